This design comes from an exercise in tuning for small area on the open sky130 flow, not from production work.
At most, simulation tests tie the RTL to the original design; equivalence was not proved.
The runs stand in the order in which they began. Some may have run side by side, so a run need not build on the results above it, and the first need not be the original design.
Not every run is shown, and edits may drop behaviour that the tests do not exercise.
For runs 5 to 10 and 13 to 16, only the layout was checked, not whether the RTL still works.
Power and IR drop assume default switching activity.

$ cat flow/design.v
module ram16x8 (data_out, clk, w_mem, address, data_in);
input[3:0] address;
input[7:0] data_in;
input w_mem, clk;
output[7:0] data_out;
reg[7:0] ram_data[15:0]; 
reg[7:0] data_out;
always@(posedge clk)begin
	if (w_mem == 1'b0)
		data_out <= ram_data[address];
	else
		ram_data[address] <= data_in;
end
endmodule
module cpu(out, in, clk, reset);
parameter DATA_IN=0, REG_C_O=1, ALU_OUT=2, MEM_OUT=3;
input[7:0] in;
input clk, reset;
output[7:0] out;
reg[7:0] reg_a, reg_b, reg_c, instr, write_data, out;
wire[7:0] in, mem_out, alu_out;
wire clk, reset;
wire [3:0] addr;
wire [1:0] sel;
wire ready, w_out, w_reg_a, w_reg_b, w_reg_c, w_mem;
always@(alu_out or in or mem_out or reg_c or sel)begin
	if (sel == DATA_IN) 
		write_data = in;
	else if (sel == REG_C_O) 
		write_data = reg_c;
	else if (sel == ALU_OUT) 
		write_data = alu_out;
	else
		write_data = mem_out;
end
always@(posedge clk)begin
	if(reset)begin
		instr <= 0;
		reg_a <= 0;
		reg_b <= 0;
		reg_c <= 0;
		out <= 0;
	end
	else begin
	    instr <= in;
		if(ready)begin
			if (w_reg_c)
				reg_c <= write_data;
			else if (w_reg_a)
				reg_a <= write_data;
			else if (w_reg_b)
				reg_b <= write_data;
			else if (w_out)
				out <= write_data;
			else
				out <= 0;
		end
	end
end
ram16x8 r1(
	.data_out	(mem_out[7:0]),
	.address	(addr[3:0]),
	.data_in	(write_data[7:0]),
	.w_mem		(w_mem & ~reset),
	.clk		(clk));
ALU a1(
	.alu_out	(alu_out[7:0]),
	.reg_a		(reg_a[7:0]),
	.reg_b		(reg_b[7:0]),
	.sel_fun	(instr[6:4]));
Control c1(
	.addr		(addr[3:0]),
	.sel		(sel[1:0]),
	.ready		(ready),
	.w_out		(w_out),
	.w_reg_a	(w_reg_a),
	.w_reg_b	(w_reg_b),
	.w_reg_c	(w_reg_c),
	.w_mem		(w_mem),
	.opcode		(instr[7:0]),
	.clk		(clk),
	.reset		(reset));
endmodule
module Control(opcode, clk, reset, addr, sel, ready,
		w_out, w_reg_a, w_reg_b, w_reg_c, w_mem) ;
parameter DATA_IN=0, REG_C_O=1, ALU_OUT=2, MEM_OUT=3;
parameter ST_0=0, ST_1=1, ST_2=2, ST_3=3;
input[7:0] opcode;
input clk, reset;
output[3:0] addr;
output[1:0] sel;
output ready, w_out, w_reg_a, w_reg_b, w_reg_c, w_mem;
reg[3:0] addr;
reg[1:0] sel;
reg ready, w_mem, w_out, w_reg_a, w_reg_b, w_reg_c;
reg[1:0] current_state, next_state;
always@(posedge clk)begin
	if (!reset)
		current_state <= next_state;
	else
		current_state <= ST_0;
	end
always@(current_state or opcode)begin
	ready = 0; addr = 0;
	w_out=0; w_reg_a=0; w_reg_b=0; w_reg_c=0; w_mem=0;
	sel=DATA_IN; next_state=ST_0;
	case(current_state)
	ST_0:begin
		ready = 1;
		addr = opcode[3:0];
		case (opcode[7:4])
		4'b0000:begin  
				w_out=0; w_reg_a=0; w_reg_b=0; w_reg_c=1; w_mem=0;
				sel=ALU_OUT; next_state=ST_0;  
				end
		4'b0001:begin  
				w_out=0; w_reg_a=0; w_reg_b=0; w_reg_c=1; w_mem=0;
				sel=ALU_OUT; next_state=ST_0;
				end
		4'b0010:begin  
				w_out=0; w_reg_a=0; w_reg_b=0; w_reg_c=1; w_mem=0;
				sel=ALU_OUT; next_state=ST_0;
				end
		4'b0011:begin  
				w_out=0; w_reg_a=0; w_reg_b=0; w_reg_c=1; w_mem=0;
				sel=ALU_OUT; next_state=ST_0;
				end
		4'b0100:begin  
				w_out=0; w_reg_a=0; w_reg_b=0; w_reg_c=1; w_mem=0;
				sel=ALU_OUT; next_state=ST_0;
				end
		4'b0101:begin  
				w_out=0; w_reg_a=0; w_reg_b=0; w_reg_c=1; w_mem=0;
				sel=ALU_OUT; next_state=ST_0;
				end
		4'b0110:begin  
				w_out=1; w_reg_a=1; w_reg_b=0; w_reg_c=0; w_mem=0;
				sel=DATA_IN;
				next_state=ST_1;
				end
		4'b0111:begin  
				w_out=0; w_reg_a=0; w_reg_b=1; w_reg_c=0; w_mem=0;
				sel=DATA_IN;
				next_state=ST_1;
				end
		4'b1000:begin  
				w_out=0; w_reg_a=0; w_reg_b=0; w_reg_c=0; w_mem=1;
				sel=DATA_IN; next_state=ST_1;
				end
		4'b1001:begin  
				w_out=0; w_reg_a=0; w_reg_b=0; w_reg_c=0; w_mem=1;
				sel=REG_C_O; next_state=ST_0;
				end
		4'b1010:begin  
				w_out=0; w_reg_a=0; w_reg_b=0; w_reg_c=0; w_mem=0;
				sel=MEM_OUT; next_state=ST_2;
				ready = 0;
				end
		4'b1011:begin  
				w_out=1; w_reg_a=0; w_reg_b=0; w_reg_c=0; w_mem=0;
				sel=REG_C_O; next_state=ST_0;
				end
		4'b1100:begin  
				w_out=0; w_reg_a=0; w_reg_b=0; w_reg_c=0; w_mem=0;
				sel=MEM_OUT; next_state=ST_3;
				ready = 0;
				end
		4'b1101:begin  
				w_out=0; w_reg_a=1; w_reg_b=0; w_reg_c=0; w_mem=0;
				sel=REG_C_O; next_state=ST_0;
				end
		4'b1110:begin  
				w_out=0; w_reg_a=0; w_reg_b=1; w_reg_c=0; w_mem=0;
				sel=REG_C_O; next_state=ST_0;
				end
		default:begin
				w_out=0; w_reg_a=0; w_reg_b=0; w_reg_c=0; w_mem=0;
				sel=ALU_OUT; next_state=ST_0;
				ready = 0;
				end
		endcase
	end
	ST_1 : begin  
			ready = 0; addr = 0;
			next_state = ST_0;
			end
	ST_2 : begin  
			ready = 1; w_reg_c = 1;
			sel = MEM_OUT;
			next_state = ST_0;
			end
	ST_3 : begin  
			ready = 1; w_out = 1;
			sel = MEM_OUT;
			next_state = ST_0;
			end
	endcase
end
endmodule
module ALU(alu_out, reg_a, reg_b, sel_fun) ;
input[7:0]  reg_a, reg_b;
input[2:0] 	sel_fun;
output[7:0] alu_out;
reg[7:0] 	alu_out;
always@(reg_a or reg_b or sel_fun)begin
	case (sel_fun)
	3'b000 : alu_out = reg_a + reg_b;
	3'b001 : alu_out = reg_a - reg_b;
	3'b010 : alu_out = reg_a + 1;
	3'b011 : alu_out = reg_a - 1;
	3'b100 : alu_out = reg_a + reg_b + 1;
	3'b101 : alu_out = (-reg_a);
	default: alu_out = 8'b0;
	endcase
end
endmodule
$ cat flow/run.sh
#!/bin/bash
# synth_recipe.tcl (not shown) runs the flow's synth.tcl, then flattens the netlist and writes it again
# the make line also repeats each setting of config.mk as NAME=value (left out here)
make -C /OpenROAD-flow-scripts/flow DESIGN_CONFIG=/design/flow/config.mk WORK_HOME=/design/flow/orfs CLKGATE_MAP_FILE= SYNTH_SCRIPT=/design/flow/synth_recipe.tcl finish
$ cat flow/config.mk
export PLATFORM = sky130hd
export DESIGN_NAME = cpu
export DESIGN_NICKNAME = cpu
export VERILOG_FILES = /design/flow/design.v
export SDC_FILE = /design/flow/constraint.sdc
export NUM_CORES = 4
export LEC_CHECK = 0
export CAP_MARGIN = 20
export CORE_MARGIN = 2
export CORE_UTILIZATION = 40
export SLEW_MARGIN = 20
$ cat flow/constraint.sdc
create_clock -name core_clock -period 5.0 [get_ports {clk}]
set_input_delay 1.0000 -clock core_clock [delete_from_list [all_inputs] [get_ports {clk}]]
set_output_delay 1.0000 -clock core_clock [all_outputs]
set_load 0.01 [all_outputs]
==> run_results.csv, run 1 <==
group,metric,value,unit
synth,netlist_top_cells_area,"edfxtp_1 (46%), dfxtp_1 (12%), nor2_1 (4.2%)",
setup_path,critPathBufInv,0,
timing,drv_slew,0,
placement,io_buffers,17,
timing,hold_ws,0.454,ns
synth,ys.flop_type,"edfxtp_1",
floorplan,dieHeight,152,um
power_and_ir_drop,ir_drop,0.000260,V
cts,ctsHtreeMaxLevel,4,
global_route,grt_antenna_before_repair,0,
layout,area_growth,11.1,%
global_route,grt_overflow,0,
synth,ys_seq_area_share,57.9,%
cts,clock_latency,0.44,ns
power_and_ir_drop,power_switching_share,27.2,%
cts,cts_tree,"built",
routing,ant_nets,0,
setup_path,crit_chain,"nor2b_1, nor3_1, a311oi_1, ha_1, and2_1, a221oi_1, nand4_1, nand3_1, mux2i_1, nor3_4, nor2_1",
layout,drive_gt1_share,10.6,%
synth,ys_async_sr_fraction,0,%
power_and_ir_drop,powerDensity,359,nW/um^2
timing,finalHoldViolations,0,
routing,wl_per_cell,20.4,um
routing,vias,6045,
setup_path,cp_data_arrival_time,4.25,ns
timing,worst_clock_skew,0.0107,ns
setup_path,criticalPathCategory,"flip-flop to flip-flop",
power_and_ir_drop,p_leak,0.00342,uW
run_status,status,"no timing/DRC/antenna violations",
synth,yosys_warnings,4,
setup_path,cp_max_fo,16,
timing,final.setup.tns,0,ns
setup_path,cp-startpoint,"instr[4]$_SDFF_PP0_",
synth,synth_area_per_cell,11.6,um^2
cts,cts_resized,0,
synth,synth.most_common_cell,"edfxtp_1",
floorplan,pin_count,18,
global_route,grt_pass1_wl,34100,um
power_and_ir_drop,p_seq_share,50.7,%
global_route,grt_max_degree,50,
cts,path_clk_slew,0.07,ns
timing,fin_crit,4.15,ns
cts,cts_setup_buffers,0,
routing,routed_via_density,5.70,
setup_path,crit_path_start_kind,"flip-flop",
synth,synth_area_leader_cell,"edfxtp_1",
power_and_ir_drop,comb_power_share,12.3,%
synth,netlist_area,8810,um^2
synth,synth_edf_count,136,
worst_hold_path,worstHoldStart,"out[4]$_SDFFE_PP0P_",
setup_path,crit_family,"simple AND/OR/NAND/NOR gates",
placement,dp_hpwl,14900,um
routing,drt_iter0_markers,525,
synth,synth_cells,759,
layout,nNetsFinal,803,
floorplan,start_util,40.5,%
setup_path,critPathRequiredTime,5.10,ns
timing,setup_violations,0,
timing,fmax,241,MHz
synth,ys_types,75,
synth,synth-seq-cells,187,
cts,numClockSinks,187,
routing,drtPass1Iterations,5,
timing,rsz0062_at_grt,"false",
power_and_ir_drop,p_switching,958,uW
floorplan,fp.dieArea,23200,um^2
placement,gp_congestion,0.870,
setup_path,cpPeakStageDelay,0.75,ns
setup_path,cpMaxStageDelayCell,"nor2_1",
timing,slew_headroom,32.1,%
floorplan,coreArea,21800,um^2
cts,cts_buffers,17,
timing,fin_crit_sh,83.0,%
setup_path,worst_setup_path_end_kind,"flip-flop",
synth,netlist.area_leader.share,46.3,%
synth,netlist_top_cells_count,"edfxtp_1 (136), nor2_1 (98), dfxtp_1 (51)",
setup_path,worstReg2RegStart,"instr[4]$_SDFF_PP0_",
cts,cts_root_buffer,"clkbuf_16",
global_route,gr-usage-all-layers,18.9,%
routing,drc_errors,0,
routing,drt_wl_total,21700,um
worst_hold_path,worst_hold_path_type,"flip-flop to flip-flop",
synth,syn_nets,794,
cts,cts_buffer_depth,2,
power_and_ir_drop,pwr-share-clk,37.0,%
floorplan,fp-row-count,54,
power_and_ir_drop,p_int,2560,uW
layout,antennaDiodeCount,0,
job,cap_viol_max_count,0,
timing,tightest_slew,1.01,ns
cts,cts_hold_buf,0,
global_route,grt_pass1_vias,6037,
floorplan,die_w,152,um
sequential cells by signal, indices dropped and copies added (netlist names), named ones only:
| name | flops |
|---|---|
| c1.current_state | 2 |
| instr | 7 |
| out | 8 |
| r1.data_out | 8 |
| r1.ram_data | 128 |
| reg_a | 8 |
| reg_b | 8 |
| reg_c | 8 |
worst reg2reg max path: stages (launching register included):
cell	delay [ns]
dfxtp_1	0.58
nor2b_1	0.42
nor3_1	0.08
a311oi_1	0.28
ha_1	0.32
and2_1	0.21
a221oi_1	0.45
nand4_1	0.16
nand3_1	0.12
mux2i_1	0.34
nor3_4	0.12
nor2_1	0.75
path summary, 6_finish.rpt:
check | cells past startpoint | slack, ns | endpoint
max | 11 | 0.85 | r1.ram_data[6][7]$_DFFE_PP_
min | 2 | 0.45 | out[4]$_SDFFE_PP0P_
max reg2reg | 11 | 0.85 | r1.ram_data[6][7]$_DFFE_PP_
min reg2reg | 2 | 0.45 | out[4]$_SDFFE_PP0P_
layout make-up:
| cell class | count | area (um^2) |
|---|---|---|
| clock buffers | 17 | 425 |
| clock inverters | 15 | 154 |
| fillers | 2036 | 12000 |
| inverters | 22 | 82.6 |
| multi-input cells | 512 | 3430 |
| flip-flops and latches | 187 | 5110 |
| well taps | 280 | 350 |
| repair buffers | 28 | 248 |
per-layer routing:
metal  vias to the layer above  part of all wire (%)  global-route usage (%)
met2                       176                    49                    31.1
met3                        45                   4.7                    3.30
li1                       2858                     -                       -
met4                         0                   3.3                    8.16
met1                      2966                    43                    24.7
met5                         -                     0                       0
cell families after synthesis:
family / after synthesis / share of synthesized area (%)
flip-flops: 187 / 57.9
multiplexers: 51 / 6.73
AND/OR/NAND/NOR: 237 / 13.3
AO/OA/AOI/OAI: 191 / 14.2
adder cells (fa/ha/maj): 25 / 3.72
buffers and inverters: 60 / 3.29
XOR/XNOR: 8 / 0.795
cell usage in the layout (no fill, tap or decap), types with 16 or more instances in the layout:
cell / count
dfxtp_1: 50
clkdlybuf4s50_1: 16
ha_1: 23
a21oi_1: 49
a211oi_1: 20
clkbuf_16: 17
edfxtp_1: 136
inv_1: 22
nor2b_1: 17
o21ai_0: 43
nand2_1: 45
nor2_1: 98
mux2i_1: 33
metrics by stage:
stage	worst slack, ns	power, uW	instance area (um^2)	utilization (%)	instances
finish	0.851	3520	9790	45.0	1061
global route	0.623	3640	9790	45.0	1061
CTS	0.929	3540	9790	45.0	1061
detailed placement	0.949	2250	9210	42.3	1029
global placement	1.09	2240	9210	42.3	1029
floorplan	1.47	2080	8810	-	759
power by group through the flow:
| stage | logic, uW | registers, uW | clock network (uW) |
|---|---|---|---|
| after global routing | 473 | 1790 | 1380 |
| final | 432 | 1780 | 1300 |
| after floorplan | 278 | 1810 | 0 |
| after CTS | 430 | 1780 | 1320 |
| after global placement | 418 | 1820 | 0 |
| after detailed placement | 428 | 1820 | 0 |
==> inputs of run 2 (changes only) <==
==> flow/design.v (replaced) <==
module cpu(out, in, clk, reset);
input  [7:0] in;
input        clk, reset;
output [7:0] out;
reg [7:0] out;
reg [7:0] reg_a, reg_b, reg_c;
reg [7:0] mem [0:15];
reg [3:0] op;       
reg [3:0] n;        
reg       skip;     
reg       ldc;      
reg       outm;     
wire exec = ~skip & ~ldc & ~outm;
wire op_in  = exec & ((op == 4'h6) | (op == 4'h7) | (op == 4'h8));
wire op_a   = exec & ((op == 4'h6) | (op == 4'hd));
wire op_b   = exec & ((op == 4'h7) | (op == 4'he));
wire op_w   = exec & ((op == 4'h8) | (op == 4'h9));
wire op_alu = exec & ~op[3] & ~(op[2] & op[1]);
wire op_ld  = exec & (op == 4'ha);
wire op_om  = exec & (op == 4'hc);
wire op_oc  = exec & (op == 4'hb);
wire [7:0] bus = (op[3] & (op[0] | op[1])) ? reg_c : in;
reg  [7:0] x, y;
reg        cin;
always @* begin
	x = reg_a; y = reg_b; cin = 1'b0;
	case (op[2:0])
	3'b000: begin y = reg_b;  cin = 1'b0; end
	3'b001: begin y = ~reg_b; cin = 1'b1; end
	3'b010: begin y = 8'h00;  cin = 1'b1; end
	3'b011: begin y = 8'hff;  cin = 1'b0; end
	3'b100: begin y = reg_b;  cin = 1'b1; end
	default: begin x = ~reg_a; y = 8'h00; cin = 1'b1; end
	endcase
end
wire [7:0] alu = x + y + {7'b0, cin};
wire [7:0] rd = mem[n];
always @(posedge clk) begin
	if (op_w & ~reset)
		mem[n] <= bus;
end
always @(posedge clk) begin
	if (reset) begin
		reg_a <= 8'h00;
		reg_b <= 8'h00;
		reg_c <= 8'h00;
		out   <= 8'h00;
		skip  <= 1'b1;
		ldc   <= 1'b0;
		outm  <= 1'b0;
	end else begin
		if (op_a) reg_a <= bus;
		if (op_b) reg_b <= bus;
		if (op_alu) reg_c <= alu;
		else if (ldc) reg_c <= rd;
		if (op_w) out <= 8'h00;
		else if (op_oc) out <= reg_c;
		else if (outm) out <= rd;
		skip <= op_in;
		ldc  <= op_ld;
		outm <= op_om;
	end
end
always @(posedge clk) begin
	op <= in[7:4];
	if (~(op_ld | op_om))
		n <= in[3:0];
end
endmodule
==> run 2 against run 1 <==
Utilization up 0.89 points. Clock power down 4%. Total power down 11%. Count of clock-buffer cells in the layout up 2. First-iteration DRC count down 24%. Sequential cell count down 12. Fmax up 25%. Routed wire length down 23%. Non-clock buffer count down 6. Combinational power down about 40%. Hold slack better by 0.046 ns. Largest power group unchanged.
==> run_results.csv, run 2 <==
group,metric,value,unit
routing,drc_errors,0,
worst_hold_path,worst_hold_path_type,"flip-flop to flip-flop",
job,cap_viol_max_count,0,
placement,dp_hpwl,11200,um
global_route,grt_max_degree,33,
floorplan,pin_count,18,
power_and_ir_drop,ir_drop,0.000260,V
layout,largest_reg_flops,128,
cts,cts_root_buffer,"clkbuf_16",
layout,final_common_cell,"edfxtp_1",
synth,ys_async_sr_fraction,0,%
routing,ant_nets,0,
run_status,status,"no timing/DRC/antenna violations",
timing,finalHoldViolations,0,
routing,wl_per_cell,22.9,um
setup_path,critPathRequiredTime,5.36,ns
setup_path,cp_data_arrival_time,3.67,ns
timing,final.setup.tns,0,ns
routing,drt_iter0_markers,399,
layout,final_cell_mix,"edfxtp_1 (132), nor2_1 (49), dfxtp_1 (42), mux4_2 (39), a21oi_1 (21)",
setup_path,worst_setup_path_end_kind,"flip-flop",
synth,ys_types,50,
timing,setup_violations,0,
global_route,grt_pass1_wl,25900,um
synth,ys.flop_type,"edfxtp_1",
timing,fmax,302,MHz
synth,synth-seq-cells,175,
power_and_ir_drop,p_leak,0.00273,uW
floorplan,coreArea,18000,um^2
synth,netlist_top_cells_area,"edfxtp_1 (54%), mux4_2 (12%), dfxtp_1 (12%)",
layout,area_growth,12.6,%
floorplan,fp.dieArea,19400,um^2
synth,synth_edf_count,132,
timing,drv_slew,0,
layout,drive_gt1_share,17.6,%
cts,cts_buffer_depth,2,
floorplan,start_util,40.8,%
cts,ctsHtreeMaxLevel,4,
layout,regMostFlops,"mem",
setup_path,cp_max_fo,21,
routing,drt_wl_total,16700,um
layout,fill_cells,1555,
synth,synth_cells,471,
cts,clock_latency,0.43,ns
global_route,grt_pass1_vias,4185,
floorplan,dieHeight,139,um
synth,synth_area_leader_cell,"edfxtp_1",
cts,cts_resized,0,
layout,antennaDiodeCount,0,
cts,cts_buffers,17,
power_and_ir_drop,power_switching_share,24.9,%
timing,fin_crit,3.31,ns
power_and_ir_drop,pwr-share-clk,40.0,%
routing,routed_via_density,5.68,
routing,drtPass1Iterations,6,
cts,cts_tree,"built",
synth,synth_area_per_cell,15.5,um^2
global_route,grt_overflow,0,
synth,synth.most_common_cell,"edfxtp_1",
setup_path,crit_path_start_kind,"flip-flop",
timing,slew_headroom,29.2,%
placement,io_buffers,17,
synth,yosys_warnings,1,
timing,rsz0062_at_grt,"false",
timing,hold_ws,0.500,ns
timing,worst_clock_skew,0.0127,ns
synth,syn_nets,489,
setup_path,worst-r2r-setup-slack,1.69,ns
power_and_ir_drop,powerDensity,380,nW/um^2
cts,cts_hold_buf,0,
synth,netlist.area_leader.share,54.1,%
power_and_ir_drop,p_seq_share,51.7,%
placement,gp_congestion,0.828,
timing,tightest_slew,1.05,ns
synth,netlist_top_cells_count,"edfxtp_1 (132), nor2_1 (50), dfxtp_1 (43)",
layout,nNetsFinal,506,
power_and_ir_drop,p_switching,779,uW
routing,vias,4150,
global_route,gr-usage-all-layers,17.9,%
cts,numClockSinks,175,
synth,netlist_area,7320,um^2
cts,cts_setup_buffers,0,
timing,fin_crit_sh,66.2,%
floorplan,fp-row-count,49,
synth,ys_seq_area_share,65.9,%
floorplan,die_w,139,um
global_route,grt_antenna_before_repair,0,
power_and_ir_drop,p_int,2350,uW
setup_path,criticalPathCategory,"flip-flop to flip-flop",
cts,path_clk_slew,0.07,ns
power_and_ir_drop,comb_power_share,8.3,%
-- run 2: cell families after synthesis --
logic type / synth area share, %
adder cells (fa/ha/maj): 1.57
AO/OA/AOI/OAI: 5.81
flip-flops: 65.9
AND/OR/NAND/NOR: 7.55
buffers and inverters: 2.51
multiplexers: 15.2
XOR/XNOR: 1.44
-- run 2: layout make-up --
cell class | count | area, um^2 | area share (%)
inverters | 14 | 52.6 | 0.637
well taps | 229 | 287 | 3.47
clock inverters | 13 | 116 | 1.41
clock buffers | 19 | 433 | 5.25
flip-flops and latches | 175 | 4830 | 58.5
multi-input cells | 258 | 2320 | 28.2
repair buffers | 22 | 208 | 2.52
-- run 2: metrics by stage --
step	total power [uW]	cell area (um^2)	setup WS [ns]	util, %	std cells
floorplan	1820	7320	2.09	-	471
global placement	1910	7690	1.69	42.8	698
detailed placement	1910	7690	1.55	42.8	698
CTS	3150	8240	1.73	45.9	730
global route	3240	8250	1.49	45.9	730
finish	3130	8250	1.69	45.9	730
-- run 2: layer usage --
metal	global-route usage [%]	wire length [um]	vias to the layer above
li1	-	-	1860
met1	25.2	7510	2156
met2	28.4	8260	119
met3	3.89	715	15
met4	5.00	221	0
met5	0	0	-
-- run 2: power groups by stage --
stage / logic [uW] / clock network [uW] / registers, uW
3_5_place_dp: 261 / 0 / 1650
3_3_place_gp: 255 / 0 / 1650
4_1_cts: 261 / 1270 / 1620
6_report: 261 / 1250 / 1620
5_1_grt: 283 / 1330 / 1620
2_1_floorplan: 190 / 0 / 1630
-- run 2: worst max-delay path, stage by stage (launching register included) --
cell and delay, ns:
dfxtp_1 0.82, o21ai_1 0.47, xor2_1 0.27, fa_1 0.47, fa_1 0.39, nor2b_1 0.20
o31a_1 0.20, o211ai_1 0.10, a31o_2 0.21, a21oi_1 0.11
-- run 2: final timing paths --
check / cells after the start / endpoint / start
max: 9 / reg_c[6]$_SDFFE_PP0P_ / op[1]$_DFF_P_
min: 2 / reg_b[4]$_SDFFE_PP0P_ / reg_b[4]$_SDFFE_PP0P_
max reg2reg: 9 / reg_c[6]$_SDFFE_PP0P_ / op[1]$_DFF_P_
min reg2reg: 2 / reg_b[4]$_SDFFE_PP0P_ / reg_b[4]$_SDFFE_PP0P_
==> inputs of run 3 (changes only) <==
--- a/flow/config.mk
+++ b/flow/config.mk
@@ -9,3 +9,6 @@
 export CORE_MARGIN = 2
 export CORE_UTILIZATION = 40
+export CTS_BUF_LIST = sky130_fd_sc_hd__clkbuf_8
+export CTS_CLUSTER_DIAMETER = 100
+export CTS_CLUSTER_SIZE = 50
 export SLEW_MARGIN = 20
==> run 3 against run 2 <==
Critical path depth is the same. Clock skew grew 0.0014 ns. Area after synthesis is the same. Largest power group unchanged. Non-clock buffer count is the same. Global-route usage shrank 0.058 points.
==> run_results.csv, run 3 <==
group,metric,value,unit
setup_path,cp_data_arrival_time,3.71,ns
layout,final_common_cell,"edfxtp_1",
placement,gp_congestion,0.828,
cts,path_clk_slew,0.10,ns
layout,area_growth,10.0,%
power_and_ir_drop,powerDensity,347,nW/um^2
synth,synth-seq-cells,175,
cts,numClockSinks,175,
synth,synth.most_common_cell,"edfxtp_1",
setup_path,crit_family,"compound AO/OA/AOI/OAI gates",
routing,drc_errors,0,
global_route,grt_pass1_vias,4204,
placement,io_buffers,17,
global_route,gr-usage-all-layers,17.9,%
synth,ys_types,50,
synth,synth_compound_area_share,5.81,%
timing,rsz0062_at_grt,"false",
worst_hold_path,hold_depth,2,
setup_path,cpPeakStageDelay,0.84,ns
setup_path,path_depth,9,
routing,wl_per_cell,22.7,um
cts,cts_hold_buf,0,
timing,setup_violations,0,
routing,drtPass1Iterations,6,
setup_path,reg2regPathDepth,9,
layout,drive_gt1_share,17.6,%
layout,multi_input_area,2320,um^2
synth,yosys-mux-area-fraction,15.2,%
setup_path,worst_setup_path_end_kind,"flip-flop",
timing,finalHoldViolations,0,
routing,drt_iter0_markers,458,
floorplan,coreArea,18000,um^2
routing,vias,4159,
floorplan,pin_count,18,
synth,yosys.area_share.simple,7.55,%
synth,netlist.area_leader.share,54.1,%
synth,ys_async_sr_fraction,0,%
synth,ys_seq_area_share,65.9,%
global_route,grt_overflow,0,
global_route,grt_antenna_before_repair,0,
setup_path,critPathRequiredTime,5.39,ns
setup_path,criticalPathCategory,"flip-flop to flip-flop",
synth,synth_adder_area_share,1.57,%
setup_path,critPathBufInv,0,
synth,netlist_area,7320,um^2
setup_path,cp_max_fo,21,
synth,syn_nets,489,
layout,final_cell_mix,"edfxtp_1 (132), nor2_1 (49), dfxtp_1 (42), mux4_2 (39), a21oi_1 (21)",
routing,routed_via_density,5.70,
routing,drt_wl_total,16600,um
floorplan,start_util,40.8,%
synth,ys.flop_type,"edfxtp_1",
floorplan,dieHeight,139,um
cts,ctsHtreeMaxLevel,4,
global_route,grt_max_degree,33,
synth,synth_edf_count,132,
global_route,grt_pass1_wl,25800,um
cts,cts_buffers,17,
setup_path,crit_chain,"o21ai_1, xor2_1, fa_1, fa_1, nor2b_1, o31a_1, o211ai_1, a31o_2, a21oi_1",
power_and_ir_drop,ir_drop,0.000220,V
cts,cts_setup_buffers,0,
setup_path,cpMostUsedCell,"fa_1",
floorplan,fp-row-count,49,
synth,synth_cells,471,
cts,cts_root_buffer,"clkbuf_8",
synth,netlist_top_cells_count,"edfxtp_1 (132), nor2_1 (50), dfxtp_1 (43)",
floorplan,fp.dieArea,19400,um^2
layout,regMostFlops,"mem",
synth,synth_area_per_cell,15.5,um^2
setup_path,crit_path_start_kind,"flip-flop",
timing,fmax,301,MHz
worst_hold_path,worst_hold_path_type,"flip-flop to flip-flop",
layout,antennaDiodeCount,0,
timing,fin_crit,3.32,ns
floorplan,die_w,139,um
timing,slew_headroom,29.8,%
run_status,status,"no timing/DRC/antenna violations",
layout,largest_reg_flops,128,
setup_path,cpMaxStageDelayCell,"dfxtp_1",
synth,synth_top_family_by_area,"multiplexers",
cts,cts_buffer_depth,2,
placement,dp_hpwl,11200,um
placement,placedCellCount,698,
synth,netlist_top_cells_area,"edfxtp_1 (54%), mux4_2 (12%), dfxtp_1 (12%)",
synth,synth_area_leader_cell,"edfxtp_1",
cts,cts_resized,0,
layout,fin_cells,730,
cts,cts_tree,"built",
synth,synthXorXnorAreaFrac,1.44,%
layout,nNetsFinal,506,
timing,worst_clock_skew,0.0141,ns
timing,drv_slew,0,
timing,tightest_slew,1.04,ns
cts,clock_latency,0.45,ns
job,cap_viol_max_count,0,
layout,final-seq-area,4830,um^2
layout,fill_cells,1576,
synth,yosys_warnings,1,
timing,fin_crit_sh,66.4,%
power_and_ir_drop,p_leak,0.00265,uW
timing,final.setup.tns,0,ns
routing,ant_nets,0,
run 3: cell counts after synthesis:
Identical to the previous run, type by type.
run 3: layout make-up:
cell class / instances / share of cell area (%)
Multi-Input combinational cell: 258 / 28.9
Clock inverter: 15 / 1.54
Timing Repair Buffer: 22 / 2.58
Inverter: 14 / 0.652
Tap cell: 229 / 3.56
Sequential cell: 175 / 59.9
Clock buffer: 17 / 2.90
run 3: worst min-delay path, stage by stage (launching register included):
cell,delay [ns]
dfxtp_1,0.34
a21oi_1,0.06
nor2_1,0.07
run 3: path summary, 6_finish.rpt:
| kind | start | endpoint | slack [ns] |
|---|---|---|---|
| min | reg_b[1]$_SDFFE_PP0P_ | reg_b[1]$_SDFFE_PP0P_ | 0.50 |
| max reg2reg | op[1]$_DFF_P_ | reg_c[6]$_SDFFE_PP0P_ | 1.68 |
| max | op[1]$_DFF_P_ | reg_c[6]$_SDFFE_PP0P_ | 1.68 |
| min reg2reg | reg_b[1]$_SDFFE_PP0P_ | reg_b[1]$_SDFFE_PP0P_ | 0.50 |
run 3: report_power, final:
part / internal [uW] / switching, uW
Sequential: 1590 / 26.6
Clock: 361 / 552
Combinational: 104 / 155
Total: 2060 / 734
run 3: stage by stage:
stage / hold WS (ns) / instance area (um^2) / power (uW) / setup slack (ns) / utilization, %
finish: 0.499 / 8060 / 2790 / 1.68 / 44.8
global route: 0.535 / 8060 / 2900 / 1.47 / 44.8
CTS: 0.500 / 8050 / 2820 / 1.72 / 44.8
detailed placement: 0.478 / 7690 / 1910 / 1.55 / 42.8
global placement: 0.468 / 7690 / 1910 / 1.69 / 42.8
floorplan: 0.456 / 7320 / 1820 / 2.09 / -
run 3: logic make-up after synthesis:
kind of cell    after synthesis
buf+inv                      38
simple gates                115
compound gates               61
xor+xnor                     12
flops                       175
fa+ha+maj                     8
mux                          62
run 3: per-layer routing:
layer / track usage [%] / share of wire [%]
met1: 25.0 / 45
met2: 28.2 / 49
met3: 4.03 / 4.3
met4: 5.16 / 1.8
met5: 0 / 0
==> inputs of run 4 (changes only) <==
==> flow/flow/run.sh (new file) <==
#!/bin/bash
# Layout: the standard flow, with a smaller clock tree (no dummy loads, small buffers).
set -euo pipefail
CTS="-sink_clustering_enable -repair_clock_nets -dont_use_dummy_load -buf_list sky130_fd_sc_hd__clkbuf_8 -sink_clustering_size 40 -sink_clustering_max_diameter 100"
bash standard.sh "CTS_ARGS=$CTS" finish > standard.log 2>&1
==> flow/standard.sh (new file) <==
#!/bin/bash
# synth_recipe.tcl (not shown) runs the flow's synth.tcl, then flattens the netlist and writes it again
# the make line also repeats each setting of config.mk as NAME=value (left out here)
make -C /OpenROAD-flow-scripts/flow DESIGN_CONFIG=/design/flow/config.mk WORK_HOME=/design/flow/orfs CLKGATE_MAP_FILE= SYNTH_SCRIPT=/design/flow/synth_recipe.tcl "${@:-finish}"
--- a/flow/config.mk
+++ b/flow/config.mk
@@ -9,6 +9,3 @@
 export CORE_MARGIN = 2
 export CORE_UTILIZATION = 40
-export CTS_BUF_LIST = sky130_fd_sc_hd__clkbuf_8
-export CTS_CLUSTER_DIAMETER = 100
-export CTS_CLUSTER_SIZE = 50
 export SLEW_MARGIN = 20
removed: flow/run.sh
==> run 4 against run 3 <==
Synthesized cell count unchanged. Clock skew grew 0.023 ns. Utilization fell by 0.69 points. Global-route usage fell by 0.12 points. Die area unchanged. Sequential share of layout area up 0.94 points. Critical path type unchanged. Routed wire length decreased by 0.34%.
==> run_results.csv, run 4 <==
group,metric,value,unit
floorplan,fp.dieArea,19400,um^2
synth,yosys.area_share.simple,7.55,%
worst_hold_path,worst_hold_path_type,"flip-flop to flip-flop",
setup_path,r2r-end,"reg_c[6]$_SDFFE_PP0P_",
power_and_ir_drop,power_switching_share,23.4,%
synth,synth-seq-cells,175,
cts,ctsHtreeMaxLevel,4,
synth,ys_async_sr_fraction,0,%
global_route,grt_max_degree,33,
global_route,grt_pass1_vias,4174,
timing,setup_ws,1.68,ns
synth,netlist.area_leader.share,54.1,%
cts,cts_buffers,17,
floorplan,die_w,139,um
worst_hold_path,hold_path_end,"reg_b[0]$_SDFFE_PP0P_",
synth,netlist_top_cells_area,"edfxtp_1 (54%), mux4_2 (12%), dfxtp_1 (12%)",
synth,yosys-mux-area-fraction,15.2,%
synth,synth_cells,471,
synth,ys_types,50,
cts,numClockSinks,175,
synth,synth_adder_area_share,1.57,%
setup_path,criticalPathCategory,"flip-flop to flip-flop",
timing,final.setup.tns,0,ns
power_and_ir_drop,power,2610,uW
routing,drt_wl_total,16500,um
timing,drv_slew,0,
routing,vias,4098,
run_status,status,"no timing/DRC/antenna violations",
synth,netlist_area,7320,um^2
synth,synth_edf_count,132,
cts,cts_buffer_depth,2,
timing,setup_violations,0,
timing,fin_crit_sh,66.3,%
synth,yosys_warnings,1,
setup_path,cp_max_fo,21,
power_and_ir_drop,ir_drop,0.000208,V
power_and_ir_drop,comb_power_share,10.0,%
setup_path,worst_setup_path_end_kind,"flip-flop",
setup_path,critPathRequiredTime,5.36,ns
setup_path,worst-r2r-setup-slack,1.68,ns
synth,synth.most_common_cell,"edfxtp_1",
cts,cts_root_buffer,"clkbuf_8",
routing,drtPass1Iterations,5,
synth,synth_area_leader_cell,"edfxtp_1",
floorplan,start_util,40.8,%
floorplan,dieHeight,139,um
placement,gp_congestion,0.828,
cts,cts_resized,0,
timing,worst_clock_skew,0.0368,ns
global_route,grt_pass1_wl,25600,um
power_and_ir_drop,p_switching,610,uW
floorplan,fp-row-count,49,
routing,ant_nets,0,
power_and_ir_drop,powerDensity,329,nW/um^2
power_and_ir_drop,pwr-share-clk,28.0,%
cts,cts_hold_buf,0,
synth,ys_seq_area_share,65.9,%
setup_path,worstReg2RegStart,"op[1]$_DFF_P_",
synth,syn_nets,489,
layout,antennaDiodeCount,0,
synth,synth_area_per_cell,15.5,um^2
placement,io_buffers,17,
routing,wl_per_cell,23.1,um
cts,clock_latency,0.45,ns
floorplan,pin_count,18,
setup_path,crit_path_start_kind,"flip-flop",
layout,final_util,44.2,%
power_and_ir_drop,p_seq_share,62.1,%
cts,cts_setup_buffers,0,
layout,nNetsFinal,506,
placement,place_area,7690,um^2
power_and_ir_drop,p_leak,0.00258,uW
layout,regMostFlops,"mem",
timing,rsz0062_at_grt,"false",
timing,slew_headroom,26.9,%
worst_hold_path,worstHoldStart,"reg_b[0]$_SDFFE_PP0P_",
synth,ys.flop_type,"edfxtp_1",
global_route,grt_antenna_before_repair,0,
job,cap_viol_max_count,0,
layout,final_cell_mix,"edfxtp_1 (132), nor2_1 (49), dfxtp_1 (42), mux4_2 (39), a21oi_1 (21)",
synth,netlist_top_cells_count,"edfxtp_1 (132), nor2_1 (50), dfxtp_1 (43)",
timing,fmax,302,MHz
layout,area_growth,8.32,%
power_and_ir_drop,p_int,2000,uW
cts,path_clk_slew,0.07,ns
timing,finalHoldViolations,0,
floorplan,coreArea,18000,um^2
timing,fin_crit,3.32,ns
cts,cts_tree,"built",
synth,synthXorXnorAreaFrac,1.44,%
synth,synth_top_family_by_area,"multiplexers",
layout,final_area,7930,um^2
timing,tightest_slew,1.09,ns
setup_path,reg2regPathDepth,9,
setup_path,cp_data_arrival_time,3.68,ns
routing,drc_errors,0,
layout,largest_reg_flops,128,
routing,drt_iter0_markers,388,
global_route,gr-usage-all-layers,17.7,%
placement,dpl_worst_slack,1.55,ns
worst_hold_path,hold_depth,2,
routing,routed_via_density,5.73,
layout,final_common_cell,"edfxtp_1",
placement,dp_hpwl,11200,um
global_route,grt_overflow,0,
synth,synth_compound_area_share,5.81,%
layout,drive_gt1_share,15.6,%
==> run 4: power groups by stage <==
stage	clock network, uW	registers (uW)	logic [uW]
floorplan	0	1630	190
global placement	0	1650	255
detailed placement	0	1650	261
CTS	752	1620	261
global route	805	1620	283
finish	729	1620	260
==> run 4: cell type report <==
class,instances,area [um^2]
fillers,1588,10000
multi-input cells,258,2320
well taps,229,287
flip-flops and latches,175,4830
repair buffers,22,208
clock buffers,17,234
inverters,14,52.6
==> run 4: cells by family (layout without fill, tap and decap cells) <==
kind of cell | Yosys count | in the layout
flops | 175 | 175
xor+xnor | 12 | 12
buf+inv | 38 | 53
mux | 62 | 62
compound gates | 61 | 61
fa+ha+maj | 8 | 8
simple gates | 115 | 115
==> run 4: worst max-delay path by stage <==
stage / start / slack [ns] / endpoint
after floorplan: op[0]$_DFF_P_ / 2.09 / reg_c[6]$_SDFFE_PP0P_
after global placement: reset / 1.69 / mem[12][2]$_DFFE_PP_
after detailed placement: reset / 1.55 / mem[0][1]$_DFFE_PP_
after CTS: op[1]$_DFF_P_ / 1.73 / reg_c[6]$_SDFFE_PP0P_
after global routing: op[1]$_DFF_P_ / 1.49 / reg_c[6]$_SDFFE_PP0P_
final: op[1]$_DFF_P_ / 1.68 / reg_c[6]$_SDFFE_PP0P_
==> run 4: metrics by stage <==
| step | hold WS (ns) | std cells |
|---|---|---|
| final | 0.498 | 715 |
| after global routing | 0.526 | 715 |
| after CTS | 0.495 | 715 |
| after global placement | 0.468 | 698 |
| after floorplan | 0.456 | 471 |
| after detailed placement | 0.478 | 698 |
==> run 4: critical path, cell delays in order, from the launching register on <==
cell and delay, ns:
dfxtp_1 0.83, o21ai_1 0.48, xor2_1 0.27, fa_1 0.47
fa_1 0.39, nor2b_1 0.19, o31a_1 0.20, o211ai_1 0.10
a31o_2 0.21, a21oi_1 0.11
==> run 4: per-layer routing <==
metal | part of all wire [%] | up-vias | track usage [%] | routed length (um)
met5 | 0 | - | 0 | 0
met4 | 1.5 | 0 | 5.05 | 252
met3 | 5.0 | 13 | 4.03 | 827
met2 | 49 | 132 | 28.4 | 8090
met1 | 45 | 2118 | 24.6 | 7370
li1 | - | 1835 | - | -
==> inputs of run 5 (changes only) <==
--- a/flow/design.v
+++ b/flow/design.v
@@ -5,5 +5,6 @@
 reg [7:0] out;
 reg [7:0] reg_a, reg_b, reg_c;
-reg [7:0] mem [0:15];
+reg [7:0] m0, m1, m2, m3, m4, m5, m6, m7;
+reg [7:0] m8, m9, m10, m11, m12, m13, m14, m15;
 reg [3:0] op;       
 reg [3:0] n;        
@@ -35,8 +36,27 @@
 end
 wire [7:0] alu = x + y + {7'b0, cin};
-wire [7:0] rd = mem[n];
+wire [15:0] dec = 16'h0001 << n;
+wire [7:0] rd = ({8{dec[0]}}  & m0)  | ({8{dec[1]}}  & m1)  | ({8{dec[2]}}  & m2)  | ({8{dec[3]}}  & m3)
+              | ({8{dec[4]}}  & m4)  | ({8{dec[5]}}  & m5)  | ({8{dec[6]}}  & m6)  | ({8{dec[7]}}  & m7)
+              | ({8{dec[8]}}  & m8)  | ({8{dec[9]}}  & m9)  | ({8{dec[10]}} & m10) | ({8{dec[11]}} & m11)
+              | ({8{dec[12]}} & m12) | ({8{dec[13]}} & m13) | ({8{dec[14]}} & m14) | ({8{dec[15]}} & m15);
+wire wr = op_w & ~reset;
 always @(posedge clk) begin
-	if (op_w & ~reset)
-		mem[n] <= bus;
+	if (wr & dec[0]) m0  <= bus;
+	if (wr & dec[1]) m1  <= bus;
+	if (wr & dec[2]) m2  <= bus;
+	if (wr & dec[3]) m3  <= bus;
+	if (wr & dec[4]) m4  <= bus;
+	if (wr & dec[5]) m5  <= bus;
+	if (wr & dec[6]) m6  <= bus;
+	if (wr & dec[7]) m7  <= bus;
+	if (wr & dec[8]) m8  <= bus;
+	if (wr & dec[9]) m9  <= bus;
+	if (wr & dec[10]) m10 <= bus;
+	if (wr & dec[11]) m11 <= bus;
+	if (wr & dec[12]) m12 <= bus;
+	if (wr & dec[13]) m13 <= bus;
+	if (wr & dec[14]) m14 <= bus;
+	if (wr & dec[15]) m15 <= bus;
 end
 always @(posedge clk) begin
==> flow/flow/run.sh (replaced) <==
#!/bin/bash
# Own layout flow: the standard flow (standard.sh) with
#  - the standard synthesis script, except that ABC maps the logic with an
#    area-oriented script (flow/area.abc); registers are untouched by ABC,
#  - single-size buffers on the ports,
#  - a smaller clock tree.
set -euo pipefail
here=$(pwd)
{
  echo 'proc abc {args} {'
  echo '  set i [lsearch -exact $args -script]'
  echo "  if { \$i >= 0 } { lset args [expr {\$i + 1}] $here/flow/area.abc }"
  echo '  yosys abc {*}$args'
  echo '}'
  cat synth_recipe.tcl
} > own_synth.tcl
CTS="-sink_clustering_enable -repair_clock_nets -dont_use_dummy_load -buf_list sky130_fd_sc_hd__clkbuf_8 -sink_clustering_size 50 -sink_clustering_max_diameter 100"
bash standard.sh "SYNTH_SCRIPT=$here/own_synth.tcl" \
  "BUFFER_PORTS_ARGS=-buffer_cell sky130_fd_sc_hd__buf_1" \
  "CTS_ARGS=$CTS" finish > standard.log 2>&1
==> flow/flow/area.abc (new file) <==
strash
ifraig
scorr
dc2
strash
dch -f
amap
topo
==> run 5 against run 4 <==
Global-route usage rose by 2.1 points. Clock power decreased by 2.7%. Cell count up 7.0%. Critical path type unchanged. Critical endpoint unchanged. Largest power group unchanged. Highest routed layer unchanged.
==> run_results.csv, run 5 <==
group,metric,value,unit
synth,synth_area_per_cell,13.6,um^2
routing,drc_errors,0,
cts,cts_root_buffer,"clkbuf_8",
cts,ctsHtreeMaxLevel,4,
timing,slew_headroom,24.9,%
synth,synth_top_family_by_area,"compound AO/OA/AOI/OAI gates",
synth,ys.flop_type,"edfxtp_1",
synth,synth_cells,492,
setup_path,crit_path_start_kind,"flip-flop",
global_route,grt_antenna_before_repair,0,
setup_path,critPathRequiredTime,5.29,ns
synth,ys_seq_area_share,70.7,%
synth,yosys.area_share.simple,9.28,%
setup_path,cp_max_fo,16,
synth,netlist_top_cells_count,"edfxtp_1 (132), nor2_1 (53), clkinv_1 (39), dfxtp_1 (39), a22oi_1 (31)",
global_route,gr-usage-all-layers,19.9,%
setup_path,cp-startpoint,"op[2]$_DFF_P_",
floorplan,fp.dieArea,17800,um^2
job,cap_viol_max_count,0,
cts,cts_hold_buf,0,
timing,drv_slew,0,
floorplan,die_w,134,um
synth,synth_compound_area_share,16.1,%
routing,routed_via_density,6.07,
placement,place_area,7200,um^2
worst_hold_path,hold_depth,2,
setup_path,worst_setup_path_end_kind,"flip-flop",
global_route,grt_pass1_vias,4226,
floorplan,pin_count,18,
worst_hold_path,worst_hold_path_type,"flip-flop to flip-flop",
worst_hold_path,worstHoldStart,"reg_b[3]$_SDFFE_PP0P_",
setup_path,reg2regPathDepth,16,
floorplan,fp-row-count,47,
synth,netlist_top_cells_area,"edfxtp_1 (59%), dfxtp_1 (12%), a22oi_1 (3.5%)",
cts,cts_resized,0,
power_and_ir_drop,p_leak,0.00243,uW
cts,cts_tree,"built",
power_and_ir_drop,comb_power_share,9.1,%
power_and_ir_drop,p_switching,588,uW
cts,clock_latency,0.44,ns
power_and_ir_drop,ir_drop,0.000137,V
setup_path,criticalPathCategory,"flip-flop to flip-flop",
cts,numClockSinks,171,
routing,wl_per_cell,22.7,um
layout,nNetsFinal,565,
routing,drt_wl_total,17400,um
synth,synth-seq-cells,171,
timing,finalHoldViolations,0,
cts,path_clk_slew,0.06,ns
global_route,grt_pass1_wl,26000,um
synth,ys_types,38,
placement,placedCellCount,748,
layout,final_cell_mix,"edfxtp_1 (132), nor2_1 (53), clkinv_1 (39), dfxtp_1 (39), a22oi_1 (31)",
global_route,grt_max_degree,25,
routing,met1_length,7720,um
synth,synth_area_leader_cell,"edfxtp_1",
timing,worst_clock_skew,0.0213,ns
layout,final_common_cell,"edfxtp_1",
power_and_ir_drop,p_seq_share,62.6,%
layout,antennaDiodeCount,0,
timing,fin_crit,3.67,ns
global_route,grt_overflow,0,
synth,syn_nets,510,
routing,drtPass1Iterations,5,
layout,area_growth,10.7,%
power_and_ir_drop,powerDensity,338,nW/um^2
cts,cts_buffers,17,
layout,drive_gt1_share,6.79,%
layout,fin_cells,765,
placement,io_buffers,17,
synth,yosys-mux-area-fraction,0,%
floorplan,start_util,40.8,%
routing,drt_iter0_markers,661,
power_and_ir_drop,p_int,1920,uW
synth,synth_adder_area_share,1.71,%
placement,gp_congestion,0.906,
timing,fin_crit_sh,73.4,%
routing,vias,4642,
timing,final.setup.tns,0,ns
timing,setup_violations,0,
power_and_ir_drop,pwr-share-clk,28.3,%
synth,yosys_warnings,1,
setup_path,cp_data_arrival_time,3.95,ns
layout,fill_cells,1487,
synth,synth.most_common_cell,"edfxtp_1",
setup_path,worstReg2RegStart,"op[2]$_DFF_P_",
routing,ant_nets,0,
timing,rsz0062_at_grt,"false",
floorplan,dieHeight,134,um
placement,dp_hpwl,11800,um
synth,synthXorXnorAreaFrac,0,%
cts,cts_setup_buffers,0,
timing,fmax,273,MHz
routing,met3_length,1460,um
layout,final_area,7430,um^2
power_and_ir_drop,power_switching_share,23.4,%
worst_hold_path,hold_path_end,"reg_b[3]$_SDFFE_PP0P_",
cts,cts_buffer_depth,2,
run_status,status,"no timing/DRC/antenna violations",
synth,netlist.area_leader.share,59.0,%
timing,tightest_slew,1.10,ns
synth,ys_async_sr_fraction,0,%
routing,wl_met2,7810,um
synth,synth_edf_count,132,
setup_path,r2r-end,"reg_c[6]$_SDFFE_PP0P_",
synth,netlist_area,6710,um^2
setup_path,worst-r2r-setup-slack,1.33,ns
floorplan,coreArea,16500,um^2
routing,maxUsedRoutingLayer,"met4",
## run 5: cell count changes after synthesis, sizes merged, moves of 12 or more
cell	before	now
nor4	2	16
nor3	16	4
nand2b	13	1
mux2i	18	0
and3	0	12
nand2	15	27
clkinv	0	39
o221ai	0	12
inv	14	0
a22o	0	13
buf	13	0
a222oi	0	20
a22oi	9	31
mux4	39	0
## run 5: kinds of logic after synthesis
| kind of cell | count (synthesis) |
|---|---|
| compound gates | 141 |
| simple gates | 133 |
| buf+inv | 39 |
| fa+ha+maj | 8 |
| flops | 171 |
## run 5: cell type report
cell class	instances	area, um^2	area share (%)
sequential	171	4740	63.8
clock buffer	17	234	3.15
timing repair buffer	36	206	2.78
multi-input combinational	282	1830	24.6
inverter	39	146	1.97
tap	220	275	3.70
## run 5: worst max path at each step
stage	to	slack (ns)	cells after the start
finish	reg_c[6]$_SDFFE_PP0P_	1.33	16
global route	reg_c[6]$_SDFFE_PP0P_	1.02	16
CTS	reg_c[6]$_SDFFE_PP0P_	1.35	16
detailed placement	reg_c[6]$_SDFFE_PP0P_	1.37	16
global placement	reg_c[6]$_SDFFE_PP0P_	1.51	16
floorplan	reg_c[6]$_SDFFE_PP0P_	1.75	16
## run 5: stage by stage
stage	util (%)	hold WS, ns	worst slack (ns)	power (uW)
after detailed placement	43.7	0.450	1.37	1830
after CTS	45.1	0.460	1.35	2520
final	45.1	0.465	1.33	2510
after floorplan	-	0.434	1.75	1730
after global placement	43.7	0.450	1.51	1820
after global routing	45.1	0.469	1.02	2590
## run 5: power groups by stage
stage | clock network [uW] | registers, uW | logic, uW
finish | 709 | 1570 | 229
global route | 772 | 1570 | 248
CTS | 720 | 1570 | 225
detailed placement | 0 | 1600 | 225
global placement | 0 | 1600 | 222
floorplan | 0 | 1600 | 131
## run 5: layer usage
layer | up-vias | track usage [%]
met1 | 2294 | 28.9
met3 | 30 | 3.88
met5 | - | 0
met4 | 0 | 7.62
met2 | 230 | 29.6
li1 | 2088 | -
## run 5: worst max-delay path, stage by stage, from the launching register on
cell and delay [ns]:
dfxtp_1 0.47, clkinv_1 0.13, nor2_1 0.67, o21ai_0 0.25, fa_1 0.50, fa_1 0.47
clkinv_1 0.08, a21oi_1 0.06, o21ai_0 0.20, nand2_1 0.11, clkinv_1 0.05, o21a_1 0.10
nor2_1 0.04, nand2_1 0.06, o211ai_1 0.09, a32oi_1 0.21, nor2_1 0.05
==> inputs of run 6 (changes only) <==
--- a/flow/config.mk
+++ b/flow/config.mk
@@ -6,6 +6,7 @@
 export NUM_CORES = 4
 export LEC_CHECK = 0
-export CAP_MARGIN = 20
+export CAP_MARGIN = 0
 export CORE_MARGIN = 2
 export CORE_UTILIZATION = 40
-export SLEW_MARGIN = 20
+export GPL_TIMING_DRIVEN = 0
+export SLEW_MARGIN = 0
==> run 6 against run 5 <==
Non-clock buffer count fell by 5. Total power rose by 0.66%. Sequential power about the same. Count of clock-buffer cells in the layout did not move. Routed wire length fell by 0.62%. Register-to-register slack lost 0.20 ns. Setup slack got worse by 0.20 ns. Via count is 0.97% lower. Fmax fell by 5.2%. Final area is 0.91% higher. Critical endpoint unchanged. Largest power group unchanged.
==> run_results.csv, run 6 <==
group,metric,value,unit
timing,hold_ws,0.460,ns
timing,drv_slew,0,
synth,synthXorXnorAreaFrac,0,%
cts,cts_buffer_depth,2,
cts,cts_resized,0,
setup_path,cp_data_arrival_time,4.17,ns
synth,syn_nets,510,
setup_path,cp_max_fo,16,
synth,netlist.area_leader.share,59.0,%
synth,netlist_top_cells_area,"edfxtp_1 (59%), dfxtp_1 (12%), a22oi_1 (3.5%)",
layout,final_util,45.5,%
cts,cts_tree,"built",
synth,yosys.area_share.simple,9.28,%
power_and_ir_drop,p_leak,0.00241,uW
routing,drt_iter0_markers,590,
placement,io_buffers,17,
synth,netlist_area,6710,um^2
synth,ys.flop_type,"edfxtp_1",
timing,final.setup.tns,0,ns
routing,wl_per_cell,22.7,um
timing,fin_crit,3.87,ns
layout,nNetsFinal,560,
layout,final_common_cell,"edfxtp_1",
synth,ys_async_sr_fraction,0,%
synth,ys_seq_area_share,70.7,%
synth,synth-seq-cells,171,
global_route,grt_antenna_before_repair,0,
placement,dp_hpwl,11700,um
layout,final_cell_mix,"edfxtp_1 (132), nor2_1 (53), clkinv_1 (39), dfxtp_1 (39), a22oi_1 (31)",
timing,setup_ws,1.13,ns
synth,netlist_top_cells_count,"edfxtp_1 (132), nor2_1 (53), clkinv_1 (39), dfxtp_1 (39), a22oi_1 (31)",
floorplan,coreArea,16500,um^2
synth,ys_types,38,
global_route,grt_overflow,0,
power_and_ir_drop,powerDensity,337,nW/um^2
layout,antennaDiodeCount,0,
routing,drt_wl_total,17300,um
timing,tightest_slew,0.958,ns
cts,cts_root_buffer,"clkbuf_8",
cts,cts_hold_buf,0,
floorplan,start_util,40.8,%
timing,fin_crit_sh,77.4,%
job,cap_viol_max_count,0,
global_route,gr-usage-all-layers,20.0,%
floorplan,fp-row-count,47,
cts,ctsHtreeMaxLevel,4,
cts,clock_latency,0.45,ns
cts,numClockSinks,171,
setup_path,crit_path_start_kind,"flip-flop",
routing,drc_errors,0,
timing,rsz0062_at_grt,"false",
synth,synth_area_per_cell,13.6,um^2
synth,synth_adder_area_share,1.71,%
timing,worst_clock_skew,0.0152,ns
timing,finalHoldViolations,0,
synth,synth_edf_count,132,
synth,synth_top_family_by_area,"compound AO/OA/AOI/OAI gates",
placement,gp_congestion,0.899,
timing,slew_headroom,35.9,%
layout,fill_cells,1464,
floorplan,pin_count,18,
cts,cts_setup_buffers,0,
synth,synth_area_leader_cell,"edfxtp_1",
synth,yosys-mux-area-fraction,0,%
floorplan,dieHeight,134,um
setup_path,criticalPathCategory,"flip-flop to flip-flop",
synth,synth.most_common_cell,"edfxtp_1",
global_route,grt_pass1_vias,4318,
worst_hold_path,worst_hold_path_type,"flip-flop to flip-flop",
global_route,grt_pass1_wl,26100,um
synth,synth_compound_area_share,16.1,%
setup_path,critPathRequiredTime,5.30,ns
synth,yosys_warnings,1,
placement,place_area,7260,um^2
run_status,status,"no timing/DRC/antenna violations",
cts,cts_buffers,17,
global_route,grt_max_degree,25,
routing,vias,4597,
cts,path_clk_slew,0.07,ns
setup_path,worst_setup_path_end_kind,"flip-flop",
placement,dpl_worst_slack,1.17,ns
layout,final_area,7500,um^2
routing,routed_via_density,6.05,
power_and_ir_drop,ir_drop,0.000148,V
floorplan,fp.dieArea,17800,um^2
layout,drive_gt1_share,9.07,%
timing,setup_violations,0,
routing,drtPass1Iterations,8,
floorplan,die_w,134,um
timing,fmax,258,MHz
routing,ant_nets,0,
layout,area_growth,11.7,%
synth,synth_cells,492,
run 6: cell counts after synthesis:
Identical to the previous run, type by type.
run 6: area by class of cell:
class | count | area [um^2] | area share (%)
Tap cell | 220 | 275 | 3.67
Timing Repair Buffer | 31 | 169 | 2.25
Multi-Input combinational cell | 282 | 1930 | 25.7
Sequential cell | 171 | 4740 | 63.3
Clock buffer | 17 | 234 | 3.12
Inverter | 39 | 146 | 1.95
run 6: cells by family (layout without fill, tap and decap cells):
logic type / count (synthesis) / in the layout
flops: 171 / 171
simple gates: 133 / 133
compound gates: 141 / 141
fa+ha+maj: 8 / 8
buf+inv: 39 / 87
run 6: final timing paths:
check	start	to	slack (ns)	cells past startpoint
setup / recovery	op[2]$_DFF_P_	reg_c[6]$_SDFFE_PP0P_	1.13	16
hold reg to reg	reg_b[6]$_SDFFE_PP0P_	reg_b[6]$_SDFFE_PP0P_	0.46	2
setup reg to reg	op[2]$_DFF_P_	reg_c[6]$_SDFFE_PP0P_	1.13	16
hold / removal	reg_b[6]$_SDFFE_PP0P_	reg_b[6]$_SDFFE_PP0P_	0.46	2
run 6: routing by layer:
metal / up-vias / global-route usage [%] / wire length [um]
met5: - / 0 / 0
li1: 2085 / - / -
met3: 36 / 6.51 / 1540
met2: 214 / 29.6 / 7890
met1: 2262 / 27.5 / 7380
met4: 0 / 8.10 / 480
run 6: worst max-delay path, stage by stage, from the launching register on:
cell,delay (ns)
dfxtp_1,0.50
clkinv_1,0.14
nor2_1,0.72
o21ai_0,0.24
fa_1,0.49
fa_1,0.46
clkinv_1,0.07
a21oi_1,0.06
o21ai_0,0.22
nand2_1,0.11
clkinv_1,0.05
o21a_1,0.10
nor2_1,0.05
nand2_1,0.07
o211ai_1,0.14
a32oi_1,0.27
nor2_1,0.05
run 6: where the power goes:
part           internal [uW]  total, uW  leakage, uW  switching (uW)
Sequential              1550       1570      0.00152            20.2
Clock                    300        721     0.000122             421
Combinational           68.3        231     0.000769             163
Total                   1920       2530      0.00241             604
run 6: per-stage QoR:
| step | cells | power (uW) |
|---|---|---|
| floorplan | 492 | 1730 |
| global placement | 729 | 1810 |
| detailed placement | 743 | 1830 |
| CTS | 760 | 2530 |
| global route | 760 | 2610 |
| finish | 760 | 2530 |
==> inputs of run 7 (changes only) <==
--- a/flow/design.v
+++ b/flow/design.v
@@ -35,5 +35,11 @@
 	endcase
 end
-wire [7:0] alu = x + y + {7'b0, cin};
+wire [8:0] cy;
+assign cy[0] = cin;
+genvar i;
+generate for (i = 0; i < 8; i = i + 1) begin : add
+	assign cy[i+1] = (x[i] & y[i]) | (x[i] & cy[i]) | (y[i] & cy[i]);
+end endgenerate
+wire [7:0] alu = x ^ y ^ cy[7:0];
 wire [15:0] dec = 16'h0001 << n;
 wire [7:0] rd = ({8{dec[0]}}  & m0)  | ({8{dec[1]}}  & m1)  | ({8{dec[2]}}  & m2)  | ({8{dec[3]}}  & m3)
==> flow/flow/run.sh (replaced) <==
#!/bin/bash
# Own layout flow: the standard flow (standard.sh) with
#  - the standard synthesis script, except that ABC maps the logic with an
#    area-oriented script (flow/area.abc); ABC does not touch the registers,
#  - single-size buffers on the ports,
#  - a clock tree of mid-size buffers without dummy loads.
# All tool output goes to standard.log here and ORFS's logs under orfs/logs.
set -euo pipefail
here=$(pwd)
{
  echo 'proc abc {args} {'
  echo '  set i [lsearch -exact $args -script]'
  echo "  if { \$i >= 0 } { lset args [expr {\$i + 1}] $here/flow/area.abc }"
  echo '  yosys abc {*}$args'
  echo '}'
  cat synth_recipe.tcl
} > own_synth.tcl
CTS="-sink_clustering_enable -repair_clock_nets -dont_use_dummy_load -buf_list sky130_fd_sc_hd__clkbuf_8"
bash standard.sh "SYNTH_SCRIPT=$here/own_synth.tcl" \
  "BUFFER_PORTS_ARGS=-buffer_cell sky130_fd_sc_hd__buf_1" \
  "CTS_ARGS=$CTS" finish > standard.log 2>&1
--- a/flow/config.mk
+++ b/flow/config.mk
@@ -6,7 +6,7 @@
 export NUM_CORES = 4
 export LEC_CHECK = 0
-export CAP_MARGIN = 0
+export CAP_MARGIN = 20
 export CORE_MARGIN = 2
-export CORE_UTILIZATION = 40
+export CORE_UTILIZATION = 60
 export GPL_TIMING_DRIVEN = 0
-export SLEW_MARGIN = 0
+export SLEW_MARGIN = 20
==> run 7 against run 6 <==
Area after synthesis is 1.3% lower. Sequential cell count stayed put. Utilization is 23 points higher. Sequential share of layout area is 0.95 points higher. Setup slack worse by 0.92 ns. Non-clock buffer count is 6 higher. Sequential power hardly changed. Via count is 1.9% lower. Hold slack better by 0.022 ns. Critical path depth stayed put. Fmax is 19% lower. Critical path type unchanged. Critical endpoint is now reg_c[7]$_SDFFE_PP0P_. Largest cell class unchanged. Highest routed layer unchanged.
==> run_results.csv, run 7 <==
group,metric,value,unit
setup_path,worst_setup_path_end_kind,"flip-flop",
global_route,grt_antenna_before_repair,0,
layout,fill_cells,753,
timing,drv_slew,0,
setup_path,cp-startpoint,"op[2]$_DFF_P_",
floorplan,coreArea,10800,um^2
synth,synth_edf_count,132,
cts,ctsHtreeMaxLevel,4,
power_and_ir_drop,ir_drop,0.000208,V
setup_path,worstReg2RegStart,"op[2]$_DFF_P_",
layout,final_common_cell,"edfxtp_1",
global_route,gr-usage-all-layers,30.5,%
setup_path,reg2regPathDepth,16,
cts,path_clk_slew,0.07,ns
layout,fin_cells,655,
run_status,status,"no timing/DRC/antenna violations",
layout,final_cell_mix,"edfxtp_1 (132), nor2_1 (60), dfxtp_1 (36), clkinv_1 (24), a222oi_1 (24)",
layout,area_growth,11.7,%
synth,netlist_top_cells_count,"edfxtp_1 (132), nor2_1 (63), dfxtp_1 (39)",
cts,cts_root_buffer,"clkbuf_8",
global_route,grt_pass1_wl,25200,um
timing,slew_headroom,34.2,%
synth,synth_area_leader_cell,"edfxtp_1",
worst_hold_path,worst_hold_path_type,"flip-flop to flip-flop",
layout,drive_gt1_share,13.6,%
cts,cts_buffer_depth,2,
worst_hold_path,hold_depth,2,
placement,io_buffers,17,
worst_hold_path,worstHoldStart,"reg_b[7]$_SDFFE_PP0P_",
timing,rsz0062_at_grt,"false",
placement,place_area,7080,um^2
setup_path,critPathRequiredTime,5.31,ns
timing,setup_violations,0,
floorplan,fp.dieArea,11900,um^2
synth,ys_types,32,
setup_path,cp_max_fo,10,
synth,netlist_area,6620,um^2
job,cap_viol_max_count,0,
layout,nNetsFinal,534,
floorplan,fp-row-count,38,
cts,numClockSinks,171,
timing,hold_ws,0.482,ns
routing,vias,4510,
placement,dp_hpwl,11300,um
worst_hold_path,hold_path_end,"reg_b[7]$_SDFFE_PP0P_",
synth,netlist_top_cells_area,"edfxtp_1 (60%), dfxtp_1 (12%), a222oi_1 (3.6%)",
routing,drt_iter0_markers,697,
floorplan,dieHeight,109,um
cts,cts_hold_buf,0,
floorplan,die_w,109,um
setup_path,worst-r2r-setup-slack,0.21,ns
placement,gp_congestion,0.898,
synth,syn_nets,478,
synth,yosys_warnings,1,
layout,final_area,7400,um^2
floorplan,start_util,61.4,%
power_and_ir_drop,p_leak,0.00242,uW
placement,placedCellCount,634,
setup_path,crit_path_start_kind,"flip-flop",
timing,setup_ws,0.214,ns
synth,ys_async_sr_fraction,0,%
routing,ant_nets,0,
cts,cts_buffers,17,
timing,fmax,209,MHz
setup_path,r2r-end,"reg_c[7]$_SDFFE_PP0P_",
synth,netlist.area_leader.share,59.9,%
routing,drtPass1Iterations,6,
global_route,grt_overflow,0,
timing,finalHoldViolations,0,
placement,dpl_worst_slack,-0.546,ns
floorplan,pin_count,18,
routing,routed_via_density,6.89,
routing,drt_wl_total,16800,um
timing,tightest_slew,0.983,ns
setup_path,criticalPathCategory,"flip-flop to flip-flop",
global_route,grt_pass1_vias,4204,
timing,fin_crit,4.79,ns
synth,synth.most_common_cell,"edfxtp_1",
timing,worst_clock_skew,0.0249,ns
timing,fin_crit_sh,95.7,%
cts,cts_tree,"built",
synth,ys_seq_area_share,71.6,%
routing,drc_errors,0,
power_and_ir_drop,powerDensity,340,nW/um^2
setup_path,cp_data_arrival_time,5.09,ns
synth,synth_area_per_cell,14.4,um^2
global_route,grt_max_degree,23,
routing,wl_per_cell,25.7,um
synth,ys.flop_type,"edfxtp_1",
layout,antennaDiodeCount,0,
synth,synth-seq-cells,171,
synth,synth_cells,461,
cts,clock_latency,0.47,ns
==> run 7: cell count changes after synthesis, sizes merged, moves of 6 or more <==
| cell | previous run | this run |
|---|---|---|
| clkinv | 39 | 25 |
| o21ai | 16 | 5 |
| a22oi | 31 | 21 |
| nor2 | 53 | 63 |
| a21oi | 21 | 12 |
| ha | 6 | 0 |
==> run 7: cell families (layout without fill, tap and decap cells) <==
family	after synthesis	in the layout	synth area share (%)
compound gates	118	118	14.8
fa+ha+maj	7	7	2.12
buf+inv	25	79	1.42
flops	171	171	71.6
simple gates	140	140	10.0
==> run 7: timing repair <==
action	CTS	global route
setup buffers	3	1
endpoints found under the hold margin	0	0
setup endpoints to repair	1	1
pin swaps	2	2
cloned	0	0
gates resized for setup	11	6
==> run 7: routing by layer <==
layer | wire length [um] | part of all wire [%] | track usage [%]
met3 | 1810 | 11 | 9.92
met4 | 474 | 2.8 | 12.1
met2 | 7610 | 45 | 44.0
met5 | 0 | 0 | 0
met1 | 6930 | 41 | 43.2
==> run 7: stage by stage <==
| stage | total power, uW | util, % | setup TNS (ns) |
|---|---|---|---|
| 2_1_floorplan | 1720 | - | 0 |
| 3_3_place_gp | 1800 | 63.7 | -0.476 |
| 3_5_place_dp | 1820 | 65.6 | -0.546 |
| 4_1_cts | 2520 | 68.3 | 0 |
| 5_1_grt | 2590 | 68.5 | 0 |
| 6_report | 2520 | 68.5 | 0 |
==> run 7: report_power, final <==
part	internal [uW]	switching, uW
sequential	1560	20.8
combinational	71.4	153
clock	300	418
==> run 7: worst max path at each step <==
stage / end / slack (ns) / cells after the start
6_report: reg_c[7]$_SDFFE_PP0P_ / 0.21 / 16
5_1_grt: reg_c[7]$_SDFFE_PP0P_ / 0.05 / 16
4_1_cts: reg_c[7]$_SDFFE_PP0P_ / 0.003 / 17
3_5_place_dp: reg_c[7]$_SDFFE_PP0P_ / -0.55 / 16
3_3_place_gp: reg_c[7]$_SDFFE_PP0P_ / -0.48 / 16
2_1_floorplan: reg_c[7]$_SDFFE_PP0P_ / 0.02 / 17
==> run 7: area by class of cell <==
type / count / area (um^2) / area share [%]
Sequential cell: 171 / 4750 / 64.2
Multi-Input combinational cell: 265 / 1950 / 26.3
Clock buffer: 17 / 234 / 3.16
Timing Repair Buffer: 37 / 196 / 2.66
Tap cell: 140 / 175 / 2.37
Inverter: 25 / 95.1 / 1.29
==> run 7: worst max-delay path, stage by stage (launching register included) <==
cell and delay (ns):
dfxtp_4 0.40, nand3b_1 0.22, nor2_1 0.12, a211oi_1 0.07
fa_2 0.38, fa_2 0.40, fa_1 0.45, fa_1 0.48
fa_2 0.41, fa_1 0.46, fa_2 0.42, a21oi_2 0.18
nor2_1 0.07, a21oi_2 0.18, a211oi_1 0.11, a311oi_1 0.22
nor2_1 0.06
==> inputs of run 8 (changes only) <==
==> flow/flow/area.abc (replaced) <==
strash
ifraig
scorr
dc2
strash
dch -f
amap
topo
stime -c
buffer -c
upsize -c
dnsize -c
==> run 8 against run 7 <==
Largest cell class unchanged. Non-clock buffer count is 5 lower. Utilization shrank 1.9 points. Via count decreased by 2.4%. Clock skew increased by 0.011 ns. Sequential cell count unchanged. Register-to-register slack is essentially flat. Critical path type unchanged. Count of clock-buffer cells in the layout unchanged. Fmax is 0.15% higher. Setup slack improved by 0.0070 ns. Critical endpoint unchanged. Global-route usage decreased by 2.5 points.
==> run_results.csv, run 8 <==
group,metric,value,unit
power_and_ir_drop,p_seq_share,61.7,%
synth,yosys_warnings,1,
setup_path,cpMostUsedCell,"fa_2",
setup_path,crit_path_start_kind,"flip-flop",
job,cap_viol_max_count,0,
synth,netlist_top_cells_count,"edfxtp_1 (132), nor2_1 (57), dfxtp_1 (39)",
floorplan,fp.dieArea,12700,um^2
setup_path,cpPeakStageDelay,0.41,ns
routing,wl_per_cell,26.0,um
setup_path,r2r-end,"reg_c[7]$_SDFFE_PP0P_",
power_and_ir_drop,ir_drop,0.000258,V
cts,cts_tree,"built",
layout,final_cell_mix,"edfxtp_1 (132), nor2_1 (56), dfxtp_1 (36), a222oi_1 (24), a22oi_1 (21)",
routing,drt_iter0_markers,638,
routing,drtPass1Iterations,7,
synth,synth.most_common_cell,"edfxtp_1",
power_and_ir_drop,p_int,1940,uW
timing,slew_headroom,32.2,%
setup_path,cpMaxStageDelayCell,"fa_2",
synth,synth_area_per_cell,14.9,um^2
worst_hold_path,hold_depth,1,
global_route,grt_pass1_vias,4273,
setup_path,cp_data_arrival_time,5.08,ns
placement,place_area,7340,um^2
power_and_ir_drop,power_switching_share,23.7,%
global_route,grt_max_degree,19,
placement,io_buffers,17,
placement,gp_congestion,0.894,
cts,clock_latency,0.46,ns
setup_path,criticalPathCategory,"flip-flop to flip-flop",
synth,ys.flop_type,"edfxtp_1",
global_route,grt_overflow,0,
cts,numClockSinks,171,
layout,antennaDiodeCount,0,
layout,final_common_cell,"edfxtp_1",
timing,setup_violations,0,
routing,routed_via_density,6.74,
synth,ys_async_sr_fraction,0,%
setup_path,worstReg2RegStart,"op[1]$_DFF_P_",
layout,area_growth,7.99,%
setup_path,cp_max_fo,10,
routing,vias,4403,
floorplan,fp-row-count,39,
synth,syn_nets,491,
setup_path,worst-r2r-setup-slack,0.22,ns
synth,synth_area_leader_cell,"edfxtp_1",
synth,ys_seq_area_share,67.0,%
timing,drv_slew,0,
timing,tightest_slew,1.01,ns
cts,path_clk_slew,0.07,ns
global_route,grt_pass1_wl,25500,um
timing,setup_ws,0.221,ns
power_and_ir_drop,p_switching,603,uW
timing,rsz0062_at_grt,"false",
floorplan,dieHeight,113,um
global_route,grt_antenna_before_repair,0,
setup_path,endpoint,"reg_c[7]$_SDFFE_PP0P_",
floorplan,start_util,61.8,%
timing,worst_clock_skew,0.0357,ns
setup_path,worst_setup_path_end_kind,"flip-flop",
timing,fin_crit_sh,95.6,%
cts,cts_buffer_depth,2,
placement,dp_hpwl,11200,um
timing,fin_crit,4.78,ns
power_and_ir_drop,p_leak,0.00248,uW
cts,cts_buffers,17,
power_and_ir_drop,pwr-share-clk,27.9,%
routing,ant_nets,0,
setup_path,cp-startpoint,"op[1]$_DFF_P_",
layout,nNetsFinal,529,
floorplan,die_w,113,um
synth,synth-seq-cells,171,
power_and_ir_drop,powerDensity,332,nW/um^2
layout,final_area,7650,um^2
routing,drc_errors,0,
synth,ys_types,50,
run_status,status,"no timing/DRC/antenna violations",
floorplan,pin_count,18,
synth,netlist.area_leader.share,56.0,%
cts,cts_root_buffer,"clkbuf_8",
routing,drt_wl_total,17000,um
synth,synth_cells,474,
synth,synth_edf_count,132,
layout,drive_gt1_share,16.1,%
timing,fmax,209,MHz
worst_hold_path,worst_hold_path_type,"flip-flop to flip-flop",
setup_path,crit_chain,"nor2_4, inv_2, nand2_4, clkbuf_8, a21oi_1, fa_2, fa_2, fa_2, fa_2, fa_2, fa_2, fa_2, nor2_1, a21oi_2, nor2_1, a21oi_2, nor2_1, a211oi_2, a311oi_1, nor2_1",
setup_path,critPathRequiredTime,5.30,ns
floorplan,coreArea,11500,um^2
placement,dpl_worst_slack,-0.502,ns
global_route,gr-usage-all-layers,28.0,%
setup_path,reg2regPathDepth,20,
synth,netlist_area,7080,um^2
cts,cts_hold_buf,0,
cts,ctsHtreeMaxLevel,4,
synth,netlist_top_cells_area,"edfxtp_1 (56%), dfxtp_1 (11%), nor4_4 (4.5%)",
power_and_ir_drop,comb_power_share,10.4,%
timing,finalHoldViolations,0,
-- run 8: worst min-delay path by stage --
stage | to | start | slack (ns)
global route | out[7]$_SDFFE_PP0P_ | outm$_SDFF_PP0_ | 0.50
floorplan | out[7]$_SDFFE_PP0P_ | outm$_SDFF_PP0_ | 0.43
global placement | reg_b[7]$_SDFFE_PP0P_ | reg_b[7]$_SDFFE_PP0P_ | 0.45
finish | out[7]$_SDFFE_PP0P_ | outm$_SDFF_PP0_ | 0.47
detailed placement | out[7]$_SDFFE_PP0P_ | outm$_SDFF_PP0_ | 0.46
CTS | out[7]$_SDFFE_PP0P_ | outm$_SDFF_PP0_ | 0.47
-- run 8: cells by family after synthesis --
family          Yosys count  share of synthesized area (%)
buf+inv                  38                           3.43
compound gates          118                           14.4
simple gates            140                           13.2
fa+ha+maj                 7                           1.98
flops                   171                           67.0
-- run 8: worst max-delay path: cells and delay by family, from the launching register on --
kind,cells,cell delay (ns)
flops,1,0.38
compound gates,5,0.56
simple gates,6,0.66
buf+inv,2,0.25
fa+ha+maj,7,2.78
-- run 8: repair_timing --
item,CTS,global route
gates cloned,0,0
gates resized for setup,8,9
setup endpoints to repair,1,1
setup buffers,3,0
pin swaps,3,2
-- run 8: layout make-up --
type	count	area, um^2
flip-flops and latches	171	4750
fillers	846	3820
multi-input cells	265	2150
clock buffers	17	234
well taps	143	179
inverters	25	144
plain buffers	12	105
repair buffers	20	86.3
-- run 8: per-stage QoR --
step / cells / TNS, ns / hold slack, ns / util [%] / power (uW)
floorplan: 474 / 0 / 0.435 / - / 1760
global placement: 634 / -0.410 / 0.453 / 64.0 / 1850
detailed placement: 634 / -0.502 / 0.458 / 64.0 / 1850
CTS: 653 / 0 / 0.469 / 66.5 / 2540
global route: 653 / 0 / 0.497 / 66.7 / 2610
finish: 653 / 0 / 0.475 / 66.7 / 2540
-- run 8: power by group through the flow --
stage	clock [uW]	combinational [uW]	sequential, uW
2_1_floorplan	0	168	1600
3_3_place_gp	0	251	1600
3_5_place_dp	0	255	1600
4_1_cts	710	260	1570
5_1_grt	754	283	1570
6_report	708	265	1570
-- run 8: layer usage --
metal | global-route usage, % | routed length [um] | vias up | part of all wire [%]
li1 | - | - | 1972 | -
met1 | 40.7 | 7210 | 2183 | 43
met2 | 41.9 | 7840 | 217 | 46
met3 | 6.48 | 1510 | 31 | 8.9
met4 | 10.4 | 410 | 0 | 2.4
met5 | 0 | 0 | - | 0
==> inputs of run 9 (changes only) <==
==> flow/flow/area.abc (replaced) <==
strash
ifraig
scorr
dc2
strash
dch -f
amap
topo
--- a/flow/config.mk
+++ b/flow/config.mk
@@ -6,7 +6,7 @@
 export NUM_CORES = 4
 export LEC_CHECK = 0
-export CAP_MARGIN = 20
+export CAP_MARGIN = 0
 export CORE_MARGIN = 2
 export CORE_UTILIZATION = 60
 export GPL_TIMING_DRIVEN = 0
-export SLEW_MARGIN = 20
+export SLEW_MARGIN = 0
==> run 9 against run 8 <==
Clock skew fell by 0.016 ns. Fmax is 0.46% lower. Synthesized cell count shrank 2.7%. Hold slack improved by 0.0092 ns. First-iteration DRC count is 0.16% lower. Critical path depth down 3. Non-clock buffer count unchanged. Routed wire length is 2.7% lower. Area after synthesis fell by 6.5%. Final area is 3.5% lower. Critical path type unchanged. Critical endpoint unchanged. Largest cell class unchanged.
==> run_results.csv, run 9 <==
group,metric,value,unit
synth,ys.flop_type,"edfxtp_1",
layout,drive_gt1_share,12.4,%
timing,setup_violations,0,
global_route,grt_pass1_wl,24600,um
cts,path_clk_slew,0.07,ns
cts,ctsHtreeMaxLevel,4,
power_and_ir_drop,p_leak,0.00240,uW
power_and_ir_drop,powerDensity,342,nW/um^2
synth,yosys.area_share.simple,10.0,%
layout,antennaDiodeCount,0,
placement,gp_congestion,0.898,
cts,numClockSinks,171,
timing,fmax,208,MHz
cts,clock_latency,0.46,ns
setup_path,endpoint,"reg_c[7]$_SDFFE_PP0P_",
routing,drc_errors,0,
placement,dp_hpwl,11000,um
setup_path,crit_chain,"nor2_4, clkinv_4, nand2_8, a21oi_1, fa_1, fa_2, fa_1, fa_2, fa_1, fa_2, fa_2, a21oi_2, nor2_1, a21oi_2, a211oi_1, a311oi_1, nor2_1",
synth,syn_nets,478,
layout,final_common_cell,"edfxtp_1",
timing,slew_headroom,27.3,%
routing,drtPass1Iterations,5,
setup_path,criticalPathCategory,"flip-flop to flip-flop",
floorplan,coreArea,10800,um^2
setup_path,reg2regPathDepth,17,
synth,yosys_warnings,1,
run_status,status,"no timing/DRC/antenna violations",
timing,setup_ws,0.199,ns
setup_path,worstReg2RegStart,"op[0]$_DFF_P_",
synth,netlist_top_cells_count,"edfxtp_1 (132), nor2_1 (63), dfxtp_1 (39)",
timing,drv_slew,0,
synth,ys_seq_area_share,71.6,%
cts,cts_root_buffer,"clkbuf_8",
setup_path,worst-r2r-setup-slack,0.20,ns
synth,synth_top_family_by_area,"compound AO/OA/AOI/OAI gates",
placement,dpl_worst_slack,-0.534,ns
synth,ys_async_sr_fraction,0,%
power_and_ir_drop,ir_drop,0.000194,V
worst_hold_path,worst_hold_path_type,"flip-flop to flip-flop",
setup_path,cpMostUsedCell,"fa_2",
synth,synthXorXnorAreaFrac,0,%
global_route,gr-usage-all-layers,29.8,%
synth,synth.most_common_cell,"edfxtp_1",
cts,cts_buffer_depth,2,
routing,drt_iter0_markers,637,
synth,synth-seq-cells,171,
global_route,grt_max_degree,23,
routing,maxUsedRoutingLayer,"met4",
synth,synth_cells,461,
layout,final_util,68.4,%
setup_path,cpPeakStageDelay,0.46,ns
setup_path,critPathRequiredTime,5.30,ns
timing,worst_clock_skew,0.0198,ns
routing,ant_nets,0,
timing,fin_crit_sh,96.0,%
routing,met1_length,7100,um
floorplan,fp.dieArea,11900,um^2
synth,synth_area_per_cell,14.4,um^2
routing,wl_per_cell,25.4,um
routing,drt_wl_total,16500,um
job,cap_viol_max_count,0,
synth,synth_area_leader_cell,"edfxtp_1",
routing,wl_met2,7390,um
routing,vias,4494,
floorplan,fp-row-count,38,
timing,hold_ws,0.484,ns
timing,finalHoldViolations,0,
floorplan,pin_count,18,
synth,yosys-mux-area-fraction,0,%
global_route,grt_pass1_vias,4119,
synth,netlist_top_cells_area,"edfxtp_1 (60%), dfxtp_1 (12%), a222oi_1 (3.6%)",
synth,synth_edf_count,132,
synth,netlist.area_leader.share,59.9,%
floorplan,die_w,109,um
floorplan,start_util,61.4,%
global_route,grt_overflow,0,
setup_path,cpMaxStageDelayCell,"fa_1",
synth,ys_types,32,
layout,area_growth,11.4,%
floorplan,dieHeight,109,um
synth,synth_adder_area_share,2.12,%
setup_path,cp_data_arrival_time,5.10,ns
setup_path,cp-startpoint,"op[0]$_DFF_P_",
timing,rsz0062_at_grt,"false",
synth,netlist_area,6620,um^2
layout,nNetsFinal,529,
routing,routed_via_density,6.91,
setup_path,worst_setup_path_end_kind,"flip-flop",
timing,fin_crit,4.80,ns
timing,tightest_slew,1.08,ns
placement,io_buffers,17,
setup_path,crit_path_start_kind,"flip-flop",
cts,cts_hold_buf,0,
cts,cts_tree,"built",
cts,cts_buffers,17,
synth,synth_compound_area_share,14.8,%
routing,met3_length,1560,um
global_route,grt_antenna_before_repair,0,
setup_path,cp_max_fo,16,
setup_path,r2r-end,"reg_c[7]$_SDFFE_PP0P_",
layout,final_cell_mix,"edfxtp_1 (132), nor2_1 (60), dfxtp_1 (36), clkinv_1 (24), a222oi_1 (24)",
[run 9: cell types whose count changed after synthesis, sizes merged]
cell	change
inv	-22
buf	-6
clkbuf	-7
clkinv	+22
[run 9: worst min-delay path by stage]
stage | from | depth (start not counted) | slack, ns | end
finish | reg_b[7]$_SDFFE_PP0P_ | 2 | 0.48 | reg_b[7]$_SDFFE_PP0P_
global route | outm$_SDFF_PP0_ | 1 | 0.49 | out[7]$_SDFFE_PP0P_
CTS | outm$_SDFF_PP0_ | 1 | 0.48 | out[7]$_SDFFE_PP0P_
detailed placement | outm$_SDFF_PP0_ | 1 | 0.47 | out[7]$_SDFFE_PP0P_
global placement | reg_b[7]$_SDFFE_PP0P_ | 2 | 0.44 | reg_b[7]$_SDFFE_PP0P_
floorplan | reg_b[7]$_SDFFE_PP0P_ | 2 | 0.43 | reg_b[7]$_SDFFE_PP0P_
[run 9: final cells by class]
| type | count | area, um^2 |
|---|---|---|
| inverters | 25 | 98.8 |
| well taps | 140 | 175 |
| repair buffers | 32 | 180 |
| flip-flops and latches | 171 | 4750 |
| clock buffers | 17 | 234 |
| multi-input cells | 265 | 1940 |
| fillers | 755 | 3420 |
[run 9: what timing repair did]
| item | 4_1_cts | 5_1_grt |
|---|---|---|
| buffers inserted | 3 | 0 |
| resized for setup | 13 | 5 |
| pin swaps | 2 | 2 |
| endpoints found under the setup margin | 1 | 1 |
[run 9: power by group]
part	internal [uW]	leakage, uW	switching [uW]
clock network	300	0.000122	418
logic	71.8	0.000756	154
registers	1560	0.00152	20.8
[run 9: routing by layer]
layer  vias up  track usage, %
met2       246            41.5
met3        34            7.77
met5         -               0
met1      2236            44.6
li1       1978               -
met4         0            12.5
[run 9: stage by stage]
| step | instances | cell area, um^2 | power (uW) | setup TNS [ns] |
|---|---|---|---|---|
| final | 650 | 7380 | 2520 | 0 |
| after global placement | 618 | 6870 | 1800 | -0.476 |
| after detailed placement | 630 | 7070 | 1820 | -0.534 |
| after floorplan | 461 | 6630 | 1720 | 0 |
| after global routing | 650 | 7380 | 2590 | 0 |
| after CTS | 650 | 7360 | 2510 | 0 |
[run 9: logic make-up after synthesis]
| group | Yosys count |
|---|---|
| fa+ha+maj | 7 |
| flops | 171 |
| simple gates | 140 |
| compound gates | 118 |
| buf+inv | 25 |
[run 9: worst max-delay path, delay by kind of cell (launching register included)]
| kind | cells | cell delay (ns) |
|---|---|---|
| fa+ha+maj | 7 | 2.98 |
| compound gates | 5 | 0.77 |
| simple gates | 4 | 0.42 |
| flops | 1 | 0.37 |
| buf+inv | 1 | 0.10 |
==> inputs of run 10 (changes only) <==
--- a/flow/config.mk
+++ b/flow/config.mk
@@ -8,5 +8,5 @@
 export CAP_MARGIN = 0
 export CORE_MARGIN = 2
-export CORE_UTILIZATION = 60
+export CORE_UTILIZATION = 40
 export GPL_TIMING_DRIVEN = 0
 export SLEW_MARGIN = 0
==> run 10 against run 9 <==
Combinational power down 3%. Sequential cell count unchanged. Global-route usage down 9.4 points. Largest power group unchanged. Clock power down 0.6%. Synthesized cell count unchanged. Still clean. Sequential share of layout area down 1.1 points. Clock skew up 0.0044 ns.
==> run_results.csv, run 10 <==
group,metric,value,unit
layout,fill_cells,1451,
setup_path,crit_chain,"nor2_4, clkinv_4, nand2_8, a21oi_1, fa_1, fa_2, fa_2, fa_1, fa_1, fa_1, fa_2, nor2_2, a21oi_2, nor2_1, a21oi_2, nor2_1, a211oi_1, a311oi_1, nor2_1",
synth,synth_area_per_cell,14.4,um^2
setup_path,cpMaxStageDelayCell,"fa_1",
floorplan,fp-row-count,47,
routing,wl_per_cell,23.6,um
floorplan,start_util,40.4,%
synth,synth_area_leader_cell,"edfxtp_1",
timing,slew_headroom,30.0,%
placement,io_buffers,17,
routing,drtPass1Iterations,5,
floorplan,coreArea,16400,um^2
synth,ys_types,32,
power_and_ir_drop,ir_drop,0.000251,V
power_and_ir_drop,powerDensity,334,nW/um^2
timing,worst_clock_skew,0.0242,ns
cts,cts_root_buffer,"clkbuf_8",
cts,cts_buffers,17,
synth,netlist.area_leader.share,59.9,%
placement,gp_congestion,0.856,
layout,nNetsFinal,532,
setup_path,worst_setup_path_end_kind,"flip-flop",
timing,tightest_slew,1.05,ns
floorplan,pin_count,18,
synth,netlist_area,6620,um^2
routing,drt_iter0_markers,607,
setup_path,crit_path_start_kind,"flip-flop",
job,cap_viol_max_count,0,
setup_path,cpPeakStageDelay,0.46,ns
timing,drv_slew,0,
placement,dpl_worst_slack,-0.417,ns
placement,dp_hpwl,11600,um
floorplan,dieHeight,133,um
cts,path_clk_slew,0.07,ns
layout,antennaDiodeCount,0,
worst_hold_path,worst_hold_path_type,"flip-flop to flip-flop",
setup_path,cp_data_arrival_time,5.09,ns
floorplan,die_w,133,um
layout,area_growth,13.3,%
setup_path,crit_family,"adder cells",
cts,clock_latency,0.45,ns
cts,ctsHtreeMaxLevel,4,
layout,drive_gt1_share,12.9,%
setup_path,criticalPathCategory,"flip-flop to flip-flop",
global_route,grt_pass1_wl,26000,um
synth,synth.most_common_cell,"edfxtp_1",
synth,yosys_warnings,1,
power_and_ir_drop,power,2510,uW
routing,vias,4463,
setup_path,critPathRequiredTime,5.30,ns
run_status,status,"no timing/DRC/antenna violations",
placement,place_area,7190,um^2
timing,fmax,209,MHz
power_and_ir_drop,p_leak,0.00242,uW
routing,routed_via_density,6.09,
synth,ys_seq_area_share,71.6,%
synth,ys.flop_type,"edfxtp_1",
global_route,grt_antenna_before_repair,0,
cts,cts_tree,"built",
synth,synth-seq-cells,171,
synth,synth_cells,461,
layout,final_area,7500,um^2
synth,syn_nets,478,
timing,fin_crit,4.80,ns
setup_path,cpMostUsedCell,"fa_1",
setup_path,critPathBufInv,1,
routing,drc_errors,0,
synth,ys_async_sr_fraction,0,%
global_route,grt_overflow,0,
layout,fin_cells,733,
routing,ant_nets,0,
setup_path,cp_max_fo,16,
timing,setup_ws,0.204,ns
placement,placedCellCount,713,
floorplan,fp.dieArea,17600,um^2
layout,final_cell_mix,"edfxtp_1 (132), nor2_1 (60), dfxtp_1 (36), clkinv_1 (24), a222oi_1 (24)",
global_route,grt_max_degree,23,
synth,netlist_top_cells_count,"edfxtp_1 (132), nor2_1 (63), dfxtp_1 (39)",
synth,synth_edf_count,132,
cts,cts_buffer_depth,2,
timing,setup_violations,0,
cts,numClockSinks,171,
timing,finalHoldViolations,0,
layout,final_common_cell,"edfxtp_1",
timing,fin_crit_sh,95.9,%
global_route,gr-usage-all-layers,20.3,%
routing,drt_wl_total,17300,um
synth,netlist_top_cells_area,"edfxtp_1 (60%), dfxtp_1 (12%), a222oi_1 (3.6%)",
global_route,grt_pass1_vias,4179,
==> run 10: timing repair <==
action | 4_1_cts | 5_1_grt
endpoints found under the setup margin | 1 | 1
endpoints found under the hold margin | 0 | 0
pin swaps | 2 | 1
hold buffers | 0 | 0
resized for setup | 10 | 7
buffers inserted | 3 | 0
==> run 10: tightest hold or removal path: cells and delay by family, from the launching register on <==
kind | cells | cell delay (ns)
AO/OA/AOI/OAI | 1 | 0.05
buffers and inverters | 1 | 0.06
flip-flops | 1 | 0.31
==> run 10: final timing paths <==
path                                       startpoint                     to  slack, ns  cells past startpoint
worst max-delay path                    op[1]$_DFF_P_  reg_c[7]$_SDFFE_PP0P_       0.20                     19
worst min-delay path            reg_b[7]$_SDFFE_PP0P_  reg_b[7]$_SDFFE_PP0P_       0.46                      2
worst max register to register          op[1]$_DFF_P_  reg_c[7]$_SDFFE_PP0P_       0.20                     19
worst min register to register  reg_b[7]$_SDFFE_PP0P_  reg_b[7]$_SDFFE_PP0P_       0.46                      2
==> run 10: layout make-up <==
class / instances / area (um^2) / share of cell area, %
clock buffers: 17 / 234 / 3.12
inverters: 25 / 98.8 / 1.32
multi-input cells: 265 / 1940 / 25.9
flip-flops and latches: 171 / 4750 / 63.3
well taps: 220 / 275 / 3.67
repair buffers: 35 / 203 / 2.70
==> run 10: cell families (layout without fill, tap and decap cells) <==
family | count (synthesis) | after routing | share of synthesized area [%]
DFF | 171 | 171 | 71.6
and+or+nand+nor | 140 | 140 | 10.0
AOI/OAI and AO/OA | 118 | 118 | 14.8
buffers and inverters | 25 | 77 | 1.42
adders and majority gates | 7 | 7 | 2.12
==> run 10: power by group <==
part | internal, uW | switching, uW | total [uW] | leakage, uW
Combinational | 69.7 | 150 | 220 | 0.000774
Sequential | 1560 | 21.1 | 1580 | 0.00152
Clock | 300 | 413 | 713 | 0.000122
==> run 10: routing by layer <==
| metal | track usage (%) | share of wire (%) | up-vias |
|---|---|---|---|
| met5 | 0 | 0 | - |
| met3 | 4.44 | 7.7 | 28 |
| li1 | - | - | 1988 |
| met4 | 6.69 | 2.1 | 0 |
| met2 | 30.6 | 47 | 201 |
| met1 | 29.4 | 43 | 2246 |
==> run 10: metrics by stage <==
stage	utilization [%]	TNS (ns)	hold slack, ns
2_1_floorplan	-	0	0.434
3_3_place_gp	42.5	-0.388	0.441
3_5_place_dp	43.8	-0.417	0.460
4_1_cts	45.6	0	0.468
5_1_grt	45.7	-0.00294	0.502
6_report	45.7	0	0.465
==> inputs of run 11 (changes only) <==
--- a/flow/design.v
+++ b/flow/design.v
@@ -43,26 +43,37 @@
 wire [7:0] alu = x ^ y ^ cy[7:0];
 wire [15:0] dec = 16'h0001 << n;
-wire [7:0] rd = ({8{dec[0]}}  & m0)  | ({8{dec[1]}}  & m1)  | ({8{dec[2]}}  & m2)  | ({8{dec[3]}}  & m3)
+wire [7:0] rdq = ({8{dec[0]}}  & m0)  | ({8{dec[1]}}  & m1)  | ({8{dec[2]}}  & m2)  | ({8{dec[3]}}  & m3)
               | ({8{dec[4]}}  & m4)  | ({8{dec[5]}}  & m5)  | ({8{dec[6]}}  & m6)  | ({8{dec[7]}}  & m7)
               | ({8{dec[8]}}  & m8)  | ({8{dec[9]}}  & m9)  | ({8{dec[10]}} & m10) | ({8{dec[11]}} & m11)
               | ({8{dec[12]}} & m12) | ({8{dec[13]}} & m13) | ({8{dec[14]}} & m14) | ({8{dec[15]}} & m15);
-wire wr = op_w & ~reset;
+wire [7:0] rd = rdq ^ {8{ph}};
+reg ph;
+reg wr_q, wrn_q;    
+wire [15:0] we  = {16{wr_q & ~reset}} & dec;
+wire [15:0] wen = {16{wrn_q | reset}} | ~dec;
+wire [7:0]  wd  = bus ^ {8{ph}};
 always @(posedge clk) begin
-	if (wr & dec[0]) m0  <= bus;
-	if (wr & dec[1]) m1  <= bus;
-	if (wr & dec[2]) m2  <= bus;
-	if (wr & dec[3]) m3  <= bus;
-	if (wr & dec[4]) m4  <= bus;
-	if (wr & dec[5]) m5  <= bus;
-	if (wr & dec[6]) m6  <= bus;
-	if (wr & dec[7]) m7  <= bus;
-	if (wr & dec[8]) m8  <= bus;
-	if (wr & dec[9]) m9  <= bus;
-	if (wr & dec[10]) m10 <= bus;
-	if (wr & dec[11]) m11 <= bus;
-	if (wr & dec[12]) m12 <= bus;
-	if (wr & dec[13]) m13 <= bus;
-	if (wr & dec[14]) m14 <= bus;
-	if (wr & dec[15]) m15 <= bus;
+	ph <= ~ph;
+	m0  <= ~(({8{we[0]}}  | m0)  & ({8{wen[0]}}  | wd));
+	m1  <= ~(({8{we[1]}}  | m1)  & ({8{wen[1]}}  | wd));
+	m2  <= ~(({8{we[2]}}  | m2)  & ({8{wen[2]}}  | wd));
+	m3  <= ~(({8{we[3]}}  | m3)  & ({8{wen[3]}}  | wd));
+	m4  <= ~(({8{we[4]}}  | m4)  & ({8{wen[4]}}  | wd));
+	m5  <= ~(({8{we[5]}}  | m5)  & ({8{wen[5]}}  | wd));
+	m6  <= ~(({8{we[6]}}  | m6)  & ({8{wen[6]}}  | wd));
+	m7  <= ~(({8{we[7]}}  | m7)  & ({8{wen[7]}}  | wd));
+	m8  <= ~(({8{we[8]}}  | m8)  & ({8{wen[8]}}  | wd));
+	m9  <= ~(({8{we[9]}}  | m9)  & ({8{wen[9]}}  | wd));
+	m10 <= ~(({8{we[10]}} | m10) & ({8{wen[10]}} | wd));
+	m11 <= ~(({8{we[11]}} | m11) & ({8{wen[11]}} | wd));
+	m12 <= ~(({8{we[12]}} | m12) & ({8{wen[12]}} | wd));
+	m13 <= ~(({8{we[13]}} | m13) & ({8{wen[13]}} | wd));
+	m14 <= ~(({8{we[14]}} | m14) & ({8{wen[14]}} | wd));
+	m15 <= ~(({8{we[15]}} | m15) & ({8{wen[15]}} | wd));
+end
+wire wr_next = ~(reset | op_in | op_ld | op_om) & in[7] & ~in[6] & ~in[5];
+always @(posedge clk) begin
+	wr_q  <= wr_next;
+	wrn_q <= ~wr_next;
 end
 always @(posedge clk) begin
--- a/flow/config.mk
+++ b/flow/config.mk
@@ -6,7 +6,7 @@
 export NUM_CORES = 4
 export LEC_CHECK = 0
-export CAP_MARGIN = 0
+export CAP_MARGIN = 20
 export CORE_MARGIN = 2
-export CORE_UTILIZATION = 40
+export CORE_UTILIZATION = 50
 export GPL_TIMING_DRIVEN = 0
-export SLEW_MARGIN = 0
+export SLEW_MARGIN = 20
==> run 11 against run 10 <==
Critical path depth is 1 higher. Highest routed layer unchanged. Non-clock buffer count is 5 lower. Synthesized cell count increased by 44%. Final area is 3.8% lower. Sequential cell count up 3. Clock power rose by 3.2%. Largest power group unchanged. Setup slack improved by 0.065 ns. Cell count rose by 21%. Register-to-register slack improved by 0.06 ns. Via count up 31%. Still clean on timing, DRC and antenna. Die area shrank 22%.
==> run_results.csv, run 11 <==
group,metric,value,unit
global_route,grt_overflow,0,
cts,cts_buffer_depth,2,
synth,synth_edf_count,4,
job,cap_viol_max_count,0,
routing,vias,5857,
timing,fmax,211,MHz
cts,clock_latency,0.46,ns
setup_path,crit_path_start_kind,"flip-flop",
timing,drv_slew,0,
timing,worst_clock_skew,0.0190,ns
timing,finalHoldViolations,0,
layout,drive_gt1_share,8.01,%
timing,rsz0062_at_grt,"false",
floorplan,die_w,117,um
floorplan,pin_count,18,
layout,final-seq-area,3530,um^2
layout,final_area,7220,um^2
layout,fin_cells,884,
cts,cts_buffers,17,
layout,final_cell_mix,"dfxtp_1 (167), o22ai_1 (136), nor2_1 (80), clkinv_1 (46), nand2_1 (33)",
cts,numClockSinks,174,
worst_hold_path,worst_hold_path_type,"flip-flop to flip-flop",
synth,ys_types,25,
cts,cts_root_buffer,"clkbuf_8",
floorplan,coreArea,12600,um^2
setup_path,cp_data_arrival_time,5.04,ns
cts,ctsHtreeMaxLevel,4,
power_and_ir_drop,powerDensity,352,nW/um^2
synth,netlist_top_cells_area,"dfxtp_1 (53%), o22ai_1 (14%), nor2_1 (4.8%)",
synth,synth_area_leader_cell,"dfxtp_1",
layout,area_growth,12.2,%
layout,final_common_cell,"dfxtp_1",
global_route,grt_antenna_before_repair,0,
cts,cts_tree,"built",
synth,ys_seq_area_share,54.8,%
floorplan,dieHeight,117,um
setup_path,cp_max_fo,6,
routing,wl_per_cell,22.4,um
timing,tightest_slew,1.01,ns
power_and_ir_drop,ir_drop,0.000205,V
synth,ys.flop_type,"dfxtp_1",
synth,netlist_top_cells_count,"dfxtp_1 (170), o22ai_1 (143), nor2_1 (83)",
setup_path,critPathRequiredTime,5.31,ns
routing,ant_nets,0,
synth,syn_nets,682,
layout,antennaDiodeCount,0,
layout,fill_cells,1185,
synth,netlist.area_leader.share,52.9,%
floorplan,fp-row-count,41,
synth,yosys_warnings,1,
routing,drtPass1Iterations,6,
floorplan,fp.dieArea,13800,um^2
synth,synth-seq-cells,174,
run_status,status,"no timing/DRC/antenna violations",
setup_path,criticalPathCategory,"flip-flop to flip-flop",
global_route,gr-usage-all-layers,29.2,%
setup_path,worst_setup_path_end_kind,"flip-flop",
global_route,grt_pass1_wl,31300,um
synth,synth_cells,665,
layout,nNetsFinal,731,
global_route,grt_max_degree,28,
routing,drt_iter0_markers,724,
synth,synth_area_per_cell,9.67,um^2
placement,dp_hpwl,13800,um
timing,slew_headroom,30.7,%
placement,place_area,6890,um^2
synth,netlist_area,6430,um^2
placement,gp_congestion,0.960,
synth,ys_async_sr_fraction,0,%
global_route,grt_pass1_vias,5586,
timing,final.setup.tns,0,ns
floorplan,start_util,51.2,%
placement,placedCellCount,863,
placement,io_buffers,17,
timing,hold_ws,0.448,ns
routing,routed_via_density,6.63,
layout,multi_input_area,2850,um^2
routing,drc_errors,0,
timing,fin_crit_sh,94.6,%
synth,synth.most_common_cell,"dfxtp_1",
timing,fin_crit,4.73,ns
timing,setup_violations,0,
routing,drt_wl_total,19800,um
power_and_ir_drop,p_leak,0.00248,uW
cts,path_clk_slew,0.08,ns
==> run 11: kinds of logic (layout without fill, tap and decap cells) <==
family          count (synthesis)  count (layout)  share of synthesized area (%)
fa+ha+maj                       7               7                           2.18
flops                         174             174                           54.8
simple gates                  167             167                           11.5
buf+inv                        47              94                           2.74
compound gates                270             270                           28.8
==> run 11: final timing paths <==
| path | from | endpoint | slack, ns | cells past startpoint |
|---|---|---|---|---|
| worst max-delay path | op[0]$_DFF_P_ | reg_c[7]$_SDFFE_PP0P_ | 0.27 | 20 |
| worst min-delay path | m8[4]$_DFF_P_ | m8[4]$_DFF_P_ | 0.45 | 1 |
| worst max register to register | op[0]$_DFF_P_ | reg_c[7]$_SDFFE_PP0P_ | 0.27 | 20 |
| worst min register to register | m8[4]$_DFF_P_ | m8[4]$_DFF_P_ | 0.45 | 1 |
==> run 11: cell type report <==
type | instances | area share [%]
clock buffers | 17 | 3.24
inverters | 47 | 2.46
multi-input cells | 444 | 39.4
flip-flops and latches | 174 | 48.8
well taps | 172 | 2.98
repair buffers | 30 | 3.05
==> run 11: report_power, final <==
group          internal [uW]  switching, uW
clock network            300            436
registers               1470           54.5
logic                    101            183
total                   1870            673
==> run 11: per-stage QoR <==
stage          power [uW]  setup WS [ns]  utilization (%)
6_report             2540          0.269             57.5
2_1_floorplan        1680         0.0412                -
4_1_cts              2530        0.00366             57.3
3_3_place_gp         1780         -0.495             53.4
3_5_place_dp         1810         -0.547             54.8
5_1_grt              2630        0.00625             57.5
==> run 11: critical path: stages (launching register included) <==
cell and delay, ns:
dfxtp_2 0.37, nor2_4 0.21, nor2_4 0.07, nand2_1 0.06, o21ai_0 0.12, fa_2 0.37
fa_2 0.40, fa_1 0.46, fa_2 0.41, fa_2 0.41, fa_2 0.41, fa_2 0.41
nor2_1 0.13, a21oi_2 0.06, nand2_1 0.08, o21ai_2 0.06, nor2_1 0.12, a21oi_2 0.06
o22a_1 0.16, o21ai_0 0.14, a21oi_1 0.06
==> run 11: metal layers <==
layer | vias to the layer above | global-route usage (%) | wire, um
met5 | - | 0 | 0
met4 | 0 | 8.51 | 455
met3 | 42 | 9.82 | 1890
met2 | 269 | 43.2 | 8690
met1 | 2827 | 40.8 | 8740
li1 | 2719 | - | -
==> run 11: repair_timing <==
item                                    4_1_cts  5_1_grt
hold buffers                                  0        0
endpoints found under the setup margin        2        1
pin swaps                                     3        0
resized for setup                            16        5
buffers inserted                              4        0
hold endpoints to repair                      0        0
==> inputs of run 12 (changes only) <==
--- a/flow/config.mk
+++ b/flow/config.mk
@@ -8,5 +8,4 @@
 export CAP_MARGIN = 20
 export CORE_MARGIN = 2
-export CORE_UTILIZATION = 50
-export GPL_TIMING_DRIVEN = 0
+export CORE_UTILIZATION = 40
 export SLEW_MARGIN = 20
==> run 12 against run 11 <==
Still clean on timing, DRC and antenna. Sequential cell count did not move. Area after synthesis unchanged. Sequential share of layout area up 0.41 points. Global-route usage fell by 5.1 points. Die area grew 24%. Count of clock-buffer cells in the layout did not move. Critical endpoint unchanged. Largest cell class unchanged. Highest routed layer unchanged.
==> run_results.csv, run 12 <==
group,metric,value,unit
run_status,status,"no timing/DRC/antenna violations",
timing,setup_violations,0,
layout,area_growth,11.4,%
setup_path,cpMaxStageDelayCell,"fa_1",
synth,synth_edf_count,4,
job,cap_viol_max_count,0,
timing,worst_clock_skew,0.0275,ns
synth,yosys.area_share.simple,11.5,%
routing,ant_nets,0,
setup_path,crit_family,"adder cells",
setup_path,cpPeakStageDelay,0.47,ns
timing,slew_headroom,37.0,%
cts,cts_buffers,17,
global_route,grt_pass1_wl,31200,um
routing,vias,5889,
synth,ys_types,25,
layout,final_common_cell,"dfxtp_1",
power_and_ir_drop,p_switching,661,uW
layout,fill_cells,1506,
synth,synth.most_common_cell,"dfxtp_1",
floorplan,start_util,40.6,%
synth,netlist_top_cells_count,"dfxtp_1 (170), o22ai_1 (143), nor2_1 (83)",
synth,synth_top_family_by_area,"compound AO/OA/AOI/OAI gates",
global_route,grt_pass1_vias,5462,
synth,syn_nets,682,
placement,io_buffers,17,
setup_path,cp_max_fo,5,
placement,placedCellCount,913,
routing,drt_iter0_markers,714,
cts,cts_setup_buffers,0,
synth,netlist.area_leader.share,52.9,%
power_and_ir_drop,p_seq_share,60.4,%
timing,tightest_slew,0.935,ns
setup_path,cpMostUsedCell,"fa_2",
cts,clock_latency,0.48,ns
setup_path,critPathRequiredTime,5.32,ns
cts,numClockSinks,174,
routing,drtPass1Iterations,5,
floorplan,coreArea,15800,um^2
synth,synth_adder_area_share,2.18,%
global_route,grt_antenna_before_repair,0,
global_route,gr-usage-all-layers,24.2,%
setup_path,crit_chain,"clkinv_2, nand3_1, nor2_1, a211oi_1, fa_1, fa_2, fa_2, fa_2, fa_2, fa_2, fa_1, a21oi_2, nand2_1, o21ai_1, a21oi_1, o22a_1, o21ai_0, a21oi_1",
routing,drt_wl_total,20300,um
synth,synth_cells,665,
synth,synth_area_leader_cell,"dfxtp_1",
cts,ctsHtreeMaxLevel,4,
synth,ys_async_sr_fraction,0,%
setup_path,cp_data_arrival_time,4.97,ns
power_and_ir_drop,powerDensity,351,nW/um^2
power_and_ir_drop,p_int,1850,uW
timing,finalHoldViolations,0,
power_and_ir_drop,ir_drop,0.000193,V
cts,cts_hold_buf,0,
synth,netlist_top_cells_area,"dfxtp_1 (53%), o22ai_1 (14%), nor2_1 (4.8%)",
timing,fmax,215,MHz
timing,fin_crit,4.65,ns
timing,rsz0062_at_grt,"false",
global_route,grt_overflow,0,
layout,drive_gt1_share,6.58,%
synth,netlist_area,6430,um^2
layout,antennaDiodeCount,0,
placement,dp_hpwl,14200,um
power_and_ir_drop,pwr-share-clk,29.2,%
synth,yosys_warnings,1,
placement,gp_congestion,0.888,
floorplan,fp-row-count,46,
floorplan,pin_count,18,
setup_path,critPathBufInv,1,
layout,final_cell_mix,"dfxtp_1 (167), o22ai_1 (143), nor2_1 (79), clkinv_1 (46), nand2_1 (33)",
floorplan,fp.dieArea,17100,um^2
synth,ys.flop_type,"dfxtp_1",
layout,nNetsFinal,733,
power_and_ir_drop,p_leak,0.00242,uW
cts,cts_buffer_depth,2,
layout,fin_cells,930,
cts,cts_root_buffer,"clkbuf_8",
cts,path_clk_slew,0.08,ns
cts,cts_tree,"built",
synth,synth_area_per_cell,9.67,um^2
power_and_ir_drop,power_switching_share,26.3,%
global_route,grt_max_degree,43,
setup_path,worst_setup_path_end_kind,"flip-flop",
worst_hold_path,worst_hold_path_type,"flip-flop to flip-flop",
floorplan,dieHeight,131,um
setup_path,criticalPathCategory,"flip-flop to flip-flop",
routing,routed_via_density,6.33,
synth,synth-seq-cells,174,
routing,drc_errors,0,
synth,synthXorXnorAreaFrac,0,%
routing,wl_per_cell,21.8,um
setup_path,crit_path_start_kind,"flip-flop",
synth,yosys-mux-area-fraction,0,%
floorplan,die_w,131,um
timing,drv_slew,0,
timing,fin_crit_sh,92.9,%
synth,synth_compound_area_share,28.8,%
synth,ys_seq_area_share,54.8,%
power_and_ir_drop,comb_power_share,10.4,%
timing,final.setup.tns,0,ns
==> run 12: worst paths after layout <==
path	from	depth (start not counted)	to	slack, ns
hold / removal	m15[3]$_DFF_P_	1	m15[3]$_DFF_P_	0.45
setup / recovery	op[2]$_DFF_P_	18	reg_c[7]$_SDFFE_PP0P_	0.35
hold reg to reg	m15[3]$_DFF_P_	1	m15[3]$_DFF_P_	0.45
setup reg to reg	op[2]$_DFF_P_	18	reg_c[7]$_SDFFE_PP0P_	0.35
==> run 12: area by class of cell <==
| cell class | count | area [um^2] | area share [%] |
|---|---|---|---|
| Sequential cell | 174 | 3530 | 49.3 |
| Clock buffer | 17 | 234 | 3.27 |
| Timing Repair Buffer | 32 | 176 | 2.46 |
| Tap cell | 216 | 270 | 3.77 |
| Multi-Input combinational cell | 444 | 2780 | 38.8 |
| Inverter | 47 | 178 | 2.48 |
==> run 12: worst register-to-register path, stage by stage, from the launching register on <==
cell	delay, ns
dfxtp_4	0.37
clkinv_2	0.09
nand3_1	0.10
nor2_1	0.12
a211oi_1	0.08
fa_1	0.44
fa_2	0.43
fa_2	0.41
fa_2	0.42
fa_2	0.41
fa_2	0.40
fa_1	0.47
a21oi_2	0.17
nand2_1	0.06
o21ai_1	0.10
a21oi_1	0.09
o22a_1	0.16
o21ai_0	0.14
a21oi_1	0.05
==> run 12: logic make-up (layout without fill, tap and decap cells) <==
logic type	count (synthesis)	after routing
compound gates	270	270
fa+ha+maj	7	7
buf+inv	47	96
flops	174	174
simple gates	167	167
==> run 12: through the flow <==
stage / util, % / cell area (um^2) / hold slack (ns) / power [uW] / worst slack, ns
after global routing: 45.3 / 7170 / 0.466 / 2610 / 0.0789
after detailed placement: 43.5 / 6890 / 0.437 / 1800 / -0.0926
after global placement: 43.5 / 6890 / 0.433 / 1790 / 0.0633
after CTS: 45.0 / 7130 / 0.451 / 2510 / 0.00932
final: 45.3 / 7170 / 0.451 / 2520 / 0.354
after floorplan: - / 6440 / 0.418 / 1680 / 0.0412
==> run 12: repair_timing <==
action | 4_1_cts | 5_1_grt
resized for setup | 6 | 12
hold endpoints to repair | 0 | 0
setup endpoints to repair | 1 | 1
pin swaps | 0 | 0
==> run 12: layer usage <==
| metal | part of all wire, % | global-route usage (%) | up-vias |
|---|---|---|---|
| met5 | 0 | 0 | - |
| met2 | 44 | 34.3 | 285 |
| met3 | 8.2 | 6.19 | 44 |
| met1 | 45 | 35.3 | 2835 |
| met4 | 2.7 | 9.01 | 0 |
| li1 | - | - | 2725 |
==> run 12: power groups by stage <==
stage,clock network (uW),logic [uW],registers [uW]
after floorplan,0,153,1530
after global placement,0,246,1550
after detailed placement,0,251,1550
after CTS,739,252,1520
after global routing,797,283,1530
final,733,262,1520
==> inputs of run 13 (changes only) <==
--- a/flow/design.v
+++ b/flow/design.v
@@ -12,9 +12,11 @@
 reg       ldc;      
 reg       outm;     
+reg       wr_q;     
+reg       wrn_q;    
+reg       ph;       
 wire exec = ~skip & ~ldc & ~outm;
 wire op_in  = exec & ((op == 4'h6) | (op == 4'h7) | (op == 4'h8));
 wire op_a   = exec & ((op == 4'h6) | (op == 4'hd));
 wire op_b   = exec & ((op == 4'h7) | (op == 4'he));
-wire op_w   = exec & ((op == 4'h8) | (op == 4'h9));
 wire op_alu = exec & ~op[3] & ~(op[2] & op[1]);
 wire op_ld  = exec & (op == 4'ha);
@@ -48,6 +50,4 @@
               | ({8{dec[12]}} & m12) | ({8{dec[13]}} & m13) | ({8{dec[14]}} & m14) | ({8{dec[15]}} & m15);
 wire [7:0] rd = rdq ^ {8{ph}};
-reg ph;
-reg wr_q, wrn_q;    
 wire [15:0] we  = {16{wr_q & ~reset}} & dec;
 wire [15:0] wen = {16{wrn_q | reset}} | ~dec;
@@ -91,5 +91,5 @@
 		if (op_alu) reg_c <= alu;
 		else if (ldc) reg_c <= rd;
-		if (op_w) out <= 8'h00;
+		if (wr_q) out <= 8'h00;
 		else if (op_oc) out <= reg_c;
 		else if (outm) out <= rd;
==> run 13 against run 12 <==
Largest power group unchanged. Count of clock-buffer cells in the layout is the same. Hold slack worse by 0.0028 ns. Via count shrank 0.29%. Non-clock buffer count unchanged. Utilization about the same. Still clean on timing, DRC and antenna. Sequential cell count stayed put.
==> run_results.csv, run 13 <==
group,metric,value,unit
global_route,grt_overflow,0,
run_status,status,"no timing/DRC/antenna violations",
power_and_ir_drop,ir_drop,0.000157,V
setup_path,crit_family,"adder cells",
routing,wl_per_cell,21.1,um
timing,rsz0062_at_grt,"false",
setup_path,r2r-end,"reg_c[7]$_SDFFE_PP0P_",
cts,ctsHtreeMaxLevel,4,
setup_path,endpoint,"reg_c[7]$_SDFFE_PP0P_",
synth,netlist.area_leader.share,52.8,%
setup_path,crit_chain,"clkinv_1, nor2_4, o21ai_0, fa_1, fa_2, fa_2, fa_1, fa_1, fa_2, fa_2, a21oi_2, nand2_1, o21ai_1, nor2_1, a21oi_1, o22a_1, o21ai_1, a21oi_1",
floorplan,coreArea,15800,um^2
synth,ys_types,27,
job,cap_viol_max_count,0,
setup_path,crit_path_start_kind,"flip-flop",
placement,io_buffers,17,
setup_path,worst-r2r-setup-slack,0.30,ns
cts,cts_tree,"built",
global_route,grt_antenna_before_repair,0,
routing,ant_nets,0,
setup_path,worstReg2RegStart,"op[2]$_DFF_P_",
synth,synth_cells,669,
timing,fin_crit_sh,94.0,%
setup_path,worst_setup_path_end_kind,"flip-flop",
cts,cts_root_buffer,"clkbuf_8",
layout,drive_gt1_share,6.13,%
synth,synth_compound_area_share,28.5,%
floorplan,dieHeight,131,um
timing,slew_headroom,33.9,%
setup_path,cpMaxStageDelayCell,"fa_1",
routing,drt_wl_total,19700,um
cts,path_clk_slew,0.08,ns
placement,gp_congestion,0.923,
setup_path,reg2regPathDepth,18,
synth,yosys.area_share.simple,12.3,%
timing,setup_violations,0,
synth,yosys_warnings,1,
synth,synth_area_per_cell,9.64,um^2
floorplan,die_w,131,um
timing,tightest_slew,0.984,ns
setup_path,criticalPathCategory,"flip-flop to flip-flop",
synth,synth_edf_count,4,
synth,synth-seq-cells,174,
setup_path,critPathBufInv,1,
cts,cts_buffers,17,
synth,synth.most_common_cell,"dfxtp_1",
synth,ys_async_sr_fraction,0,%
synth,ys_seq_area_share,54.6,%
synth,synth_adder_area_share,2.17,%
setup_path,cp_data_arrival_time,5.08,ns
layout,final_common_cell,"dfxtp_1",
cts,clock_latency,0.46,ns
setup_path,cp-startpoint,"op[2]$_DFF_P_",
routing,routed_via_density,6.29,
setup_path,cp_max_fo,5,
synth,yosys-mux-area-fraction,0,%
routing,drtPass1Iterations,5,
setup_path,path_depth,18,
setup_path,cpPeakStageDelay,0.48,ns
synth,synthXorXnorAreaFrac,0,%
timing,fin_crit,4.70,ns
global_route,grt_max_degree,42,
synth,synth_top_family_by_area,"compound AO/OA/AOI/OAI gates",
floorplan,fp.dieArea,17200,um^2
global_route,grt_pass1_wl,31000,um
floorplan,start_util,40.7,%
power_and_ir_drop,p_leak,0.00243,uW
synth,netlist_area,6450,um^2
synth,netlist_top_cells_area,"dfxtp_1 (53%), o22ai_1 (14%), nor2_1 (4.7%)",
setup_path,critPathRequiredTime,5.38,ns
layout,final_cell_mix,"dfxtp_1 (168), o22ai_1 (143), nor2_1 (76), clkinv_1 (42), nand2_1 (41)",
layout,area_growth,11.1,%
synth,syn_nets,686,
setup_path,cpMostUsedCell,"fa_2",
cts,numClockSinks,174,
routing,drt_iter0_markers,682,
routing,vias,5872,
layout,nNetsFinal,737,
timing,drv_slew,0,
global_route,gr-usage-all-layers,23.8,%
placement,dp_hpwl,13800,um
timing,fmax,213,MHz
power_and_ir_drop,power,2510,uW
power_and_ir_drop,powerDensity,350,nW/um^2
worst_hold_path,worst_hold_path_type,"flip-flop to flip-flop",
layout,antennaDiodeCount,0,
synth,ys.flop_type,"dfxtp_1",
routing,drc_errors,0,
timing,finalHoldViolations,0,
timing,final.setup.tns,0,ns
timing,worst_clock_skew,0.0255,ns
floorplan,pin_count,18,
cts,cts_buffer_depth,2,
synth,synth_area_leader_cell,"dfxtp_1",
floorplan,fp-row-count,46,
synth,netlist_top_cells_count,"dfxtp_1 (170), o22ai_1 (143), nor2_1 (80)",
cts,cts_hold_buf,0,
global_route,grt_pass1_vias,5590,
==> run 13: report_power, final <==
part           switching [uW]  leakage [uW]  internal, uW  total, uW
Clock                     432      0.000122           301        732
Combinational             170      0.000766          86.0        256
Sequential               52.0       0.00155          1470       1520
==> run 13: cells by family (layout without fill, tap and decap cells) <==
family | Yosys count | in the layout
adders and majority gates | 7 | 7
buffers and inverters | 42 | 91
AOI/OAI and AO/OA | 269 | 269
DFF | 174 | 174
and+or+nand+nor | 177 | 177
==> run 13: worst min path at each step <==
stage | start | to | slack, ns | cells after the start
after detailed placement | m9[2]$_DFF_P_ | m9[2]$_DFF_P_ | 0.44 | 1
final | m1[1]$_DFF_P_ | m1[1]$_DFF_P_ | 0.45 | 1
after global placement | m10[2]$_DFF_P_ | m10[2]$_DFF_P_ | 0.43 | 1
after CTS | m10[2]$_DFF_P_ | m10[2]$_DFF_P_ | 0.45 | 1
after global routing | m14[5]$_DFF_P_ | m14[5]$_DFF_P_ | 0.47 | 1
after floorplan | m10[1]$_DFF_P_ | m10[1]$_DFF_P_ | 0.42 | 1
==> run 13: repair_timing <==
item | 4_1_cts | 5_1_grt
endpoints found under the setup margin | 1 | 1
setup buffers | 0 | 0
gates resized for setup | 1 | 12
==> run 13: cell type report <==
class                           count  area, um^2
Inverter                           42         158
Tap cell                          216         270
Fill cell                        1527        8660
Sequential cell                   174        3530
Clock buffer                       17         234
Multi-Input combinational cell    453        2800
Timing Repair Buffer               32         178
==> run 13: layer usage <==
layer	global-route usage [%]	wire length, um	up-vias
li1	-	-	2736
met1	33.9	9140	2859
met2	35.4	8740	244
met3	5.17	1380	33
met4	8.64	470	0
met5	0	0	-
==> run 13: metrics by stage <==
step | cells | util, % | worst slack, ns | hold slack (ns) | cell area (um^2)
after floorplan | 669 | - | 0.0334 | 0.418 | 6450
after global placement | 917 | 43.6 | 0.0609 | 0.431 | 6900
after detailed placement | 917 | 43.6 | 0.0156 | 0.437 | 6900
after CTS | 934 | 45.1 | 0.0187 | 0.447 | 7140
after global routing | 934 | 45.3 | 0.0437 | 0.467 | 7170
final | 934 | 45.3 | 0.301 | 0.449 | 7170
==> run 13: worst register-to-register path, delay by kind of cell, from the launching register on <==
kind | cells | cell delay, ns
buffers and inverters | 1 | 0.16
DFF | 1 | 0.38
and+or+nand+nor | 3 | 0.27
AOI/OAI and AO/OA | 7 | 0.82
adders and majority gates | 7 | 3.01
==> inputs of run 14 (changes only) <==
==> flow/flow/area.abc (replaced) <==
strash
&get -n
&st
&dch
&nf -R 1000
&put
topo
==> run 14 against run 13 <==
Global-route usage decreased by 2.3 points. Sequential share of layout area decreased by 0.39 points. Sequential cell count unchanged. Total power rose by 1.5%. Critical path depth is 1 higher. Via count fell by 7.8%.
==> run_results.csv, run 14 <==
group,metric,value,unit
layout,drive_gt1_share,8.61,%
layout,final_area,7220,um^2
synth,synth.most_common_cell,"dfxtp_1",
power_and_ir_drop,p_leak,0.00247,uW
synth,yosys_warnings,1,
global_route,grt_antenna_before_repair,0,
setup_path,endpoint,"reg_c[7]$_SDFFE_PP0P_",
floorplan,die_w,131,um
synth,synth_area_per_cell,10.4,um^2
cts,path_clk_slew,0.07,ns
power_and_ir_drop,powerDensity,352,nW/um^2
synth,netlist.area_leader.share,53.1,%
layout,final_util,45.8,%
placement,io_buffers,17,
timing,tightest_slew,1.07,ns
cts,cts_buffer_depth,2,
setup_path,cpMaxStageDelayCell,"fa_1",
layout,nNetsFinal,693,
synth,ys_types,28,
timing,final.setup.tns,0,ns
setup_path,cp-startpoint,"op[1]$_DFF_P_",
synth,synth_edf_count,4,
floorplan,fp.dieArea,17000,um^2
timing,drv_slew,0,
floorplan,coreArea,15800,um^2
synth,ys_seq_area_share,55.0,%
routing,drc_errors,0,
synth,synth_cells,617,
floorplan,fp-row-count,46,
power_and_ir_drop,p_switching,647,uW
setup_path,cpPeakStageDelay,0.44,ns
routing,ant_nets,0,
routing,drt_iter0_markers,555,
setup_path,r2r-end,"reg_c[7]$_SDFFE_PP0P_",
timing,slew_headroom,28.0,%
setup_path,cp_max_fo,5,
cts,cts_root_buffer,"clkbuf_8",
cts,cts_buffers,17,
power_and_ir_drop,comb_power_share,10.9,%
synth,syn_nets,634,
timing,fin_crit_sh,93.2,%
timing,fmax,215,MHz
setup_path,crit_chain,"nor2_4, clkinv_2, nand2_4, xor2_1, fa_2, fa_2, fa_2, fa_2, fa_2, fa_2, fa_1, xor2_1, xnor2_1, xnor2_1, nor2_1, a21oi_1, nor2_1, a21oi_1, nor2_1",
power_and_ir_drop,pwr-share-clk,28.1,%
global_route,grt_max_degree,31,
routing,routed_via_density,6.08,
worst_hold_path,worst_hold_path_type,"flip-flop to flip-flop",
placement,gp_congestion,0.833,
global_route,grt_pass1_wl,27800,um
setup_path,critPathRequiredTime,5.32,ns
timing,rsz0062_at_grt,"false",
floorplan,dieHeight,131,um
cts,cts_tree,"built",
setup_path,worstReg2RegStart,"op[1]$_DFF_P_",
floorplan,start_util,40.6,%
setup_path,worst-r2r-setup-slack,0.34,ns
setup_path,cp_data_arrival_time,4.98,ns
placement,placedCellCount,872,
global_route,gr-usage-all-layers,21.5,%
layout,area_growth,12.8,%
cts,ctsHtreeMaxLevel,4,
run_status,status,"no timing/DRC/antenna violations",
global_route,grt_pass1_vias,4950,
synth,ys.flop_type,"dfxtp_1",
routing,wl_per_cell,19.9,um
layout,fin_cells,890,
cts,numClockSinks,174,
layout,multi_input_area,2940,um^2
layout,final-seq-area,3520,um^2
setup_path,reg2regPathDepth,19,
global_route,grt_overflow,0,
timing,fin_crit,4.66,ns
routing,drt_wl_total,17700,um
layout,antennaDiodeCount,0,
placement,dp_hpwl,12400,um
power_and_ir_drop,p_int,1900,uW
layout,final_common_cell,"dfxtp_1",
routing,drtPass1Iterations,6,
setup_path,criticalPathCategory,"flip-flop to flip-flop",
timing,setup_violations,0,
timing,worst_clock_skew,0.0260,ns
power_and_ir_drop,power_switching_share,25.4,%
cts,clock_latency,0.46,ns
synth,synth_area_leader_cell,"dfxtp_1",
setup_path,crit_path_start_kind,"flip-flop",
timing,finalHoldViolations,0,
setup_path,worst_setup_path_end_kind,"flip-flop",
routing,vias,5415,
synth,netlist_top_cells_area,"dfxtp_1 (53%), o22ai_1 (13%), a221o_1 (5.0%)",
layout,fill_cells,1525,
synth,netlist_area,6400,um^2
placement,place_area,6940,um^2
setup_path,cpMostUsedCell,"fa_2",
job,cap_viol_max_count,0,
power_and_ir_drop,power,2540,uW
synth,ys_async_sr_fraction,0,%
synth,synth-seq-cells,174,
layout,final_cell_mix,"dfxtp_1 (169), o22ai_1 (128), nand2_1 (55), nor2_1 (48), a221o_1 (32)",
power_and_ir_drop,p_seq_share,61.0,%
synth,netlist_top_cells_count,"dfxtp_1 (170), o22ai_1 (128), nand2_1 (56)",
floorplan,pin_count,18,
power_and_ir_drop,ir_drop,0.000166,V
==> run 14: worst min path at each step <==
stage / from / endpoint / slack, ns / cells after the start
final: m12[3]$_DFF_P_ / m12[3]$_DFF_P_ / 0.43 / 1
after global routing: m7[4]$_DFF_P_ / m7[4]$_DFF_P_ / 0.45 / 1
after CTS: m12[3]$_DFF_P_ / m12[3]$_DFF_P_ / 0.44 / 1
after detailed placement: m4[4]$_DFF_P_ / m4[4]$_DFF_P_ / 0.43 / 1
after global placement: m7[0]$_DFF_P_ / m7[0]$_DFF_P_ / 0.42 / 1
after floorplan: m2[0]$_DFF_P_ / m2[0]$_DFF_P_ / 0.41 / 1
==> run 14: power groups by stage <==
| stage | logic, uW | clock network, uW | registers [uW] |
|---|---|---|---|
| 3_5_place_dp | 271 | 0 | 1580 |
| 4_1_cts | 272 | 736 | 1550 |
| 2_1_floorplan | 176 | 0 | 1560 |
| 3_3_place_gp | 263 | 0 | 1570 |
| 5_1_grt | 305 | 786 | 1560 |
| 6_report | 279 | 714 | 1550 |
==> run 14: cell families after synthesis <==
family | synth area share, %
AO/OA/AOI/OAI | 26.0
flip-flops | 55.0
AND/OR/NAND/NOR | 11.8
XOR/XNOR | 3.56
multiplexers | 1.25
adder cells (fa/ha/maj) | 2.19
buffers and inverters | 0.234
==> run 14: routing by layer <==
metal / part of all wire (%) / up-vias / track usage, % / routed length, um
li1: - / 2574 / - / -
met1: 47 / 2623 / 30.7 / 8290
met2: 45 / 197 / 31.8 / 7960
met3: 6.7 / 21 / 4.85 / 1190
met4: 1.6 / 0 / 7.82 / 286
met5: 0 / - / 0 / 0
==> run 14: timing repair <==
item | CTS | global route
endpoints found under the setup margin | 1 | 1
resized for setup | 1 | 6
hold buffers | 0 | 0
buffers inserted | 0 | 1
pin swaps | 0 | 2
==> run 14: critical path, delay by kind of cell, from the launching register on <==
kind | cells | cell delay [ns]
XOR/XNOR | 4 | 0.57
buffers and inverters | 1 | 0.11
adder cells (fa/ha/maj) | 7 | 2.84
AND/OR/NAND/NOR | 5 | 0.40
flip-flops | 1 | 0.36
AO/OA/AOI/OAI | 2 | 0.26
==> run 14: final cells by class <==
cell class	count	area share [%]
Clock buffer	17	3.24
Inverter	4	0.225
Multi-Input combinational cell	439	40.7
Sequential cell	174	48.8
Tap cell	216	3.74
Timing Repair Buffer	40	3.27
==> run 14: metrics by stage <==
stage	hold slack (ns)	setup WS (ns)
floorplan	0.411	0.0205
detailed placement	0.428	-0.000104
global route	0.448	0.0480
global placement	0.420	0.109
CTS	0.438	0.00245
finish	0.434	0.340
==> inputs of run 15 (changes only) <==
--- a/flow/design.v
+++ b/flow/design.v
@@ -13,5 +13,5 @@
 reg       outm;     
 reg       wr_q;     
-reg       wrn_q;    
+reg       actn_q;   
 reg       ph;       
 wire exec = ~skip & ~ldc & ~outm;
@@ -45,12 +45,12 @@
 wire [7:0] alu = x ^ y ^ cy[7:0];
 wire [15:0] dec = 16'h0001 << n;
-wire [7:0] rdq = ({8{dec[0]}}  & m0)  | ({8{dec[1]}}  & m1)  | ({8{dec[2]}}  & m2)  | ({8{dec[3]}}  & m3)
-              | ({8{dec[4]}}  & m4)  | ({8{dec[5]}}  & m5)  | ({8{dec[6]}}  & m6)  | ({8{dec[7]}}  & m7)
-              | ({8{dec[8]}}  & m8)  | ({8{dec[9]}}  & m9)  | ({8{dec[10]}} & m10) | ({8{dec[11]}} & m11)
-              | ({8{dec[12]}} & m12) | ({8{dec[13]}} & m13) | ({8{dec[14]}} & m14) | ({8{dec[15]}} & m15);
+wire [15:0] we  = {16{wr_q & ~reset}} & dec;
+wire [15:0] wen = {16{actn_q | reset}} | ~dec;
+wire [7:0] rdq = ({8{wen[0]}}  | m0)  & ({8{wen[1]}}  | m1)  & ({8{wen[2]}}  | m2)  & ({8{wen[3]}}  | m3)
+               & ({8{wen[4]}}  | m4)  & ({8{wen[5]}}  | m5)  & ({8{wen[6]}}  | m6)  & ({8{wen[7]}}  | m7)
+               & ({8{wen[8]}}  | m8)  & ({8{wen[9]}}  | m9)  & ({8{wen[10]}} | m10) & ({8{wen[11]}} | m11)
+               & ({8{wen[12]}} | m12) & ({8{wen[13]}} | m13) & ({8{wen[14]}} | m14) & ({8{wen[15]}} | m15);
 wire [7:0] rd = rdq ^ {8{ph}};
-wire [15:0] we  = {16{wr_q & ~reset}} & dec;
-wire [15:0] wen = {16{wrn_q | reset}} | ~dec;
-wire [7:0]  wd  = bus ^ {8{ph}};
+wire [7:0]  wd  = (bus ^ {8{ph}}) | {8{ldc | outm}};
 always @(posedge clk) begin
 	ph <= ~ph;
@@ -73,7 +73,8 @@
 end
 wire wr_next = ~(reset | op_in | op_ld | op_om) & in[7] & ~in[6] & ~in[5];
+wire act_next = wr_next | (~reset & (op_ld | op_om));
 always @(posedge clk) begin
-	wr_q  <= wr_next;
-	wrn_q <= ~wr_next;
+	wr_q   <= wr_next;
+	actn_q <= ~act_next;
 end
 always @(posedge clk) begin
==> run 15 against run 14 <==
Still clean. Global-route usage is 0.083 points lower. Routed wire length is 0.36% lower. Utilization is 0.24 points lower. First-iteration DRC count is 9.2% lower. Via count is 1.7% higher. Count of clock-buffer cells in the layout stayed put. Largest cell class unchanged. Largest power group unchanged.
==> run_results.csv, run 15 <==
group,metric,value,unit
cts,cts_setup_buffers,0,
routing,routed_via_density,6.00,
setup_path,criticalPathCategory,"flip-flop to flip-flop",
setup_path,cpMaxStageDelayCell,"fa_1",
cts,cts_buffer_depth,2,
layout,antennaDiodeCount,0,
timing,fmax,214,MHz
floorplan,coreArea,15800,um^2
timing,drv_slew,0,
cts,path_clk_slew,0.08,ns
placement,io_buffers,17,
layout,final_area,7180,um^2
layout,final_cell_mix,"dfxtp_1 (169), o22ai_1 (157), nor2_1 (86), nand2_1 (28), nor4_1 (22)",
routing,drt_iter0_markers,504,
floorplan,die_w,131,um
setup_path,cp_max_fo,5,
cts,cts_root_buffer,"clkbuf_8",
worst_hold_path,worst_hold_path_type,"flip-flop to flip-flop",
placement,gp_congestion,0.870,
power_and_ir_drop,p_seq_share,61.7,%
cts,ctsHtreeMaxLevel,4,
global_route,grt_max_degree,31,
job,cap_viol_max_count,0,
routing,drc_errors,0,
placement,place_area,6920,um^2
layout,drive_gt1_share,7.26,%
power_and_ir_drop,powerDensity,347,nW/um^2
power_and_ir_drop,ir_drop,0.000178,V
global_route,grt_antenna_before_repair,0,
global_route,grt_pass1_vias,5247,
synth,synth_cells,647,
floorplan,dieHeight,131,um
power_and_ir_drop,p_switching,624,uW
routing,vias,5507,
setup_path,cp_data_arrival_time,4.99,ns
power_and_ir_drop,p_leak,0.00262,uW
power_and_ir_drop,power_switching_share,25.0,%
floorplan,fp-row-count,46,
synth,synth_edf_count,4,
setup_path,cpPeakStageDelay,0.44,ns
timing,rsz0062_at_grt,"false",
timing,slew_headroom,30.7,%
placement,dp_hpwl,12200,um
cts,clock_latency,0.45,ns
global_route,grt_pass1_wl,28000,um
synth,synth_area_leader_cell,"dfxtp_1",
floorplan,start_util,40.7,%
synth,ys.flop_type,"dfxtp_1",
cts,cts_hold_buf,0,
timing,fin_crit_sh,93.2,%
global_route,gr-usage-all-layers,21.4,%
routing,ant_nets,0,
synth,syn_nets,664,
cts,numClockSinks,174,
power_and_ir_drop,comb_power_share,9.5,%
synth,synth.most_common_cell,"dfxtp_1",
synth,netlist_area,6420,um^2
setup_path,crit_chain,"buf_4, nor2b_1, nor3_1, fa_2, fa_2, fa_2, fa_2, fa_2, fa_2, fa_1, xor2_1, xnor2_1, xnor2_1, nor2_1, a21oi_1, nor2_1, a21oi_1, nor2_1",
setup_path,crit_path_start_kind,"flip-flop",
global_route,grt_overflow,0,
synth,synth_area_per_cell,9.92,um^2
floorplan,pin_count,18,
worst_hold_path,worstHoldStart,"m3[5]$_DFF_P_",
layout,fin_cells,918,
setup_path,cpMostUsedCell,"fa_2",
synth,netlist.area_leader.share,53.0,%
layout,final_common_cell,"dfxtp_1",
layout,nNetsFinal,721,
timing,tightest_slew,1.03,ns
synth,synth-seq-cells,174,
cts,cts_tree,"built",
setup_path,worst_setup_path_end_kind,"flip-flop",
timing,finalHoldViolations,0,
timing,fin_crit,4.66,ns
setup_path,critPathRequiredTime,5.33,ns
routing,drtPass1Iterations,5,
power_and_ir_drop,pwr-share-clk,28.8,%
placement,placedCellCount,901,
synth,netlist_top_cells_area,"dfxtp_1 (53%), o22ai_1 (15%), nor2_1 (5.1%)",
layout,area_growth,11.9,%
floorplan,fp.dieArea,17100,um^2
cts,cts_buffers,17,
run_status,status,"no timing/DRC/antenna violations",
synth,netlist_top_cells_count,"dfxtp_1 (170), o22ai_1 (157), nor2_1 (87)",
synth,ys_seq_area_share,54.9,%
timing,setup_violations,0,
setup_path,cp-startpoint,"op[1]$_DFF_P_",
synth,ys_async_sr_fraction,0,%
routing,wl_per_cell,19.2,um
timing,worst_clock_skew,0.0265,ns
setup_path,worstReg2RegStart,"op[1]$_DFF_P_",
synth,yosys_warnings,1,
synth,ys_types,28,
power_and_ir_drop,p_int,1870,uW
routing,drt_wl_total,17700,um
-- run 15: cell types whose count changed in the layout (fill, tap and decap cells not counted), sizes merged, moves of 12 or more --
| cell | previous run | this run |
|---|---|---|
| o221ai | 0 | 15 |
| nand3 | 5 | 17 |
| nor2 | 49 | 87 |
| o22ai | 128 | 157 |
| a221o | 32 | 0 |
| nand2 | 56 | 28 |
| nor4 | 8 | 22 |
-- run 15: layout make-up --
class,instances,area [um^2]
clock buffer,17,234
fill,1501,8590
inverter,2,7.51
multi-input combinational,471,2930
sequential,174,3520
tap,216,270
timing repair buffer,38,221
-- run 15: worst max-delay path, delay by kind of cell, from the launching register on --
family	cells	cell delay (ns)
buf+inv	1	0.16
xor+xnor	3	0.46
compound gates	2	0.26
fa+ha+maj	7	2.91
simple gates	5	0.41
flops	1	0.34
-- run 15: stage by stage --
| stage | total power, uW | utilization, % | TNS, ns | worst slack, ns | hold WS [ns] |
|---|---|---|---|---|---|
| 6_report | 2500 | 45.6 | 0 | 0.338 | 0.436 |
| 5_1_grt | 2610 | 45.6 | 0 | 0.0620 | 0.450 |
| 4_1_cts | 2510 | 45.4 | 0 | 0.0172 | 0.437 |
| 3_5_place_dp | 1800 | 43.9 | -0.0761 | -0.0761 | 0.427 |
| 3_3_place_gp | 1790 | 43.9 | 0 | 0.0228 | 0.419 |
| 2_1_floorplan | 1710 | - | 0 | 0.00932 | 0.412 |
-- run 15: routing by layer --
layer	part of all wire, %	global-route usage (%)	wire, um
met2	46	32.9	8090
met4	2.0	6.57	354
met3	5.0	5.05	886
met5	0	0	0
met1	47	29.9	8320
-- run 15: power groups by stage --
stage          registers [uW]  clock network, uW  logic [uW]
2_1_floorplan            1560                  0         153
3_3_place_gp             1570                  0         223
3_5_place_dp             1570                  0         231
4_1_cts                  1540                740         232
5_1_grt                  1550                795         263
6_report                 1540                718         237
-- run 15: logic make-up after synthesis --
kind of cell               Yosys count  synth area share, %
AOI/OAI and AO/OA                  229                 23.5
xor gates and xnor gates            26                 3.55
adders and majority gates            7                 2.18
buffers and inverters                2                0.117
DFF                                174                 54.9
muxes                                8                 1.25
and+or+nand+nor                    201                 14.5
-- run 15: worst paths after layout --
| path | to | slack [ns] | cells past startpoint |
|---|---|---|---|
| min | m3[5]$_DFF_P_ | 0.44 | 1 |
| min reg2reg | m3[5]$_DFF_P_ | 0.44 | 1 |
| max | reg_c[7]$_SDFFE_PP0P_ | 0.34 | 18 |
| max reg2reg | reg_c[7]$_SDFFE_PP0P_ | 0.34 | 18 |
-- run 15: repair_timing --
item	in CTS	in global routing
hold endpoints to repair	0	0
endpoints found under the setup margin	1	1
resized for setup	2	5
==> inputs of run 16 (changes only) <==
==> flow/flow/area.abc (replaced) <==
strash
ifraig
scorr
dc2
strash
dch -f
amap
topo
==> run 16 against run 15 <==
Fmax down 2.1%. Setup slack worse by 0.10 ns. Routed wire length is 15% higher. Sequential share of layout area shrank 0.31 points. Count of clock-buffer cells in the layout did not move. Clock power grew 3.6%. Via count increased by 8.3%. Utilization rose by 0.16 points. Sequential power hardly changed. Synthesized cell count rose by 6.0%. First-iteration DRC count rose by 17%. Non-clock buffer count did not move. Largest power group unchanged. Highest routed layer unchanged.
==> run_results.csv, run 16 <==
group,metric,value,unit
job,cap_viol_max_count,0,
synth,syn_nets,703,
synth,ys.flop_type,"dfxtp_1",
routing,ant_nets,0,
layout,multi_input_area,2890,um^2
synth,synthXorXnorAreaFrac,0,%
cts,clock_latency,0.49,ns
floorplan,pin_count,18,
power_and_ir_drop,p_seq_share,61.0,%
synth,synth_edf_count,4,
placement,gp_congestion,0.916,
global_route,grt_pass1_vias,5350,
setup_path,crit_family,"adder cells",
floorplan,coreArea,15800,um^2
synth,netlist.area_leader.share,52.8,%
synth,netlist_top_cells_area,"dfxtp_1 (53%), o22ai_1 (18%), nor2_1 (7.8%)",
synth,synth_cells,686,
floorplan,die_w,131,um
setup_path,worst_setup_path_end_kind,"flip-flop",
floorplan,fp.dieArea,17200,um^2
cts,cts_buffer_depth,2,
timing,fin_crit_sh,95.3,%
routing,drt_wl_total,20400,um
layout,drive_gt1_share,7.69,%
synth,ys_types,31,
layout,final_common_cell,"o22ai_1",
setup_path,cp_max_fo,8,
cts,ctsHtreeMaxLevel,4,
timing,hold_ws,0.451,ns
synth,yosys-mux-area-fraction,0,%
routing,wl_per_cell,21.3,um
synth,synth.most_common_cell,"o22ai_1",
routing,drt_iter0_markers,588,
synth,synth_top_family_by_area,"compound AO/OA/AOI/OAI gates",
timing,worst_clock_skew,0.0290,ns
cts,path_clk_slew,0.08,ns
timing,fmax,210,MHz
cts,cts_tree,"built",
cts,cts_buffers,17,
placement,io_buffers,17,
setup_path,critPathBufInv,1,
power_and_ir_drop,p_int,1890,uW
timing,finalHoldViolations,0,
floorplan,start_util,40.7,%
layout,area_growth,12.2,%
timing,slew_headroom,32.4,%
layout,final-seq-area,3530,um^2
worst_hold_path,worst_hold_path_type,"flip-flop to flip-flop",
cts,cts_setup_buffers,0,
cts,cts_root_buffer,"clkbuf_8",
global_route,grt_overflow,0,
timing,fin_crit,4.76,ns
run_status,status,"no timing/DRC/antenna violations",
power_and_ir_drop,power_switching_share,26.2,%
layout,nNetsFinal,760,
synth,ys_seq_area_share,54.6,%
synth,yosys_warnings,1,
global_route,grt_antenna_before_repair,0,
routing,routed_via_density,6.23,
placement,dp_hpwl,13900,um
routing,drc_errors,0,
timing,rsz0062_at_grt,"false",
power_and_ir_drop,p_leak,0.00262,uW
layout,final_area,7240,um^2
layout,antennaDiodeCount,0,
synth,synth_area_leader_cell,"dfxtp_1",
global_route,grt_pass1_wl,30800,um
synth,synth-seq-cells,174,
power_and_ir_drop,pwr-share-clk,29.1,%
synth,netlist_area,6450,um^2
power_and_ir_drop,p_switching,671,uW
synth,synth_adder_area_share,2.17,%
layout,final_cell_mix,"o22ai_1 (183), dfxtp_1 (167), nor2_1 (132), a21oi_1 (24), clkinv_1 (24)",
setup_path,cpMostUsedCell,"fa_2",
synth,ys_async_sr_fraction,0,%
layout,fill_cells,1515,
timing,drv_slew,0,
setup_path,criticalPathCategory,"flip-flop to flip-flop",
power_and_ir_drop,comb_power_share,9.9,%
timing,setup_violations,0,
synth,synth_compound_area_share,26.5,%
timing,tightest_slew,1.01,ns
global_route,gr-usage-all-layers,24.2,%
floorplan,fp-row-count,46,
routing,drtPass1Iterations,6,
cts,numClockSinks,174,
setup_path,crit_chain,"nor2_4, buf_4, a211oi_1, fa_2, fa_2, fa_2, fa_2, fa_2, fa_1, fa_1, nor2_1, a21oi_2, nor2_1, a21oi_1, nor2_1, a21oi_1, o221a_1, a31oi_1, nor2_1",
synth,netlist_top_cells_count,"o22ai_1 (183), dfxtp_1 (170), nor2_1 (134)",
synth,yosys.area_share.simple,15.2,%
synth,synth_area_per_cell,9.40,um^2
setup_path,crit_path_start_kind,"flip-flop",
power_and_ir_drop,powerDensity,353,nW/um^2
setup_path,cpMaxStageDelayCell,"fa_1",
power_and_ir_drop,ir_drop,0.000175,V
placement,place_area,6980,um^2
routing,vias,5966,
floorplan,dieHeight,131,um
setup_path,cpPeakStageDelay,0.47,ns
setup_path,critPathRequiredTime,5.36,ns
setup_path,cp_data_arrival_time,5.12,ns
global_route,grt_max_degree,29,
## run 16: changes by cell type after synthesis, moves of 11 or more
| cell | before | now |
|---|---|---|
| nor2_1 | 87 | 134 |
| o22ai_1 | 157 | 183 |
| clkinv_1 | 2 | 25 |
| nand2_1 | 28 | 8 |
| or3_1 | 1 | 21 |
| xnor2_1 | 18 | 0 |
| nand3_1 | 17 | 2 |
| o221ai_1 | 15 | 3 |
| a21oi_1 | 14 | 25 |
| nand2b_1 | 11 | 0 |
## run 16: logic make-up (layout without fill, tap and decap cells)
logic type / after synthesis / after routing
AO/OA/AOI/OAI: 266 / 266
adder cells (fa/ha/maj): 7 / 7
AND/OR/NAND/NOR: 214 / 214
buffers and inverters: 25 / 80
flip-flops: 174 / 174
## run 16: worst paths after layout
path | startpoint | endpoint | slack, ns | cells past startpoint
min reg2reg | m15[2]$_DFF_P_ | m15[2]$_DFF_P_ | 0.45 | 1
max reg2reg | op[1]$_DFF_P_ | reg_c[7]$_SDFFE_PP0P_ | 0.24 | 19
max | op[1]$_DFF_P_ | reg_c[7]$_SDFFE_PP0P_ | 0.24 | 19
min | m15[2]$_DFF_P_ | m15[2]$_DFF_P_ | 0.45 | 1
## run 16: cell type report
class	count	area share, %
Inverter	25	1.31
Tap cell	216	3.74
Clock buffer	17	3.23
Timing Repair Buffer	38	3.06
Sequential cell	174	48.7
Multi-Input combinational cell	487	39.9
## run 16: repair_timing
item,4_1_cts,5_1_grt
gates resized for setup,6,4
endpoints found under the setup margin,1,1
pin swaps,0,0
hold buffers,0,0
## run 16: power groups by stage
| stage | clock network, uW | logic (uW) | registers (uW) |
|---|---|---|---|
| floorplan | 0 | 153 | 1570 |
| global placement | 0 | 233 | 1590 |
| detailed placement | 0 | 243 | 1590 |
| CTS | 751 | 244 | 1560 |
| global route | 802 | 274 | 1570 |
| finish | 744 | 253 | 1560 |
## run 16: through the flow
step           worst slack, ns  TNS, ns  std cells  util [%]  power (uW)
4_1_cts                 0.0175        0        957      45.6        2550
3_3_place_gp           0.00386        0        940      44.1        1820
3_5_place_dp           -0.0956  -0.0956        940      44.1        1830
2_1_floorplan          0.00813        0        686         -        1720
6_report                 0.237        0        957      45.7        2560
5_1_grt                0.00625        0        957      45.7        2650
## run 16: routing by layer
metal	GRT usage (%)	routed length [um]	vias up
met2	35.6	8930	263
met3	5.54	1420	45
met1	35.0	9470	2866
li1	-	-	2792
met4	8.45	544	0
met5	0	0	-
## run 16: worst reg2reg max path: cells and delay by family, from the launching register on
family,cells,cell delay (ns)
buffers and inverters,1,0.17
adders and majority gates,7,2.95
AOI/OAI and AO/OA,6,0.71
and+or+nand+nor,5,0.49
DFF,1,0.34
==> inputs of run 17 (changes only) <==
--- a/flow/design.v
+++ b/flow/design.v
@@ -10,11 +10,10 @@
 reg [3:0] n;        
 reg       skip;     
-reg       ldc;      
 reg       outm;     
 reg       wr_q;     
 reg       actn_q;   
 reg       ph;       
-wire exec = ~skip & ~ldc & ~outm;
-wire op_in  = exec & ((op == 4'h6) | (op == 4'h7) | (op == 4'h8));
+wire exec = ~skip & ~outm;
+wire op_in  = exec & ((op == 4'h6) | (op == 4'h7) | (op == 4'h8) | (op == 4'ha));
 wire op_a   = exec & ((op == 4'h6) | (op == 4'hd));
 wire op_b   = exec & ((op == 4'h7) | (op == 4'he));
@@ -52,5 +51,5 @@
                & ({8{wen[12]}} | m12) & ({8{wen[13]}} | m13) & ({8{wen[14]}} | m14) & ({8{wen[15]}} | m15);
 wire [7:0] rd = rdq ^ {8{ph}};
-wire [7:0]  wd  = (bus ^ {8{ph}}) | {8{ldc | outm}};
+wire [7:0]  wd  = (bus ^ {8{ph}}) | {8{op_ld | outm}};
 always @(posedge clk) begin
 	ph <= ~ph;
@@ -72,6 +71,7 @@
 	m15 <= ~(({8{we[15]}} | m15) & ({8{wen[15]}} | wd));
 end
-wire wr_next = ~(reset | op_in | op_ld | op_om) & in[7] & ~in[6] & ~in[5];
-wire act_next = wr_next | (~reset & (op_ld | op_om));
+wire nexec = ~(reset | op_in | op_om);    
+wire wr_next = nexec & in[7] & ~in[6] & ~in[5];
+wire act_next = wr_next | (nexec & (in[7:4] == 4'ha)) | (~reset & op_om);
 always @(posedge clk) begin
 	wr_q   <= wr_next;
@@ -85,5 +85,4 @@
 		out   <= 8'h00;
 		skip  <= 1'b1;
-		ldc   <= 1'b0;
 		outm  <= 1'b0;
 	end else begin
@@ -91,10 +90,9 @@
 		if (op_b) reg_b <= bus;
 		if (op_alu) reg_c <= alu;
-		else if (ldc) reg_c <= rd;
+		else if (op_ld) reg_c <= rd;
 		if (wr_q) out <= 8'h00;
 		else if (op_oc) out <= reg_c;
 		else if (outm) out <= rd;
 		skip <= op_in;
-		ldc  <= op_ld;
 		outm <= op_om;
 	end
@@ -102,5 +100,5 @@
 always @(posedge clk) begin
 	op <= in[7:4];
-	if (~(op_ld | op_om))
+	if (~op_om)
 		n <= in[3:0];
 end
==> flow/flow/area.abc (replaced) <==
strash
dc2
dch -f
amap
topo
==> run 17 against run 16 <==
Count of clock-buffer cells in the layout is the same. Die area shrank 1.9%. Synthesized cell count fell by 6.0%. Combinational power shrank 23%. First-iteration DRC count rose by 13%. Clock power shrank 2%. Sequential power decreased by 3%. Final area is 2.1% lower. Critical path type unchanged. Critical endpoint unchanged. Largest power group unchanged. Highest routed layer unchanged.
==> run_results.csv, run 17 <==
group,metric,value,unit
layout,final_common_cell,"o22ai_1",
synth,ys.flop_type,"dfxtp_1",
setup_path,crit_path_start_kind,"flip-flop",
floorplan,pin_count,18,
timing,fin_crit_sh,95.5,%
synth,netlist_area,6320,um^2
timing,drv_slew,0,
cts,cts_setup_buffers,0,
routing,drc_errors,0,
global_route,grt_pass1_wl,30600,um
synth,netlist.area_leader.share,53.5,%
layout,multi_input_area,2800,um^2
timing,fin_crit,4.77,ns
setup_path,criticalPathCategory,"flip-flop to flip-flop",
power_and_ir_drop,comb_power_share,8.1,%
setup_path,reg2regPathDepth,18,
layout,final-seq-area,3510,um^2
power_and_ir_drop,ir_drop,0.000156,V
setup_path,critPathRequiredTime,5.34,ns
power_and_ir_drop,power_switching_share,24.6,%
power_and_ir_drop,p_leak,0.00250,uW
routing,ant_nets,0,
synth,syn_nets,662,
floorplan,dieHeight,130,um
setup_path,cp_max_fo,7,
placement,io_buffers,17,
synth,ys_types,26,
run_status,status,"no timing/DRC/antenna violations",
synth,ys_async_sr_fraction,0,%
cts,ctsHtreeMaxLevel,4,
global_route,grt_overflow,0,
floorplan,fp.dieArea,16800,um^2
power_and_ir_drop,p_seq_share,61.9,%
layout,fill_cells,1502,
routing,drtPass1Iterations,8,
layout,area_growth,12.1,%
timing,rsz0062_at_grt,"false",
layout,nNetsFinal,712,
timing,tightest_slew,1.11,ns
timing,fmax,209,MHz
routing,vias,5756,
routing,routed_via_density,6.37,
synth,synth_area_leader_cell,"dfxtp_1",
timing,worst_clock_skew,0.0315,ns
power_and_ir_drop,powerDensity,343,nW/um^2
setup_path,worstReg2RegStart,"op[1]$_DFF_P_",
power_and_ir_drop,p_switching,599,uW
timing,setup_violations,0,
synth,netlist_top_cells_area,"dfxtp_1 (54%), o22ai_1 (20%), nor2_1 (4.2%)",
cts,path_clk_slew,0.07,ns
floorplan,fp-row-count,45,
layout,final_cell_mix,"o22ai_1 (205), dfxtp_1 (167), nor2_1 (68), clkinv_1 (29), or3_1 (29)",
synth,netlist_top_cells_count,"o22ai_1 (205), dfxtp_1 (169), nor2_1 (71)",
job,cap_viol_max_count,0,
floorplan,start_util,41.3,%
global_route,gr-usage-all-layers,23.9,%
setup_path,cp_data_arrival_time,5.11,ns
layout,antennaDiodeCount,0,
setup_path,worst_setup_path_end_kind,"flip-flop",
synth,ys_seq_area_share,55.4,%
power_and_ir_drop,pwr-share-clk,30.0,%
routing,drt_wl_total,19500,um
cts,cts_tree,"built",
setup_path,cp-startpoint,"op[1]$_DFF_P_",
cts,cts_buffers,17,
synth,synth_cells,645,
global_route,grt_antenna_before_repair,0,
worst_hold_path,worst_hold_path_type,"flip-flop to flip-flop",
setup_path,r2r-end,"reg_c[7]$_SDFFE_PP0P_",
setup_path,endpoint,"reg_c[7]$_SDFFE_PP0P_",
synth,yosys_warnings,1,
placement,place_area,6810,um^2
setup_path,worst-r2r-setup-slack,0.23,ns
layout,drive_gt1_share,8.08,%
cts,cts_buffer_depth,2,
placement,dp_hpwl,13300,um
routing,wl_per_cell,21.6,um
placement,gp_congestion,0.892,
cts,numClockSinks,173,
placement,dpl_worst_slack,-0.0798,ns
timing,finalHoldViolations,0,
synth,synth-seq-cells,173,
synth,synth_edf_count,4,
timing,setup_ws,0.226,ns
global_route,grt_max_degree,25,
synth,synth.most_common_cell,"o22ai_1",
routing,drt_iter0_markers,667,
cts,cts_root_buffer,"clkbuf_8",
synth,synth_area_per_cell,9.80,um^2
timing,slew_headroom,25.8,%
power_and_ir_drop,p_int,1840,uW
layout,final_area,7090,um^2
floorplan,coreArea,15300,um^2
global_route,grt_pass1_vias,5534,
cts,clock_latency,0.47,ns
floorplan,die_w,130,um
==> run 17: cell count changes after synthesis, sizes merged, moves of 6 or more <==
cell     delta
nor3        +9
a2111oi     -6
nor2       -63
or3         +8
o22ai      +22
a222oi      +6
nand4       -8
nor4       -12
or4        +14
==> run 17: through the flow <==
| step | setup TNS (ns) | total power [uW] | hold WS [ns] | utilization [%] | std cells |
|---|---|---|---|---|---|
| after CTS | 0 | 2440 | 0.450 | 46.0 | 904 |
| after floorplan | 0 | 1650 | 0.426 | - | 645 |
| final | 0 | 2430 | 0.445 | 46.3 | 904 |
| after global placement | 0 | 1720 | 0.435 | 44.2 | 887 |
| after global routing | 0 | 2530 | 0.457 | 46.3 | 904 |
| after detailed placement | -0.0798 | 1730 | 0.440 | 44.4 | 887 |
==> run 17: repair_timing <==
action                     4_1_cts  5_1_grt
setup endpoints to repair        1        1
pin swaps                        0        0
gates resized for setup          3        8
hold buffers                     0        0
==> run 17: kinds of logic after synthesis <==
| group | count (synthesis) | synth area share, % |
|---|---|---|
| AOI/OAI and AO/OA | 278 | 28.3 |
| adders and majority gates | 7 | 2.22 |
| buffers and inverters | 30 | 1.78 |
| DFF | 173 | 55.4 |
| and+or+nand+nor | 157 | 12.2 |
==> run 17: layer usage <==
layer  track usage, %  part of all wire [%]  vias up
met5                0                     0        -
met3             5.24                   7.3       37
met4             9.42                   3.1        0
met2             37.7                    46      247
li1                 -                     -     2693
met1             32.1                    44     2779
==> run 17: worst max-delay path, stage by stage (launching register included) <==
cell and delay [ns]:
dfxtp_4 0.37, buf_4 0.15, o21ai_4 0.15, a21oi_1 0.10, fa_2 0.35, fa_1 0.46, fa_2 0.42, fa_2 0.41
fa_2 0.40, fa_1 0.46, fa_2 0.42, nor2_1 0.13, a21oi_2 0.05, nor2_1 0.08, a21oi_1 0.06, or2_0 0.23
a31oi_1 0.17, o21ai_0 0.12, o311a_1 0.14
==> run 17: cell type report <==
| class | instances | area share, % |
|---|---|---|
| Inverter | 30 | 1.59 |
| Clock buffer | 17 | 3.30 |
| Tap cell | 211 | 3.73 |
| Sequential cell | 173 | 49.5 |
| Multi-Input combinational cell | 442 | 39.5 |
| Timing Repair Buffer | 31 | 2.38 |
==> run 17: how the worst min path moves through the flow <==
| stage | from | to | slack (ns) | depth (start not counted) |
|---|---|---|---|---|
| after global routing | m0[1]$_DFF_P_ | m0[1]$_DFF_P_ | 0.46 | 1 |
| after detailed placement | m9[5]$_DFF_P_ | m9[5]$_DFF_P_ | 0.44 | 1 |
| after floorplan | m0[0]$_DFF_P_ | m0[0]$_DFF_P_ | 0.43 | 1 |
| final | m0[1]$_DFF_P_ | m0[1]$_DFF_P_ | 0.45 | 1 |
| after CTS | m0[1]$_DFF_P_ | m0[1]$_DFF_P_ | 0.45 | 1 |
| after global placement | m4[2]$_DFF_P_ | m4[2]$_DFF_P_ | 0.43 | 1 |
==> run 17: power by group through the flow <==
stage	Clock (uW)	Sequential, uW	Combinational (uW)
floorplan	0	1530	127
global placement	0	1530	183
detailed placement	0	1530	191
CTS	740	1500	193
global route	793	1510	217
finish	731	1510	196
==> inputs of run 18 (changes only) <==
--- a/flow/config.mk
+++ b/flow/config.mk
@@ -6,6 +6,6 @@
 export NUM_CORES = 4
 export LEC_CHECK = 0
-export CAP_MARGIN = 20
+export CAP_MARGIN = 10
 export CORE_MARGIN = 2
 export CORE_UTILIZATION = 40
-export SLEW_MARGIN = 20
+export SLEW_MARGIN = 10
==> run 18 against run 17 <==
Sequential share of layout area is 0.20 points higher. Area after synthesis stayed put. Routed wire length is 0.72% lower. Critical endpoint unchanged. Sequential power hardly changed. Synthesized cell count stayed put. Non-clock buffer count is 1 higher. Fmax is 0.69% higher. Clock power hardly changed.
==> run_results.csv, run 18 <==
group,metric,value,unit
timing,rsz0062_at_grt,"false",
worst_hold_path,worst_hold_path_type,"flip-flop to flip-flop",
layout,final-seq-area,3510,um^2
setup_path,worst_setup_path_end_kind,"flip-flop",
cts,cts_tree,"built",
global_route,grt_antenna_before_repair,0,
setup_path,cpMaxStageDelayCell,"fa_1",
timing,fmax,211,MHz
layout,fill_cells,1474,
power_and_ir_drop,powerDensity,344,nW/um^2
layout,multi_input_area,2760,um^2
job,cap_viol_max_count,0,
layout,area_growth,11.6,%
synth,synth_area_per_cell,9.80,um^2
layout,final_common_cell,"o22ai_1",
synth,ys_types,26,
synth,netlist.area_leader.share,53.5,%
layout,drive_gt1_share,6.92,%
run_status,status,"no timing/DRC/antenna violations",
setup_path,cp_data_arrival_time,5.06,ns
placement,dp_hpwl,13200,um
synth,ys_seq_area_share,55.4,%
routing,ant_nets,0,
cts,cts_hold_buf,0,
placement,dpl_worst_slack,-0.0706,ns
timing,fin_crit_sh,94.8,%
placement,gp_congestion,0.892,
layout,final_util,46.1,%
global_route,grt_overflow,0,
cts,numClockSinks,173,
timing,final.setup.tns,0,ns
floorplan,coreArea,15300,um^2
synth,netlist_top_cells_area,"dfxtp_1 (54%), o22ai_1 (20%), nor2_1 (4.2%)",
power_and_ir_drop,p_leak,0.00249,uW
routing,drt_iter0_markers,743,
cts,ctsHtreeMaxLevel,4,
cts,path_clk_slew,0.07,ns
layout,antennaDiodeCount,0,
cts,clock_latency,0.46,ns
floorplan,start_util,41.3,%
setup_path,crit_path_start_kind,"flip-flop",
timing,slew_headroom,14.7,%
cts,cts_root_buffer,"clkbuf_8",
synth,netlist_area,6320,um^2
timing,fin_crit,4.74,ns
floorplan,die_w,130,um
synth,ys.flop_type,"dfxtp_1",
synth,synth-seq-cells,173,
synth,synth_cells,645,
timing,setup_ws,0.259,ns
setup_path,criticalPathCategory,"flip-flop to flip-flop",
global_route,grt_max_degree,25,
synth,netlist_top_cells_count,"o22ai_1 (205), dfxtp_1 (169), nor2_1 (71)",
setup_path,crit_chain,"clkinv_1, nor2_2, nor3_1, fa_2, fa_1, fa_2, fa_2, fa_2, fa_1, fa_2, nor2_1, a21oi_2, nor2_1, a21oi_1, or2_0, a31oi_1, o21ai_1, o311a_1",
setup_path,cp_max_fo,7,
floorplan,fp-row-count,45,
routing,routed_via_density,6.35,
timing,worst_clock_skew,0.0276,ns
synth,synth_area_leader_cell,"dfxtp_1",
placement,io_buffers,17,
floorplan,dieHeight,130,um
timing,tightest_slew,1.27,ns
setup_path,critPathRequiredTime,5.32,ns
routing,wl_per_cell,21.4,um
setup_path,critPathBufInv,1,
synth,yosys_warnings,1,
setup_path,crit_family,"adder cells",
synth,synth_edf_count,4,
layout,final_cell_mix,"o22ai_1 (205), dfxtp_1 (168), nor2_1 (68), clkinv_1 (30), or3_1 (29)",
timing,setup_violations,0,
cts,cts_buffer_depth,2,
synth,syn_nets,662,
cts,cts_buffers,17,
routing,drtPass1Iterations,6,
routing,drt_wl_total,19400,um
synth,ys_async_sr_fraction,0,%
global_route,grt_pass1_vias,5478,
floorplan,pin_count,18,
timing,drv_slew,0,
layout,nNetsFinal,713,
routing,drc_errors,0,
global_route,gr-usage-all-layers,23.8,%
routing,vias,5750,
power_and_ir_drop,ir_drop,0.000173,V
floorplan,fp.dieArea,16800,um^2
setup_path,cpMostUsedCell,"fa_2",
timing,finalHoldViolations,0,
setup_path,cpPeakStageDelay,0.46,ns
synth,synth.most_common_cell,"o22ai_1",
global_route,grt_pass1_wl,30400,um
## run 18: cell counts after synthesis
Identical to the previous run, type by type.
## run 18: report_power, final
group	internal (uW)	switching (uW)	total, uW
Combinational	75.1	120	196
Sequential	1460	45.6	1500
Clock	300	429	729
## run 18: kinds of logic after synthesis
group           Yosys count  share of synthesized area, %
compound gates          278                          28.3
fa+ha+maj                 7                          2.22
buf+inv                  30                          1.78
flops                   173                          55.4
simple gates            157                          12.2
## run 18: path summary, 6_finish.rpt
path | from | endpoint | slack, ns | depth (start not counted)
setup / recovery | op[1]$_DFF_P_ | reg_c[7]$_SDFFE_PP0P_ | 0.26 | 18
setup reg to reg | op[1]$_DFF_P_ | reg_c[7]$_SDFFE_PP0P_ | 0.26 | 18
hold reg to reg | m0[1]$_DFF_P_ | m0[1]$_DFF_P_ | 0.45 | 1
hold / removal | m0[1]$_DFF_P_ | m0[1]$_DFF_P_ | 0.45 | 1
## run 18: what timing repair did
| action | 4_1_cts | 5_1_grt |
|---|---|---|
| setup buffers | 0 | 0 |
| setup endpoints to repair | 1 | 1 |
| resized for setup | 4 | 6 |
| endpoints found under the hold margin | 0 | 0 |
## run 18: metal layers
| layer | share of wire (%) | GRT usage [%] | wire [um] |
|---|---|---|---|
| met1 | 45 | 32.8 | 8800 |
| met5 | 0 | 0 | 0 |
| met4 | 2.8 | 8.48 | 536 |
| met3 | 6.2 | 4.67 | 1210 |
| met2 | 46 | 37.2 | 8820 |
## run 18: metrics by stage
stage | total power, uW | cell area [um^2] | std cells | hold slack [ns]
after global placement | 1720 | 6770 | 887 | 0.435
after global routing | 2530 | 7050 | 905 | 0.458
after floorplan | 1650 | 6330 | 645 | 0.426
after detailed placement | 1720 | 6770 | 887 | 0.440
final | 2430 | 7050 | 905 | 0.448
after CTS | 2440 | 7020 | 904 | 0.451
## run 18: worst reg2reg max path, cell delays in order (launching register included)
cell and delay [ns]:
dfxtp_4 0.39, clkinv_1 0.11, nor2_2 0.14, nor3_1 0.08, fa_2 0.41, fa_1 0.46, fa_2 0.42, fa_2 0.41
fa_2 0.40, fa_1 0.46, fa_2 0.42, nor2_1 0.12, a21oi_2 0.05, nor2_1 0.08, a21oi_1 0.05, or2_0 0.22
a31oi_1 0.17, o21ai_1 0.10, o311a_1 0.13
## run 18: area by class of cell
type / count / area share (%)
timing repair buffer: 32 / 2.47
sequential: 173 / 49.7
inverter: 30 / 1.60
tap: 211 / 3.74
multi-input combinational: 442 / 39.2
clock buffer: 17 / 3.32
==> inputs of run 19 (changes only) <==
--- a/flow/config.mk
+++ b/flow/config.mk
@@ -6,6 +6,7 @@
 export NUM_CORES = 4
 export LEC_CHECK = 0
-export CAP_MARGIN = 10
+export CAP_MARGIN = 20
 export CORE_MARGIN = 2
 export CORE_UTILIZATION = 40
-export SLEW_MARGIN = 10
+export GPL_TIMING_DRIVEN = 0
+export SLEW_MARGIN = 20
==> run 19 against run 18 <==
Critical path type unchanged. Critical path depth decreased by 2. Sequential power about the same. Hold slack got worse by 0.0051 ns.
==> run_results.csv, run 19 <==
group,metric,value,unit
floorplan,fp-row-count,45,
synth,synth_area_per_cell,9.80,um^2
power_and_ir_drop,power,2420,uW
timing,tightest_slew,1.22,ns
synth,netlist_area,6320,um^2
power_and_ir_drop,powerDensity,344,nW/um^2
layout,area_growth,11.6,%
routing,drt_wl_total,18400,um
floorplan,coreArea,15300,um^2
job,cap_viol_max_count,0,
floorplan,fp.dieArea,16800,um^2
cts,cts_buffers,17,
synth,synth_area_leader_cell,"dfxtp_1",
cts,path_clk_slew,0.07,ns
cts,cts_buffer_depth,2,
global_route,grt_overflow,0,
worst_hold_path,hold_depth,1,
setup_path,cp_max_fo,5,
timing,fin_crit,4.75,ns
placement,io_buffers,17,
synth,syn_nets,662,
global_route,grt_antenna_before_repair,0,
cts,ctsHtreeMaxLevel,4,
synth,synth_cells,645,
setup_path,worst-r2r-setup-slack,0.25,ns
power_and_ir_drop,p_int,1830,uW
power_and_ir_drop,p_leak,0.00247,uW
routing,wl_per_cell,20.6,um
routing,ant_nets,0,
timing,drv_slew,0,
routing,drtPass1Iterations,5,
timing,rsz0062_at_grt,"false",
setup_path,cpMostUsedCell,"fa_2",
setup_path,worstReg2RegStart,"op[1]$_DFF_P_",
synth,ys_seq_area_share,55.4,%
layout,final_common_cell,"o22ai_1",
setup_path,reg2regPathDepth,16,
floorplan,pin_count,18,
setup_path,critPathRequiredTime,5.33,ns
routing,drc_errors,0,
placement,dp_hpwl,12300,um
cts,cts_tree,"built",
power_and_ir_drop,pwr-share-clk,30.1,%
cts,cts_root_buffer,"clkbuf_8",
synth,synth_edf_count,4,
routing,routed_via_density,6.17,
global_route,grt_pass1_wl,29400,um
placement,gp_congestion,0.886,
setup_path,cp_data_arrival_time,5.08,ns
layout,final_util,46.0,%
power_and_ir_drop,p_switching,591,uW
timing,slew_headroom,18.2,%
setup_path,cp-startpoint,"op[1]$_DFF_P_",
layout,final_cell_mix,"o22ai_1 (205), dfxtp_1 (166), nor2_1 (68), or3_1 (29), clkinv_1 (27)",
power_and_ir_drop,ir_drop,0.000175,V
global_route,gr-usage-all-layers,23.0,%
worst_hold_path,worst_hold_path_type,"flip-flop to flip-flop",
setup_path,cpPeakStageDelay,0.46,ns
synth,synth.most_common_cell,"o22ai_1",
power_and_ir_drop,p_seq_share,62.1,%
global_route,grt_max_degree,26,
run_status,status,"no timing/DRC/antenna violations",
timing,fmax,210,MHz
cts,numClockSinks,173,
timing,fin_crit_sh,95.1,%
routing,vias,5535,
synth,ys_async_sr_fraction,0,%
synth,yosys_warnings,1,
power_and_ir_drop,comb_power_share,7.8,%
worst_hold_path,hold_path_end,"m13[0]$_DFF_P_",
timing,finalHoldViolations,0,
timing,setup_violations,0,
global_route,grt_pass1_vias,5285,
synth,netlist.area_leader.share,53.5,%
setup_path,r2r-end,"reg_c[7]$_SDFFE_PP0P_",
worst_hold_path,worstHoldStart,"m13[0]$_DFF_P_",
layout,antennaDiodeCount,0,
timing,worst_clock_skew,0.0277,ns
layout,drive_gt1_share,7.58,%
floorplan,dieHeight,130,um
synth,ys.flop_type,"dfxtp_1",
setup_path,worst_setup_path_end_kind,"flip-flop",
floorplan,die_w,130,um
floorplan,start_util,41.3,%
layout,nNetsFinal,705,
cts,clock_latency,0.45,ns
synth,netlist_top_cells_count,"o22ai_1 (205), dfxtp_1 (169), nor2_1 (71)",
synth,netlist_top_cells_area,"dfxtp_1 (54%), o22ai_1 (20%), nor2_1 (4.2%)",
power_and_ir_drop,power_switching_share,24.4,%
setup_path,crit_path_start_kind,"flip-flop",
setup_path,cpMaxStageDelayCell,"fa_1",
synth,ys_types,26,
synth,synth-seq-cells,173,
setup_path,criticalPathCategory,"flip-flop to flip-flop",
setup_path,crit_chain,"clkinvlp_4, nor2_2, nor3_1, fa_2, fa_2, fa_2, fa_2, fa_2, fa_1, fa_1, a21oi_1, a21oi_1, or2_0, a31oi_1, o21ai_0, o311a_1",
routing,drt_iter0_markers,492,
## run 19: cell counts after synthesis
No cell type changed its count.
## run 19: worst max path at each step
| stage | to | slack (ns) | cells past startpoint |
|---|---|---|---|
| 4_1_cts | reg_c[7]$_SDFFE_PP0P_ | 0.01 | 16 |
| 2_1_floorplan | reg_c[7]$_SDFFE_PP0P_ | 0.004 | 16 |
| 5_1_grt | reg_c[7]$_SDFFE_PP0P_ | 0.01 | 18 |
| 3_3_place_gp | reg_c[7]$_SDFFE_PP0P_ | -0.37 | 18 |
| 6_report | reg_c[7]$_SDFFE_PP0P_ | 0.25 | 16 |
| 3_5_place_dp | reg_c[7]$_SDFFE_PP0P_ | -0.42 | 18 |
## run 19: cells by family after synthesis
logic type / Yosys count / share of synthesized area [%]
compound gates: 278 / 28.3
fa+ha+maj: 7 / 2.22
buf+inv: 30 / 1.78
flops: 173 / 55.4
simple gates: 157 / 12.2
## run 19: layout make-up
class,count,area (um^2)
inverters,30,120
multi-input cells,442,2800
fillers,1507,8260
flip-flops and latches,173,3510
well taps,211,264
clock buffers,17,234
repair buffers,24,118
## run 19: power groups by stage
stage	Clock [uW]	Sequential (uW)	Combinational (uW)
floorplan	0	1530	127
global placement	0	1530	171
detailed placement	0	1540	177
CTS	742	1500	182
global route	805	1520	212
finish	729	1510	189
## run 19: repair_timing
item / 4_1_cts / 5_1_grt
hold buffers: 0 / 0
buffers inserted: 5 / 2
endpoints found under the setup margin: 1 / 1
gates resized for setup: 8 / 9
pin swaps: 2 / 0
hold endpoints to repair: 0 / 0
## run 19: stage by stage
stage          instances  area (um^2)  hold slack, ns  TNS (ns)  worst slack, ns
2_1_floorplan        645         6330           0.426         0          0.00353
3_3_place_gp         873         6660           0.436    -0.366           -0.366
3_5_place_dp         873         6710           0.442    -0.422           -0.422
4_1_cts              895         7000           0.451         0          0.00958
5_1_grt              897         7050           0.461         0           0.0120
6_report             897         7050           0.442         0            0.247
## run 19: worst max-delay path: cells and delay by family, from the launching register on
| family | cells | cell delay [ns] |
|---|---|---|
| flip-flops | 1 | 0.39 |
| AO/OA/AOI/OAI | 5 | 0.71 |
| buffers and inverters | 1 | 0.11 |
| AND/OR/NAND/NOR | 3 | 0.47 |
| adder cells (fa/ha/maj) | 7 | 2.98 |
## run 19: per-layer routing
| metal | track usage (%) | vias up | wire length [um] |
|---|---|---|---|
| met5 | 0 | - | 0 |
| met4 | 9.80 | 0 | 622 |
| met3 | 5.49 | 44 | 1100 |
| met2 | 34.6 | 206 | 8160 |
| met1 | 31.6 | 2613 | 8560 |
| li1 | - | 2672 | - |
==> inputs of run 20 (changes only) <==
--- a/flow/config.mk
+++ b/flow/config.mk
@@ -8,5 +8,4 @@
 export CAP_MARGIN = 20
 export CORE_MARGIN = 2
-export CORE_UTILIZATION = 40
-export GPL_TIMING_DRIVEN = 0
+export CORE_UTILIZATION = 55
 export SLEW_MARGIN = 20
==> run 20 against run 19 <==
Still clean. Global-route usage rose by 8.3 points. Via count rose by 2.6%. Clock power barely moved. Sequential share of layout area rose by 0.42 points. Critical path type unchanged.
==> run_results.csv, run 20 <==
group,metric,value,unit
floorplan,fp.dieArea,12400,um^2
synth,netlist.area_leader.share,53.5,%
floorplan,coreArea,11300,um^2
floorplan,fp-row-count,39,
setup_path,critPathRequiredTime,5.34,ns
setup_path,criticalPathCategory,"flip-flop to flip-flop",
global_route,gr-usage-all-layers,31.3,%
synth,yosys_warnings,1,
timing,slew_headroom,23.4,%
synth,netlist_top_cells_count,"o22ai_1 (205), dfxtp_1 (169), nor2_1 (71)",
cts,cts_buffer_depth,2,
global_route,grt_pass1_wl,29900,um
layout,final_common_cell,"o22ai_1",
synth,netlist_top_cells_area,"dfxtp_1 (54%), o22ai_1 (20%), nor2_1 (4.2%)",
timing,rsz0062_at_grt,"false",
synth,ys_seq_area_share,55.4,%
routing,drt_wl_total,18600,um
setup_path,cp_data_arrival_time,5.06,ns
synth,synth.most_common_cell,"o22ai_1",
synth,synth_edf_count,4,
placement,gp_congestion,0.946,
power_and_ir_drop,powerDensity,347,nW/um^2
routing,drtPass1Iterations,5,
cts,ctsHtreeMaxLevel,4,
synth,synth-seq-cells,173,
cts,path_clk_slew,0.08,ns
global_route,grt_pass1_vias,5342,
timing,fin_crit_sh,94.5,%
synth,ys.flop_type,"dfxtp_1",
layout,area_growth,10.5,%
routing,drt_iter0_markers,752,
layout,drive_gt1_share,7.51,%
cts,numClockSinks,173,
global_route,grt_max_degree,25,
placement,io_buffers,17,
routing,drc_errors,0,
layout,antennaDiodeCount,0,
synth,netlist_area,6320,um^2
timing,worst_clock_skew,0.0223,ns
timing,fmax,212,MHz
floorplan,start_util,55.8,%
cts,clock_latency,0.47,ns
floorplan,die_w,111,um
setup_path,worst_setup_path_end_kind,"flip-flop",
power_and_ir_drop,ir_drop,0.000237,V
setup_path,crit_path_start_kind,"flip-flop",
routing,routed_via_density,6.80,
synth,synth_area_leader_cell,"dfxtp_1",
synth,ys_types,26,
job,cap_viol_max_count,0,
setup_path,cp_max_fo,7,
synth,synth_area_per_cell,9.80,um^2
global_route,grt_overflow,0,
setup_path,worst-r2r-setup-slack,0.27,ns
timing,fin_crit,4.73,ns
cts,cts_tree,"built",
global_route,grt_antenna_before_repair,0,
layout,nNetsFinal,711,
run_status,status,"no timing/DRC/antenna violations",
timing,drv_slew,0,
layout,fin_cells,835,
floorplan,pin_count,18,
floorplan,dieHeight,111,um
power_and_ir_drop,p_leak,0.00248,uW
layout,final_cell_mix,"o22ai_1 (205), dfxtp_1 (168), nor2_1 (67), clkinv_1 (29), or3_1 (29)",
routing,ant_nets,0,
cts,cts_buffers,17,
synth,syn_nets,662,
timing,finalHoldViolations,0,
routing,wl_per_cell,22.3,um
placement,placedCellCount,818,
worst_hold_path,worst_hold_path_type,"flip-flop to flip-flop",
synth,synth_cells,645,
placement,dp_hpwl,13000,um
timing,final.setup.tns,0,ns
cts,cts_root_buffer,"clkbuf_8",
timing,setup_violations,0,
timing,tightest_slew,1.14,ns
synth,ys_async_sr_fraction,0,%
routing,vias,5677,
==> run 20: power by group <==
group	internal (uW)	switching, uW
logic	73.5	117
clock network	300	430
registers	1460	46.8
==> run 20: area by class of cell <==
cell class / count / area [um^2]
repair buffers: 30 / 161
multi-input cells: 442 / 2790
fillers: 960 / 4340
inverters: 30 / 116
clock buffers: 17 / 234
flip-flops and latches: 173 / 3510
well taps: 143 / 179
==> run 20: critical path, stage by stage (launching register included) <==
cell and delay [ns]:
dfxtp_4 0.38, buf_4 0.15, o21ai_4 0.16, a21oi_1 0.10, fa_2 0.36, fa_2 0.41, fa_2 0.41, fa_2 0.40
fa_1 0.45, fa_1 0.47, fa_2 0.42, nor2_2 0.10, a21oi_2 0.04, nor2_1 0.09, a21oi_1 0.05, or2_0 0.22
a31oi_1 0.15, o21ai_0 0.10, o311a_1 0.13
==> run 20: kinds of logic after synthesis <==
| logic type | count (synthesis) | share of synthesized area, % |
|---|---|---|
| adder cells (fa/ha/maj) | 7 | 2.22 |
| AO/OA/AOI/OAI | 278 | 28.3 |
| flip-flops | 173 | 55.4 |
| buffers and inverters | 30 | 1.78 |
| AND/OR/NAND/NOR | 157 | 12.2 |
==> run 20: what timing repair did <==
action	in CTS	in global routing
setup buffers	0	0
setup endpoints to repair	1	1
hold buffers	0	0
gates resized for setup	3	8
==> run 20: final timing paths <==
kind / start / to / cells past startpoint
worst max register to register: op[1]$_DFF_P_ / reg_c[7]$_SDFFE_PP0P_ / 18
worst min-delay path: m13[1]$_DFF_P_ / m13[1]$_DFF_P_ / 1
worst min register to register: m13[1]$_DFF_P_ / m13[1]$_DFF_P_ / 1
worst max-delay path: op[1]$_DFF_P_ / reg_c[7]$_SDFFE_PP0P_ / 18
==> run 20: layer usage <==
layer  global-route usage, %  routed length, um  share of wire [%]
met1                    42.4               8070                 43
met2                    48.7               8640                 47
met3                    7.27               1270                6.8
met4                    12.6                607                3.3
met5                       0                  0                  0
==> run 20: through the flow <==
step	setup slack [ns]	utilization, %	total power (uW)	instance area (um^2)	hold slack, ns
2_1_floorplan	0.00353	-	1650	6330	0.426
3_5_place_dp	0.0121	59.1	1720	6690	0.439
4_1_cts	0.0142	61.2	2420	6930	0.452
3_3_place_gp	0.0301	59.0	1710	6670	0.436
6_report	0.275	61.7	2430	6980	0.448
5_1_grt	0.0419	61.7	2510	6980	0.463
==> inputs of run 21 (changes only) <==
--- a/flow/config.mk
+++ b/flow/config.mk
@@ -8,4 +8,5 @@
 export CAP_MARGIN = 20
 export CORE_MARGIN = 2
-export CORE_UTILIZATION = 55
+export CORE_UTILIZATION = 70
+export GPL_TIMING_DRIVEN = 0
 export SLEW_MARGIN = 20
==> run 21 against run 20 <==
Still clean on timing, DRC and antenna. First-iteration DRC count is 4.8% lower. Routed wire length hardly changed. Synthesized cell count stayed put. Global-route usage is 6.6 points higher. Clock power is 1% lower. Critical path depth stayed put.
==> run_results.csv, run 21 <==
group,metric,value,unit
layout,antennaDiodeCount,0,
setup_path,cpMaxStageDelayCell,"fa_2",
floorplan,dieHeight,99.0,um
setup_path,cpMostUsedCell,"fa_2",
synth,ys.flop_type,"dfxtp_1",
setup_path,critPathRequiredTime,5.33,ns
layout,drive_gt1_share,7.97,%
routing,vias,5949,
floorplan,fp-row-count,34,
setup_path,worst_setup_path_end_kind,"flip-flop",
routing,drtPass1Iterations,6,
placement,dp_hpwl,11900,um
cts,cts_root_buffer,"clkbuf_8",
layout,multi_input_area,2800,um^2
power_and_ir_drop,powerDensity,350,nW/um^2
floorplan,pin_count,18,
layout,nNetsFinal,709,
timing,fin_crit,4.74,ns
cts,ctsHtreeMaxLevel,4,
routing,wl_per_cell,23.3,um
timing,finalHoldViolations,0,
setup_path,crit_chain,"clkinvlp_4, nor2_4, nor3_1, fa_2, fa_2, fa_2, fa_2, fa_2, fa_2, fa_2, nor2_2, a21oi_2, nor2_1, a21oi_1, or2_0, a31oi_1, o21ai_0, o311a_1",
setup_path,critPathBufInv,1,
timing,setup_violations,0,
floorplan,start_util,72.5,%
setup_path,criticalPathCategory,"flip-flop to flip-flop",
synth,synth-seq-cells,173,
global_route,grt_overflow,0,
synth,ys_async_sr_fraction,0,%
timing,fin_crit_sh,94.9,%
synth,syn_nets,662,
layout,final_common_cell,"o22ai_1",
global_route,grt_max_degree,26,
global_route,grt_pass1_wl,28800,um
timing,tightest_slew,1.16,ns
synth,ys_seq_area_share,55.4,%
cts,path_clk_slew,0.06,ns
cts,cts_tree,"built",
global_route,grt_pass1_vias,5578,
routing,ant_nets,0,
routing,drt_iter0_markers,716,
cts,cts_hold_buf,0,
placement,gp_congestion,0.949,
timing,rsz0062_at_grt,"false",
synth,yosys_warnings,1,
cts,clock_latency,0.47,ns
global_route,gr-usage-all-layers,37.9,%
layout,fin_cells,798,
synth,synth_area_leader_cell,"dfxtp_1",
power_and_ir_drop,p_leak,0.00248,uW
timing,drv_slew,0,
worst_hold_path,worst_hold_path_type,"flip-flop to flip-flop",
synth,netlist.area_leader.share,53.5,%
synth,synth_cells,645,
layout,final_cell_mix,"o22ai_1 (205), dfxtp_1 (166), nor2_1 (67), or3_1 (29), clkinv_1 (27)",
synth,netlist_area,6320,um^2
floorplan,fp.dieArea,9800,um^2
synth,ys_types,26,
timing,worst_clock_skew,0.0378,ns
synth,netlist_top_cells_area,"dfxtp_1 (54%), o22ai_1 (20%), nor2_1 (4.2%)",
timing,slew_headroom,22.8,%
routing,routed_via_density,7.45,
synth,synth_area_per_cell,9.80,um^2
setup_path,cp_max_fo,5,
cts,numClockSinks,173,
job,cap_viol_max_count,0,
setup_path,cp_data_arrival_time,5.07,ns
floorplan,die_w,99.0,um
timing,fmax,211,MHz
cts,cts_buffer_depth,2,
routing,drt_wl_total,18600,um
routing,drc_errors,0,
power_and_ir_drop,ir_drop,0.000243,V
synth,synth_edf_count,4,
placement,placedCellCount,770,
setup_path,crit_family,"adder cells",
run_status,status,"no timing/DRC/antenna violations",
global_route,grt_antenna_before_repair,0,
synth,synth.most_common_cell,"o22ai_1",
synth,netlist_top_cells_count,"o22ai_1 (205), dfxtp_1 (169), nor2_1 (71)",
layout,final_util,79.7,%
floorplan,coreArea,8720,um^2
layout,fill_cells,582,
placement,io_buffers,17,
cts,cts_buffers,17,
setup_path,cpPeakStageDelay,0.43,ns
layout,final-seq-area,3510,um^2
setup_path,crit_path_start_kind,"flip-flop",
layout,area_growth,9.98,%
-- run 21: worst reg2reg max path, delay by kind of cell (launching register included) --
kind,cells,cell delay [ns]
buf+inv,1,0.15
simple gates,5,0.68
fa+ha+maj,7,2.89
compound gates,5,0.50
flops,1,0.41
-- run 21: cells by family (layout without fill, tap and decap cells) --
group                      Yosys count  in the layout  synth area share (%)
AOI/OAI and AO/OA                  278            278                  28.3
adders and majority gates            7              7                  2.22
buffers and inverters               30             75                  1.78
DFF                                173            173                  55.4
and+or+nand+nor                    157            157                  12.2
-- run 21: routing by layer --
metal  GRT usage [%]  routed length [um]
met4            20.4                 957
met5               0                   0
met2            58.4                8450
met1            49.1                7290
met3            9.72                1910
-- run 21: area by class of cell --
type,count,area share [%]
inverters,30,1.78
flip-flops and latches,173,50.5
well taps,108,1.94
clock buffers,17,3.37
repair buffers,28,2.07
multi-input cells,442,40.3
-- run 21: path summary, 6_finish.rpt --
path                       start                    end  slack, ns  depth (start not counted)
hold reg to reg   m11[6]$_DFF_P_         m11[6]$_DFF_P_       0.45                          1
setup reg to reg   op[1]$_DFF_P_  reg_c[7]$_SDFFE_PP0P_       0.26                         18
setup / recovery   op[1]$_DFF_P_  reg_c[7]$_SDFFE_PP0P_       0.26                         18
hold / removal    m11[6]$_DFF_P_         m11[6]$_DFF_P_       0.45                          1
-- run 21: timing repair --
item / CTS / global route
pin swaps: 3 / 0
endpoints found under the setup margin: 1 / 1
resized for setup: 10 / 11
buffers inserted: 6 / 4
-- run 21: per-stage QoR --
stage	cell area [um^2]	hold WS [ns]	setup WS (ns)	TNS, ns	power (uW)
final	6950	0.452	0.256	0	2430
after global routing	6950	0.459	0.0385	0	2500
after CTS	6840	0.451	0.0276	0	2410
after detailed placement	6540	0.442	-0.378	-0.378	1710
after global placement	6530	0.437	-0.300	-0.300	1700
after floorplan	6330	0.426	0.00353	0	1650
-- run 21: report_power, final --
group          internal, uW  switching (uW)  total, uW
registers              1460            50.0       1510
clock network           300             422        722
logic                  78.6             123        202
==> inputs of run 22 (changes only) <==
--- a/flow/config.mk
+++ b/flow/config.mk
@@ -8,5 +8,5 @@
 export CAP_MARGIN = 20
 export CORE_MARGIN = 2
-export CORE_UTILIZATION = 70
+export CORE_UTILIZATION = 55
 export GPL_TIMING_DRIVEN = 0
 export SLEW_MARGIN = 20
==> run 22 against run 21 <==
Still clean. Global-route usage is 7.7 points lower. Setup slack worse by 0.0040 ns. Area after synthesis stayed put. Combinational power is 6% lower. Die area is 26% higher. Final area hardly changed. Count of clock-buffer cells in the layout stayed put. Utilization is 18 points lower. Via count is 4.0% lower. Critical path type unchanged. Largest power group unchanged.
==> run_results.csv, run 22 <==
group,metric,value,unit
floorplan,coreArea,11300,um^2
synth,synth-seq-cells,173,
setup_path,r2r-end,"reg_c[7]$_SDFFE_PP0P_",
layout,antennaDiodeCount,0,
timing,drv_slew,0,
worst_hold_path,worst_hold_path_type,"flip-flop to flip-flop",
floorplan,die_w,111,um
timing,fmax,211,MHz
synth,syn_nets,662,
synth,ys_seq_area_share,55.4,%
job,cap_viol_max_count,0,
layout,final_common_cell,"o22ai_1",
timing,finalHoldViolations,0,
power_and_ir_drop,ir_drop,0.000211,V
setup_path,critPathRequiredTime,5.34,ns
cts,path_clk_slew,0.07,ns
cts,cts_buffers,17,
timing,tightest_slew,1.17,ns
synth,netlist.area_leader.share,53.5,%
synth,yosys_warnings,1,
synth,synth_edf_count,4,
placement,placedCellCount,806,
global_route,grt_pass1_vias,5342,
timing,setup_ws,0.252,ns
cts,cts_tree,"built",
worst_hold_path,worstHoldStart,"m13[3]$_DFF_P_",
routing,drt_iter0_markers,585,
power_and_ir_drop,power,2410,uW
synth,synth.most_common_cell,"o22ai_1",
cts,cts_hold_buf,0,
cts,cts_buffer_depth,2,
timing,slew_headroom,21.6,%
timing,fin_crit,4.75,ns
routing,routed_via_density,6.87,
global_route,gr-usage-all-layers,30.2,%
synth,synth_area_per_cell,9.80,um^2
routing,drt_wl_total,18200,um
layout,fin_cells,832,
synth,synth_cells,645,
setup_path,crit_path_start_kind,"flip-flop",
layout,drive_gt1_share,6.82,%
layout,final_util,61.4,%
synth,ys.flop_type,"dfxtp_1",
layout,area_growth,9.94,%
floorplan,start_util,55.8,%
routing,wl_per_cell,21.9,um
placement,io_buffers,17,
timing,final.setup.tns,0,ns
power_and_ir_drop,powerDensity,347,nW/um^2
setup_path,cp_max_fo,7,
synth,synth_area_leader_cell,"dfxtp_1",
floorplan,fp-row-count,39,
setup_path,worst-r2r-setup-slack,0.25,ns
synth,netlist_top_cells_count,"o22ai_1 (205), dfxtp_1 (169), nor2_1 (71)",
setup_path,worstReg2RegStart,"op[0]$_DFF_P_",
timing,fin_crit_sh,95.0,%
worst_hold_path,hold_path_end,"m13[3]$_DFF_P_",
layout,final_cell_mix,"o22ai_1 (205), dfxtp_1 (166), nor2_1 (68), or3_1 (29), clkinv_1 (28)",
setup_path,worst_setup_path_end_kind,"flip-flop",
routing,ant_nets,0,
floorplan,pin_count,18,
cts,cts_root_buffer,"clkbuf_8",
floorplan,dieHeight,111,um
synth,netlist_area,6320,um^2
timing,worst_clock_skew,0.0222,ns
timing,setup_violations,0,
setup_path,criticalPathCategory,"flip-flop to flip-flop",
global_route,grt_overflow,0,
worst_hold_path,hold_depth,1,
synth,ys_types,26,
synth,netlist_top_cells_area,"dfxtp_1 (54%), o22ai_1 (20%), nor2_1 (4.2%)",
routing,drc_errors,0,
setup_path,reg2regPathDepth,18,
setup_path,cp_data_arrival_time,5.09,ns
layout,nNetsFinal,708,
placement,dpl_worst_slack,-0.368,ns
cts,clock_latency,0.47,ns
global_route,grt_antenna_before_repair,0,
cts,numClockSinks,173,
placement,gp_congestion,0.878,
synth,ys_async_sr_fraction,0,%
routing,vias,5713,
global_route,grt_pass1_wl,28900,um
routing,drtPass1Iterations,5,
timing,rsz0062_at_grt,"false",
run_status,status,"no timing/DRC/antenna violations",
layout,fill_cells,966,
cts,ctsHtreeMaxLevel,4,
placement,dp_hpwl,12400,um
power_and_ir_drop,p_leak,0.00248,uW
floorplan,fp.dieArea,12400,um^2
global_route,grt_max_degree,26,
-- run 22: cells by family after synthesis --
kind of cell / Yosys count / synth area share [%]
adder cells (fa/ha/maj): 7 / 2.22
AND/OR/NAND/NOR: 157 / 12.2
flip-flops: 173 / 55.4
buffers and inverters: 30 / 1.78
AO/OA/AOI/OAI: 278 / 28.3
-- run 22: final cells by class --
cell class              count  area (um^2)  area share (%)
clock buffers              17          234            3.37
repair buffers             27          138            1.98
flip-flops and latches    173         3510            50.6
well taps                 143          179            2.58
multi-input cells         442         2770            39.9
inverters                  30          115            1.66
-- run 22: worst max-delay path: stages (launching register included) --
cell      delay, ns
dfxtp_4        0.40
clkinv_2       0.11
nor2_4         0.12
nor3_1         0.10
fa_2           0.42
fa_2           0.41
fa_2           0.41
fa_2           0.40
fa_1           0.46
fa_2           0.41
fa_1           0.44
nor2_1         0.10
a21oi_1        0.06
nor2_1         0.09
a21oi_1        0.06
or2_0          0.23
a31oi_1        0.18
o21ai_0        0.11
o311a_1        0.13
-- run 22: what timing repair did --
item	in CTS	in global routing
setup endpoints to repair	1	1
pin swaps	2	1
resized for setup	10	5
gates cloned	0	0
buffers inserted	6	1
-- run 22: worst max path at each step --
stage	start	end	slack, ns	cells past startpoint
global route	op[1]$_DFF_P_	reg_c[7]$_SDFFE_PP0P_	0.03	18
finish	op[0]$_DFF_P_	reg_c[7]$_SDFFE_PP0P_	0.25	18
detailed placement	op[0]$_DFF_P_	reg_c[7]$_SDFFE_PP0P_	-0.37	18
CTS	op[1]$_DFF_P_	reg_c[7]$_SDFFE_PP0P_	0.03	18
global placement	op[0]$_DFF_P_	reg_c[7]$_SDFFE_PP0P_	-0.32	18
floorplan	op[0]$_DFF_P_	reg_c[7]$_SDFFE_PP0P_	0.004	16
-- run 22: report_power, final --
group	internal, uW	switching (uW)	leakage (uW)	total [uW]
Clock	300	416	0.000122	716
Combinational	74.5	115	0.000824	190
Sequential	1460	46.7	0.00154	1510
-- run 22: routing by layer --
metal | wire length [um] | share of wire (%) | vias to the layer above | GRT usage [%]
met5 | 0 | 0 | - | 0
met4 | 723 | 4.0 | 0 | 14.6
met3 | 1090 | 6.0 | 47 | 6.67
met2 | 8550 | 47 | 256 | 47.5
met1 | 7890 | 43 | 2739 | 39.6
li1 | - | - | 2671 | -
-- run 22: metrics by stage --
| step | area, um^2 | hold slack, ns |
|---|---|---|
| after detailed placement | 6610 | 0.442 |
| after CTS | 6910 | 0.452 |
| after floorplan | 6330 | 0.426 |
| final | 6950 | 0.449 |
| after global routing | 6950 | 0.464 |
| after global placement | 6580 | 0.437 |
==> inputs of run 23 (changes only) <==
--- a/flow/config.mk
+++ b/flow/config.mk
@@ -10,3 +10,4 @@
 export CORE_UTILIZATION = 55
 export GPL_TIMING_DRIVEN = 0
+export PLACE_DENSITY = 0.75
 export SLEW_MARGIN = 20
==> run 23 against run 22 <==
Sequential cell count unchanged. Final area about the same. Setup slack worse by 0.019 ns. Routed wire length down 0.85%. Area after synthesis unchanged. Combinational power about the same. Die area unchanged. Critical endpoint unchanged.
==> run_results.csv, run 23 <==
group,metric,value,unit
synth,netlist_area,6320,um^2
timing,drv_slew,0,
routing,drc_errors,0,
layout,area_growth,9.96,%
synth,synthXorXnorAreaFrac,0,%
power_and_ir_drop,p_int,1830,uW
power_and_ir_drop,comb_power_share,7.9,%
setup_path,reg2regPathDepth,18,
setup_path,cp_max_fo,4,
placement,io_buffers,17,
floorplan,pin_count,18,
synth,ys_types,26,
floorplan,die_w,111,um
synth,syn_nets,662,
cts,numClockSinks,173,
placement,gp_congestion,0.898,
power_and_ir_drop,powerDensity,349,nW/um^2
global_route,grt_overflow,0,
layout,final_cell_mix,"o22ai_1 (205), dfxtp_1 (166), nor2_1 (69), or3_1 (29), clkinv_1 (28)",
synth,netlist.area_leader.share,53.5,%
synth,synth_compound_area_share,28.3,%
power_and_ir_drop,p_leak,0.00246,uW
synth,synth_adder_area_share,2.22,%
synth,yosys-mux-area-fraction,0,%
routing,drt_iter0_markers,642,
cts,cts_hold_buf,0,
worst_hold_path,hold_path_end,"m14[1]$_DFF_P_",
synth,yosys_warnings,1,
cts,path_clk_slew,0.08,ns
setup_path,r2r-end,"reg_c[7]$_SDFFE_PP0P_",
timing,fin_crit,4.77,ns
setup_path,cp_data_arrival_time,5.09,ns
layout,nNetsFinal,704,
timing,rsz0062_at_grt,"false",
cts,cts_tree,"built",
synth,synth-seq-cells,173,
cts,clock_latency,0.47,ns
global_route,grt_antenna_before_repair,0,
routing,vias,5817,
floorplan,coreArea,11300,um^2
layout,antennaDiodeCount,0,
worst_hold_path,worst_hold_path_type,"flip-flop to flip-flop",
timing,fmax,210,MHz
power_and_ir_drop,power_switching_share,24.3,%
floorplan,fp-row-count,39,
global_route,grt_pass1_wl,28600,um
synth,synth_top_family_by_area,"compound AO/OA/AOI/OAI gates",
routing,routed_via_density,7.03,
layout,final_util,61.4,%
global_route,gr-usage-all-layers,29.4,%
timing,slew_headroom,18.5,%
synth,synth_area_leader_cell,"dfxtp_1",
synth,netlist_top_cells_count,"o22ai_1 (205), dfxtp_1 (169), nor2_1 (71)",
timing,finalHoldViolations,0,
routing,drtPass1Iterations,6,
floorplan,start_util,55.8,%
synth,synth_edf_count,4,
timing,fin_crit_sh,95.3,%
timing,setup_violations,0,
worst_hold_path,hold_depth,1,
cts,cts_buffers,17,
global_route,grt_max_degree,26,
synth,ys.flop_type,"dfxtp_1",
setup_path,critPathRequiredTime,5.33,ns
cts,cts_root_buffer,"clkbuf_8",
placement,dp_hpwl,11900,um
setup_path,worst-r2r-setup-slack,0.23,ns
synth,netlist_top_cells_area,"dfxtp_1 (54%), o22ai_1 (20%), nor2_1 (4.2%)",
global_route,grt_pass1_vias,5346,
synth,synth_area_per_cell,9.80,um^2
synth,yosys.area_share.simple,12.2,%
setup_path,worstReg2RegStart,"op[0]$_DFF_P_",
timing,worst_clock_skew,0.0283,ns
layout,final_common_cell,"o22ai_1",
cts,cts_buffer_depth,2,
synth,synth.most_common_cell,"o22ai_1",
routing,drt_wl_total,18100,um
layout,drive_gt1_share,7.15,%
floorplan,dieHeight,111,um
layout,fill_cells,962,
cts,ctsHtreeMaxLevel,4,
synth,synth_cells,645,
routing,wl_per_cell,21.9,um
power_and_ir_drop,p_switching,589,uW
floorplan,fp.dieArea,12400,um^2
worst_hold_path,worstHoldStart,"m14[1]$_DFF_P_",
routing,ant_nets,0,
timing,final.setup.tns,0,ns
timing,tightest_slew,1.21,ns
setup_path,criticalPathCategory,"flip-flop to flip-flop",
power_and_ir_drop,p_seq_share,62.2,%
synth,ys_seq_area_share,55.4,%
setup_path,crit_path_start_kind,"flip-flop",
setup_path,worst_setup_path_end_kind,"flip-flop",
power_and_ir_drop,ir_drop,0.000257,V
synth,ys_async_sr_fraction,0,%
power_and_ir_drop,pwr-share-clk,29.9,%
run_status,status,"no timing/DRC/antenna violations",
job,cap_viol_max_count,0,
[run 23: cell counts after synthesis]
No cell type changed its count.
[run 23: final cells by class]
| cell class | count | area, um^2 | area share [%] |
|---|---|---|---|
| inverters | 30 | 120 | 1.73 |
| flip-flops and latches | 173 | 3510 | 50.5 |
| multi-input cells | 442 | 2800 | 40.2 |
| well taps | 143 | 179 | 2.58 |
| repair buffers | 23 | 108 | 1.55 |
| clock buffers | 17 | 234 | 3.37 |
[run 23: timing repair]
action,CTS,global route
resized for setup,9,8
setup buffers,4,1
pin swaps,3,1
endpoints found under the setup margin,1,1
[run 23: cell families after synthesis]
logic type	count (synthesis)
adders and majority gates	7
and+or+nand+nor	157
AOI/OAI and AO/OA	278
DFF	173
buffers and inverters	30
[run 23: power by group through the flow]
stage | clock network (uW) | logic (uW) | registers, uW
2_1_floorplan | 0 | 127 | 1530
3_3_place_gp | 0 | 167 | 1530
3_5_place_dp | 0 | 175 | 1540
4_1_cts | 729 | 182 | 1510
5_1_grt | 787 | 211 | 1520
6_report | 724 | 190 | 1510
[run 23: worst max path at each step]
stage             startpoint               endpoint  slack [ns]  cells after the start
2_1_floorplan  op[0]$_DFF_P_  reg_c[7]$_SDFFE_PP0P_       0.004                     16
3_3_place_gp   op[0]$_DFF_P_  reg_c[7]$_SDFFE_PP0P_       -0.34                     18
3_5_place_dp   op[0]$_DFF_P_  reg_c[7]$_SDFFE_PP0P_       -0.41                     18
4_1_cts        op[0]$_DFF_P_  reg_c[7]$_SDFFE_PP0P_        0.01                     18
5_1_grt        op[0]$_DFF_P_  reg_c[7]$_SDFFE_PP0P_        0.02                     18
6_report       op[0]$_DFF_P_  reg_c[7]$_SDFFE_PP0P_        0.23                     18
[run 23: stage by stage]
stage | total power, uW | worst slack, ns | cell area [um^2] | instances | hold WS (ns)
2_1_floorplan | 1650 | 0.00353 | 6330 | 645 | 0.426
3_3_place_gp | 1700 | -0.341 | 6580 | 805 | 0.436
3_5_place_dp | 1710 | -0.412 | 6600 | 805 | 0.442
4_1_cts | 2420 | 0.00991 | 6890 | 826 | 0.453
5_1_grt | 2510 | 0.0202 | 6950 | 828 | 0.465
6_report | 2420 | 0.233 | 6950 | 828 | 0.452
[run 23: worst max-delay path, cell delays in order (launching register included)]
cell,delay (ns)
dfxtp_4,0.39
clkinvlp_4,0.13
nor2_4,0.16
nor3_1,0.11
fa_2,0.43
fa_2,0.41
fa_2,0.41
fa_2,0.41
fa_2,0.41
fa_2,0.41
fa_2,0.41
nor2_1,0.14
a21oi_2,0.05
nor2_1,0.09
a21oi_1,0.05
or2_0,0.23
a31oi_1,0.16
o21ai_0,0.11
o311a_1,0.13
[run 23: per-layer routing]
| metal | share of wire (%) | GRT usage [%] | vias up |
|---|---|---|---|
| li1 | - | - | 2671 |
| met1 | 42 | 39.7 | 2781 |
| met2 | 46 | 45.4 | 317 |
| met3 | 8.4 | 7.11 | 48 |
| met4 | 3.6 | 12.4 | 0 |
| met5 | 0 | 0 | - |
==> inputs of run 24 (changes only) <==
--- a/flow/config.mk
+++ b/flow/config.mk
@@ -8,6 +8,6 @@
 export CAP_MARGIN = 20
 export CORE_MARGIN = 2
-export CORE_UTILIZATION = 55
+export CORE_UTILIZATION = 50
+export GPL_ROUTABILITY_DRIVEN = 0
 export GPL_TIMING_DRIVEN = 0
-export PLACE_DENSITY = 0.75
 export SLEW_MARGIN = 20
==> run 24 against run 23 <==
Area after synthesis is the same. Hold slack got worse by 0.0053 ns. Utilization fell by 5.1 points. Combinational power grew 3%. Synthesized cell count stayed put. Final area grew 0.95%. Total power barely moved. Register-to-register slack hardly changed. Clock skew rose by 0.0043 ns. Count of clock-buffer cells in the layout unchanged. Die area is 9.6% higher. Sequential cell count did not move. Critical endpoint unchanged.
==> run_results.csv, run 24 <==
group,metric,value,unit
routing,drt_wl_total,18800,um
timing,tightest_slew,1.15,ns
timing,finalHoldViolations,0,
routing,wl_per_cell,21.9,um
synth,syn_nets,662,
timing,setup_ws,0.231,ns
setup_path,cpMaxStageDelayCell,"fa_1",
run_status,status,"no timing/DRC/antenna violations",
timing,final.setup.tns,0,ns
cts,cts_root_buffer,"clkbuf_8",
layout,nNetsFinal,706,
timing,worst_clock_skew,0.0327,ns
timing,slew_headroom,23.0,%
layout,area_growth,11.0,%
layout,final_cell_mix,"o22ai_1 (205), dfxtp_1 (166), nor2_1 (68), or3_1 (29), clkinv_1 (28)",
global_route,gr-usage-all-layers,28.9,%
cts,numClockSinks,173,
layout,multi_input_area,2810,um^2
job,cap_viol_max_count,0,
setup_path,worst_setup_path_end_kind,"flip-flop",
synth,yosys_warnings,1,
setup_path,crit_chain,"clkinvlp_4, nor2_4, nor3_1, fa_2, fa_2, fa_2, fa_2, fa_1, fa_2, fa_2, nor2_1, a21oi_2, nor2_1, a21oi_1, or2_0, a31oi_1, o21ai_1, o311a_1",
setup_path,cp_max_fo,4,
cts,cts_buffers,17,
synth,netlist_top_cells_area,"dfxtp_1 (54%), o22ai_1 (20%), nor2_1 (4.2%)",
worst_hold_path,worst_hold_path_type,"flip-flop to flip-flop",
placement,io_buffers,17,
synth,ys_types,26,
placement,placedCellCount,834,
synth,ys_async_sr_fraction,0,%
global_route,grt_pass1_wl,29200,um
placement,dp_hpwl,12700,um
placement,place_area,6650,um^2
synth,synth_cells,645,
timing,fmax,210,MHz
cts,ctsHtreeMaxLevel,4,
cts,cts_buffer_depth,2,
timing,drv_slew,0,
floorplan,die_w,116,um
routing,drtPass1Iterations,6,
cts,cts_tree,"built",
power_and_ir_drop,powerDensity,345,nW/um^2
setup_path,criticalPathCategory,"flip-flop to flip-flop",
synth,ys_seq_area_share,55.4,%
timing,fin_crit_sh,95.4,%
routing,vias,5645,
setup_path,crit_path_start_kind,"flip-flop",
layout,fill_cells,1131,
synth,synth_area_per_cell,9.80,um^2
synth,synth-seq-cells,173,
timing,fin_crit,4.77,ns
placement,dpl_worst_slack,-0.391,ns
synth,synth_edf_count,4,
floorplan,pin_count,18,
routing,routed_via_density,6.57,
global_route,grt_pass1_vias,5217,
global_route,grt_overflow,0,
synth,netlist.area_leader.share,53.5,%
floorplan,fp.dieArea,13600,um^2
routing,drc_errors,0,
routing,ant_nets,0,
synth,netlist_top_cells_count,"o22ai_1 (205), dfxtp_1 (169), nor2_1 (71)",
layout,final_area,7010,um^2
power_and_ir_drop,ir_drop,0.000202,V
layout,final-seq-area,3510,um^2
layout,fin_cells,859,
floorplan,fp-row-count,41,
layout,drive_gt1_share,7.86,%
synth,ys.flop_type,"dfxtp_1",
timing,hold_ws,0.446,ns
synth,synth_area_leader_cell,"dfxtp_1",
floorplan,coreArea,12500,um^2
layout,antennaDiodeCount,0,
floorplan,start_util,50.7,%
global_route,grt_antenna_before_repair,0,
cts,clock_latency,0.46,ns
setup_path,cpPeakStageDelay,0.47,ns
layout,final_common_cell,"o22ai_1",
synth,netlist_area,6320,um^2
global_route,grt_max_degree,26,
setup_path,cpMostUsedCell,"fa_2",
cts,cts_hold_buf,0,
setup_path,critPathRequiredTime,5.32,ns
floorplan,dieHeight,116,um
routing,drt_iter0_markers,523,
timing,setup_violations,0,
synth,synth.most_common_cell,"o22ai_1",
setup_path,cp_data_arrival_time,5.09,ns
power_and_ir_drop,p_leak,0.00247,uW
cts,path_clk_slew,0.08,ns
==> run 24: cell types whose count changed in the layout (fill, tap and decap cells not counted) <==
| cell | previous run | this run |
|---|---|---|
| nor2_2 | 0 | 1 |
| nor2_1 | 69 | 68 |
| nor3_2 | 9 | 12 |
| o21ai_1 | 0 | 1 |
| fa_1 | 0 | 1 |
| buf_4 | 5 | 7 |
| fa_2 | 7 | 6 |
| nor3_1 | 8 | 5 |
| o21ai_0 | 10 | 9 |
==> run 24: logic make-up (layout without fill, tap and decap cells) <==
logic type | count (synthesis) | count (layout) | synth area share, %
compound gates | 278 | 278 | 28.3
fa+ha+maj | 7 | 7 | 2.22
buf+inv | 30 | 72 | 1.78
flops | 173 | 173 | 55.4
simple gates | 157 | 157 | 12.2
==> run 24: final cells by class <==
| cell class | instances | area share [%] |
|---|---|---|
| flip-flops and latches | 173 | 50.1 |
| clock buffers | 17 | 3.34 |
| well taps | 172 | 3.07 |
| repair buffers | 25 | 1.75 |
| inverters | 30 | 1.71 |
| multi-input cells | 442 | 40.1 |
==> run 24: what timing repair did <==
item | 4_1_cts | 5_1_grt
endpoints found under the setup margin | 1 | 1
resized for setup | 10 | 8
pin swaps | 3 | 1
setup buffers | 5 | 2
==> run 24: metal layers <==
metal	up-vias	GRT usage, %	wire, um
li1	2666	-	-
met1	2763	38.4	8280
met2	186	47.1	9030
met3	30	5.35	943
met4	0	11.3	551
met5	-	0	0
==> run 24: worst paths after layout <==
kind | depth (start not counted) | slack [ns] | endpoint | start
hold / removal | 1 | 0.45 | m13[3]$_DFF_P_ | m13[3]$_DFF_P_
setup / recovery | 18 | 0.23 | reg_c[7]$_SDFFE_PP0P_ | op[0]$_DFF_P_
setup reg to reg | 18 | 0.23 | reg_c[7]$_SDFFE_PP0P_ | op[0]$_DFF_P_
hold reg to reg | 1 | 0.45 | m13[3]$_DFF_P_ | m13[3]$_DFF_P_
==> run 24: per-stage QoR <==
stage	power (uW)	utilization, %
3_3_place_gp	1700	53.0
5_1_grt	2520	56.3
6_report	2420	56.3
4_1_cts	2420	55.8
3_5_place_dp	1720	53.4
2_1_floorplan	1650	-
==> run 24: power breakdown <==
part	total [uW]	leakage (uW)	internal [uW]	switching, uW
Combinational	195	0.000811	75.6	119
Sequential	1510	0.00154	1460	46.9
Clock	721	0.000122	300	420
==> run 24: worst max-delay path: cells and delay by family, from the launching register on <==
kind / cells / cell delay (ns)
buffers and inverters: 1 / 0.13
AOI/OAI and AO/OA: 5 / 0.49
DFF: 1 / 0.38
and+or+nand+nor: 5 / 0.72
adders and majority gates: 7 / 2.92

re-timing with driven ports:
Ports are ideal in the flow. The routed layouts listed here were re-timed in OpenROAD. Step 1 (the two cells are an assumption about what drives the block):
set clk [get_ports {clk}]
set_driving_cell -lib_cell sky130_fd_sc_hd__clkbuf_16 $clk
set_driving_cell -lib_cell sky130_fd_sc_hd__buf_2 [delete_from_list [all_inputs] $clk]
Step 2 moves the port delays by t, midway between the first and last clock arrival at a register: inputs arrive t later, outputs are due t later. That takes back most of the time a late clock gives input paths. Three values: no drivers, after step 1, after step 2; two values: the first two.
| run | t (ns) | setup WS [ns] | slew at the worst register clock pin (ns) |
|---|---|---|---|
| run 1 | 0.474 | 0.851 / 0.851 / 0.851 | 0.07 / 0.07 |
| run 2 | 0.463 | 1.691 / 1.691 / 1.556 | 0.07 / 0.07 |
| run 3 | 0.482 | 1.678 / 1.678 / 1.578 | 0.10 / 0.10 |
| run 4 | 0.473 | 1.685 / 1.685 / 1.531 | 0.10 / 0.10 |
| run 5 | 0.469 | 1.332 / 1.331 / 1.331 | 0.08 / 0.08 |
| run 6 | 0.484 | 1.129 / 1.129 / 1.129 | 0.08 / 0.08 |
| run 7 | 0.494 | 0.214 / 0.214 / 0.214 | 0.09 / 0.09 |
| run 8 | 0.476 | 0.221 / 0.221 / 0.221 | 0.09 / 0.09 |
| run 9 | 0.487 | 0.199 / 0.199 / 0.199 | 0.09 / 0.09 |
| run 10 | 0.477 | 0.204 / 0.204 / 0.204 | 0.09 / 0.09 |
| run 11 | 0.490 | 0.269 / 0.269 / 0.269 | 0.09 / 0.09 |
| run 12 | 0.500 | 0.354 / 0.354 / 0.354 | 0.10 / 0.10 |
| run 13 | 0.485 | 0.301 / 0.301 / 0.301 | 0.09 / 0.09 |
| run 14 | 0.486 | 0.340 / 0.340 / 0.340 | 0.09 / 0.09 |
| run 15 | 0.477 | 0.338 / 0.338 / 0.338 | 0.10 / 0.10 |
| run 16 | 0.514 | 0.237 / 0.237 / 0.237 | 0.09 / 0.09 |
| run 17 | 0.491 | 0.226 / 0.226 / 0.226 | 0.09 / 0.09 |
| run 18 | 0.482 | 0.259 / 0.259 / 0.259 | 0.09 / 0.09 |
| run 19 | 0.476 | 0.247 / 0.247 / 0.247 | 0.09 / 0.09 |
| run 20 | 0.491 | 0.275 / 0.275 / 0.275 | 0.09 / 0.09 |
| run 21 | 0.483 | 0.256 / 0.256 / 0.149 | 0.10 / 0.10 |
| run 22 | 0.491 | 0.252 / 0.252 / 0.252 | 0.08 / 0.08 |
| run 23 | 0.486 | 0.233 / 0.233 / 0.233 | 0.09 / 0.09 |
| run 24 | 0.484 | 0.231 / 0.231 / 0.231 | 0.10 / 0.10 |
After both steps setup and hold are still met in every run listed. The setup slack of run 4, which loses most, moves by 0.000 ns with the drivers and by -0.154 ns with both steps.
